What follows belongs to an exercise in optimizing a design on an open flow for small area; a production flow would make more cautious choices.
RTL that was checked went through simulation tests only; none was proved equivalent to the original.
Order is by start time. A run may have started before the one above it ended, and the first run may already hold edits.
Some runs may be left out. An edit can pass the tests and still lose a function that they never use.
No functional check of the RTL was part of runs 8 to 11 and 15.
The flow treats the clock pin as an ideal source, which a real chip does not have.
Power is estimated from default activity; no workload was simulated.

## flow/config.mk

```make
export PLATFORM = sky130hd
export DESIGN_NAME = MIPSL
export DESIGN_NICKNAME = MIPSL
export VERILOG_FILES = /design/flow/design.v
export SDC_FILE = /design/flow/constraint.sdc
export NUM_CORES = 4
export LEC_CHECK = 0
export CAP_MARGIN = 20
export CORE_MARGIN = 2
export CORE_UTILIZATION = 40
export PLACE_DENSITY = 0.6
export SLEW_MARGIN = 20
```

## flow/constraint.sdc

```tcl
create_clock -name core_clock -period 11.0 [get_ports {clock}]
set_input_delay 2.2000 -clock core_clock [delete_from_list [all_inputs] [get_ports {clock}]]
set_output_delay 2.2000 -clock core_clock [all_outputs]
set_load 0.01 [all_outputs]
```

## flow/design.v

```verilog
module RegFile(
	rdata1,			 
	rdata2,			 
	clock,		
	wdata,			 
	waddr,			 
	raddr1,			 
	raddr2,			 
	write			 
	);			
output [15:0] rdata1, rdata2; 	
input clock;
input [15:0] wdata; 			
input [2:0] raddr1, raddr2; 	
input [2:0] waddr; 			
input write;					
reg [15:0] rdata1, rdata2;
reg [15:0] regcell[0:7];		 
always @(posedge clock) if (write==1) regcell[waddr]<=wdata;
always @(*)
	if (raddr1 == 0) 	rdata1 = 0;
	else 				rdata1 = regcell[raddr1];
always @(*)
	if (raddr2 == 0) 	rdata2 = 0;
	else 				rdata2 = regcell[raddr2];
endmodule
module ALU(
	result,			 
	zero_result,	 
	indata0,		 
	indata1,		 
	select			 
	);		
output [15:0] result;
output zero_result;
input [15:0] indata0, indata1;
input [2:0] select;
reg [15:0] result;
reg zero_result;
always @(indata0 or indata1 or select)
	case(select)
	0: result = indata0 + indata1;
	1: result = indata0 - indata1;
    2: result = indata1;
	3: result = indata0 | indata1;
	4: result = indata0 & indata1;
	default: result = 0;
	endcase
always @(result)  
	if (result == 0) 	zero_result = 1;
	else 			  	zero_result = 0;
endmodule
module MUX2(
	result,		 
	indata0,	 
	indata1,	 
	select		 
	);	
output [15:0] result;
input [15:0] indata0, indata1;
input select;
reg [15:0] result;
always @(indata0 or indata1 or select)
	case(select)
	0: result = indata0;
	1: result = indata1;
	endcase
endmodule
module Control(
		reg2loc,
		branch,
		memread,
		memtoreg,
		alu_select,
		memwrite,
		alusrc,
		regwrite,
		opcode
		);
output reg2loc;
output branch;
output memread;
output memtoreg;
output [2:0] alu_select;  
output memwrite;
output alusrc;
output regwrite;
input  [2:0] opcode;
reg reg2loc;
reg branch;
reg memread;
reg memtoreg;
reg [2:0] alu_select;
reg memwrite;
reg alusrc;
reg regwrite;
always @(opcode)
	case(opcode)
	0:			 
		begin
		reg2loc = 1;     
		branch = 0;     
		memread = 0;    
		memtoreg = 0;   
		alu_select = 0;  
		memwrite = 0;   
		alusrc = 0;     
		regwrite = 1;   
		end
    1:  begin		 
        reg2loc = 1;     
		branch = 0;     
		memread = 0;    
		memtoreg = 0;   
		alu_select = 1;  
		memwrite = 0;   
		alusrc = 0;     
		regwrite = 1;   
        end
    2:  begin		 
        reg2loc = 1;     
		branch = 0;     
		memread = 0;    
		memtoreg = 0;   
		alu_select = 2;  
		memwrite = 0;   
		alusrc = 0;     
		regwrite = 1;   
        end
    3: begin		 
        reg2loc = 0;     
		branch = 0;     
		memread = 1;    
		memtoreg = 1;   
		alu_select = 0;  
		memwrite = 0;   
		alusrc = 1;     
		regwrite = 1;   
        end
    4: begin		 
        reg2loc = 0;     
		branch = 0;     
		memread = 0;    
		memtoreg = 0;   
		alu_select = 0;  
		memwrite = 1;   
		alusrc = 1;     
		regwrite = 0;
        end
    5: begin		 
        reg2loc = 0;     
		branch = 1;     
		memread = 0;    
		memtoreg = 0;   
		alu_select = 1;  
		memwrite = 0;   
		alusrc = 0;     
		regwrite = 0;
        end
    6:	begin  
        reg2loc = 0;     
		branch = 0;     
		memread = 0;    
		memtoreg = 0;   
		alu_select = 0;  
		memwrite = 0;   
		alusrc = 1;     
		regwrite = 1;
        end
    7:  begin   
        reg2loc = 1;
        branch = 0;
        memread= 0;
        memtoreg = 0;
        alu_select = 4;
        memwrite = 0;
        alusrc = 1;
        regwrite = 1;
        end
    default:
			begin
        reg2loc = 0;     
		branch = 0;     
		memread = 0;    
		memtoreg = 0;   
		alu_select = 0;  
		memwrite = 0;   
		alusrc = 0;     
		regwrite = 0;
			end
	endcase
endmodule
module PCLogic(
		pc_next,	 
		pc,		 
		signext,	 
		branch,	 
		alu_zero,	 
		reset 
		);
output [15:0] pc_next;
input [15:0] pc;
input [15:0] signext;   
input branch;
input alu_zero;
input reset;
reg [15:0] pc_next;
always @(pc or reset or branch or alu_zero or signext)
	begin
	if (reset==1) pc_next = 0;
	else if((branch & alu_zero)==1)
        pc_next = (pc + {(signext << 1)});
    else 
        pc_next = pc+2;  
	end
endmodule
module MIPSL(
      iaddr,             
      daddr,             
      dwrite,            
      dread,             
      dwdata,            
      alu_out,     
      clock,
      idata,             
      ddata,             
      reset
            );
wire reg2loc;
wire branch;
wire memread;
wire memtoreg;
wire [2:0] alu_select;
wire memwrite;
wire alusrc;
wire regwrite;
wire [15:0] signext;
wire alu_zero;
wire [15:0] rdata1;
wire [15:0] rdata2;
wire [15:0] rdata3;      
wire [15:0] wdata;
wire [15:0] raddr;
reg [15:0] PC;
wire [15:0] PCNext;
output [15:0] iaddr;
output [15:0] daddr;
output dwrite;
output dread;
output [15:0] dwdata;
output [15:0] alu_out;
input clock;
input [15:0] idata;  
input [15:0] ddata;
input reset;
wire [2:0] opcode;
wire [2:0] Xm;
wire [2:0] Xn;
wire [2:0] Xd;
wire [6:0] immediate;
assign opcode = idata[15:13];
assign Xm = idata[12:10];
assign Xn= idata[5:3];
assign Xd = idata[2:0];
assign signext = {{9{idata[12]}},idata[12:6]};
assign dwdata = rdata2;
assign dwrite = memwrite;
assign dread = memread;
assign alu_out = daddr;
always @(posedge clock)
      begin
      if (reset == 1)
            begin
            PC <= 0;
            end
      else
            begin
            PC <= PCNext;
            end
      end
assign iaddr = PC;
PCLogic pclogic1(
            PCNext,      
            PC,          
            signext,     
            branch,      
            alu_zero,    
            reset        
            );
Control control1(
            reg2loc,
            branch,
            memread,
            memtoreg,
            alu_select,
            memwrite,
            alusrc,
            regwrite,
            opcode
            );
RegFile regfile1(
      rdata1,                  
      rdata2,                  
      clock,
      wdata,                   
      Xd,              
      Xn,                
      raddr[2:0],                
      regwrite                 
      );         
MUX2 mux_reg(
      raddr,             
      {13'b0,Xm},  
      {13'b0,Xd},  
      reg2loc             
      );   
MUX2 mux_alu(
      rdata3,            
      rdata2,      
      signext,     
      alusrc             
      );   
ALU alu1(
      daddr,                   
      alu_zero,    
      rdata1,            
      rdata3,            
      alu_select               
      );         
MUX2 mux_mem(
      wdata,             
      daddr,       
      ddata,       
      memtoreg           
      );   
endmodule
```

## flow/run.sh

```bash
#!/bin/bash
# synth_recipe.tcl (not shown) runs the flow's synth.tcl, then flattens the netlist and writes it again
# the make line also repeats each setting of config.mk as NAME=value (left out here)
make -C /OpenROAD-flow-scripts/flow DESIGN_CONFIG=/design/flow/config.mk WORK_HOME=/design/flow/orfs CLKGATE_MAP_FILE= SYNTH_SCRIPT=/design/flow/synth_recipe.tcl finish
```

==> results.py, run 1 <==
metrics = {
    "run_status": {
        "outcome": "complete, no violations",
    },
    "pwr": {
        "p_clk_share_pct": 27.6,
        "leakage_nw": 4.50,
        "fin_total_pwr_mw": 2.07,
        "combPwrFrac_pct": 41.4,
        "power.internal_mw": 1.32,
        "ir_drop_v": 0.0000957,
        "seq_power_share_pct": 31.1,
        "swShare_pct": 36.2,
        "powerDensity_nw_per_um2": 181,
        "p_switching_mw": 0.750,
    },
    "finish": {
        "multi_input_area_um2": 4740,
        "area_growth_pct": 29.4,
        "layout-drive-gt1-share_pct": 20.9,
        "mostFrequentLayoutCells": "edfxtp_1, buf_4, clkdlybuf4s50_1, nor2_1, a21oi_1",
        "fillCellCount": 1952,
        "final_util_pct": 52.7,
        "diodes": 0,
        "register_area_um2": 3780,
        "mostFrequentLayoutCell": "edfxtp_1",
        "fin_nets": 1118,
    },
    "clock_tree": {
        "cts.sinks": 131,
        "cts_tree": "done",
        "clk_latency_ps": 430,
        "clk_pin_slew_ps": 70,
        "h-tree-depth": 4,
        "cts_buffers": 17,
        "root_buffer": "clkbuf_16",
        "cts_max_path_buffers": 2,
    },
    "worst_setup_path": {
        "cp_slowest_cell": "clkdlybuf4s50_1",
        "cp_max_fo": 7,
        "cp-end-kind": "primary output",
        "reg2reg_slack_ps": 3130,
        "path_common_cell": "buf_4",
        "worstPathRequired_ps": 8800,
        "cp.arrival_ps": 8500,
        "cpPeakStageDelay_ps": 530,
        "path_class": "in -> out",
        "reg2reg_depth": 31,
        "cp-start-kind": "input port",
        "r2r_end": "PC[15]$_SDFF_PP0_",
        "r2r_start": "regfile1.regcell[2][0]$_DFFE_PP_",
    },
    "drt": {
        "dr.pass1.iters": 6,
        "vias": 7990,
        "ant_nets": 0,
        "drt_iter0_drc": 760,
        "wl_met3_um": 2390,
        "post-route-drc-count": 0,
        "highest_layer": "met4",
        "routed_wl_um": 29800,
        "met2_length_um": 14100,
        "drt-vias-per-instance": 5.95,
        "wl_met1_um": 12600,
        "wl_per_cell_um": 22.2,
    },
    "global_routing": {
        "first_global_vias": 7737,
        "grt_max_degree": 27,
        "antenna_found_initial": 0,
        "grt_pass1_wl_um": 44900,
        "grt_use_total_pct": 25.0,
        "overflow": 0,
    },
    "timing": {
        "hold_viol": 0,
        "slew_viol_final": 0,
        "hold_slack_ps": 659,
        "min_period_ps": 10700,
        "fin_tns_setup_ps": 0,
        "fin_crit_sh_pct": 97.3,
        "tightest_slew_ps": 821,
        "clock.fmax_mhz": 93.5,
        "setup_violations": 0,
        "max-slew-margin-rel_pct": 44.7,
        "skew_ps": 14.1,
    },
    "floorplan": {
        "fp.dieArea_um2": 23300,
        "ios": 100,
        "rows": 54,
        "coreArea_um2": 21800,
        "start_util_pct": 40.7,
        "die_h_um": 153,
        "fp.dieW_um": 153,
    },
    "yosys": {
        "yosys_warnings": 6,
        "synth_edf_count": 116,
        "syn-instance-count": 890,
        "synthArstFlopShare_pct": 0,
        "yosys-top-cells-area": "edfxtp_1, ha_1, a21oi_1",
        "avgSynthCellArea_um2": 9.95,
        "ys.flop_type": "edfxtp_1",
        "syn_area_um2": 8850,
        "seq_area_frac_synth_pct": 42.7,
        "yosys.area.top_type_share_pct": 39.3,
        "ys_seq_elements": 131,
        "yosysTopAreaCell": "edfxtp_1",
        "ys_types": 79,
    },
    "placement": {
        "port-buffer-count": 98,
        "dpl.hpwl_um": 22000,
        "place_congestion": 0.935,
    },
    "min_path": {
        "holdPathEnd": "PC[1]$_SDFF_PP0_",
        "hold_path.class": "reg -> reg",
        "hold_start": "PC[1]$_SDFF_PP0_",
        "holdPathStages": 2,
    },
    "flow_run": {
        "drv_cap": 0,
    },
}
==> synthesized netlist by cell type, types with 7 or more instances <==
master / instances
xnor2_1: 15
mux4_2: 16
nand2_1: 69
ha_1: 32
buf_2: 9
clkbuf_1: 30
edfxtp_1: 116
a21o_1: 17
a211oi_1: 9
mux2_2: 14
and3_1: 16
dfxtp_1: 15
nand3_1: 38
nor2b_1: 7
nor3_1: 19
mux2i_1: 16
xor2_1: 18
o21ai_0: 51
a31oi_1: 10
nor2_1: 74
o21ai_1: 8
a21oi_1: 73
buf_4: 21
inv_1: 40
and2_1: 8
a22oi_1: 14
==> cell families (layout without fill, tap and decap cells) <==
| kind of cell | Yosys count | in the layout | synth area share, % |
|---|---|---|---|
| xor gates and xnor gates | 33 | 33 | 3.26 |
| other | 1 | 1 | 0.0424 |
| buffers and inverters | 108 | 281 | 5.68 |
| AOI/OAI and AO/OA | 271 | 271 | 21.1 |
| DFF | 131 | 131 | 42.7 |
| adders and majority gates | 34 | 34 | 4.97 |
| muxes | 46 | 46 | 7.66 |
| and+or+nand+nor | 266 | 266 | 14.6 |
==> worst max-delay path: cells and delay by family <==
kind	cells	cell delay (ps)
AND/OR/NAND/NOR	6	990
XOR/XNOR	2	360
AO/OA/AOI/OAI	10	2560
adder cells (fa/ha/maj)	1	290
buffers and inverters	8	2090
==> per-stage QoR <==
stage	std cells	setup WS, ps	area, um2
finish	1343	300	11500
global route	1343	-93.0	11500
CTS	1342	128	11300
detailed placement	1310	-154	10700
global placement	1310	-140	10700
floorplan	890	746	8850
==> layout make-up <==
| class | instances | area share, % |
|---|---|---|
| sequential | 131 | 33.0 |
| clock buffer | 17 | 3.71 |
| tap | 280 | 3.06 |
| multi-input combinational | 651 | 41.4 |
| inverter | 42 | 1.38 |
| timing repair buffer | 207 | 15.9 |
| clock inverter | 15 | 1.52 |
==> power by group through the flow <==
| stage | Combinational [mW] | Clock, mW | Sequential, mW |
|---|---|---|---|
| 2_1_floorplan | 0.471 | 0 | 0.648 |
| 3_3_place_gp | 0.826 | 0 | 0.653 |
| 3_5_place_dp | 0.824 | 0 | 0.653 |
| 4_1_cts | 0.829 | 0.573 | 0.643 |
| 5_1_grt | 0.919 | 0.596 | 0.646 |
| 6_report | 0.856 | 0.570 | 0.643 |
==> sequential cells by signal, indices dropped and copies added (netlist names) <==
name / cells
regfile1.regcell: 116
PC: 15
==> repair_timing <==
item	in CTS	in global routing
buffers inserted	0	1
hold buffers	0	0
gates resized for setup	0	31
setup endpoints to repair	0	5
==> per-layer routing <==
layer  track usage, %  up-vias
met5                0        -
met4             8.51        0
met3             5.03       60
met2             40.7      380
met1             33.3     3866
li1                 -     3684
==> worst max-delay path by stage <==
stage	start	cells past startpoint	slack, ps	to
global route	idata[15]	43	-90	PC[15]$_SDFF_PP0_
finish	idata[15]	27	300	daddr[15]
CTS	idata[13]	23	130	daddr[15]
floorplan	idata[3]	35	750	PC[15]$_SDFF_PP0_
global placement	idata[13]	36	-140	PC[15]$_SDFF_PP0_
detailed placement	idata[13]	38	-150	PC[15]$_SDFF_PP0_
==> run 2: changes to the inputs <==
==> flow/design.v (replaced) <==
module g_inv(input a, output y);
assign y = ~a;
endmodule
module g_nand2(input a, input b, output y);
assign y = ~(a & b);
endmodule
module g_nand3(input a, input b, input c, output y);
assign y = ~(a & b & c);
endmodule
module g_xor2(input a, input b, output y);
assign y = a ^ b;
endmodule
module g_xnor2(input a, input b, output y);
assign y = ~(a ^ b);
endmodule
module g_a222oi(input a1, input a2, input b1, input b2, input c1, input c2, output y);
assign y = ~((a1 & a2) | (b1 & b2) | (c1 & c2));
endmodule
module g_a31oi(input a1, input a2, input a3, input b1, output y);
assign y = ~((a1 & a2 & a3) | b1);
endmodule
module g_a21oi(input a1, input a2, input b1, output y);
assign y = ~((a1 & a2) | b1);
endmodule
module g_a22o(input a1, input a2, input b1, input b2, output y);
assign y = (a1 & a2) | (b1 & b2);
endmodule
module g_mux2i(input a0, input a1, input s, output y);
assign y = ~(s ? a1 : a0);
endmodule
module g_ha(input a, input b, output s, output co);
assign s = a ^ b;
assign co = a & b;
endmodule
module g_fa(input a, input b, input ci, output s, output co);
assign s = a ^ b ^ ci;
assign co = (a & b) | (ci & (a ^ b));
endmodule
module Dec7(input [2:0] a, input en, output [7:1] y);
assign y[1] = en & (a == 3'd1);
assign y[2] = en & (a == 3'd2);
assign y[3] = en & (a == 3'd3);
assign y[4] = en & (a == 3'd4);
assign y[5] = en & (a == 3'd5);
assign y[6] = en & (a == 3'd6);
assign y[7] = en & (a == 3'd7);
endmodule
module ReadBit(input [7:1] sel, input [7:1] r, output y);
wire x1, x2, x3;
g_a222oi u1(.a1(sel[1]), .a2(r[1]), .b1(sel[2]), .b2(r[2]), .c1(sel[3]), .c2(r[3]), .y(x1));
g_a222oi u2(.a1(sel[4]), .a2(r[4]), .b1(sel[5]), .b2(r[5]), .c1(sel[6]), .c2(r[6]), .y(x2));
g_nand2  u3(.a(sel[7]), .b(r[7]), .y(x3));
g_nand3  u4(.a(x1), .b(x2), .c(x3), .y(y));
endmodule
module ReadBitK(input [7:1] sel, input [7:1] r, input kill, output y);
wire x1, x2, x3;
g_a222oi u1(.a1(sel[1]), .a2(r[1]), .b1(sel[2]), .b2(r[2]), .c1(sel[3]), .c2(r[3]), .y(x1));
g_a222oi u2(.a1(sel[4]), .a2(r[4]), .b1(sel[5]), .b2(r[5]), .c1(sel[6]), .c2(r[6]), .y(x2));
g_nand2  u3(.a(sel[7]), .b(r[7]), .y(x3));
g_a31oi  u4(.a1(x1), .a2(x2), .a3(x3), .b1(kill), .y(y));
endmodule
module RegFile(
    input         clock,
    input  [7:1]  wsel,      
    input  [15:0] wdata,
    input  [7:1]  rsel1,
    input  [15:0] kill1,
    output [15:0] rdata1,
    input  [7:1]  rsel2,
    output [15:0] rdata2
);
reg [15:0] regcell [1:7];
integer i;
always @(posedge clock)
    for (i = 1; i < 8; i = i + 1)
        if (wsel[i]) regcell[i] <= wdata;
genvar k;
generate for (k = 0; k < 16; k = k + 1) begin : rd
    wire [7:1] col = {regcell[7][k], regcell[6][k], regcell[5][k], regcell[4][k],
                      regcell[3][k], regcell[2][k], regcell[1][k]};
    ReadBitK p1(.sel(rsel1), .r(col), .kill(kill1[k]), .y(rdata1[k]));
    ReadBit  p2(.sel(rsel2), .r(col), .y(rdata2[k]));
end endgenerate
endmodule
module ALU(
    input  [15:0] a,
    input  [15:0] b,
    input  [15:0] imm,
    input         regb,
    input         sub,
    output [15:0] result
);
wire [16:0] c;       
assign c[0] = sub;
genvar k;
generate for (k = 0; k < 16; k = k + 1) begin : bs
    wire bn, bx, p;
    g_a21oi sel(.a1(b[k]), .a2(regb), .b1(imm[k]), .y(bn));
    if (k % 2 == 0) begin : ev
        g_xnor2 inv(.a(bn), .b(sub), .y(bx));                
        g_xor2  pr(.a(a[k]), .b(bx), .y(p));
        g_mux2i cy(.a0(a[k]), .a1(c[k]), .s(p), .y(c[k+1]));  
        g_xor2  sm(.a(p), .b(c[k]), .y(result[k]));
    end else begin : od
        g_xor2  inv(.a(bn), .b(sub), .y(bx));                 
        g_xnor2 pr(.a(a[k]), .b(bx), .y(p));
        g_mux2i cy(.a0(bx), .a1(c[k]), .s(p), .y(c[k+1]));    
        g_xnor2 sm(.a(p), .b(c[k]), .y(result[k]));
    end
end endgenerate
endmodule
module Control(
    input  [2:0] opcode,
    output       memread,    
    output       nmemread,
    output       memwrite,   
    output       regwrite,   
    output       nbranch,    
    output       sub,        
    output       regb,       
    output       kimm,       
    output       andi,       
    output       npass,      
    output       breg_xm     
);
assign memread  = (opcode == 3'd3);
assign nmemread = ~(opcode == 3'd3);
assign memwrite = (opcode == 3'd4);
assign nbranch  = ~(opcode == 3'd5);
assign regwrite = ~(opcode == 3'd4 || opcode == 3'd5);
assign sub      = (opcode == 3'd1 || opcode == 3'd5);
assign regb     = (opcode == 3'd0 || opcode == 3'd1 || opcode == 3'd2 || opcode == 3'd5);
assign kimm     = (opcode == 3'd3 || opcode == 3'd4 || opcode == 3'd6);
assign andi     = (opcode == 3'd7);
assign npass    = ~(opcode == 3'd2);
assign breg_xm  = opcode[2];
endmodule
module ImmGate(
    input  [6:0]  imm,
    input         kimm,
    input         andi,
    output [15:0] immg,
    output [15:0] kill
);
wire [6:0] ig = imm & {7{kimm}};
wire [6:0] kl = ~imm & {7{andi}};
assign immg = {{9{ig[6]}}, ig};
assign kill = {{9{kl[6]}}, kl};
endmodule
module PCLogic(
    input  [15:1] pc,
    input  [6:0]  imm,
    input         tk,
    input         ntk,
    output [15:1] pc_next
);
wire [15:1] off = {{8{imm[6]}}, imm};
wire [15:1] inc, tgt, ci, ct;
g_inv i1(.a(pc[1]), .y(inc[1]));
assign ci[1] = pc[1];
g_ha  t1(.a(pc[1]), .b(off[1]), .s(tgt[1]), .co(ct[1]));
genvar k;
generate for (k = 2; k < 16; k = k + 1) begin : bs
    if (k < 15) begin : c
        g_ha ia(.a(pc[k]), .b(ci[k-1]), .s(inc[k]), .co(ci[k]));
    end else begin : e
        g_xor2 ia(.a(pc[k]), .b(ci[k-1]), .y(inc[k]));
    end
    g_fa ta(.a(pc[k]), .b(off[k]), .ci(ct[k-1]), .s(tgt[k]), .co(ct[k]));
end endgenerate
generate for (k = 1; k < 16; k = k + 1) begin : mx
    g_a22o m(.a1(tk), .a2(tgt[k]), .b1(ntk), .b2(inc[k]), .y(pc_next[k]));
end endgenerate
endmodule
module Taken(
    input  [15:0] result,
    input         nbranch,
    input         reset,
    output        tk,
    output        ntk
);
wire zero = (result == 16'd0);
assign tk = zero & ~nbranch & ~reset;
assign ntk = ~tk & ~reset;
endmodule
module MIPSL(
    output [15:0] iaddr,     
    output [15:0] daddr,     
    output        dwrite,    
    output        dread,     
    output [15:0] dwdata,    
    output [15:0] alu_out,   
    input         clock,
    input  [15:0] idata,     
    input  [15:0] ddata,     
    input         reset
);
wire [2:0] opcode = idata[15:13];
wire [2:0] Xm = idata[12:10];
wire [2:0] Xn = idata[5:3];
wire [2:0] Xd = idata[2:0];
wire [6:0] imm = idata[12:6];
wire memread, nmemread, memwrite, regwrite, nbranch, sub, regb, kimm, andi, npass, breg_xm;
Control control1(
    .opcode(opcode), .memread(memread), .nmemread(nmemread), .memwrite(memwrite),
    .regwrite(regwrite), .nbranch(nbranch), .sub(sub), .regb(regb), .kimm(kimm),
    .andi(andi), .npass(npass), .breg_xm(breg_xm)
);
wire [15:0] immg, kill;
ImmGate immgate1(.imm(imm), .kimm(kimm), .andi(andi), .immg(immg), .kill(kill));
wire [7:1] wsel, rsel1, rsel2;
Dec7 decw(.a(Xd), .en(regwrite), .y(wsel));
Dec7 dec1(.a(Xn), .en(npass), .y(rsel1));
Dec7 dec2(.a(breg_xm ? Xm : Xd), .en(1'b1), .y(rsel2));
wire [15:0] rdata1, rdata2, result, wdata;
RegFile regfile1(
    .clock(clock), .wsel(wsel), .wdata(wdata),
    .rsel1(rsel1), .kill1(kill), .rdata1(rdata1),
    .rsel2(rsel2), .rdata2(rdata2)
);
ALU alu1(
    .a(rdata1), .b(rdata2), .imm(immg), .regb(regb), .sub(sub), .result(result)
);
genvar k;
generate for (k = 0; k < 16; k = k + 1) begin : wd
    g_a22o m(.a1(memread), .a2(ddata[k]), .b1(nmemread), .b2(result[k]), .y(wdata[k]));
end endgenerate
wire tk, ntk;
Taken taken1(.result(result), .nbranch(nbranch), .reset(reset), .tk(tk), .ntk(ntk));
reg [15:1] PC;
wire [15:1] PCNext;
PCLogic pclogic1(.pc(PC), .imm(imm), .tk(tk), .ntk(ntk), .pc_next(PCNext));
always @(posedge clock) PC <= PCNext;
assign iaddr = {PC, 1'b0};
assign daddr = result;
assign alu_out = result;
assign dread = memread;
assign dwrite = memwrite;
assign dwdata = rdata2;
endmodule
==> flow/flow/run.sh (new file) <==
#!/bin/bash
# Layout flow: the standard ORFS flow, with
#  - synthesis mapped by an area-oriented ABC script (flow/abc_area.script),
#  - the smallest buffer (buf_1) on the ports,
#  - small clock-tree buffers and no dummy clock loads.
# Each step's full output goes to a log file in the work folder.
set -euo pipefail
W=$(pwd)
rm -rf "$W/scripts_area"
cp -r "$FLOW_HOME/scripts" "$W/scripts_area"
cp "$W/flow/abc_area.script" "$W/scripts_area/abc_area.script"

bash "$W/standard.sh" SCRIPTS_DIR="$W/scripts_area" synth > "$W/flow_synth.log" 2>&1

bash "$W/standard.sh" \
  BUFFER_PORTS_ARGS="-buffer_cell sky130_fd_sc_hd__buf_1" \
  CTS_ARGS="-sink_clustering_enable -repair_clock_nets -dont_use_dummy_load -buf_list {sky130_fd_sc_hd__clkbuf_4 sky130_fd_sc_hd__clkbuf_8} -root_buf sky130_fd_sc_hd__clkbuf_8" \
  finish > "$W/flow_layout.log" 2>&1
==> flow/flow/abc_area.script (new file) <==
&get -n
&st
&dch
&nf -R 1000
&put
==> flow/standard.sh (new file) <==
#!/bin/bash
# synth_recipe.tcl (not shown) runs the flow's synth.tcl, then flattens the netlist and writes it again
# the make line also repeats each setting of config.mk as NAME=value (left out here)
make -C /OpenROAD-flow-scripts/flow DESIGN_CONFIG=/design/flow/config.mk WORK_HOME=/design/flow/orfs CLKGATE_MAP_FILE= SYNTH_SCRIPT=/design/flow/synth_recipe.tcl "${@:-finish}"
--- a/flow/config.mk
+++ b/flow/config.mk
@@ -5,8 +5,10 @@
 export SDC_FILE = /design/flow/constraint.sdc
 export NUM_CORES = 4
 export LEC_CHECK = 0
+export ABC_AREA = 1
 export CAP_MARGIN = 20
 export CORE_MARGIN = 2
 export CORE_UTILIZATION = 40
 export PLACE_DENSITY = 0.6
 export SLEW_MARGIN = 20
+export SYNTH_HIERARCHICAL = 1
removed: flow/run.sh
==> run 2 against run 1 <==
Against the previous run:
- power is 34% lower
- flip-flop and latch count is 4 lower
- sequential power is 0.9% higher
- non-clock buffer count is 82 lower
- clock skew is 14 ps higher
- critical path depth stayed put
- cell count is 38% lower
- worst setup slack better by 550 ps
- die area is 24% lower
- global-route usage is 2.7 points lower
- critical path type unchanged
==> results.py, run 2 <==
metrics = {
    "timing": {
        "tightest_slew_ps": 737,
        "hold_slack_ps": 528,
        "slew_viol_final": 0,
        "max-slew-margin-rel_pct": 50.9,
        "worst_slack_ps": 851,
        "rsz0062_at_grt": "no",
        "hold_viol": 0,
        "clock.fmax_mhz": 98.5,
        "setup_violations": 0,
        "skew_ps": 28.6,
        "fin_tns_setup_ps": 0,
        "fin_crit_sh_pct": 92.3,
        "min_period_ps": 10150,
    },
    "global_routing": {
        "grt_pass1_wl_um": 29000,
        "first_global_vias": 4951,
        "grt_max_degree": 20,
        "grt_use_total_pct": 22.2,
        "antenna_found_initial": 0,
        "overflow": 0,
    },
    "clock_tree": {
        "clk_pin_slew_ps": 50,
        "root_buffer": "clkbuf_8",
        "holdBufCountCts": 0,
        "h-tree-depth": 4,
        "ctsResizeCount": 0,
        "cts_max_path_buffers": 2,
        "cts_tree": "done",
        "clk_latency_ps": 450,
        "cts_setup_buffers": 0,
        "cts.sinks": 127,
        "cts_buffers": 17,
    },
    "floorplan": {
        "fp.dieArea_um2": 17700,
        "ios": 100,
        "rows": 47,
        "die_h_um": 133,
        "start_util_pct": 40.6,
        "fp.dieW_um": 133,
        "coreArea_um2": 16400,
    },
    "yosys": {
        "ys_types": 26,
        "seq_area_frac_synth_pct": 55.0,
        "yosys_warnings": 9,
        "post-synth-top-count-cell": "edfxtp_1",
        "syn-instance-count": 508,
        "synthArstFlopShare_pct": 0,
        "synth_edf_count": 112,
        "yosys.area.top_type_share_pct": 50.5,
        "yosys-top-cells-area": "edfxtp_1, a222oi_1, dfxtp_1",
        "yosysTopAreaCell": "edfxtp_1",
        "ys.flop_type": "edfxtp_1",
        "synth_common_cells": "edfxtp_1, a222oi_1, nand2_1",
        "syn_area_um2": 6660,
        "avgSynthCellArea_um2": 13.1,
        "ys_seq_elements": 127,
    },
    "worst_setup_path": {
        "path_common_cell": "mux2i_1",
        "cp_top_family": "multiplexers",
        "cp-start-kind": "input port",
        "cp_max_fo": 16,
        "worstPathRequired_ps": 8800,
        "cpPeakStageDelay_ps": 420,
        "cp.arrival_ps": 7950,
        "cp-end-kind": "primary output",
        "cp_slowest_cell": "mux2_1",
        "path_class": "in -> out",
        "crit_buf_inv": 3,
    },
    "pwr": {
        "ir_drop_v": 0.000133,
        "fin_total_pwr_mw": 1.37,
        "leakage_nw": 2.63,
        "powerDensity_nw_per_um2": 182,
    },
    "finish": {
        "register_area_um2": 3660,
        "diodes": 0,
        "final_util_pct": 45.7,
        "largest_register": "regfile1.regcell",
        "multi_input_area_um2": 2750,
        "largest_register_ffs": 112,
        "area_growth_pct": 12.6,
        "top_regs": "regfile1.regcell: 112 flops, PC: 15 flops",
        "layout-drive-gt1-share_pct": 8.13,
        "fin_nets": 679,
        "fillCellCount": 1485,
        "fin_area_um2": 7500,
        "mostFrequentLayoutCell": "edfxtp_1",
        "mostFrequentLayoutCells": "edfxtp_1, buf_1, a222oi_1, nand2_1, a22o_1",
        "layoutNonFillerInstCount": 835,
    },
    "drt": {
        "vias": 5074,
        "post-route-drc-count": 0,
        "ant_nets": 0,
        "dr.pass1.iters": 8,
        "drt-vias-per-instance": 6.08,
        "routed_wl_um": 19800,
        "drt_iter0_drc": 841,
        "wl_per_cell_um": 23.7,
    },
    "flow_run": {
        "drv_cap": 0,
    },
    "placement": {
        "port-buffer-count": 98,
        "place_ws_ps": 900,
        "dpl.hpwl_um": 12900,
        "place_congestion": 0.849,
        "dpl.cell_count": 818,
        "place_area_um2": 7270,
    },
    "min_path": {
        "hold_path.class": "reg -> reg",
    },
    "run_status": {
        "outcome": "complete, no violations",
    },
}
==> run 2: changes by cell type after synthesis, sizes merged, moves of 18 or more <==
cell / change
o21ai: -61
nand2: -26
nand3: -23
a21oi: -56
ha: -18
nor2: -51
clkbuf: -30
inv: -42
a222oi: +64
a22o: +28
==> run 2: final timing paths <==
kind              cells after the start  slack (ps)              to     startpoint
hold reg to reg                       2         530   PC[1]$_DFF_P_  PC[1]$_DFF_P_
hold / removal                        2         530   PC[1]$_DFF_P_  PC[1]$_DFF_P_
setup reg to reg                     16        4380  PC[15]$_DFF_P_  PC[1]$_DFF_P_
setup / recovery                     27         850     alu_out[15]      idata[15]
==> run 2: cells by family (layout without fill, tap and decap cells) <==
kind of cell             after synthesis  in the layout  share of synthesized area, %
AND/OR/NAND/NOR                      118            118                          8.23
buffers and inverters                 38            144                          4.17
other                                  2              3                         0.113
adder cells (fa/ha/maj)               28             28                          6.84
multiplexers                          18             18                          2.76
AO/OA/AOI/OAI                        128            128                          16.5
flip-flops                           127            127                          55.0
XOR/XNOR                              49             49                          6.44
==> run 2: layout make-up <==
class                   count  share of cell area (%)
clock buffers              17                    3.12
inverters                   2                   0.100
multi-input cells         344                    36.7
flip-flops and latches    127                    48.8
well taps                 220                    3.67
repair buffers            125                    7.61
==> run 2: worst min-delay path: stages (launching register included) <==
cell and delay (ps):
dfxtp_1 330, clkinv_1 50, a22o_1 110
==> run 2: power by group <==
part | switching (mW) | leakage (nW) | internal, mW | total [mW]
clock | 0.148 | 0.122 | 0.135 | 0.283
sequential | 0.0176 | 1.15 | 0.631 | 0.649
combinational | 0.297 | 1.36 | 0.137 | 0.434
==> run 2: metal layers <==
metal	vias up	GRT usage, %	routed length [um]
li1	2248	-	-
met1	2532	27.5	7660
met2	252	37.1	9850
met3	42	4.87	1670
met4	0	10.6	577
met5	-	0	0
==> run 2: Yosys stat by module (local to each module, per instance), a selection <==
module	flops+latches	cells inside
ImmGate	0	32
RegFile	112	112
Taken	0	10
g_a222oi	0	1
g_ha	0	1
Dec7	0	12
g_xor2	0	1
g_fa	0	1
MIPSL	15	37
g_mux2i	0	1
g_a22o	0	1
g_a21oi	0	1
Control	0	13
g_xnor2	0	1
g_nand2	0	1
g_a31oi	0	1
==> run 3: changes to the inputs <==
--- a/flow/design.v
+++ b/flow/design.v
@@ -27,6 +27,9 @@
 endmodule
 module g_mux2i(input a0, input a1, input s, output y);
 assign y = ~(s ? a1 : a0);
+endmodule
+module g_nor2(input a, input b, output y);
+assign y = ~(a | b);
 endmodule
 module g_ha(input a, input b, output s, output co);
 assign s = a ^ b;
@@ -88,7 +91,8 @@
     input  [15:0] imm,
     input         regb,
     input         sub,
-    output [15:0] result
+    output [15:0] result,
+    output [15:0] prop
 );
 wire [16:0] c;       
 assign c[0] = sub;
@@ -107,6 +111,7 @@
         g_mux2i cy(.a0(bx), .a1(c[k]), .s(p), .y(c[k+1]));    
         g_xnor2 sm(.a(p), .b(c[k]), .y(result[k]));
     end
+    assign prop[k] = p;
 end endgenerate
 endmodule
 module Control(
@@ -147,41 +152,62 @@
 assign immg = {{9{ig[6]}}, ig};
 assign kill = {{9{kl[6]}}, kl};
 endmodule
+module PCBit1(
+    input  pc1,
+    input  taken,
+    input  imm0,
+    input  reset,
+    output next1,
+    output c2
+);
+wire o1 = ~taken | imm0;
+assign next1 = ~reset & (pc1 ^ o1);
+assign c2 = pc1 & o1;
+endmodule
+module PCOffset(
+    input  [6:1] imm,
+    input        taken,
+    output [15:2] offn
+);
+wire [6:1] t = ~(imm & {6{taken}});
+assign offn = {{9{t[6]}}, t[5:1]};
+endmodule
 module PCLogic(
     input  [15:1] pc,
     input  [6:0]  imm,
-    input         tk,
-    input         ntk,
+    input         taken,
+    input         reset,
     output [15:1] pc_next
 );
-wire [15:1] off = {{8{imm[6]}}, imm};
-wire [15:1] inc, tgt, ci, ct;
-g_inv i1(.a(pc[1]), .y(inc[1]));
-assign ci[1] = pc[1];
-g_ha  t1(.a(pc[1]), .b(off[1]), .s(tgt[1]), .co(ct[1]));
+wire [15:2] offn;
+wire [16:2] c;       
+PCBit1 b1(.pc1(pc[1]), .taken(taken), .imm0(imm[0]), .reset(reset),
+          .next1(pc_next[1]), .c2(c[2]));
+PCOffset off1(.imm(imm[6:1]), .taken(taken), .offn(offn));
 genvar k;
 generate for (k = 2; k < 16; k = k + 1) begin : bs
-    if (k < 15) begin : c
-        g_ha ia(.a(pc[k]), .b(ci[k-1]), .s(inc[k]), .co(ci[k]));
-    end else begin : e
-        g_xor2 ia(.a(pc[k]), .b(ci[k-1]), .y(inc[k]));
+    wire p, sn;
+    g_xnor2 pr(.a(pc[k]), .b(offn[k]), .y(p));             
+    if (k % 2 == 0) begin : ev
+        if (k < 15) begin : cy
+            g_mux2i m(.a0(pc[k]), .a1(c[k]), .s(p), .y(c[k+1]));      
+        end
+        g_xnor2 sm(.a(p), .b(c[k]), .y(sn));                
+    end else begin : od
+        if (k < 15) begin : cy
+            g_mux2i m(.a0(offn[k]), .a1(c[k]), .s(p), .y(c[k+1]));    
+        end
+        g_xor2 sm(.a(p), .b(c[k]), .y(sn));                 
     end
-    g_fa ta(.a(pc[k]), .b(off[k]), .ci(ct[k-1]), .s(tgt[k]), .co(ct[k]));
-end endgenerate
-generate for (k = 1; k < 16; k = k + 1) begin : mx
-    g_a22o m(.a1(tk), .a2(tgt[k]), .b1(ntk), .b2(inc[k]), .y(pc_next[k]));
+    g_nor2 rs(.a(sn), .b(reset), .y(pc_next[k]));
 end endgenerate
 endmodule
 module Taken(
-    input  [15:0] result,
+    input  [15:0] prop,
     input         nbranch,
-    input         reset,
-    output        tk,
-    output        ntk
-);
-wire zero = (result == 16'd0);
-assign tk = zero & ~nbranch & ~reset;
-assign ntk = ~tk & ~reset;
+    output        taken
+);
+assign taken = (&prop) & ~nbranch;
 endmodule
 module MIPSL(
     output [15:0] iaddr,     
@@ -212,24 +238,24 @@
 Dec7 decw(.a(Xd), .en(regwrite), .y(wsel));
 Dec7 dec1(.a(Xn), .en(npass), .y(rsel1));
 Dec7 dec2(.a(breg_xm ? Xm : Xd), .en(1'b1), .y(rsel2));
-wire [15:0] rdata1, rdata2, result, wdata;
+wire [15:0] rdata1, rdata2, result, wdata, prop;
 RegFile regfile1(
     .clock(clock), .wsel(wsel), .wdata(wdata),
     .rsel1(rsel1), .kill1(kill), .rdata1(rdata1),
     .rsel2(rsel2), .rdata2(rdata2)
 );
 ALU alu1(
-    .a(rdata1), .b(rdata2), .imm(immg), .regb(regb), .sub(sub), .result(result)
+    .a(rdata1), .b(rdata2), .imm(immg), .regb(regb), .sub(sub), .result(result), .prop(prop)
 );
 genvar k;
 generate for (k = 0; k < 16; k = k + 1) begin : wd
     g_a22o m(.a1(memread), .a2(ddata[k]), .b1(nmemread), .b2(result[k]), .y(wdata[k]));
 end endgenerate
-wire tk, ntk;
-Taken taken1(.result(result), .nbranch(nbranch), .reset(reset), .tk(tk), .ntk(ntk));
+wire taken;
+Taken taken1(.prop(prop), .nbranch(nbranch), .taken(taken));
 reg [15:1] PC;
 wire [15:1] PCNext;
-PCLogic pclogic1(.pc(PC), .imm(imm), .tk(tk), .ntk(ntk), .pc_next(PCNext));
+PCLogic pclogic1(.pc(PC), .imm(imm), .taken(taken), .reset(reset), .pc_next(PCNext));
 always @(posedge clock) PC <= PCNext;
 assign iaddr = {PC, 1'b0};
 assign daddr = result;
--- a/flow/config.mk
+++ b/flow/config.mk
@@ -9,6 +9,7 @@
 export CAP_MARGIN = 20
 export CORE_MARGIN = 2
 export CORE_UTILIZATION = 40
+export GPL_TIMING_DRIVEN = 0
 export PLACE_DENSITY = 0.6
 export SLEW_MARGIN = 20
 export SYNTH_HIERARCHICAL = 1
==> run 3 against run 2 <==
Against the previous run:
- largest cell class unchanged
- routed wire length increased by 7.5%
- combinational power is 22% higher
- clock skew fell by 1.3 ps
- global-route usage is 1.4 points higher
- utilization is 3.4 points higher
- flip-flop and latch count stayed put
- first-iteration DRC count rose by 10%
- area after synthesis rose by 0.66%
- synthesized cell count up 7.9%
- sequential share of layout area fell by 3.5 points
- die area rose by 0.64%
- still clean on timing, DRC and antenna
- hold slack gained 71 ps
==> results.py, run 3 <==
metrics = {
    "finish": {
        "mostFrequentLayoutCell": "edfxtp_1",
        "mostFrequentLayoutCells": "edfxtp_1, buf_1, buf_4, a222oi_1, nand2_1",
        "layout-drive-gt1-share_pct": 20.1,
        "top_regs": "regfile1.regcell: 112 flops, PC: 15 flops",
        "diodes": 0,
        "area_growth_pct": 20.5,
        "largest_register_ffs": 112,
        "largest_register": "regfile1.regcell",
        "fin_nets": 730,
    },
    "timing": {
        "tightest_slew_ps": 936,
        "setup_violations": 0,
        "hold_viol": 0,
        "skew_ps": 27.3,
        "hold_slack_ps": 599,
        "min_period_ps": 10600,
        "rsz0062_at_grt": "no",
        "fin_tns_setup_ps": 0,
        "worst_slack_ps": 396,
        "slew_viol_final": 0,
        "clock.fmax_mhz": 94.3,
        "fin_crit_sh_pct": 96.4,
        "max-slew-margin-rel_pct": 37.6,
    },
    "yosys": {
        "seq_area_frac_synth_pct": 54.6,
        "synth_edf_count": 112,
        "ys_seq_elements": 127,
        "avgSynthCellArea_um2": 12.2,
        "syn-instance-count": 548,
        "ys.flop_type": "edfxtp_1",
        "post-synth-top-count-cell": "edfxtp_1",
        "synth_common_cells": "edfxtp_1, a222oi_1, buf_4",
        "yosys_warnings": 9,
        "synthArstFlopShare_pct": 0,
        "yosys.area.top_type_share_pct": 50.1,
        "ys_types": 25,
        "syn_area_um2": 6710,
        "yosys-top-cells-area": "edfxtp_1, a222oi_1, buf_4",
        "yosysTopAreaCell": "edfxtp_1",
    },
    "worst_setup_path": {
        "r2r_start": "regfile1.regcell[4][12]$_DFFE_PP_",
        "reg2reg_slack_ps": 4270,
        "cp-end-kind": "primary output",
        "cpPeakStageDelay_ps": 410,
        "cp_slowest_cell": "a222oi_1",
        "worstPathRequired_ps": 8800,
        "path_common_cell": "mux2i_1",
        "startpoint": "idata[15]",
        "path_class": "in -> out",
        "cp_max_fo": 8,
        "cp-start-kind": "input port",
        "cp.arrival_ps": 8400,
    },
    "global_routing": {
        "use_met2_pct": 35.3,
        "overflow": 0,
        "grt_use_total_pct": 23.7,
        "busiest_layer": "met2",
        "grt_pass1_wl_um": 30900,
        "use_met1_pct": 33.0,
        "gr-usage-met3_pct": 5.10,
        "antenna_found_initial": 0,
        "grt_max_degree": 17,
        "first_global_vias": 5372,
    },
    "pwr": {
        "powerDensity_nw_per_um2": 181,
        "p_clk_share_pct": 19.6,
        "swShare_pct": 32.9,
        "leakage_nw": 2.73,
        "fin_total_pwr_mw": 1.47,
        "power.internal_mw": 0.984,
        "seq_power_share_pct": 44.2,
        "p_switching_mw": 0.483,
        "combPwrFrac_pct": 36.1,
        "ir_drop_v": 0.000168,
    },
    "drt": {
        "post-route-drc-count": 0,
        "routed_wl_um": 21200,
        "vias": 5393,
        "wl_per_cell_um": 23.3,
        "dr.pass1.iters": 7,
        "ant_nets": 0,
        "drt-vias-per-instance": 5.91,
        "drt_iter0_drc": 926,
    },
    "clock_tree": {
        "holdBufCountCts": 0,
        "cts_tree": "done",
        "cts.sinks": 127,
        "clk_latency_ps": 450,
        "cts_max_path_buffers": 2,
        "cts_buffers": 17,
        "root_buffer": "clkbuf_8",
        "clk_pin_slew_ps": 50,
        "h-tree-depth": 4,
    },
    "floorplan": {
        "fp.dieW_um": 133,
        "die_h_um": 133,
        "fp.dieArea_um2": 17800,
        "rows": 47,
        "coreArea_um2": 16500,
        "start_util_pct": 40.7,
        "ios": 100,
    },
    "placement": {
        "place_ws_ps": -7.86,
        "port-buffer-count": 98,
        "dpl.hpwl_um": 15400,
        "place_congestion": 0.793,
    },
    "flow_run": {
        "drv_cap": 0,
    },
    "run_status": {
        "outcome": "complete, no violations",
    },
    "min_path": {
        "hold_start": "PC[1]$_DFF_P_",
        "hold_path.class": "reg -> reg",
    },
}
## run 3: changes by cell type after synthesis, sizes merged, moves of 3 or more
cell and change:
mux2i +13, ha -13, a22o -15, nand2 +6
nor4 -4, nand4 +3, fa -14, buf +24
xnor2 +21, xor2 +6, nor2 +12
## run 3: worst max-delay path, delay by kind of cell
kind | cells | cell delay (ps)
buffers and inverters | 4 | 780
AO/OA/AOI/OAI | 2 | 630
multiplexers | 15 | 3480
XOR/XNOR | 3 | 810
AND/OR/NAND/NOR | 3 | 470
## run 3: final timing paths
check | end | depth (start not counted)
setup reg to reg | PC[15]$_DFF_P_ | 26
hold / removal | PC[1]$_DFF_P_ | 2
setup / recovery | daddr[15] | 27
hold reg to reg | PC[1]$_DFF_P_ | 2
## run 3: kinds of logic after synthesis
group / share of synthesized area, %
AO/OA/AOI/OAI: 14.4
XOR/XNOR: 9.93
buffers and inverters: 6.77
other: 0.112
multiplexers: 4.68
flip-flops: 54.6
AND/OR/NAND/NOR: 9.29
adder cells (fa/ha/maj): 0.187
## run 3: per-stage QoR
step,utilization [%],instances,area (um2)
2_1_floorplan,-,549,6710
3_3_place_gp,44.7,867,7350
3_5_place_dp,47.2,894,7780
4_1_cts,48.8,911,8030
5_1_grt,49.1,913,8080
6_report,49.1,913,8080
## run 3: power groups by stage
stage | logic [mW] | clock network, mW | registers [mW]
3_5_place_dp | 0.512 | 0 | 0.658
3_3_place_gp | 0.483 | 0 | 0.656
5_1_grt | 0.565 | 0.312 | 0.652
6_report | 0.530 | 0.288 | 0.649
2_1_floorplan | 0.346 | 0 | 0.654
4_1_cts | 0.516 | 0.294 | 0.648
## run 3: modules after synthesis, one instance, submodules excluded, excerpt
module / cells / flip-flops and latches / copies in the design / area (um2)
g_a222oi: 1 / 0 / 64 / 10.0
MIPSL: 37 / 15 / 1 / 469
g_a21oi: 1 / 0 / 16 / 5.00
Taken: 7 / 0 / 1 / 38.8
Dec7: 12 / 0 / 3 / 53.8
PCBit1: 3 / 0 / 1 / 25.0
g_nand2: 1 / 0 / 32 / 3.75
g_xor2: 1 / 0 / 31 / 8.76
RegFile: 112 / 112 / 1 / 3360
g_mux2i: 1 / 0 / 28 / 10.0
## run 3: what timing repair did
action / CTS / global route
buffers inserted: 0 / 2
gates resized for setup: 3 / 9
endpoints found under the setup margin: 1 / 6
gates cloned: 0 / 0
hold endpoints to repair: 0 / 0
pin swaps: 0 / 0
## run 3: layout make-up
type                            count  area (um2)
Multi-Input combinational cell    361        2720
Fill cell                        1490        8380
Tap cell                          220         275
Sequential cell                   127        3660
Clock buffer                       17         234
Buffer                             60         450
Timing Repair Buffer              127         739
Inverter                            1        3.75
## run 3: layer usage
layer,part of all wire (%),up-vias
li1,-,2387
met1,41,2587
met2,45,371
met3,12,48
met4,2.8,0
met5,0,-
==> run 4: changes to the inputs <==
--- a/flow/config.mk
+++ b/flow/config.mk
@@ -9,7 +9,6 @@
 export CAP_MARGIN = 20
 export CORE_MARGIN = 2
 export CORE_UTILIZATION = 40
-export GPL_TIMING_DRIVEN = 0
 export PLACE_DENSITY = 0.6
 export SLEW_MARGIN = 20
 export SYNTH_HIERARCHICAL = 1
==> run 4 against run 3 <==
Against the previous run:
- still clean
- fmax is 2.8% higher
- global-route usage is 1.4 points lower
- cell count fell by 6.9%
- design area down 9.0%
- largest power group unchanged
==> results.py, run 4 <==
metrics = {
    "yosys": {
        "syn-instance-count": 548,
        "syn_area_um2": 6710,
        "synth_edf_count": 112,
        "synthArstFlopShare_pct": 0,
        "synth_common_cells": "edfxtp_1, a222oi_1, buf_4",
        "ys.flop_type": "edfxtp_1",
        "yosys-top-cells-area": "edfxtp_1, a222oi_1, buf_4",
        "yosysTopAreaCell": "edfxtp_1",
        "avgSynthCellArea_um2": 12.2,
        "yosys_warnings": 9,
        "ys_seq_elements": 127,
        "post-synth-top-count-cell": "edfxtp_1",
        "seq_area_frac_synth_pct": 54.6,
        "ys_types": 25,
        "yosys.area.top_type_share_pct": 50.1,
    },
    "worst_setup_path": {
        "r2r_end": "PC[15]$_DFF_P_",
        "reg2reg_slack_ps": 4750,
        "cp_top_family": "multiplexers",
        "cpPeakStageDelay_ps": 390,
        "crit_buf_inv": 3,
        "worstPathRequired_ps": 8800,
        "path_common_cell": "mux2i_1",
        "cp-start-kind": "input port",
        "cp_max_fo": 16,
        "r2r_start": "regfile1.regcell[4][12]$_DFFE_PP_",
        "cp.arrival_ps": 8120,
        "cp_slowest_cell": "mux2_1",
        "reg2reg_depth": 26,
        "cp-end-kind": "primary output",
        "path_class": "in -> out",
    },
    "pwr": {
        "combPwrFrac_pct": 31.4,
        "powerDensity_nw_per_um2": 185,
        "fin_total_pwr_mw": 1.36,
        "swShare_pct": 33.6,
        "p_clk_share_pct": 20.8,
        "p_switching_mw": 0.458,
        "ir_drop_v": 0.000121,
        "leakage_nw": 2.38,
        "power.internal_mw": 0.904,
        "seq_power_share_pct": 47.8,
    },
    "timing": {
        "worst_slack_ps": 682,
        "slew_viol_final": 0,
        "hold_viol": 0,
        "setup_violations": 0,
        "rsz0062_at_grt": "no",
        "fin_tns_setup_ps": 0,
        "skew_ps": 30.0,
        "tightest_slew_ps": 1040,
        "fin_crit_sh_pct": 93.8,
        "min_period_ps": 10320,
        "hold_slack_ps": 658,
        "clock.fmax_mhz": 96.9,
        "max-slew-margin-rel_pct": 30.7,
    },
    "clock_tree": {
        "h-tree-depth": 4,
        "ctsResizeCount": 0,
        "cts.sinks": 127,
        "cts_tree": "done",
        "cts_setup_buffers": 0,
        "holdBufCountCts": 0,
        "clk_latency_ps": 440,
        "cts_max_path_buffers": 2,
        "root_buffer": "clkbuf_8",
        "clk_pin_slew_ps": 60,
        "cts_buffers": 17,
    },
    "placement": {
        "place_ws_ps": 699,
        "dpl.hpwl_um": 12800,
        "place_congestion": 0.930,
        "port-buffer-count": 98,
    },
    "run_status": {
        "outcome": "complete, no violations",
    },
    "drt": {
        "drt_iter0_drc": 1086,
        "dr.pass1.iters": 10,
        "routed_wl_um": 20000,
        "wl_per_cell_um": 23.5,
        "post-route-drc-count": 0,
        "ant_nets": 0,
        "vias": 5174,
        "drt-vias-per-instance": 6.09,
    },
    "finish": {
        "mostFrequentLayoutCell": "edfxtp_1",
        "area_growth_pct": 9.65,
        "diodes": 0,
        "layout-drive-gt1-share_pct": 7.46,
        "largest_register": "regfile1.regcell",
        "final_util_pct": 44.7,
        "largest_register_ffs": 112,
        "top_regs": "regfile1.regcell: 112 flops, PC: 15 flops",
        "mostFrequentLayoutCells": "edfxtp_1, buf_1, a222oi_1, nand2_1, xnor2_1",
        "fin_nets": 667,
    },
    "global_routing": {
        "grt_use_total_pct": 22.2,
        "grt_pass1_wl_um": 29300,
        "overflow": 0,
        "antenna_found_initial": 0,
        "grt_max_degree": 20,
        "first_global_vias": 5037,
    },
    "floorplan": {
        "coreArea_um2": 16500,
        "fp.dieArea_um2": 17800,
        "rows": 47,
        "fp.dieW_um": 133,
        "ios": 100,
        "start_util_pct": 40.7,
        "die_h_um": 133,
    },
    "flow_run": {
        "drv_cap": 0,
    },
    "min_path": {
        "hold_path.class": "reg -> reg",
        "hold_start": "PC[1]$_DFF_P_",
        "holdPathStages": 2,
        "holdPathEnd": "PC[1]$_DFF_P_",
    },
}
-- run 4: cell counts after synthesis --
No cell type changed its count.
-- run 4: Yosys stat by module (local to each module, per instance), excerpt --
module | cells inside | area, um2
ImmGate | 32 | 223
Control | 13 | 63.8
Dec7 | 12 | 53.8
Taken | 7 | 38.8
g_a222oi | 1 | 10.0
g_a22o | 1 | 8.76
g_xor2 | 1 | 8.76
g_a31oi | 1 | 6.26
-- run 4: through the flow --
step / cells / cell area, um2
2_1_floorplan: 549 / 6710
3_3_place_gp: 833 / 7120
3_5_place_dp: 833 / 7120
4_1_cts: 850 / 7350
5_1_grt: 850 / 7350
6_report: 850 / 7350
-- run 4: worst register-to-register path, delay by kind of cell (launching register included) --
kind	cells	cell delay (ps)
mux	13	2750
simple gates	6	1220
xor+xnor	4	970
compound gates	2	580
flops	1	390
buf+inv	1	200
-- run 4: how the worst max path moves through the flow --
stage                     depth (start not counted)       from         to  slack (ps)
after floorplan                                  24  idata[13]  daddr[15]         800
after global placement                           27  idata[15]  daddr[15]        1020
after detailed placement                         27  idata[15]  daddr[15]         700
after CTS                                        27  idata[15]  daddr[15]         690
after global routing                             27  idata[15]  daddr[15]         220
final                                            27  idata[15]  daddr[15]         680
-- run 4: power groups by stage --
stage / sequential [mW] / clock [mW] / combinational, mW
3_5_place_dp: 0.659 / 0 / 0.424
6_report: 0.651 / 0.283 / 0.428
2_1_floorplan: 0.654 / 0 / 0.346
3_3_place_gp: 0.658 / 0 / 0.413
5_1_grt: 0.653 / 0.313 / 0.458
4_1_cts: 0.649 / 0.291 / 0.425
-- run 4: area by class of cell --
| type | instances | area, um2 |
|---|---|---|
| clock buffer | 17 | 234 |
| tap | 220 | 275 |
| inverter | 1 | 3.75 |
| timing repair buffer | 124 | 563 |
| multi-input combinational | 361 | 2610 |
| sequential | 127 | 3660 |
| fill | 1575 | 9110 |
-- run 4: kinds of logic after synthesis --
| group | count (synthesis) | share of synthesized area, % |
|---|---|---|
| AO/OA/AOI/OAI | 113 | 14.4 |
| buffers and inverters | 61 | 6.77 |
| adder cells (fa/ha/maj) | 1 | 0.187 |
| XOR/XNOR | 76 | 9.93 |
| AND/OR/NAND/NOR | 137 | 9.29 |
| other | 2 | 0.112 |
| multiplexers | 31 | 4.68 |
| flip-flops | 127 | 54.6 |
-- run 4: metal layers --
metal / track usage (%) / vias up / wire length (um)
met1: 29.4 / 2446 / 7930
li1: - / 2265 / -
met2: 35.5 / 408 / 9270
met3: 6.09 / 55 / 2320
met4: 7.51 / 0 / 433
met5: 0 / - / 0
==> run 5: changes to the inputs <==
==> flow/flow/run.sh (replaced) <==
#!/bin/bash
# Layout flow: the standard ORFS flow, with
#  - synthesis mapped by an area-oriented ABC script (flow/abc_area.script),
#  - the smallest buffer (buf_1) on the ports,
#  - a hand-built two-level clock tree (flow/manual_cts.tcl: one root
#    buffer driving eight leaf buffers, each at the centre of its group of
#    flip-flops) in place of TritonCTS, which is pointed at the clock port
#    net only and so finds nothing left to buffer.
# Each step's full output goes to a log file in the work folder.
set -euo pipefail
W=$(pwd)
rm -rf "$W/scripts_area"
cp -r "$FLOW_HOME/scripts" "$W/scripts_area"
cp "$W/flow/abc_area.script" "$W/scripts_area/abc_area.script"

bash "$W/standard.sh" SCRIPTS_DIR="$W/scripts_area" synth > "$W/flow_synth.log" 2>&1

export MCTS_N=8 MCTS_BUF=sky130_fd_sc_hd__clkbuf_8 MCTS_N1=1 MCTS_BUF1=sky130_fd_sc_hd__clkbuf_8
bash "$W/standard.sh" \
  BUFFER_PORTS_ARGS="-buffer_cell sky130_fd_sc_hd__buf_1" \
  PRE_CTS_TCL="$W/flow/manual_cts.tcl" \
  CTS_ARGS="-repair_clock_nets -dont_use_dummy_load -clk_nets clock" \
  finish > "$W/flow_layout.log" 2>&1
==> flow/flow/manual_cts.tcl (new file) <==
# Build the clock tree by hand: the flip-flops are split into MCTS_N groups
# by position (alternating median cuts), each driven by a buffer of type
# MCTS_BUF placed at its group's centre. If MCTS_N1 is set, those buffers
# are in turn split into MCTS_N1 groups, each driven by a buffer of type
# MCTS_BUF1; the clock port drives the top level.
proc mcts_split {items axis n} {
  if {$n <= 1} { return [list $items] }
  set idx [expr {$axis == "x" ? 1 : 2}]
  set sorted [lsort -real -index $idx $items]
  set half [expr {$n / 2}]
  set cut [expr {int(round([llength $sorted] * double($half) / $n))}]
  set a [lrange $sorted 0 [expr {$cut - 1}]]
  set b [lrange $sorted $cut end]
  set next [expr {$axis == "x" ? "y" : "x"}]
  return [concat [mcts_split $a $next $half] [mcts_split $b $next [expr {$n - $half}]]]
}
proc mcts_center {it} {
  set bb [[$it getInst] getBBox]
  return [list $it [expr {([$bb xMin] + [$bb xMax]) / 2}] [expr {([$bb yMin] + [$bb yMax]) / 2}]]
}
# Drive each group of iterms from a new buffer on net src; returns the
# buffers' input iterms.
proc mcts_level {src groups bufname prefix} {
  set db [ord::get_db]
  set block [ord::get_db_block]
  set master [$db findMaster $bufname]
  set ins {}
  set i 0
  foreach g $groups {
    set sx 0; set sy 0
    foreach e $g { set sx [expr {$sx + [lindex $e 1]}]; set sy [expr {$sy + [lindex $e 2]}] }
    set cx [expr {int($sx / [llength $g])}]
    set cy [expr {int($sy / [llength $g])}]
    set buf [odb::dbInst_create $block $master "${prefix}_buf_$i"]
    set net [odb::dbNet_create $block "${prefix}_net_$i"]
    $net setSigType CLOCK
    foreach e $g {
      set it [lindex $e 0]
      $it disconnect
      $it connect $net
    }
    [$buf findITerm A] connect $src
    [$buf findITerm X] connect $net
    $buf setLocation $cx $cy
    $buf setPlacementStatus PLACED
    puts "mcts: $prefix buffer $i ($bufname) drives [llength $g] pins at ($cx, $cy)"
    lappend ins [$buf findITerm A]
    incr i
  }
  return $ins
}
proc manual_clock_tree {} {
  set block [ord::get_db_block]
  set clk [$block findNet clock]
  set items {}
  foreach it [$clk getITerms] { lappend items [mcts_center $it] }
  set leaves [mcts_level $clk [mcts_split $items x $::env(MCTS_N)] $::env(MCTS_BUF) mcts_leaf]
  if {[info exists ::env(MCTS_N1)] && $::env(MCTS_N1) > 0} {
    set items {}
    foreach it $leaves { lappend items [mcts_center $it] }
    mcts_level $clk [mcts_split $items x $::env(MCTS_N1)] $::env(MCTS_BUF1) mcts_mid
  }
}
manual_clock_tree
==> run 5 against run 4 <==
Against the previous run:
- clock power shrank 24%
- highest routed layer unchanged
- critical path type unchanged
- largest cell class unchanged
- worst setup slack gained 20 ps
- fmax grew 0.19%
- sequential power is essentially flat
==> results.py, run 5 <==
metrics = {
    "timing": {
        "hold_slack_ps": 664,
        "fin_tns_setup_ps": 0,
        "rsz0062_at_grt": "no",
        "min_period_ps": 10300,
        "slew_viol_final": 0,
        "setup_violations": 0,
        "skew_ps": 17.2,
        "tightest_slew_ps": 1030,
        "fin_crit_sh_pct": 93.6,
        "clock.fmax_mhz": 97.1,
        "worst_slack_ps": 703,
        "hold_viol": 0,
        "max-slew-margin-rel_pct": 31.4,
    },
    "clock_tree": {
        "cts_setup_buffers": 0,
        "holdBufCountCts": 0,
        "clk_pin_slew_ps": 110,
        "clk_latency_ps": 400,
        "ctsResizeCount": 0,
    },
    "min_path": {
        "hold_start": "PC[1]$_DFF_P_",
        "holdPathStages": 2,
        "hold_path.class": "reg -> reg",
        "holdPathEnd": "PC[1]$_DFF_P_",
    },
    "pwr": {
        "ir_drop_v": 0.000120,
        "leakage_nw": 2.32,
        "fin_total_pwr_mw": 1.29,
        "powerDensity_nw_per_um2": 178,
    },
    "drt": {
        "post-route-drc-count": 0,
        "ant_nets": 0,
        "drt_iter0_drc": 1158,
        "dr.pass1.iters": 9,
        "vias": 5122,
        "drt-vias-per-instance": 6.08,
        "wl_per_cell_um": 23.6,
        "routed_wl_um": 19900,
    },
    "flow_run": {
        "drv_cap": 0,
    },
    "yosys": {
        "syn_area_um2": 6710,
        "synth_common_cells": "edfxtp_1, a222oi_1, buf_4",
        "ys.flop_type": "edfxtp_1",
        "yosysTopAreaCell": "edfxtp_1",
        "synth_edf_count": 112,
        "synthArstFlopShare_pct": 0,
        "yosys.area.top_type_share_pct": 50.1,
        "yosys_warnings": 9,
        "ys_types": 25,
        "ys_seq_elements": 127,
        "yosys-top-cells-area": "edfxtp_1, a222oi_1, buf_4",
        "post-synth-top-count-cell": "edfxtp_1",
        "seq_area_frac_synth_pct": 54.6,
        "avgSynthCellArea_um2": 12.2,
        "syn-instance-count": 548,
    },
    "placement": {
        "place_congestion": 0.930,
        "place_ws_ps": 699,
        "dpl.cell_count": 833,
        "place_area_um2": 7120,
        "port-buffer-count": 98,
        "dpl.hpwl_um": 12800,
    },
    "finish": {
        "fin_nets": 659,
        "area_growth_pct": 8.00,
        "diodes": 0,
        "layout-drive-gt1-share_pct": 6.27,
        "largest_register": "regfile1.regcell",
        "top_regs": "regfile1.regcell: 112 flops, PC: 15 flops",
        "largest_register_ffs": 112,
        "fin_area_um2": 7240,
        "mostFrequentLayoutCells": "edfxtp_1, buf_1, a222oi_1, nand2_1, xnor2_1",
        "layoutNonFillerInstCount": 842,
        "mostFrequentLayoutCell": "edfxtp_1",
        "final_util_pct": 44.0,
        "fillCellCount": 1580,
    },
    "worst_setup_path": {
        "cp-start-kind": "input port",
        "r2r_start": "regfile1.regcell[4][12]$_DFFE_PP_",
        "cp.arrival_ps": 8100,
        "reg2reg_depth": 26,
        "cp_max_fo": 16,
        "reg2reg_slack_ps": 4710,
        "cp-end-kind": "primary output",
        "r2r_end": "PC[15]$_DFF_P_",
        "worstPathRequired_ps": 8800,
        "path_class": "in -> out",
    },
    "global_routing": {
        "use_met1_pct": 29.2,
        "grt_max_degree": 20,
        "use_met2_pct": 35.3,
        "gr-usage-met3_pct": 3.23,
        "first_global_vias": 4951,
        "busiest_layer": "met2",
        "grt_use_total_pct": 21.1,
        "antenna_found_initial": 0,
        "overflow": 0,
        "grt_pass1_wl_um": 29100,
    },
    "floorplan": {
        "coreArea_um2": 16500,
        "start_util_pct": 40.7,
        "rows": 47,
        "fp.dieW_um": 133,
        "ios": 100,
        "fp.dieArea_um2": 17800,
        "die_h_um": 133,
    },
    "run_status": {
        "outcome": "complete, no violations",
    },
}
## run 5: logic make-up (layout without fill, tap and decap cells)
kind of cell | Yosys count | in the layout | share of synthesized area [%]
and+or+nand+nor | 137 | 137 | 9.29
other | 2 | 3 | 0.112
AOI/OAI and AO/OA | 113 | 113 | 14.4
adders and majority gates | 1 | 1 | 0.187
buffers and inverters | 61 | 134 | 6.77
muxes | 31 | 31 | 4.68
xor gates and xnor gates | 76 | 76 | 9.93
DFF | 127 | 127 | 54.6
## run 5: worst max path at each step
| stage | slack, ps | to | cells after the start | start |
|---|---|---|---|---|
| 2_1_floorplan | 800 | daddr[15] | 24 | idata[13] |
| 3_3_place_gp | 1020 | daddr[15] | 27 | idata[15] |
| 3_5_place_dp | 700 | daddr[15] | 27 | idata[15] |
| 4_1_cts | 690 | daddr[15] | 27 | idata[15] |
| 5_1_grt | 240 | daddr[15] | 27 | idata[15] |
| 6_report | 700 | daddr[15] | 27 | idata[15] |
## run 5: area by class of cell
class	instances	area, um2	share of cell area (%)
multi-input combinational	361	2610	36.1
sequential	127	3660	50.6
timing repair buffer	124	563	7.77
buffer	9	124	1.71
inverter	1	3.75	0.0518
tap	220	275	3.80
## run 5: power by group
| group | total, mW | internal [mW] | switching [mW] |
|---|---|---|---|
| Clock | 0.214 | 0.0742 | 0.140 |
| Combinational | 0.428 | 0.136 | 0.292 |
| Sequential | 0.649 | 0.631 | 0.0180 |
| Total | 1.29 | 0.842 | 0.449 |
## run 5: routing by layer
metal / vias up / wire, um
li1: 2245 / -
met1: 2495 / 7980
met2: 341 / 9290
met3: 41 / 2180
met4: 0 / 420
met5: - / 0
## run 5: Yosys stat by module (local to each module, per instance), excerpt
module,cell area (um2),flip-flops and latches,times used
g_a22o,8.76,0,16
ImmGate,223,0,1
PCBit1,25.0,0,1
Taken,38.8,0,1
PCOffset,82.6,0,1
g_a21oi,5.00,0,16
Dec7,53.8,0,3
ALU,120,0,1
g_a222oi,10.0,0,64
Control,63.8,0,1
MIPSL,469,15,1
g_nor2,3.75,0,14
## run 5: critical path, stage by stage
cell and delay, ps:
buf_1 330, mux2_1 390, nand2_1 130, nor3_1 80, buf_4 210, a222oi_1 370, nand3_1 150, a21oi_1 200
xnor2_1 160, xor2_1 310, mux2i_1 300, mux2i_1 150, mux2i_1 240, mux2i_1 150, mux2i_1 230, mux2i_1 150
mux2i_1 240, mux2i_1 150, mux2i_1 290, mux2i_1 190, mux2i_1 260, mux2i_1 170, mux2i_1 310, mux2i_1 170
mux2i_1 200, xnor2_1 180, buf_1 180
==> run 6: changes to the inputs <==
--- a/flow/design.v
+++ b/flow/design.v
@@ -47,6 +47,15 @@
 assign y[5] = en & (a == 3'd5);
 assign y[6] = en & (a == 3'd6);
 assign y[7] = en & (a == 3'd7);
+endmodule
+module Dec7N(input [2:0] a, output [7:1] y);
+assign y[1] = (a == 3'd1);
+assign y[2] = (a == 3'd2);
+assign y[3] = (a == 3'd3);
+assign y[4] = (a == 3'd4);
+assign y[5] = (a == 3'd5);
+assign y[6] = (a == 3'd6);
+assign y[7] = (a == 3'd7);
 endmodule
 module ReadBit(input [7:1] sel, input [7:1] r, output y);
 wire x1, x2, x3;
@@ -124,7 +133,7 @@
     output       sub,        
     output       regb,       
     output       kimm,       
-    output       andi,       
+    output       nandi,      
     output       npass,      
     output       breg_xm     
 );
@@ -136,19 +145,19 @@
 assign sub      = (opcode == 3'd1 || opcode == 3'd5);
 assign regb     = (opcode == 3'd0 || opcode == 3'd1 || opcode == 3'd2 || opcode == 3'd5);
 assign kimm     = (opcode == 3'd3 || opcode == 3'd4 || opcode == 3'd6);
-assign andi     = (opcode == 3'd7);
+assign nandi    = ~(opcode == 3'd7);
 assign npass    = ~(opcode == 3'd2);
 assign breg_xm  = opcode[2];
 endmodule
 module ImmGate(
     input  [6:0]  imm,
     input         kimm,
-    input         andi,
+    input         nandi,
     output [15:0] immg,
     output [15:0] kill
 );
 wire [6:0] ig = imm & {7{kimm}};
-wire [6:0] kl = ~imm & {7{andi}};
+wire [6:0] kl = ~(imm | {7{nandi}});
 assign immg = {{9{ig[6]}}, ig};
 assign kill = {{9{kl[6]}}, kl};
 endmodule
@@ -226,18 +235,18 @@
 wire [2:0] Xn = idata[5:3];
 wire [2:0] Xd = idata[2:0];
 wire [6:0] imm = idata[12:6];
-wire memread, nmemread, memwrite, regwrite, nbranch, sub, regb, kimm, andi, npass, breg_xm;
+wire memread, nmemread, memwrite, regwrite, nbranch, sub, regb, kimm, nandi, npass, breg_xm;
 Control control1(
     .opcode(opcode), .memread(memread), .nmemread(nmemread), .memwrite(memwrite),
     .regwrite(regwrite), .nbranch(nbranch), .sub(sub), .regb(regb), .kimm(kimm),
-    .andi(andi), .npass(npass), .breg_xm(breg_xm)
+    .nandi(nandi), .npass(npass), .breg_xm(breg_xm)
 );
 wire [15:0] immg, kill;
-ImmGate immgate1(.imm(imm), .kimm(kimm), .andi(andi), .immg(immg), .kill(kill));
+ImmGate immgate1(.imm(imm), .kimm(kimm), .nandi(nandi), .immg(immg), .kill(kill));
 wire [7:1] wsel, rsel1, rsel2;
 Dec7 decw(.a(Xd), .en(regwrite), .y(wsel));
 Dec7 dec1(.a(Xn), .en(npass), .y(rsel1));
-Dec7 dec2(.a(breg_xm ? Xm : Xd), .en(1'b1), .y(rsel2));
+Dec7N dec2(.a(breg_xm ? Xm : Xd), .y(rsel2));
 wire [15:0] rdata1, rdata2, result, wdata, prop;
 RegFile regfile1(
     .clock(clock), .wsel(wsel), .wdata(wdata),
--- a/flow/config.mk
+++ b/flow/config.mk
@@ -8,7 +8,7 @@
 export ABC_AREA = 1
 export CAP_MARGIN = 20
 export CORE_MARGIN = 2
-export CORE_UTILIZATION = 40
-export PLACE_DENSITY = 0.6
+export CORE_UTILIZATION = 60
+export PLACE_DENSITY = 0.72
 export SLEW_MARGIN = 20
 export SYNTH_HIERARCHICAL = 1
==> run 6 against run 5 <==
Against the previous run:
- still clean on timing, DRC and antenna
- critical path depth fell by 2
- area after synthesis fell by 0.34%
- sequential power rose by 2%
- die area fell by 33%
- routed wire length fell by 7.6%
- register-to-register slack got worse by 480 ps
- via count rose by 0.39%
==> results.py, run 6 <==
metrics = {
    "run_status": {
        "outcome": "complete, no violations",
    },
    "yosys": {
        "ys_seq_elements": 127,
        "post-synth-top-count-cell": "edfxtp_1",
        "yosys.area.top_type_share_pct": 50.3,
        "yosys-top-cells-area": "edfxtp_1, a222oi_1, buf_4",
        "synthArstFlopShare_pct": 0,
        "avgSynthCellArea_um2": 12.3,
        "syn-instance-count": 543,
        "yosys_warnings": 9,
        "ys.flop_type": "edfxtp_1",
        "ys_types": 27,
        "synth_edf_count": 112,
        "yosysTopAreaCell": "edfxtp_1",
        "synth_common_cells": "edfxtp_1, a222oi_1, buf_4",
        "syn_area_um2": 6680,
        "seq_area_frac_synth_pct": 54.8,
    },
    "finish": {
        "largest_register": "regfile1.regcell",
        "largest_register_ffs": 112,
        "fillCellCount": 838,
        "area_growth_pct": 6.59,
        "fin_nets": 651,
        "mostFrequentLayoutCell": "edfxtp_1",
        "diodes": 0,
        "mostFrequentLayoutCells": "edfxtp_1, buf_1, a222oi_1, nand2_1, xnor2_1",
        "top_regs": "regfile1.regcell: 112 flops, PC: 15 flops",
        "layout-drive-gt1-share_pct": 6.68,
    },
    "worst_setup_path": {
        "cp_max_fo": 16,
        "cp-start-kind": "input port",
        "worstPathRequired_ps": 8800,
        "startpoint": "idata[15]",
        "path_common_cell": "mux2i_1",
        "cp_slowest_cell": "mux2_1",
        "cpPeakStageDelay_ps": 480,
        "cp-end-kind": "primary output",
        "r2r_start": "regfile1.regcell[1][13]$_DFFE_PP_",
        "path_class": "in -> out",
        "cp.arrival_ps": 8170,
    },
    "drt": {
        "ant_nets": 0,
        "routed_wl_um": 18400,
        "drt_iter0_drc": 933,
        "vias": 5142,
        "wl_per_cell_um": 24.3,
        "post-route-drc-count": 0,
        "dr.pass1.iters": 12,
        "drt-vias-per-instance": 6.82,
    },
    "global_routing": {
        "grt_pass1_wl_um": 26500,
        "grt_use_total_pct": 29.6,
        "first_global_vias": 4806,
        "antenna_found_initial": 0,
        "grt_max_degree": 21,
        "overflow": 0,
    },
    "clock_tree": {
        "clk_pin_slew_ps": 110,
        "clk_latency_ps": 410,
        "holdBufCountCts": 0,
    },
    "placement": {
        "port-buffer-count": 98,
        "place_ws_ps": 544,
        "place_congestion": 0.868,
        "dpl.hpwl_um": 11700,
    },
    "floorplan": {
        "start_util_pct": 61.7,
        "die_h_um": 110,
        "coreArea_um2": 10800,
        "fp.dieW_um": 110,
        "fp.dieArea_um2": 12000,
        "rows": 38,
        "ios": 100,
    },
    "timing": {
        "clock.fmax_mhz": 96.5,
        "min_period_ps": 10370,
        "setup_violations": 0,
        "hold_slack_ps": 598,
        "fin_tns_setup_ps": 0,
        "rsz0062_at_grt": "no",
        "hold_viol": 0,
        "skew_ps": 16.7,
        "fin_crit_sh_pct": 94.2,
        "slew_viol_final": 0,
        "max-slew-margin-rel_pct": 25.5,
        "worst_slack_ps": 634,
        "tightest_slew_ps": 1110,
    },
    "pwr": {
        "swShare_pct": 35.6,
        "combPwrFrac_pct": 35.1,
        "ir_drop_v": 0.000124,
        "p_clk_share_pct": 15.9,
        "p_switching_mw": 0.479,
        "powerDensity_nw_per_um2": 189,
        "leakage_nw": 2.31,
        "seq_power_share_pct": 49.0,
        "power.internal_mw": 0.868,
    },
    "min_path": {
        "hold_start": "PC[1]$_DFF_P_",
        "hold_path.class": "reg -> reg",
    },
    "flow_run": {
        "drv_cap": 0,
    },
}
## run 6: cell count changes in the layout (fill, tap and decap cells not counted), sizes merged, moves of 2 or more
cell    delta
nor2b      -7
nand2b     -3
nor3b      +3
and3b      +2
buf        -2
conb       -2
nor2       +2
## run 6: cells by family after synthesis
logic type,synth area share (%)
multiplexers,4.70
flip-flops,54.8
AND/OR/NAND/NOR,9.04
adder cells (fa/ha/maj),0.187
AO/OA/AOI/OAI,14.5
buffers and inverters,6.80
XOR/XNOR,9.96
other,0.0561
## run 6: layer usage
metal	GRT usage (%)	wire length, um	vias to the layer above
li1	-	-	2237
met1	39.3	6620	2493
met2	49.6	8980	360
met3	3.68	2160	52
met4	11.8	584	0
met5	0	0	-
## run 6: stage by stage
stage,total power [mW],cell area [um2],cells,utilization (%)
6_report,1.35,7120,754,65.7
2_1_floorplan,1.05,6680,543,-
4_1_cts,1.29,7090,750,65.4
3_5_place_dp,1.13,6970,741,64.3
3_3_place_gp,1.12,6960,741,64.2
5_1_grt,1.41,7120,754,65.7
## run 6: area by class of cell
class	count	area, um2	share of cell area (%)
Multi-Input combinational cell	355	2610	36.6
Buffer	9	124	1.74
Tap cell	140	175	2.46
Sequential cell	127	3660	51.4
Inverter	1	3.75	0.0527
Timing Repair Buffer	122	548	7.69
## run 6: timing repair
| action | 4_1_cts | 5_1_grt |
|---|---|---|
| endpoints found under the hold margin | 0 | 0 |
| endpoints found under the setup margin | 0 | 2 |
| gates resized for setup | 0 | 2 |
| setup buffers | 0 | 4 |
## run 6: modules after synthesis, one instance, submodules excluded, excerpt
| module | cells inside | area [um2] | times used |
|---|---|---|---|
| RegFile | 112 | 3360 | 1 |
| MIPSL | 36 | 465 | 1 |
| g_a21oi | 1 | 5.00 | 16 |
| Dec7 | 12 | 53.8 | 2 |
| PCBit1 | 3 | 25.0 | 1 |
| g_nand2 | 1 | 3.75 | 32 |
| g_a222oi | 1 | 10.0 | 64 |
| g_nand3 | 1 | 5.00 | 16 |
| g_xnor2 | 1 | 8.76 | 45 |
| g_a22o | 1 | 8.76 | 16 |
| ImmGate | 32 | 205 | 1 |
| g_mux2i | 1 | 10.0 | 28 |
| Control | 13 | 62.6 | 1 |
| ALU | 16 | 120 | 1 |
| g_a31oi | 1 | 6.26 | 16 |
| PCOffset | 14 | 82.6 | 1 |
## run 6: final timing paths
check / to / slack [ps] / cells past startpoint
setup / recovery: daddr[15] / 630 / 25
hold / removal: PC[1]$_DFF_P_ / 600 / 2
setup reg to reg: PC[15]$_DFF_P_ / 4230 / 25
hold reg to reg: PC[1]$_DFF_P_ / 600 / 2
## run 6: worst max-delay path, delay by kind of cell
kind                   cells  cell delay (ps)
multiplexers              16             3540
AO/OA/AOI/OAI              2              600
buffers and inverters      2              480
AND/OR/NAND/NOR            2              640
XOR/XNOR                   3              690
## run 6: power by group through the flow
stage,Sequential [mW],Clock (mW),Combinational [mW]
floorplan,0.665,0,0.384
global placement,0.666,0,0.453
detailed placement,0.670,0,0.463
CTS,0.670,0.153,0.465
global route,0.663,0.236,0.509
finish,0.660,0.214,0.472
==> run 7: changes to the inputs <==
--- a/flow/config.mk
+++ b/flow/config.mk
@@ -8,7 +8,7 @@
 export ABC_AREA = 1
 export CAP_MARGIN = 20
 export CORE_MARGIN = 2
-export CORE_UTILIZATION = 60
-export PLACE_DENSITY = 0.72
+export CORE_UTILIZATION = 40
+export PLACE_DENSITY = 0.6
 export SLEW_MARGIN = 20
 export SYNTH_HIERARCHICAL = 1
==> run 7 against run 6 <==
Against the previous run:
- still clean on timing, DRC and antenna
- synthesized cell count is the same
- utilization shrank 22 points
- global-route usage shrank 7.9 points
- combinational power grew 2%
- flip-flop and latch count is the same
- clock skew is essentially flat
- sequential share of layout area shrank 0.66 points
- critical path depth grew 1
- worst setup slack gained 43 ps
- routed wire length grew 9.9%
- highest routed layer unchanged
==> results.py, run 7 <==
metrics = {
    "clock_tree": {
        "clk_pin_slew_ps": 100,
        "clk_latency_ps": 400,
        "ctsResizeCount": 0,
        "holdBufCountCts": 0,
        "cts_setup_buffers": 0,
    },
    "yosys": {
        "yosys_warnings": 9,
        "synth_common_cells": "edfxtp_1, a222oi_1, buf_4",
        "post-synth-top-count-cell": "edfxtp_1",
        "ys_types": 27,
        "synth_edf_count": 112,
        "ys_seq_elements": 127,
        "yosys-top-cells-area": "edfxtp_1, a222oi_1, buf_4",
        "syn-instance-count": 543,
        "syn_area_um2": 6680,
        "ys.flop_type": "edfxtp_1",
        "avgSynthCellArea_um2": 12.3,
        "yosysTopAreaCell": "edfxtp_1",
        "synthArstFlopShare_pct": 0,
        "seq_area_frac_synth_pct": 54.8,
        "yosys.area.top_type_share_pct": 50.3,
    },
    "finish": {
        "mostFrequentLayoutCell": "edfxtp_1",
        "final_util_pct": 43.8,
        "largest_register": "regfile1.regcell",
        "area_growth_pct": 7.97,
        "diodes": 0,
        "fin_nets": 651,
        "fillCellCount": 1544,
        "top_regs": "regfile1.regcell: 112 flops, PC: 15 flops",
        "largest_register_ffs": 112,
        "mostFrequentLayoutCells": "edfxtp_1, buf_1, a222oi_1, nand2_1, xnor2_1",
        "layout-drive-gt1-share_pct": 6.51,
    },
    "pwr": {
        "swShare_pct": 36.0,
        "leakage_nw": 2.31,
        "fin_total_pwr_mw": 1.36,
        "p_switching_mw": 0.489,
        "seq_power_share_pct": 48.7,
        "power.internal_mw": 0.867,
        "ir_drop_v": 0.0000709,
        "powerDensity_nw_per_um2": 188,
        "p_clk_share_pct": 15.9,
        "combPwrFrac_pct": 35.4,
    },
    "timing": {
        "min_period_ps": 10320,
        "rsz0062_at_grt": "no",
        "max-slew-margin-rel_pct": 22.5,
        "hold_viol": 0,
        "fin_tns_setup_ps": 0,
        "tightest_slew_ps": 1160,
        "setup_violations": 0,
        "clock.fmax_mhz": 96.9,
        "slew_viol_final": 0,
        "fin_crit_sh_pct": 93.8,
        "skew_ps": 16.5,
    },
    "drt": {
        "ant_nets": 0,
        "wl_per_cell_um": 24.2,
        "vias": 5123,
        "routed_wl_um": 20200,
        "drt_iter0_drc": 887,
        "dr.pass1.iters": 9,
        "post-route-drc-count": 0,
        "drt-vias-per-instance": 6.14,
    },
    "floorplan": {
        "die_h_um": 133,
        "coreArea_um2": 16500,
        "fp.dieArea_um2": 17800,
        "start_util_pct": 40.6,
        "fp.dieW_um": 133,
        "rows": 47,
        "ios": 100,
    },
    "placement": {
        "place_congestion": 0.890,
        "dpl.hpwl_um": 13700,
        "port-buffer-count": 98,
    },
    "global_routing": {
        "first_global_vias": 4950,
        "grt_pass1_wl_um": 29500,
        "grt_use_total_pct": 21.7,
        "antenna_found_initial": 0,
        "grt_max_degree": 20,
        "overflow": 0,
    },
    "worst_setup_path": {
        "cp.arrival_ps": 8120,
        "cp_max_fo": 11,
        "worstPathRequired_ps": 8800,
        "path_class": "in -> out",
        "cp-start-kind": "input port",
        "cp-end-kind": "primary output",
    },
    "min_path": {
        "hold_path.class": "reg -> reg",
    },
    "flow_run": {
        "drv_cap": 0,
    },
    "run_status": {
        "outcome": "complete, no violations",
    },
}
## run 7: cell counts after synthesis
Identical to the previous run, type by type.
## run 7: kinds of logic after synthesis
group | Yosys count | synth area share [%]
simple gates | 133 | 9.04
mux | 31 | 4.70
fa+ha+maj | 1 | 0.187
flops | 127 | 54.8
buf+inv | 61 | 6.80
compound gates | 113 | 14.5
xor+xnor | 76 | 9.96
other cells | 1 | 0.0561
## run 7: critical path, cell delays in order
cell and delay [ps]:
buf_1 180, mux2_1 450, nor3b_2 560, buf_4 340, a222oi_1 100, nand3_1 150
a21oi_1 90, xnor2_1 200, xor2_1 320, mux2i_1 170, mux2i_1 240, mux2i_1 150
mux2i_1 280, mux2i_1 170, mux2i_1 270, mux2i_1 160, mux2i_1 250, mux2i_1 150
mux2i_1 240, mux2i_1 160, mux2i_1 250, mux2i_1 160, mux2i_1 230, mux2i_1 120
xnor2_1 330, buf_1 190
## run 7: metrics by stage
step                      std cells  cell area (um2)  setup slack, ps  hold slack (ps)
after floorplan                 543             6680              805              629
after global placement          825             7090              986              584
after detailed placement        825             7090              823              644
after CTS                       834             7220              769              652
after global routing            834             7220              196              707
final                           834             7220              678              667
## run 7: modules after synthesis, one instance, submodules excluded, excerpt
module	flip-flops and latches	cells
Control	0	13
Dec7	0	12
Dec7N	0	8
MIPSL	15	36
PCBit1	0	3
PCOffset	0	14
g_a21oi	0	1
g_a222oi	0	1
g_a22o	0	1
g_nand2	0	1
g_nand3	0	1
g_xor2	0	1
## run 7: power by group through the flow
stage	Clock [mW]	Combinational, mW	Sequential [mW]
floorplan	0	0.384	0.665
global placement	0	0.470	0.668
detailed placement	0	0.475	0.670
CTS	0.153	0.477	0.670
global route	0.236	0.516	0.664
finish	0.216	0.480	0.660
## run 7: worst paths after layout
check	cells after the start	slack, ps	from	endpoint
worst max-delay path	26	680	idata[15]	daddr[15]
worst min-delay path	2	670	PC[1]$_DFF_P_	PC[1]$_DFF_P_
worst max register to register	26	4760	regfile1.regcell[1][14]$_DFFE_PP_	PC[15]$_DFF_P_
worst min register to register	2	670	PC[1]$_DFF_P_	PC[1]$_DFF_P_
## run 7: area by class of cell
type,instances,area [um2],share of cell area [%]
flip-flops and latches,127,3660,50.8
multi-input cells,355,2600,36.1
repair buffers,122,548,7.59
well taps,220,275,3.81
plain buffers,9,124,1.72
inverters,1,3.75,0.0520
## run 7: routing by layer
metal	global-route usage, %	up-vias	share of wire, %
li1	-	2234	-
met1	29.5	2472	39
met2	35.8	370	46
met3	4.15	47	11
met4	5.73	0	3.1
met5	0	-	0
==> run 8: changes to the inputs <==
--- a/flow/design.v
+++ b/flow/design.v
@@ -40,22 +40,38 @@
 assign co = (a & b) | (ci & (a ^ b));
 endmodule
 module Dec7(input [2:0] a, input en, output [7:1] y);
-assign y[1] = en & (a == 3'd1);
-assign y[2] = en & (a == 3'd2);
-assign y[3] = en & (a == 3'd3);
-assign y[4] = en & (a == 3'd4);
-assign y[5] = en & (a == 3'd5);
-assign y[6] = en & (a == 3'd6);
-assign y[7] = en & (a == 3'd7);
+wire [7:1] yn;
+assign yn[1] = ~(en & (a == 3'd1));
+assign yn[2] = ~(en & (a == 3'd2));
+assign yn[3] = ~(en & (a == 3'd3));
+assign yn[4] = ~(en & (a == 3'd4));
+assign yn[5] = ~(en & (a == 3'd5));
+assign yn[6] = ~(en & (a == 3'd6));
+assign yn[7] = ~(en & (a == 3'd7));
+g_inv d1(.a(yn[1]), .y(y[1]));
+g_inv d2(.a(yn[2]), .y(y[2]));
+g_inv d3(.a(yn[3]), .y(y[3]));
+g_inv d4(.a(yn[4]), .y(y[4]));
+g_inv d5(.a(yn[5]), .y(y[5]));
+g_inv d6(.a(yn[6]), .y(y[6]));
+g_inv d7(.a(yn[7]), .y(y[7]));
 endmodule
 module Dec7N(input [2:0] a, output [7:1] y);
-assign y[1] = (a == 3'd1);
-assign y[2] = (a == 3'd2);
-assign y[3] = (a == 3'd3);
-assign y[4] = (a == 3'd4);
-assign y[5] = (a == 3'd5);
-assign y[6] = (a == 3'd6);
-assign y[7] = (a == 3'd7);
+wire [7:1] yn;
+assign yn[1] = ~(a == 3'd1);
+assign yn[2] = ~(a == 3'd2);
+assign yn[3] = ~(a == 3'd3);
+assign yn[4] = ~(a == 3'd4);
+assign yn[5] = ~(a == 3'd5);
+assign yn[6] = ~(a == 3'd6);
+assign yn[7] = ~(a == 3'd7);
+g_inv d1(.a(yn[1]), .y(y[1]));
+g_inv d2(.a(yn[2]), .y(y[2]));
+g_inv d3(.a(yn[3]), .y(y[3]));
+g_inv d4(.a(yn[4]), .y(y[4]));
+g_inv d5(.a(yn[5]), .y(y[5]));
+g_inv d6(.a(yn[6]), .y(y[6]));
+g_inv d7(.a(yn[7]), .y(y[7]));
 endmodule
 module ReadBit(input [7:1] sel, input [7:1] r, output y);
 wire x1, x2, x3;
==> run 8 against run 7 <==
Against the previous run:
- still clean on timing, DRC and antenna
- register-to-register slack got worse by 90 ps
- design area about the same
- fmax is 1.0% higher
- clock skew shrank 3.4 ps
- hold slack lost 35 ps
- first-iteration DRC count shrank 5.7%
==> results.py, run 8 <==
metrics = {
    "run_status": {
        "outcome": "complete, no violations",
    },
    "floorplan": {
        "fp.dieArea_um2": 18000,
        "rows": 47,
        "fp.dieW_um": 134,
        "start_util_pct": 40.8,
        "ios": 100,
        "die_h_um": 134,
        "coreArea_um2": 16600,
    },
    "yosys": {
        "synthArstFlopShare_pct": 0,
        "syn_area_um2": 6770,
        "synth_common_cells": "edfxtp_1, a222oi_1, buf_4",
        "yosys.area.top_type_share_pct": 49.7,
        "synthSimpleGateAreaFrac_pct": 8.99,
        "post-synth-top-count-cell": "edfxtp_1",
        "seq_area_frac_synth_pct": 54.1,
        "synthMuxAreaShare_pct": 4.64,
        "synth_compound_area_share_pct": 14.3,
        "ys.flop_type": "edfxtp_1",
        "ys_seq_elements": 127,
        "synth_top_family_by_area": "compound AO/OA/AOI/OAI gates",
        "synth-adder-area-share_pct": 0.185,
        "ys_types": 26,
        "synth_xor_xnor_area_share_pct": 9.84,
        "yosys-top-cells-area": "edfxtp_1, a222oi_1, buf_4",
        "yosysTopAreaCell": "edfxtp_1",
        "avgSynthCellArea_um2": 12.0,
        "syn-instance-count": 562,
        "yosys_warnings": 9,
        "synth_edf_count": 112,
    },
    "timing": {
        "slew_viol_final": 0,
        "clock.fmax_mhz": 97.9,
        "rsz0062_at_grt": "no",
        "worst_slack_ps": 780,
        "fin_tns_setup_ps": 0,
        "hold_viol": 0,
        "tightest_slew_ps": 1130,
        "min_period_ps": 10220,
        "max-slew-margin-rel_pct": 24.1,
        "fin_crit_sh_pct": 92.9,
        "skew_ps": 13.0,
        "setup_violations": 0,
    },
    "worst_setup_path": {
        "reg2reg_depth": 26,
        "cp-start-kind": "input port",
        "r2r_end": "PC[15]$_DFF_P_",
        "path_class": "in -> out",
        "cp.arrival_ps": 8020,
        "reg2reg_slack_ps": 4670,
        "worstPathRequired_ps": 8800,
        "r2r_start": "regfile1.regcell[4][10]$_DFFE_PP_",
        "cp-end-kind": "primary output",
        "cp_max_fo": 10,
    },
    "finish": {
        "top_regs": "regfile1.regcell: 112 flops, PC: 15 flops",
        "layout-drive-gt1-share_pct": 4.31,
        "layoutNonFillerInstCount": 846,
        "fin_nets": 663,
        "mostFrequentLayoutCell": "edfxtp_1",
        "largest_register_ffs": 112,
        "mostFrequentLayoutCells": "edfxtp_1, buf_1, a222oi_1, nand2_1, xnor2_1",
        "fin_area_um2": 7210,
        "diodes": 0,
        "largest_register": "regfile1.regcell",
        "area_growth_pct": 6.60,
    },
    "pwr": {
        "leakage_nw": 2.28,
        "powerDensity_nw_per_um2": 187,
        "fin_total_pwr_mw": 1.35,
        "ir_drop_v": 0.000110,
    },
    "global_routing": {
        "grt_pass1_wl_um": 29800,
        "use_met1_pct": 28.2,
        "antenna_found_initial": 0,
        "busiest_layer": "met2",
        "grt_use_total_pct": 21.6,
        "grt_max_degree": 20,
        "overflow": 0,
        "first_global_vias": 5054,
        "use_met2_pct": 36.3,
        "gr-usage-met3_pct": 3.48,
    },
    "min_path": {
        "hold_path.class": "reg -> reg",
        "hold_start": "PC[1]$_DFF_P_",
        "holdPathStages": 2,
        "holdPathEnd": "PC[1]$_DFF_P_",
    },
    "placement": {
        "dpl.hpwl_um": 13700,
        "place_congestion": 0.872,
        "port-buffer-count": 98,
        "place_area_um2": 7090,
        "place_ws_ps": 804,
        "dpl.cell_count": 837,
    },
    "drt": {
        "drt_iter0_drc": 836,
        "ant_nets": 0,
        "dr.pass1.iters": 6,
        "wl_per_cell_um": 23.8,
        "vias": 5177,
        "drt-vias-per-instance": 6.12,
        "routed_wl_um": 20200,
        "post-route-drc-count": 0,
    },
    "clock_tree": {
        "holdBufCountCts": 0,
        "cts_setup_buffers": 0,
        "clk_latency_ps": 400,
        "ctsResizeCount": 0,
        "clk_pin_slew_ps": 100,
    },
    "flow_run": {
        "drv_cap": 0,
    },
}
[run 8: changes by cell type in the layout (fill, tap and decap cells not counted), sizes merged, moves of 6 or more]
cell    change
buf         -7
clkinv     +21
nand2b      -6
nand3       +9
nor2       -10
nor2b       +6
[run 8: how the worst max path moves through the flow]
| stage | start | end | slack (ps) | cells past startpoint |
|---|---|---|---|---|
| after floorplan | idata[13] | daddr[15] | 810 | 24 |
| after global placement | idata[15] | alu_out[15] | 1120 | 26 |
| after detailed placement | idata[15] | alu_out[15] | 800 | 26 |
| after CTS | idata[15] | alu_out[15] | 810 | 26 |
| after global routing | idata[15] | alu_out[15] | 150 | 26 |
| final | idata[15] | alu_out[15] | 780 | 26 |
[run 8: layout make-up]
| class | instances | area [um2] |
|---|---|---|
| Buffer | 9 | 124 |
| Fill cell | 1585 | 9370 |
| Inverter | 22 | 82.6 |
| Multi-Input combinational cell | 353 | 2570 |
| Sequential cell | 127 | 3660 |
| Tap cell | 220 | 275 |
| Timing Repair Buffer | 115 | 495 |
[run 8: kinds of logic after synthesis]
kind of cell             after synthesis
AND/OR/NAND/NOR                      131
flip-flops                           127
AO/OA/AOI/OAI                        113
buffers and inverters                 82
XOR/XNOR                              76
multiplexers                          31
adder cells (fa/ha/maj)                1
other                                  1
[run 8: per-stage QoR]
stage | util [%] | hold WS (ps)
2_1_floorplan | - | 629
3_3_place_gp | 42.7 | 608
3_5_place_dp | 42.7 | 613
4_1_cts | 43.5 | 613
5_1_grt | 43.5 | 674
6_report | 43.5 | 632
[run 8: worst max-delay path, stage by stage]
cell and delay [ps]:
buf_1 300, mux2_1 460, nand3b_1 140, clkinv_1 300, a222oi_1 390, nand3_1 150
a21oi_1 220, xnor2_1 170, xor2_1 340, mux2i_1 320, mux2i_1 150, mux2i_1 230
mux2i_1 150, mux2i_1 240, mux2i_1 150, mux2i_1 240, mux2i_1 160, mux2i_1 240
mux2i_1 140, mux2i_1 250, mux2i_1 160, mux2i_1 230, mux2i_1 150, mux2i_1 190
xnor2_1 180, buf_1 180
[run 8: Yosys stat by module, one instance, submodules excluded, a selection]
| module | cells inside | times used | area, um2 |
|---|---|---|---|
| ImmGate | 32 | 1 | 205 |
| g_xor2 | 1 | 31 | 8.76 |
| g_mux2i | 1 | 28 | 10.0 |
| Taken | 7 | 1 | 38.8 |
| RegFile | 112 | 1 | 3360 |
| g_nand2 | 1 | 32 | 3.75 |
| Dec7N | 8 | 1 | 52.6 |
| g_inv | 1 | 21 | 3.75 |
| g_xnor2 | 1 | 45 | 8.76 |
| g_a22o | 1 | 16 | 8.76 |
| g_nor2 | 1 | 14 | 3.75 |
| Dec7 | 11 | 2 | 56.3 |
| g_a222oi | 1 | 64 | 10.0 |
| g_a31oi | 1 | 16 | 6.26 |
[run 8: power by group]
group | internal, mW | switching (mW) | leakage [nW]
Clock | 0.0742 | 0.142 | 0.0647
Combinational | 0.151 | 0.322 | 1.07
Sequential | 0.641 | 0.0208 | 1.15
Total | 0.867 | 0.485 | 2.28
[run 8: routing by layer]
layer	vias to the layer above	part of all wire (%)
met4	0	3.5
met5	-	0
li1	2264	-
met1	2487	39
met2	363	47
met3	63	11
==> run 9: changes to the inputs <==
--- a/flow/config.mk
+++ b/flow/config.mk
@@ -9,6 +9,6 @@
 export CAP_MARGIN = 20
 export CORE_MARGIN = 2
 export CORE_UTILIZATION = 40
-export PLACE_DENSITY = 0.6
+export PLACE_DENSITY = 0.8
 export SLEW_MARGIN = 20
 export SYNTH_HIERARCHICAL = 1
==> run 9 against run 8 <==
Against the previous run:
- critical path type unchanged
- highest routed layer unchanged
- first-iteration DRC count increased by 27%
- via count down 0.15%
- routed wire length down 6.6%
==> results.py, run 9 <==
metrics = {
    "worst_setup_path": {
        "reg2reg_slack_ps": 4450,
        "cp_top_family": "multiplexers",
        "cp_max_fo": 9,
        "r2r_end": "PC[15]$_DFF_P_",
        "cpPeakStageDelay_ps": 450,
        "reg2reg_depth": 26,
        "path_class": "in -> out",
        "worstSetupEndpoint": "daddr[15]",
        "crit_buf_inv": 3,
        "path_depth": 26,
        "cp-end-kind": "primary output",
        "cp_slowest_cell": "mux2_1",
        "startpoint": "idata[15]",
        "worstPathRequired_ps": 8800,
        "cp-start-kind": "input port",
        "path_common_cell": "mux2i_1",
        "cp.arrival_ps": 8200,
        "r2r_start": "regfile1.regcell[4][14]$_DFFE_PP_",
    },
    "placement": {
        "place_congestion": 0.925,
        "dpl.hpwl_um": 12600,
        "port-buffer-count": 98,
        "place_area_um2": 7090,
        "place_ws_ps": 678,
    },
    "yosys": {
        "ys_types": 26,
        "seq_area_frac_synth_pct": 54.1,
        "yosys_warnings": 9,
        "yosys.area.top_type_share_pct": 49.7,
        "yosysTopAreaCell": "edfxtp_1",
        "avgSynthCellArea_um2": 12.0,
        "yosys-top-cells-area": "edfxtp_1, a222oi_1, buf_4",
        "syn_area_um2": 6770,
        "synth_edf_count": 112,
        "synthArstFlopShare_pct": 0,
        "ys_seq_elements": 127,
        "post-synth-top-count-cell": "edfxtp_1",
        "syn-instance-count": 562,
        "synth_common_cells": "edfxtp_1, a222oi_1, buf_4",
        "ys.flop_type": "edfxtp_1",
    },
    "floorplan": {
        "ios": 100,
        "die_h_um": 134,
        "rows": 47,
        "fp.dieArea_um2": 18000,
        "fp.dieW_um": 134,
        "start_util_pct": 40.8,
        "coreArea_um2": 16600,
    },
    "timing": {
        "hold_slack_ps": 618,
        "worst_slack_ps": 599,
        "fin_tns_setup_ps": 0,
        "fin_crit_sh_pct": 94.6,
        "tightest_slew_ps": 1040,
        "hold_viol": 0,
        "max-slew-margin-rel_pct": 30.3,
        "min_period_ps": 10400,
        "clock.fmax_mhz": 96.1,
        "skew_ps": 14.3,
        "rsz0062_at_grt": "no",
        "slew_viol_final": 0,
        "setup_violations": 0,
    },
    "finish": {
        "mostFrequentLayoutCell": "edfxtp_1",
        "largest_register_ffs": 112,
        "fillCellCount": 1530,
        "area_growth_pct": 6.64,
        "register_area_um2": 3660,
        "layout-drive-gt1-share_pct": 4.47,
        "diodes": 0,
        "fin_area_um2": 7220,
        "mostFrequentLayoutCells": "edfxtp_1, buf_1, a222oi_1, nand2_1, xnor2_1",
        "largest_register": "regfile1.regcell",
        "fin_nets": 663,
        "multi_input_area_um2": 2570,
        "top_regs": "regfile1.regcell: 112 flops, PC: 15 flops",
    },
    "drt": {
        "post-route-drc-count": 0,
        "drt_iter0_drc": 1063,
        "vias": 5169,
        "dr.pass1.iters": 9,
        "routed_wl_um": 18800,
        "wl_per_cell_um": 22.3,
        "ant_nets": 0,
        "drt-vias-per-instance": 6.11,
    },
    "pwr": {
        "p_clk_share_pct": 15.8,
        "ir_drop_v": 0.0000714,
        "combPwrFrac_pct": 35.2,
        "power.internal_mw": 0.867,
        "fin_total_pwr_mw": 1.35,
        "p_switching_mw": 0.484,
        "leakage_nw": 2.28,
        "seq_power_share_pct": 49.0,
        "swShare_pct": 35.9,
        "powerDensity_nw_per_um2": 187,
    },
    "global_routing": {
        "overflow": 0,
        "antenna_found_initial": 0,
        "first_global_vias": 4921,
        "use_met1_pct": 27.5,
        "grt_max_degree": 21,
        "busiest_layer": "met2",
        "gr-usage-met3_pct": 3.55,
        "use_met2_pct": 33.4,
        "grt_use_total_pct": 20.1,
        "grt_pass1_wl_um": 28200,
    },
    "clock_tree": {
        "holdBufCountCts": 0,
        "cts_setup_buffers": 0,
        "ctsResizeCount": 0,
        "clk_latency_ps": 390,
        "clk_pin_slew_ps": 100,
    },
    "flow_run": {
        "drv_cap": 0,
    },
    "run_status": {
        "outcome": "complete, no violations",
    },
    "min_path": {
        "hold_path.class": "reg -> reg",
    },
}
run 9: cell counts after synthesis:
No cell type changed its count.
run 9: layout make-up:
class	count	area share (%)
Timing Repair Buffer	115	6.87
Tap cell	220	3.81
Buffer	9	1.72
Inverter	22	1.14
Sequential cell	127	50.8
Multi-Input combinational cell	353	35.7
run 9: stage by stage:
step	std cells	util, %
floorplan	562	-
CTS	846	43.5
finish	846	43.5
detailed placement	837	42.8
global placement	837	42.8
global route	846	43.5
run 9: worst min path at each step:
stage                        from             to  cells after the start
floorplan           PC[1]$_DFF_P_  PC[1]$_DFF_P_                      2
global placement    PC[1]$_DFF_P_  PC[1]$_DFF_P_                      2
detailed placement  PC[1]$_DFF_P_  PC[1]$_DFF_P_                      2
CTS                 PC[1]$_DFF_P_  PC[1]$_DFF_P_                      2
global route        PC[1]$_DFF_P_  PC[1]$_DFF_P_                      2
finish              PC[1]$_DFF_P_  PC[1]$_DFF_P_                      2
run 9: cell families after synthesis:
group,count (synthesis),synth area share [%]
buffers and inverters,82,7.88
AND/OR/NAND/NOR,131,8.99
multiplexers,31,4.64
flip-flops,127,54.1
AO/OA/AOI/OAI,113,14.3
XOR/XNOR,76,9.84
other,1,0.0554
adder cells (fa/ha/maj),1,0.185
run 9: metal layers:
metal  part of all wire [%]  vias up
met3                     11       51
met5                      0        -
met1                     38     2442
li1                       -     2271
met4                    2.4        0
met2                     48      405
run 9: power by group through the flow:
stage / clock network [mW] / registers [mW] / logic (mW)
3_5_place_dp: 0 / 0.670 / 0.471
6_report: 0.214 / 0.662 / 0.475
2_1_floorplan: 0 / 0.665 / 0.385
5_1_grt: 0.229 / 0.665 / 0.513
4_1_cts: 0.153 / 0.672 / 0.472
3_3_place_gp: 0 / 0.670 / 0.463
run 9: per-module statistics from Yosys, one instance, submodules excluded, excerpt:
module | times used | cells | area [um2]
Dec7N | 1 | 8 | 52.6
g_nor2 | 14 | 1 | 3.75
PCOffset | 1 | 14 | 82.6
Dec7 | 2 | 11 | 56.3
g_nand3 | 16 | 1 | 5.00
RegFile | 1 | 112 | 3360
g_a222oi | 64 | 1 | 10.0
g_nand2 | 32 | 1 | 3.75
ALU | 1 | 16 | 120
g_xor2 | 31 | 1 | 8.76
ImmGate | 1 | 32 | 205
Taken | 1 | 7 | 38.8
PCBit1 | 1 | 3 | 25.0
g_a22o | 16 | 1 | 8.76
run 9: worst reg2reg max path, stage by stage, from the launching register on:
cell      delay [ps]
edfxtp_1         420
a222oi_1         460
nand3_1          190
a21oi_1          210
xnor2_1          150
xor2_1           320
nand4_1          240
or4_1            520
nor3_1           160
buf_4            190
nand2_1           80
xnor2_1          280
mux2i_1          320
mux2i_1          170
mux2i_1          270
mux2i_1          180
mux2i_1          270
mux2i_1          160
mux2i_1          260
mux2i_1          150
mux2i_1          270
mux2i_1          180
mux2i_1          310
mux2i_1          190
mux2i_1          240
xor2_1           170
nor2_1            60
==> run 10: changes to the inputs <==
--- a/flow/config.mk
+++ b/flow/config.mk
@@ -8,7 +8,8 @@
 export ABC_AREA = 1
 export CAP_MARGIN = 20
 export CORE_MARGIN = 2
-export CORE_UTILIZATION = 40
-export PLACE_DENSITY = 0.8
+export CORE_UTILIZATION = 50
+export GPL_ROUTABILITY_DRIVEN = 0
+export PLACE_DENSITY = 0.7
 export SLEW_MARGIN = 20
 export SYNTH_HIERARCHICAL = 1
==> run 10 against run 9 <==
Against the previous run:
- hold slack improved by 13 ps
- fmax rose by 3.1%
- power fell by 0.48%
- combinational power fell by 1%
- clock skew barely moved
- synthesized cell count did not move
- utilization rose by 10 points
==> results.py, run 10 <==
metrics = {
    "run_status": {
        "outcome": "complete, no violations",
    },
    "yosys": {
        "seq_area_frac_synth_pct": 54.1,
        "ys.flop_type": "edfxtp_1",
        "ys_seq_elements": 127,
        "syn_area_um2": 6770,
        "synth_edf_count": 112,
        "synth_common_cells": "edfxtp_1, a222oi_1, buf_4",
        "yosys.area.top_type_share_pct": 49.7,
        "ys_types": 26,
        "synthArstFlopShare_pct": 0,
        "syn-instance-count": 562,
        "yosys_warnings": 9,
        "post-synth-top-count-cell": "edfxtp_1",
        "yosysTopAreaCell": "edfxtp_1",
        "yosys-top-cells-area": "edfxtp_1, a222oi_1, buf_4",
        "avgSynthCellArea_um2": 12.0,
    },
    "drt": {
        "routed_wl_um": 19300,
        "post-route-drc-count": 0,
        "vias": 5129,
        "drt_iter0_drc": 748,
        "drt-vias-per-instance": 6.40,
        "wl_per_cell_um": 24.1,
        "ant_nets": 0,
        "dr.pass1.iters": 10,
    },
    "global_routing": {
        "grt_max_degree": 20,
        "first_global_vias": 5102,
        "grt_pass1_wl_um": 28700,
        "antenna_found_initial": 0,
        "grt_use_total_pct": 25.9,
        "overflow": 0,
    },
    "floorplan": {
        "start_util_pct": 51.1,
        "coreArea_um2": 13200,
        "ios": 100,
        "fp.dieW_um": 120,
        "fp.dieArea_um2": 14500,
        "die_h_um": 120,
        "rows": 42,
    },
    "timing": {
        "clock.fmax_mhz": 99.2,
        "max-slew-margin-rel_pct": 27.6,
        "hold_viol": 0,
        "min_period_ps": 10080,
        "skew_ps": 14.8,
        "setup_violations": 0,
        "fin_crit_sh_pct": 91.7,
        "fin_tns_setup_ps": 0,
        "rsz0062_at_grt": "no",
        "slew_viol_final": 0,
        "worst_slack_ps": 916,
        "tightest_slew_ps": 1080,
    },
    "finish": {
        "multi_input_area_um2": 2570,
        "fillCellCount": 1161,
        "largest_register": "regfile1.regcell",
        "mostFrequentLayoutCells": "edfxtp_1, buf_1, a222oi_1, nand2_1, xnor2_1",
        "area_growth_pct": 5.68,
        "register_area_um2": 3660,
        "top_regs": "regfile1.regcell: 112 flops, PC: 15 flops",
        "diodes": 0,
        "layout-drive-gt1-share_pct": 4.16,
        "largest_register_ffs": 112,
        "fin_area_um2": 7150,
        "mostFrequentLayoutCell": "edfxtp_1",
        "final_util_pct": 54.0,
        "fin_nets": 662,
    },
    "pwr": {
        "ir_drop_v": 0.000119,
        "powerDensity_nw_per_um2": 188,
        "leakage_nw": 2.27,
    },
    "placement": {
        "place_area_um2": 7030,
        "dpl.hpwl_um": 12400,
        "place_ws_ps": 963,
        "port-buffer-count": 98,
    },
    "worst_setup_path": {
        "reg2reg_depth": 25,
        "cp-end-kind": "primary output",
        "cp.arrival_ps": 7880,
        "cp_max_fo": 9,
        "reg2reg_slack_ps": 4160,
        "worstPathRequired_ps": 8800,
        "r2r_start": "regfile1.regcell[4][13]$_DFFE_PP_",
        "r2r_end": "PC[15]$_DFF_P_",
        "cp-start-kind": "input port",
        "path_class": "in -> out",
    },
    "clock_tree": {
        "clk_pin_slew_ps": 100,
        "cts_setup_buffers": 0,
        "clk_latency_ps": 410,
        "holdBufCountCts": 0,
        "ctsResizeCount": 0,
    },
    "min_path": {
        "hold_path.class": "reg -> reg",
        "holdPathEnd": "PC[1]$_DFF_P_",
        "hold_start": "PC[1]$_DFF_P_",
        "holdPathStages": 2,
    },
    "flow_run": {
        "drv_cap": 0,
    },
}
## run 10: cell counts after synthesis
No cell type changed its count.
## run 10: worst max-delay path by stage
stage / start / to / slack, ps / cells past startpoint
global route: idata[15] / alu_out[15] / 360 / 26
global placement: idata[15] / alu_out[15] / 1170 / 26
CTS: idata[15] / alu_out[15] / 940 / 26
floorplan: idata[13] / daddr[15] / 810 / 24
finish: idata[15] / alu_out[15] / 920 / 26
detailed placement: idata[15] / alu_out[15] / 960 / 26
## run 10: area by class of cell
cell class                      count  area share (%)
Timing Repair Buffer              114            6.82
Inverter                           22            1.15
Sequential cell                   127            51.2
Buffer                              9            1.73
Multi-Input combinational cell    353            36.0
Tap cell                          176            3.08
## run 10: where the power goes
part           total [mW]  internal [mW]  switching (mW)
Combinational       0.468          0.151           0.317
Clock               0.217         0.0741           0.143
Sequential          0.660          0.641          0.0189
Total                1.34          0.866           0.479
## run 10: worst max-delay path: stages
cell	delay (ps)
buf_1	330
mux2_1	460
or3b_1	210
clkinv_1	110
a222oi_1	350
nand3_1	150
a21oi_1	200
xnor2_1	150
xor2_1	310
mux2i_1	170
mux2i_1	260
mux2i_1	160
mux2i_1	260
mux2i_1	150
mux2i_1	230
mux2i_1	150
mux2i_1	240
mux2i_1	150
mux2i_1	240
mux2i_1	150
mux2i_1	280
mux2i_1	170
mux2i_1	240
mux2i_1	130
xnor2_1	260
buf_1	180
## run 10: kinds of logic (layout without fill, tap and decap cells)
kind of cell             after synthesis  count (layout)  synth area share [%]
multiplexers                          31              31                  4.64
buffers and inverters                 82             145                  7.88
XOR/XNOR                              76              76                  9.84
adder cells (fa/ha/maj)                1               1                 0.185
flip-flops                           127             127                  54.1
AND/OR/NAND/NOR                      131             131                  8.99
AO/OA/AOI/OAI                        113             113                  14.3
other                                  1               1                0.0554
## run 10: modules after synthesis, one instance, submodules excluded, a selection
module,area (um2),cells inside,copies in the design
Control,62.6,13,1
Dec7,56.3,11,2
Dec7N,52.6,8,1
ImmGate,205,32,1
MIPSL,465,36,1
PCBit1,25.0,3,1
PCOffset,82.6,14,1
Taken,38.8,7,1
g_a31oi,6.26,1,16
g_inv,3.75,1,21
g_mux2i,10.0,1,28
g_nand2,3.75,1,32
g_nand3,5.00,1,16
## run 10: layer usage
metal | wire (um) | track usage, %
met3 | 2270 | 4.29
met2 | 9120 | 42.7
met5 | 0 | 0
met4 | 769 | 9.96
met1 | 7160 | 34.3
## run 10: through the flow
step           cells  power [mW]  hold WS, ps
6_report         801        1.34          631
3_5_place_dp     792        1.13          616
4_1_cts          801        1.29          616
3_3_place_gp     792        1.12          593
2_1_floorplan    562        1.05          629
5_1_grt          801        1.40          669
==> run 11: changes to the inputs <==
--- a/flow/design.v
+++ b/flow/design.v
@@ -56,6 +56,22 @@
 g_inv d6(.a(yn[6]), .y(y[6]));
 g_inv d7(.a(yn[7]), .y(y[7]));
 endmodule
+module Dec7B(input [2:0] a, input en, output [7:1] y, output [7:1] yn);
+assign yn[1] = ~(en & (a == 3'd1));
+assign yn[2] = ~(en & (a == 3'd2));
+assign yn[3] = ~(en & (a == 3'd3));
+assign yn[4] = ~(en & (a == 3'd4));
+assign yn[5] = ~(en & (a == 3'd5));
+assign yn[6] = ~(en & (a == 3'd6));
+assign yn[7] = ~(en & (a == 3'd7));
+g_inv d1(.a(yn[1]), .y(y[1]));
+g_inv d2(.a(yn[2]), .y(y[2]));
+g_inv d3(.a(yn[3]), .y(y[3]));
+g_inv d4(.a(yn[4]), .y(y[4]));
+g_inv d5(.a(yn[5]), .y(y[5]));
+g_inv d6(.a(yn[6]), .y(y[6]));
+g_inv d7(.a(yn[7]), .y(y[7]));
+endmodule
 module Dec7N(input [2:0] a, output [7:1] y);
 wire [7:1] yn;
 assign yn[1] = ~(a == 3'd1);
@@ -90,6 +106,7 @@
 module RegFile(
     input         clock,
     input  [7:1]  wsel,      
+    input  [7:1]  wseln,
     input  [15:0] wdata,
     input  [7:1]  rsel1,
     input  [15:0] kill1,
@@ -97,15 +114,19 @@
     input  [7:1]  rsel2,
     output [15:0] rdata2
 );
-reg [15:0] regcell [1:7];
-integer i;
-always @(posedge clock)
-    for (i = 1; i < 8; i = i + 1)
-        if (wsel[i]) regcell[i] <= wdata;
-genvar k;
+wire [15:0] q [1:7];
+genvar j, k;
+generate for (j = 1; j < 8; j = j + 1) begin : rg
+    reg  [15:0] r;
+    wire [15:0] d;
+    for (k = 0; k < 16; k = k + 1) begin : b
+        g_a22o hold(.a1(wsel[j]), .a2(wdata[k]), .b1(wseln[j]), .b2(r[k]), .y(d[k]));
+    end
+    always @(posedge clock) r <= d;
+    assign q[j] = r;
+end endgenerate
 generate for (k = 0; k < 16; k = k + 1) begin : rd
-    wire [7:1] col = {regcell[7][k], regcell[6][k], regcell[5][k], regcell[4][k],
-                      regcell[3][k], regcell[2][k], regcell[1][k]};
+    wire [7:1] col = {q[7][k], q[6][k], q[5][k], q[4][k], q[3][k], q[2][k], q[1][k]};
     ReadBitK p1(.sel(rsel1), .r(col), .kill(kill1[k]), .y(rdata1[k]));
     ReadBit  p2(.sel(rsel2), .r(col), .y(rdata2[k]));
 end endgenerate
@@ -259,13 +280,13 @@
 );
 wire [15:0] immg, kill;
 ImmGate immgate1(.imm(imm), .kimm(kimm), .nandi(nandi), .immg(immg), .kill(kill));
-wire [7:1] wsel, rsel1, rsel2;
-Dec7 decw(.a(Xd), .en(regwrite), .y(wsel));
+wire [7:1] wsel, wseln, rsel1, rsel2;
+Dec7B decw(.a(Xd), .en(regwrite), .y(wsel), .yn(wseln));
 Dec7 dec1(.a(Xn), .en(npass), .y(rsel1));
 Dec7N dec2(.a(breg_xm ? Xm : Xd), .y(rsel2));
 wire [15:0] rdata1, rdata2, result, wdata, prop;
 RegFile regfile1(
-    .clock(clock), .wsel(wsel), .wdata(wdata),
+    .clock(clock), .wsel(wsel), .wseln(wseln), .wdata(wdata),
     .rsel1(rsel1), .kill1(kill), .rdata1(rdata1),
     .rsel2(rsel2), .rdata2(rdata2)
 );
--- a/flow/config.mk
+++ b/flow/config.mk
@@ -8,8 +8,7 @@
 export ABC_AREA = 1
 export CAP_MARGIN = 20
 export CORE_MARGIN = 2
-export CORE_UTILIZATION = 50
-export GPL_ROUTABILITY_DRIVEN = 0
-export PLACE_DENSITY = 0.7
+export CORE_UTILIZATION = 40
+export PLACE_DENSITY = 0.6
 export SLEW_MARGIN = 20
 export SYNTH_HIERARCHICAL = 1
==> run 11 against run 10 <==
Against the previous run:
- flip-flop and latch count unchanged
- die area up 22%
- clock power up 3%
- cell count up 20%
- largest cell class is now multi-input combinational cells
- worst setup slack worse by 270 ps
- largest power group is now combinational cells
- register-to-register slack better by 80 ps
- hold slack worse by 120 ps
- utilization down 11 points
==> results.py, run 11 <==
metrics = {
    "yosys": {
        "ys_seq_elements": 127,
        "synth_edf_count": 0,
        "ys.flop_type": "dfxtp_1",
        "syn-instance-count": 674,
        "yosysTopAreaCell": "dfxtp_1",
        "avgSynthCellArea_um2": 9.83,
        "post-synth-top-count-cell": "a22o_1",
        "synthArstFlopShare_pct": 0,
        "seq_area_frac_synth_pct": 38.4,
        "yosys.area.top_type_share_pct": 38.4,
        "synth_common_cells": "a22o_1, dfxtp_1, a222oi_1",
        "yosys_warnings": 8,
        "ys_types": 25,
        "syn_area_um2": 6630,
        "yosys-top-cells-area": "dfxtp_1, a22o_1, a222oi_1",
    },
    "timing": {
        "min_period_ps": 10360,
        "skew_ps": 18.9,
        "slew_viol_final": 0,
        "setup_violations": 0,
        "clock.fmax_mhz": 96.6,
        "max-slew-margin-rel_pct": 27.7,
        "fin_tns_setup_ps": 0,
        "worst_slack_ps": 643,
        "tightest_slew_ps": 1080,
        "fin_crit_sh_pct": 94.2,
        "rsz0062_at_grt": "no",
        "hold_viol": 0,
    },
    "finish": {
        "largest_register_ffs": 112,
        "final_util_pct": 43.4,
        "diodes": 0,
        "fin_nets": 780,
        "mostFrequentLayoutCells": "a22o_1, dfxtp_1, buf_1, a222oi_1, nand2_1",
        "area_growth_pct": 7.36,
        "layout-drive-gt1-share_pct": 4.58,
        "mostFrequentLayoutCell": "a22o_1",
        "largest_register": "regfile1.rg.r",
        "top_regs": "regfile1.rg.r: 112 flops, PC: 15 flops",
    },
    "global_routing": {
        "grt_use_total_pct": 25.1,
        "antenna_found_initial": 0,
        "first_global_vias": 6027,
        "grt_max_degree": 20,
        "grt_pass1_wl_um": 35000,
        "overflow": 0,
    },
    "drt": {
        "drt_iter0_drc": 1189,
        "drt-vias-per-instance": 6.50,
        "post-route-drc-count": 0,
        "wl_per_cell_um": 24.5,
        "ant_nets": 0,
        "routed_wl_um": 23600,
        "dr.pass1.iters": 11,
        "vias": 6257,
    },
    "floorplan": {
        "fp.dieW_um": 133,
        "rows": 47,
        "fp.dieArea_um2": 17600,
        "coreArea_um2": 16400,
        "start_util_pct": 40.4,
        "ios": 100,
        "die_h_um": 133,
    },
    "pwr": {
        "powerDensity_nw_per_um2": 293,
        "ir_drop_v": 0.000197,
        "leakage_nw": 2.73,
    },
    "worst_setup_path": {
        "crit_buf_inv": 3,
        "reg2reg_slack_ps": 4240,
        "cp_slowest_cell": "a222oi_1",
        "cp-end-kind": "primary output",
        "cp-start-kind": "input port",
        "cpPeakStageDelay_ps": 450,
        "cp.arrival_ps": 8160,
        "cp_top_family": "multiplexers",
        "path_class": "in -> out",
        "cp_max_fo": 10,
        "worstPathRequired_ps": 8800,
        "path_common_cell": "mux2i_1",
    },
    "placement": {
        "port-buffer-count": 98,
        "dpl.hpwl_um": 14900,
        "place_congestion": 0.874,
        "place_ws_ps": 534,
    },
    "clock_tree": {
        "cts_setup_buffers": 0,
        "clk_pin_slew_ps": 100,
        "clk_latency_ps": 420,
        "holdBufCountCts": 0,
    },
    "flow_run": {
        "drv_cap": 0,
    },
    "min_path": {
        "hold_path.class": "reg -> reg",
    },
    "run_status": {
        "outcome": "complete, no violations",
    },
}
==> run 11: changes by cell type in the layout (fill, tap and decap cells not counted) <==
cell      before  now
a22o_1        16  128
nor2_2         0    1
nor2_1        27   26
dfxtp_1       15  127
edfxtp_1     112    0
clkbuf_2       0    1
buf_1         98   97
buf_4         16   22
==> run 11: Yosys stat by module (local to each module, per instance), a selection <==
module / copies in the design / flip-flops and latches / cell area (um2) / cells
Taken: 1 / 0 / 38.8 / 7
PCOffset: 1 / 0 / 82.6 / 14
g_mux2i: 28 / 0 / 10.0 / 1
ImmGate: 1 / 0 / 205 / 32
g_nand2: 32 / 0 / 3.75 / 1
g_a22o: 128 / 0 / 8.76 / 1
MIPSL: 1 / 15 / 465 / 36
Dec7: 1 / 0 / 56.3 / 11
==> run 11: per-layer routing <==
layer | track usage [%] | wire (um) | vias up
met1 | 33.6 | 9360 | 2969
met2 | 39.0 | 10300 | 502
met5 | 0 | 0 | -
met3 | 4.90 | 2940 | 64
li1 | - | - | 2722
met4 | 11.6 | 970 | 0
==> run 11: worst reg2reg max path, stage by stage, from the launching register on <==
cell      delay [ps]
dfxtp_1          340
a222oi_1         450
nand3_1          200
a21oi_1          220
xnor2_1          160
xor2_1           290
nand4_1          280
or4_1            540
nor3_1           650
nand2_1          160
xnor2_1          340
mux2i_1          310
mux2i_1          160
mux2i_1          250
mux2i_1          160
mux2i_1          240
mux2i_1          170
mux2i_1          290
mux2i_1          170
mux2i_1          260
mux2i_1          150
mux2i_1          270
mux2i_1          150
mux2i_1          220
xor2_1           150
nor2_1            50
==> run 11: area by class of cell <==
type / count / area [um2]
inverter: 22 / 82.6
tap: 220 / 275
fill: 1600 / 9290
sequential: 127 / 2540
buffer: 9 / 124
multi-input combinational: 465 / 3560
timing repair buffer: 120 / 534
==> run 11: power by group <==
part	switching [mW]	internal, mW
Combinational	0.629	0.408
Sequential	0.163	0.662
Clock	0.148	0.0742
Total	0.940	1.14
==> run 11: cell families after synthesis <==
logic type | after synthesis | synth area share, %
AO/OA/AOI/OAI | 225 | 29.4
XOR/XNOR | 76 | 10.0
adder cells (fa/ha/maj) | 1 | 0.189
buffers and inverters | 82 | 8.04
flip-flops | 127 | 38.4
multiplexers | 31 | 4.74
other | 1 | 0.0566
AND/OR/NAND/NOR | 131 | 9.18
==> run 11: path summary, 6_finish.rpt <==
check	depth (start not counted)	to	start
worst min register to register	1	regfile1.rg[7].r[7]$_DFF_P_	regfile1.rg[7].r[7]$_DFF_P_
worst max register to register	25	PC[15]$_DFF_P_	regfile1.rg[1].r[14]$_DFF_P_
worst min-delay path	1	regfile1.rg[7].r[7]$_DFF_P_	regfile1.rg[7].r[7]$_DFF_P_
worst max-delay path	26	alu_out[15]	idata[15]
==> run 11: what timing repair did <==
action | in CTS | in global routing
setup endpoints to repair | 0 | 2
endpoints found under the hold margin | 0 | 0
gates resized for setup | 0 | 1
==> run 11: stage by stage <==
step	instances	area, um2	total power [mW]	hold slack, ps
final	963	7110	2.08	508
after floorplan	674	6630	1.64	460
after CTS	963	7110	2.01	485
after detailed placement	954	6990	1.84	480
after global routing	963	7110	2.18	522
after global placement	954	6990	1.81	473
==> run 12: changes to the inputs <==
--- a/flow/design.v
+++ b/flow/design.v
@@ -40,54 +40,32 @@
 assign co = (a & b) | (ci & (a ^ b));
 endmodule
 module Dec7(input [2:0] a, input en, output [7:1] y);
-wire [7:1] yn;
-assign yn[1] = ~(en & (a == 3'd1));
-assign yn[2] = ~(en & (a == 3'd2));
-assign yn[3] = ~(en & (a == 3'd3));
-assign yn[4] = ~(en & (a == 3'd4));
-assign yn[5] = ~(en & (a == 3'd5));
-assign yn[6] = ~(en & (a == 3'd6));
-assign yn[7] = ~(en & (a == 3'd7));
-g_inv d1(.a(yn[1]), .y(y[1]));
-g_inv d2(.a(yn[2]), .y(y[2]));
-g_inv d3(.a(yn[3]), .y(y[3]));
-g_inv d4(.a(yn[4]), .y(y[4]));
-g_inv d5(.a(yn[5]), .y(y[5]));
-g_inv d6(.a(yn[6]), .y(y[6]));
-g_inv d7(.a(yn[7]), .y(y[7]));
+assign y[1] = en & (a == 3'd1);
+assign y[2] = en & (a == 3'd2);
+assign y[3] = en & (a == 3'd3);
+assign y[4] = en & (a == 3'd4);
+assign y[5] = en & (a == 3'd5);
+assign y[6] = en & (a == 3'd6);
+assign y[7] = en & (a == 3'd7);
 endmodule
 module Dec7B(input [2:0] a, input en, output [7:1] y, output [7:1] yn);
-assign yn[1] = ~(en & (a == 3'd1));
-assign yn[2] = ~(en & (a == 3'd2));
-assign yn[3] = ~(en & (a == 3'd3));
-assign yn[4] = ~(en & (a == 3'd4));
-assign yn[5] = ~(en & (a == 3'd5));
-assign yn[6] = ~(en & (a == 3'd6));
-assign yn[7] = ~(en & (a == 3'd7));
-g_inv d1(.a(yn[1]), .y(y[1]));
-g_inv d2(.a(yn[2]), .y(y[2]));
-g_inv d3(.a(yn[3]), .y(y[3]));
-g_inv d4(.a(yn[4]), .y(y[4]));
-g_inv d5(.a(yn[5]), .y(y[5]));
-g_inv d6(.a(yn[6]), .y(y[6]));
-g_inv d7(.a(yn[7]), .y(y[7]));
+assign y[1] = en & (a == 3'd1);
+assign y[2] = en & (a == 3'd2);
+assign y[3] = en & (a == 3'd3);
+assign y[4] = en & (a == 3'd4);
+assign y[5] = en & (a == 3'd5);
+assign y[6] = en & (a == 3'd6);
+assign y[7] = en & (a == 3'd7);
+assign yn = ~y;
 endmodule
 module Dec7N(input [2:0] a, output [7:1] y);
-wire [7:1] yn;
-assign yn[1] = ~(a == 3'd1);
-assign yn[2] = ~(a == 3'd2);
-assign yn[3] = ~(a == 3'd3);
-assign yn[4] = ~(a == 3'd4);
-assign yn[5] = ~(a == 3'd5);
-assign yn[6] = ~(a == 3'd6);
-assign yn[7] = ~(a == 3'd7);
-g_inv d1(.a(yn[1]), .y(y[1]));
-g_inv d2(.a(yn[2]), .y(y[2]));
-g_inv d3(.a(yn[3]), .y(y[3]));
-g_inv d4(.a(yn[4]), .y(y[4]));
-g_inv d5(.a(yn[5]), .y(y[5]));
-g_inv d6(.a(yn[6]), .y(y[6]));
-g_inv d7(.a(yn[7]), .y(y[7]));
+assign y[1] = (a == 3'd1);
+assign y[2] = (a == 3'd2);
+assign y[3] = (a == 3'd3);
+assign y[4] = (a == 3'd4);
+assign y[5] = (a == 3'd5);
+assign y[6] = (a == 3'd6);
+assign y[7] = (a == 3'd7);
 endmodule
 module ReadBit(input [7:1] sel, input [7:1] r, output y);
 wire x1, x2, x3;
==> run 12 against run 11 <==
Against the previous run:
- still clean
- clock skew rose by 1.1 ps
- first-iteration DRC count grew 3.6%
- via count decreased by 2.8%
- design area decreased by 1.3%
- largest cell class unchanged
==> results.py, run 12 <==
metrics = {
    "yosys": {
        "synth-adder-area-share_pct": 0.190,
        "synthMuxAreaShare_pct": 4.78,
        "synth_edf_count": 0,
        "synthArstFlopShare_pct": 0,
        "ys_seq_elements": 127,
        "ys.flop_type": "dfxtp_1",
        "synth_xor_xnor_area_share_pct": 10.1,
        "synth_compound_area_share_pct": 29.6,
        "seq_area_frac_synth_pct": 38.7,
        "synth_top_family_by_area": "compound AO/OA/AOI/OAI gates",
        "ys_types": 27,
        "avgSynthCellArea_um2": 9.95,
        "syn_area_um2": 6570,
        "yosys.area.top_type_share_pct": 38.7,
        "yosys-top-cells-area": "dfxtp_1, a22o_1, a222oi_1",
        "synth_common_cells": "a22o_1, dfxtp_1, a222oi_1",
        "yosys_warnings": 8,
        "synthSimpleGateAreaFrac_pct": 9.25,
        "yosysTopAreaCell": "dfxtp_1",
        "syn-instance-count": 661,
        "post-synth-top-count-cell": "a22o_1",
    },
    "finish": {
        "mostFrequentLayoutCells": "a22o_1, dfxtp_1, buf_1, a222oi_1, nand2_1",
        "fillCellCount": 1601,
        "diodes": 0,
        "layout-drive-gt1-share_pct": 4.29,
        "fin_area_um2": 7020,
        "top_regs": "regfile1.rg.r: 112 flops, PC: 15 flops",
        "largest_register_ffs": 112,
        "mostFrequentLayoutCell": "a22o_1",
        "final_util_pct": 43.9,
        "fin_nets": 760,
        "largest_register": "regfile1.rg.r",
        "area_growth_pct": 6.85,
    },
    "timing": {
        "hold_viol": 0,
        "worst_slack_ps": 550,
        "setup_violations": 0,
        "fin_crit_sh_pct": 95.0,
        "max-slew-margin-rel_pct": 27.5,
        "rsz0062_at_grt": "no",
        "skew_ps": 20.0,
        "clock.fmax_mhz": 95.7,
        "slew_viol_final": 0,
        "fin_tns_setup_ps": 0,
        "tightest_slew_ps": 1080,
        "min_period_ps": 10450,
    },
    "floorplan": {
        "coreArea_um2": 16000,
        "start_util_pct": 41.1,
        "fp.dieArea_um2": 17500,
        "fp.dieW_um": 132,
        "die_h_um": 132,
        "ios": 100,
        "rows": 46,
    },
    "pwr": {
        "ir_drop_v": 0.000146,
        "fin_total_pwr_mw": 2.07,
        "powerDensity_nw_per_um2": 295,
        "leakage_nw": 2.69,
    },
    "worst_setup_path": {
        "r2r_start": "regfile1.rg[4].r[12]$_DFF_P_",
        "path_class": "in -> out",
        "cp-start-kind": "input port",
        "worstSetupEndpoint": "alu_out[15]",
        "cp.arrival_ps": 8250,
        "reg2reg_slack_ps": 4250,
        "worstPathRequired_ps": 8800,
        "startpoint": "idata[15]",
        "reg2reg_depth": 25,
        "r2r_end": "PC[15]$_DFF_P_",
        "cp_max_fo": 16,
        "cp-end-kind": "primary output",
    },
    "global_routing": {
        "grt_max_degree": 20,
        "antenna_found_initial": 0,
        "overflow": 0,
        "grt_use_total_pct": 24.0,
        "grt_pass1_wl_um": 34100,
        "first_global_vias": 6018,
    },
    "placement": {
        "place_area_um2": 6900,
        "place_congestion": 0.858,
        "port-buffer-count": 98,
        "dpl.hpwl_um": 14400,
        "place_ws_ps": 568,
    },
    "drt": {
        "post-route-drc-count": 0,
        "wl_per_cell_um": 23.9,
        "drt_iter0_drc": 1232,
        "routed_wl_um": 22400,
        "dr.pass1.iters": 7,
        "vias": 6083,
        "drt-vias-per-instance": 6.48,
        "ant_nets": 0,
    },
    "clock_tree": {
        "clk_pin_slew_ps": 90,
        "clk_latency_ps": 420,
        "cts_setup_buffers": 0,
    },
    "flow_run": {
        "drv_cap": 0,
    },
    "run_status": {
        "outcome": "complete, no violations",
    },
    "min_path": {
        "hold_path.class": "reg -> reg",
    },
}
-- run 12: cell types whose count changed after synthesis --
cell / before / now
nor2b_1: 8 / 5
nor3b_1: 0 / 3
and3_1: 0 / 1
or3_1: 0 / 1
nor2_1: 27 / 31
nand2b_1: 2 / 5
nand2_1: 48 / 49
nand3b_1: 3 / 0
clkinv_1: 22 / 8
nor3_1: 1 / 2
and3b_1: 0 / 2
nand3_1: 26 / 20
nand4_1: 5 / 4
or3b_1: 2 / 0
-- run 12: modules after synthesis, one instance, submodules excluded, excerpt --
module   area (um2)  cells  flip-flops and latches
g_a31oi        6.26      1                       0
Dec7           53.8     12                       0
g_a22o         8.76      1                       0
ImmGate         205     32                       0
g_a21oi        5.00      1                       0
ALU             120     16                       0
PCBit1         25.0      3                       0
g_xnor2        8.76      1                       0
Dec7N          53.8      8                       0
MIPSL           465     36                      15
Dec7B          83.8     18                       0
-- run 12: kinds of logic after synthesis --
| logic type | Yosys count |
|---|---|
| compound gates | 225 |
| simple gates | 132 |
| flops | 127 |
| xor+xnor | 76 |
| buf+inv | 68 |
| mux | 31 |
| fa+ha+maj | 1 |
| other cells | 1 |
-- run 12: metrics by stage --
step	hold slack, ps	std cells
finish	509	939
global route	519	939
CTS	487	939
detailed placement	482	930
global placement	473	930
floorplan	460	661
-- run 12: layout make-up --
| cell class | instances | area (um2) | area share (%) |
|---|---|---|---|
| Timing Repair Buffer | 113 | 480 | 6.84 |
| Buffer | 9 | 124 | 1.76 |
| Multi-Input combinational cell | 466 | 3580 | 50.9 |
| Sequential cell | 127 | 2540 | 36.2 |
| Tap cell | 216 | 270 | 3.85 |
| Inverter | 8 | 30.0 | 0.428 |
-- run 12: layer usage --
metal	vias up	wire length, um	global-route usage [%]
li1	2681	-	-
met1	2929	8920	31.7
met2	399	10400	38.8
met3	74	2190	3.73
met4	0	903	10.8
met5	-	0	0
-- run 12: timing repair --
item                       in CTS  in global routing
hold buffers                    0                  0
resized for setup               0                  1
setup endpoints to repair       0                  2
-- run 12: worst max-delay path, cell delays in order --
cell and delay, ps:
buf_1 340, mux2_1 470, and3b_1 470, a222oi_1 350, nand3_1 150, a21oi_1 250, xnor2_1 160, xor2_1 300
mux2i_1 160, mux2i_1 260, mux2i_1 160, mux2i_1 320, mux2i_1 170, mux2i_1 240, mux2i_1 150, mux2i_1 250
mux2i_1 170, mux2i_1 250, mux2i_1 160, mux2i_1 280, mux2i_1 170, mux2i_1 250, mux2i_1 130, xnor2_1 250
buf_1 180
-- run 12: how the worst min path moves through the flow --
stage | startpoint | cells after the start | slack, ps | endpoint
floorplan | regfile1.rg[1].r[0]$_DFF_P_ | 1 | 460 | regfile1.rg[1].r[0]$_DFF_P_
global placement | regfile1.rg[4].r[5]$_DFF_P_ | 1 | 470 | regfile1.rg[4].r[5]$_DFF_P_
detailed placement | regfile1.rg[3].r[12]$_DFF_P_ | 1 | 480 | regfile1.rg[3].r[12]$_DFF_P_
CTS | regfile1.rg[7].r[5]$_DFF_P_ | 1 | 490 | regfile1.rg[7].r[5]$_DFF_P_
global route | regfile1.rg[2].r[14]$_DFF_P_ | 1 | 520 | regfile1.rg[2].r[14]$_DFF_P_
finish | regfile1.rg[7].r[5]$_DFF_P_ | 1 | 510 | regfile1.rg[7].r[5]$_DFF_P_
-- run 12: where the power goes --
group	switching, mW	internal (mW)	total, mW
clock network	0.147	0.0742	0.222
logic	0.612	0.406	1.02
registers	0.167	0.662	0.829
==> run 13: changes to the inputs <==
--- a/flow/flow/run.sh
+++ b/flow/flow/run.sh
@@ -3,7 +3,7 @@
 #  - synthesis mapped by an area-oriented ABC script (flow/abc_area.script),
 #  - the smallest buffer (buf_1) on the ports,
 #  - a hand-built two-level clock tree (flow/manual_cts.tcl: one root
-#    buffer driving eight leaf buffers, each at the centre of its group of
+#    buffer driving nine leaf buffers, each at the centre of its group of
 #    flip-flops) in place of TritonCTS, which is pointed at the clock port
 #    net only and so finds nothing left to buffer.
 # Each step's full output goes to a log file in the work folder.
@@ -15,7 +15,7 @@
 
 bash "$W/standard.sh" SCRIPTS_DIR="$W/scripts_area" synth > "$W/flow_synth.log" 2>&1
 
-export MCTS_N=8 MCTS_BUF=sky130_fd_sc_hd__clkbuf_8 MCTS_N1=1 MCTS_BUF1=sky130_fd_sc_hd__clkbuf_8
+export MCTS_N=9 MCTS_BUF=sky130_fd_sc_hd__clkbuf_8 MCTS_N1=1 MCTS_BUF1=sky130_fd_sc_hd__clkbuf_8
 bash "$W/standard.sh" \
   BUFFER_PORTS_ARGS="-buffer_cell sky130_fd_sc_hd__buf_1" \
   PRE_CTS_TCL="$W/flow/manual_cts.tcl" \
--- a/flow/config.mk
+++ b/flow/config.mk
@@ -8,7 +8,8 @@
 export ABC_AREA = 1
 export CAP_MARGIN = 20
 export CORE_MARGIN = 2
-export CORE_UTILIZATION = 40
-export PLACE_DENSITY = 0.6
+export CORE_UTILIZATION = 50
+export GPL_ROUTABILITY_DRIVEN = 0
+export PLACE_DENSITY = 0.7
 export SLEW_MARGIN = 20
 export SYNTH_HIERARCHICAL = 1
==> run 13 against run 12 <==
Against the previous run:
- sequential share of layout area grew 0.23 points
- critical path depth unchanged
- synthesized cell count stayed put
- largest cell class unchanged
- critical path type unchanged
- largest power group unchanged
- flip-flop and latch count did not move
==> results.py, run 13 <==
metrics = {
    "finish": {
        "layout-drive-gt1-share_pct": 4.01,
        "area_growth_pct": 6.19,
        "largest_register": "regfile1.rg.r",
        "diodes": 0,
        "mostFrequentLayoutCell": "a22o_1",
        "mostFrequentLayoutCells": "a22o_1, dfxtp_1, buf_1, a222oi_1, nand2_1",
        "multi_input_area_um2": 3570,
        "fin_nets": 761,
        "register_area_um2": 2540,
        "fin_area_um2": 6980,
        "top_regs": "regfile1.rg.r: 112 flops, PC: 15 flops",
        "largest_register_ffs": 112,
        "fillCellCount": 1231,
    },
    "yosys": {
        "yosys_warnings": 8,
        "yosysTopAreaCell": "dfxtp_1",
        "synth_common_cells": "a22o_1, dfxtp_1, a222oi_1",
        "synthArstFlopShare_pct": 0,
        "synth_edf_count": 0,
        "yosys.area.top_type_share_pct": 38.7,
        "ys_types": 27,
        "seq_area_frac_synth_pct": 38.7,
        "ys.flop_type": "dfxtp_1",
        "syn_area_um2": 6570,
        "avgSynthCellArea_um2": 9.95,
        "ys_seq_elements": 127,
        "yosys-top-cells-area": "dfxtp_1, a22o_1, a222oi_1",
        "post-synth-top-count-cell": "a22o_1",
        "syn-instance-count": 661,
    },
    "timing": {
        "tightest_slew_ps": 1090,
        "rsz0062_at_grt": "no",
        "setup_violations": 0,
        "skew_ps": 17.2,
        "slew_viol_final": 0,
        "fin_tns_setup_ps": 0,
        "max-slew-margin-rel_pct": 26.9,
        "hold_viol": 0,
        "min_period_ps": 10500,
        "fin_crit_sh_pct": 95.4,
        "clock.fmax_mhz": 95.2,
    },
    "worst_setup_path": {
        "cp.arrival_ps": 8300,
        "cpPeakStageDelay_ps": 790,
        "crit_buf_inv": 2,
        "path_common_cell": "mux2i_1",
        "cp_top_family": "multiplexers",
        "cp-start-kind": "input port",
        "worstPathRequired_ps": 8800,
        "path_class": "in -> out",
        "cp-end-kind": "primary output",
        "cp_max_fo": 16,
        "cp_slowest_cell": "nor3b_4",
    },
    "placement": {
        "port-buffer-count": 98,
        "place_area_um2": 6840,
        "dpl.hpwl_um": 13900,
    },
    "drt": {
        "drt_iter0_drc": 1011,
        "dr.pass1.iters": 9,
        "wl_per_cell_um": 24.5,
        "vias": 6155,
        "ant_nets": 0,
        "post-route-drc-count": 0,
        "routed_wl_um": 21900,
        "drt-vias-per-instance": 6.87,
    },
    "clock_tree": {
        "clk_pin_slew_ps": 80,
        "clk_latency_ps": 410,
        "holdBufCountCts": 0,
        "ctsResizeCount": 0,
        "cts_setup_buffers": 0,
    },
    "global_routing": {
        "use_met2_pct": 47.7,
        "gr-usage-met3_pct": 3.19,
        "use_met1_pct": 39.9,
        "grt_max_degree": 21,
        "overflow": 0,
        "grt_use_total_pct": 29.4,
        "first_global_vias": 5985,
        "busiest_layer": "met2",
        "antenna_found_initial": 0,
        "grt_pass1_wl_um": 33100,
    },
    "flow_run": {
        "drv_cap": 0,
    },
    "pwr": {
        "leakage_nw": 2.70,
        "powerDensity_nw_per_um2": 296,
        "ir_drop_v": 0.000185,
    },
    "floorplan": {
        "start_util_pct": 51.7,
        "coreArea_um2": 12700,
        "fp.dieArea_um2": 14100,
        "fp.dieW_um": 119,
        "die_h_um": 119,
        "rows": 41,
        "ios": 100,
    },
    "run_status": {
        "outcome": "complete, no violations",
    },
    "min_path": {
        "hold_path.class": "reg -> reg",
    },
}
## run 13: cell counts after synthesis
No cell type changed its count.
## run 13: path summary, 6_finish.rpt
check / cells past startpoint / end / startpoint / slack [ps]
max: 25 / daddr[15] / idata[15] / 500
min: 1 / regfile1.rg[2].r[4]$_DFF_P_ / regfile1.rg[2].r[4]$_DFF_P_ / 500
min reg2reg: 1 / regfile1.rg[2].r[4]$_DFF_P_ / regfile1.rg[2].r[4]$_DFF_P_ / 500
max reg2reg: 25 / PC[15]$_DFF_P_ / regfile1.rg[4].r[14]$_DFF_P_ / 4220
## run 13: layer usage
metal	vias to the layer above	share of wire (%)
li1	2690	-
met1	2936	39
met2	448	45
met3	81	11
met4	0	4.3
met5	-	0
## run 13: logic make-up (layout without fill, tap and decap cells)
logic type               Yosys count  in the layout  synth area share, %
AO/OA/AOI/OAI                    225            225                 29.6
XOR/XNOR                          76             76                 10.1
adder cells (fa/ha/maj)            1              1                0.190
buffers and inverters             68            131                 7.31
flip-flops                       127            127                 38.7
multiplexers                      31             31                 4.78
other                              1              1               0.0570
AND/OR/NAND/NOR                  132            132                 9.25
## run 13: layout make-up
class | count | share of cell area, %
inverters | 8 | 0.430
multi-input cells | 466 | 51.2
flip-flops and latches | 127 | 36.4
well taps | 172 | 3.08
plain buffers | 10 | 1.97
repair buffers | 113 | 6.88
## run 13: per-stage QoR
stage | power, mW | setup WS [ps] | cells | hold slack (ps) | utilization (%)
2_1_floorplan | 1.64 | 805 | 661 | 460 | -
3_3_place_gp | 1.79 | 580 | 886 | 472 | 53.7
3_5_place_dp | 1.81 | 343 | 886 | 479 | 53.7
4_1_cts | 1.99 | 334 | 896 | 485 | 54.8
5_1_grt | 2.18 | 0.00888 | 896 | 520 | 54.9
6_report | 2.07 | 501 | 896 | 501 | 54.9
## run 13: where the power goes
group	internal [mW]	total [mW]	switching [mW]
Sequential	0.662	0.821	0.158
Clock	0.0820	0.231	0.149
Combinational	0.406	1.02	0.609
Total	1.15	2.07	0.917
## run 13: modules after synthesis, one instance, submodules excluded, a selection
| module | cells inside | copies in the design |
|---|---|---|
| g_nand2 | 1 | 32 |
| g_a222oi | 1 | 64 |
| Control | 13 | 1 |
| ImmGate | 32 | 1 |
| g_xor2 | 1 | 31 |
| g_a22o | 1 | 128 |
| PCOffset | 14 | 1 |
| Taken | 7 | 1 |
| Dec7 | 12 | 1 |
| g_mux2i | 1 | 28 |
## run 13: worst reg2reg max path, delay by kind of cell, from the launching register on
kind,cells,cell delay (ps)
muxes,13,2940
DFF,1,350
AOI/OAI and AO/OA,2,600
xor gates and xnor gates,4,960
and+or+nand+nor,6,1790
==> run 14: changes to the inputs <==
--- a/flow/config.mk
+++ b/flow/config.mk
@@ -8,8 +8,7 @@
 export ABC_AREA = 1
 export CAP_MARGIN = 20
 export CORE_MARGIN = 2
-export CORE_UTILIZATION = 50
-export GPL_ROUTABILITY_DRIVEN = 0
-export PLACE_DENSITY = 0.7
+export CORE_UTILIZATION = 40
+export PLACE_DENSITY = 0.6
 export SLEW_MARGIN = 20
 export SYNTH_HIERARCHICAL = 1
==> run 14 against run 13 <==
Against the previous run:
- still clean on timing, DRC and antenna
- die area increased by 24%
- combinational power about the same
- global-route usage decreased by 5.4 points
- utilization decreased by 11 points
- flip-flop and latch count unchanged
- power increased by 0.31%
- sequential power increased by 0.9%
- clock skew decreased by 1.6 ps
- first-iteration DRC count increased by 17%
- critical path type unchanged
- largest cell class unchanged
- highest routed layer unchanged
==> results.py, run 14 <==
metrics = {
    "timing": {
        "setup_violations": 0,
        "hold_viol": 0,
        "fin_tns_setup_ps": 0,
        "slew_viol_final": 0,
        "hold_slack_ps": 511,
        "skew_ps": 15.6,
        "fin_crit_sh_pct": 94.6,
        "min_period_ps": 10410,
        "tightest_slew_ps": 1090,
        "clock.fmax_mhz": 96.1,
        "max-slew-margin-rel_pct": 27.2,
        "rsz0062_at_grt": "no",
    },
    "yosys": {
        "avgSynthCellArea_um2": 9.95,
        "yosys.area.top_type_share_pct": 38.7,
        "post-synth-top-count-cell": "a22o_1",
        "ys.flop_type": "dfxtp_1",
        "syn-instance-count": 661,
        "yosys-top-cells-area": "dfxtp_1, a22o_1, a222oi_1",
        "yosys_warnings": 8,
        "ys_seq_elements": 127,
        "seq_area_frac_synth_pct": 38.7,
        "synth_common_cells": "a22o_1, dfxtp_1, a222oi_1",
        "synth_edf_count": 0,
        "synthArstFlopShare_pct": 0,
        "ys_types": 27,
        "yosysTopAreaCell": "dfxtp_1",
        "syn_area_um2": 6570,
    },
    "worst_setup_path": {
        "cp-start-kind": "input port",
        "worstPathRequired_ps": 8800,
        "cp-end-kind": "primary output",
        "path_common_cell": "mux2i_1",
        "cp_top_family": "multiplexers",
        "path_class": "in -> out",
        "crit_buf_inv": 3,
        "cp_slowest_cell": "mux2_1",
        "cp_max_fo": 16,
        "cpPeakStageDelay_ps": 480,
        "cp.arrival_ps": 8210,
    },
    "pwr": {
        "powerDensity_nw_per_um2": 295,
        "leakage_nw": 2.69,
        "ir_drop_v": 0.000146,
        "fin_total_pwr_mw": 2.07,
    },
    "clock_tree": {
        "cts_setup_buffers": 0,
        "ctsResizeCount": 0,
        "holdBufCountCts": 0,
        "clk_pin_slew_ps": 90,
        "clk_latency_ps": 420,
    },
    "drt": {
        "wl_met3_um": 2170,
        "post-route-drc-count": 0,
        "dr.pass1.iters": 9,
        "wl_per_cell_um": 23.9,
        "ant_nets": 0,
        "drt-vias-per-instance": 6.48,
        "met2_length_um": 10500,
        "drt_iter0_drc": 1185,
        "wl_met1_um": 8900,
        "vias": 6090,
        "routed_wl_um": 22500,
        "highest_layer": "met4",
    },
    "global_routing": {
        "antenna_found_initial": 0,
        "grt_pass1_wl_um": 34100,
        "overflow": 0,
        "grt_use_total_pct": 24.0,
        "grt_max_degree": 20,
        "first_global_vias": 6037,
    },
    "placement": {
        "port-buffer-count": 98,
        "dpl.hpwl_um": 14400,
        "place_congestion": 0.858,
    },
    "run_status": {
        "outcome": "complete, no violations",
    },
    "flow_run": {
        "drv_cap": 0,
    },
    "floorplan": {
        "fp.dieArea_um2": 17500,
        "die_h_um": 132,
        "ios": 100,
        "rows": 46,
        "fp.dieW_um": 132,
        "coreArea_um2": 16000,
        "start_util_pct": 41.1,
    },
    "finish": {
        "largest_register_ffs": 112,
        "top_regs": "regfile1.rg.r: 112 flops, PC: 15 flops",
        "largest_register": "regfile1.rg.r",
        "area_growth_pct": 7.06,
        "layout-drive-gt1-share_pct": 4.42,
        "register_area_um2": 2540,
        "mostFrequentLayoutCell": "a22o_1",
        "diodes": 0,
        "mostFrequentLayoutCells": "a22o_1, dfxtp_1, buf_1, a222oi_1, nand2_1",
        "multi_input_area_um2": 3580,
        "fin_nets": 761,
        "fillCellCount": 1598,
    },
    "min_path": {
        "hold_path.class": "reg -> reg",
    },
}
==> run 14: cell count changes in the layout (fill, tap and decap cells not counted) <==
cell	change
and3b_1	-1
nor3_1	-1
nor3_2	+1
nor3b_2	+1
nor2_2	+1
nor3b_4	-1
nor2_1	-1
and3b_2	+1
==> run 14: cell type report <==
| type | instances | share of cell area (%) |
|---|---|---|
| Buffer | 10 | 1.96 |
| Sequential cell | 127 | 36.1 |
| Multi-Input combinational cell | 466 | 50.8 |
| Tap cell | 216 | 3.84 |
| Timing Repair Buffer | 113 | 6.83 |
| Inverter | 8 | 0.427 |
==> run 14: metal layers <==
metal | track usage [%] | vias to the layer above
met5 | 0 | -
met4 | 10.8 | 0
met3 | 3.50 | 87
met2 | 38.9 | 383
met1 | 31.7 | 2933
li1 | - | 2687
==> run 14: Yosys stat by module (local to each module, per instance), a selection <==
module	cells inside	flops+latches	area, um2	copies in the design
Control	13	0	62.6	1
Dec7	12	0	53.8	1
Dec7N	8	0	53.8	1
MIPSL	36	15	465	1
PCBit1	3	0	25.0	1
PCOffset	14	0	82.6	1
RegFile	112	112	2240	1
Taken	7	0	38.8	1
g_a31oi	1	0	6.26	16
g_nand3	1	0	5.00	16
g_nor2	1	0	3.75	14
==> run 14: cell families (layout without fill, tap and decap cells) <==
kind of cell    count (synthesis)  after routing  share of synthesized area [%]
compound gates                225            225                           29.6
xor+xnor                       76             76                           10.1
fa+ha+maj                       1              1                          0.190
buf+inv                        68            131                           7.31
flops                         127            127                           38.7
mux                            31             31                           4.78
other cells                     1              1                         0.0570
simple gates                  132            132                           9.25
==> run 14: metrics by stage <==
step | area [um2] | worst slack (ps) | cells | utilization [%]
floorplan | 6570 | 805 | 661 | -
global placement | 6900 | 858 | 930 | 43.1
detailed placement | 6900 | 568 | 930 | 43.1
CTS | 7040 | 555 | 940 | 44.0
global route | 7040 | 35.3 | 940 | 44.0
finish | 7040 | 589 | 940 | 44.0
==> run 14: path summary, 6_finish.rpt <==
kind	from	endpoint	slack (ps)	depth (start not counted)
min	regfile1.rg[5].r[4]$_DFF_P_	regfile1.rg[5].r[4]$_DFF_P_	510	1
max reg2reg	regfile1.rg[4].r[12]$_DFF_P_	PC[15]$_DFF_P_	4300	25
max	idata[15]	alu_out[15]	590	26
min reg2reg	regfile1.rg[5].r[4]$_DFF_P_	regfile1.rg[5].r[4]$_DFF_P_	510	1
==> run 14: where the power goes <==
group / leakage [nW] / total, mW / internal, mW / switching [mW]
Clock: 0.0719 / 0.228 / 0.0818 / 0.146
Sequential: 1.06 / 0.828 / 0.662 / 0.166
Combinational: 1.56 / 1.02 / 0.407 / 0.612
Total: 2.69 / 2.07 / 1.15 / 0.924
==> run 15: changes to the inputs <==
--- a/flow/design.v
+++ b/flow/design.v
@@ -58,6 +58,23 @@
 assign y[7] = en & (a == 3'd7);
 assign yn = ~y;
 endmodule
+module Predec(input [2:0] a, input en, output [3:0] pn, output [1:0] hn);
+assign pn[0] = ~(a[1:0] == 2'd0);
+assign pn[1] = ~(a[1:0] == 2'd1);
+assign pn[2] = ~(a[1:0] == 2'd2);
+assign pn[3] = ~(a[1:0] == 2'd3);
+assign hn[0] = ~(en & ~a[2]);
+assign hn[1] = ~(en & a[2]);
+endmodule
+module DecHalf(input [3:0] pn, input [1:0] hn, output [7:1] y);
+g_nor2 s1(.a(pn[1]), .b(hn[0]), .y(y[1]));
+g_nor2 s2(.a(pn[2]), .b(hn[0]), .y(y[2]));
+g_nor2 s3(.a(pn[3]), .b(hn[0]), .y(y[3]));
+g_nor2 s4(.a(pn[0]), .b(hn[1]), .y(y[4]));
+g_nor2 s5(.a(pn[1]), .b(hn[1]), .y(y[5]));
+g_nor2 s6(.a(pn[2]), .b(hn[1]), .y(y[6]));
+g_nor2 s7(.a(pn[3]), .b(hn[1]), .y(y[7]));
+endmodule
 module Dec7N(input [2:0] a, output [7:1] y);
 assign y[1] = (a == 3'd1);
 assign y[2] = (a == 3'd2);
@@ -86,10 +103,12 @@
     input  [7:1]  wsel,      
     input  [7:1]  wseln,
     input  [15:0] wdata,
-    input  [7:1]  rsel1,
+    input  [7:1]  rsel1lo,   
+    input  [7:1]  rsel1hi,   
     input  [15:0] kill1,
     output [15:0] rdata1,
-    input  [7:1]  rsel2,
+    input  [7:1]  rsel2lo,
+    input  [7:1]  rsel2hi,
     output [15:0] rdata2
 );
 wire [15:0] q [1:7];
@@ -105,8 +124,8 @@
 end endgenerate
 generate for (k = 0; k < 16; k = k + 1) begin : rd
     wire [7:1] col = {q[7][k], q[6][k], q[5][k], q[4][k], q[3][k], q[2][k], q[1][k]};
-    ReadBitK p1(.sel(rsel1), .r(col), .kill(kill1[k]), .y(rdata1[k]));
-    ReadBit  p2(.sel(rsel2), .r(col), .y(rdata2[k]));
+    ReadBitK p1(.sel(k < 8 ? rsel1lo : rsel1hi), .r(col), .kill(kill1[k]), .y(rdata1[k]));
+    ReadBit  p2(.sel(k < 8 ? rsel2lo : rsel2hi), .r(col), .y(rdata2[k]));
 end endgenerate
 endmodule
 module ALU(
@@ -258,15 +277,21 @@
 );
 wire [15:0] immg, kill;
 ImmGate immgate1(.imm(imm), .kimm(kimm), .nandi(nandi), .immg(immg), .kill(kill));
-wire [7:1] wsel, wseln, rsel1, rsel2;
+wire [7:1] wsel, wseln, rsel1lo, rsel1hi, rsel2lo, rsel2hi;
+wire [3:0] pn1, pn2;
+wire [1:0] hn1, hn2;
 Dec7B decw(.a(Xd), .en(regwrite), .y(wsel), .yn(wseln));
-Dec7 dec1(.a(Xn), .en(npass), .y(rsel1));
-Dec7N dec2(.a(breg_xm ? Xm : Xd), .y(rsel2));
+Predec pre1(.a(Xn), .en(npass), .pn(pn1), .hn(hn1));
+DecHalf dec1lo(.pn(pn1), .hn(hn1), .y(rsel1lo));
+DecHalf dec1hi(.pn(pn1), .hn(hn1), .y(rsel1hi));
+Predec pre2(.a(breg_xm ? Xm : Xd), .en(1'b1), .pn(pn2), .hn(hn2));
+DecHalf dec2lo(.pn(pn2), .hn(hn2), .y(rsel2lo));
+DecHalf dec2hi(.pn(pn2), .hn(hn2), .y(rsel2hi));
 wire [15:0] rdata1, rdata2, result, wdata, prop;
 RegFile regfile1(
     .clock(clock), .wsel(wsel), .wseln(wseln), .wdata(wdata),
-    .rsel1(rsel1), .kill1(kill), .rdata1(rdata1),
-    .rsel2(rsel2), .rdata2(rdata2)
+    .rsel1lo(rsel1lo), .rsel1hi(rsel1hi), .kill1(kill), .rdata1(rdata1),
+    .rsel2lo(rsel2lo), .rsel2hi(rsel2hi), .rdata2(rdata2)
 );
 ALU alu1(
     .a(rdata1), .b(rdata2), .imm(immg), .regb(regb), .sub(sub), .result(result), .prop(prop)
--- a/flow/flow/run.sh
+++ b/flow/flow/run.sh
@@ -15,7 +15,7 @@
 
 bash "$W/standard.sh" SCRIPTS_DIR="$W/scripts_area" synth > "$W/flow_synth.log" 2>&1
 
-export MCTS_N=9 MCTS_BUF=sky130_fd_sc_hd__clkbuf_8 MCTS_N1=1 MCTS_BUF1=sky130_fd_sc_hd__clkbuf_8
+export MCTS_N=9 MCTS_BUF=sky130_fd_sc_hd__clkbuf_8 MCTS_N1=1 MCTS_BUF1=sky130_fd_sc_hd__clkbuf_4
 bash "$W/standard.sh" \
   BUFFER_PORTS_ARGS="-buffer_cell sky130_fd_sc_hd__buf_1" \
   PRE_CTS_TCL="$W/flow/manual_cts.tcl" \
==> run 15 against run 14 <==
Against the previous run:
- still clean on timing, DRC and antenna
- routed wire length increased by 5.2%
- worst setup slack improved by 120 ps
- critical path depth unchanged
- die area increased by 0.98%
- register-to-register slack improved by 270 ps
- sequential share of layout area decreased by 0.29 points
- critical endpoint unchanged
- highest routed layer is now met5
==> results.py, run 15 <==
metrics = {
    "run_status": {
        "outcome": "complete, no violations",
    },
    "yosys": {
        "seq_area_frac_synth_pct": 38.3,
        "yosysTopAreaCell": "dfxtp_1",
        "synthArstFlopShare_pct": 0,
        "yosys_warnings": 8,
        "synth_edf_count": 0,
        "ys.flop_type": "dfxtp_1",
        "yosys-top-cells-area": "dfxtp_1, a22o_1, a222oi_1",
        "syn-instance-count": 682,
        "yosys.area.top_type_share_pct": 38.3,
        "post-synth-top-count-cell": "a22o_1",
        "ys_types": 24,
        "syn_area_um2": 6640,
        "synth_common_cells": "a22o_1, dfxtp_1, a222oi_1",
        "ys_seq_elements": 127,
        "avgSynthCellArea_um2": 9.74,
    },
    "drt": {
        "drt_iter0_drc": 1373,
        "drt-vias-per-instance": 6.50,
        "vias": 6284,
        "post-route-drc-count": 0,
        "ant_nets": 0,
        "wl_per_cell_um": 24.4,
        "routed_wl_um": 23600,
        "dr.pass1.iters": 8,
    },
    "timing": {
        "clock.fmax_mhz": 97.2,
        "slew_viol_final": 0,
        "rsz0062_at_grt": "no",
        "fin_crit_sh_pct": 93.5,
        "max-slew-margin-rel_pct": 25.8,
        "hold_viol": 0,
        "min_period_ps": 10290,
        "hold_slack_ps": 509,
        "fin_tns_setup_ps": 0,
        "skew_ps": 20.4,
        "setup_violations": 0,
        "tightest_slew_ps": 1110,
    },
    "global_routing": {
        "first_global_vias": 6028,
        "antenna_found_initial": 1,
        "grt_max_degree": 20,
        "overflow": 0,
        "grt_use_total_pct": 25.5,
        "grt_pass1_wl_um": 35600,
    },
    "finish": {
        "area_growth_pct": 6.86,
        "mostFrequentLayoutCell": "a22o_1",
        "top_regs": "regfile1.rg.r: 112 flops, PC: 15 flops",
        "fin_nets": 783,
        "layout-drive-gt1-share_pct": 3.62,
        "layoutNonFillerInstCount": 967,
        "largest_register_ffs": 112,
        "mostFrequentLayoutCells": "a22o_1, dfxtp_1, buf_1, a222oi_1, nor2_1",
        "largest_register": "regfile1.rg.r",
    },
    "worst_setup_path": {
        "cp_top_family": "multiplexers",
        "r2r_start": "regfile1.rg[1].r[2]$_DFF_P_",
        "reg2reg_slack_ps": 4570,
        "cp.arrival_ps": 8090,
        "reg2reg_depth": 26,
        "cpPeakStageDelay_ps": 490,
        "cp_slowest_cell": "nor2_1",
        "cp-end-kind": "primary output",
        "cp_max_fo": 9,
        "cp-start-kind": "input port",
        "path_common_cell": "mux2i_1",
        "path_class": "in -> out",
        "r2r_end": "PC[15]$_DFF_P_",
        "crit_buf_inv": 2,
        "worstPathRequired_ps": 8800,
    },
    "min_path": {
        "hold_start": "regfile1.rg[1].r[10]$_DFF_P_",
        "hold_path.class": "reg -> reg",
        "holdPathEnd": "regfile1.rg[1].r[10]$_DFF_P_",
        "holdPathStages": 1,
    },
    "pwr": {
        "power.internal_mw": 1.14,
        "powerDensity_nw_per_um2": 287,
        "seq_power_share_pct": 42.8,
        "p_switching_mw": 0.898,
        "swShare_pct": 44.1,
        "ir_drop_v": 0.000122,
        "fin_total_pwr_mw": 2.04,
        "p_clk_share_pct": 11.0,
        "leakage_nw": 2.72,
        "combPwrFrac_pct": 46.3,
    },
    "floorplan": {
        "start_util_pct": 40.5,
        "fp.dieArea_um2": 17600,
        "die_h_um": 133,
        "rows": 47,
        "coreArea_um2": 16400,
        "fp.dieW_um": 133,
        "ios": 100,
    },
    "placement": {
        "place_congestion": 0.903,
        "dpl.cell_count": 956,
        "port-buffer-count": 98,
        "dpl.hpwl_um": 15900,
    },
    "clock_tree": {
        "clk_pin_slew_ps": 90,
        "holdBufCountCts": 0,
        "ctsResizeCount": 0,
        "clk_latency_ps": 560,
        "cts_setup_buffers": 0,
    },
    "flow_run": {
        "drv_cap": 0,
    },
}
[run 15: how the worst max path moves through the flow]
stage / startpoint / endpoint / slack, ps / cells past startpoint
2_1_floorplan: idata[13] / daddr[15] / 810 / 24
3_3_place_gp: idata[15] / alu_out[15] / 890 / 26
3_5_place_dp: idata[15] / alu_out[15] / 670 / 26
4_1_cts: idata[15] / alu_out[15] / 650 / 26
5_1_grt: idata[15] / alu_out[15] / 50 / 26
6_report: idata[15] / alu_out[15] / 710 / 26
[run 15: area by class of cell]
class | instances | area (um2)
well taps | 220 | 275
plain buffers | 10 | 131
flip-flops and latches | 127 | 2540
multi-input cells | 488 | 3630
repair buffers | 113 | 488
inverters | 8 | 30.0
diodes | 1 | 2.50
fillers | 1626 | 9310
[run 15: worst register-to-register path: cells and delay by family, from the launching register on]
kind                   cells  cell delay (ps)
AO/OA/AOI/OAI              2              720
XOR/XNOR                   4              890
buffers and inverters      1              220
flip-flops                 1              340
multiplexers              13             2810
AND/OR/NAND/NOR            6             1310
[run 15: logic make-up after synthesis]
logic type	count (synthesis)	share of synthesized area [%]
xor gates and xnor gates	76	10.0
other	2	0.113
DFF	127	38.3
buffers and inverters	68	7.24
AOI/OAI and AO/OA	225	29.3
and+or+nand+nor	152	10.1
adders and majority gates	1	0.188
muxes	31	4.73
[run 15: power by group through the flow]
stage	combinational, mW	clock (mW)	sequential (mW)
2_1_floorplan	0.802	0	0.805
6_report	0.942	0.224	0.871
4_1_cts	0.933	0.160	0.870
3_3_place_gp	0.913	0	0.861
3_5_place_dp	0.929	0	0.864
5_1_grt	1.01	0.246	0.891
[run 15: layer usage]
layer	global-route usage, %	up-vias	routed length, um	share of wire (%)
met5	0	-	13	0.055
met4	9.50	2	934	4.0
met3	3.49	89	2600	11
met2	39.9	427	10400	44
met1	35.9	3013	9640	41
li1	-	2753	-	-
[run 15: Yosys stat by module, one instance, submodules excluded, a selection]
module    cell area (um2)  copies in the design  flip-flops and latches  cells inside
g_a31oi              6.26                    16                       0             1
PCOffset             82.6                     1                       0            14
Taken                38.8                     1                       0             7
g_a222oi             10.0                    64                       0             1
g_a22o               8.76                   128                       0             1
RegFile              2240                     1                     112           112
[run 15: metrics by stage]
stage          util [%]  worst slack (ps)  cell area [um2]
2_1_floorplan         -               805             6640
3_3_place_gp       42.3               887             6940
3_5_place_dp       42.4               674             6960
4_1_cts            43.2               652             7090
5_1_grt            43.2              48.2             7100
6_report           43.2               710             7100
==> run 16: changes to the inputs <==
==> flow/design.v: back to that of run 12 <==
--- a/flow/config.mk
+++ b/flow/config.mk
@@ -8,7 +8,8 @@
 export ABC_AREA = 1
 export CAP_MARGIN = 20
 export CORE_MARGIN = 2
-export CORE_UTILIZATION = 40
-export PLACE_DENSITY = 0.6
+export CORE_UTILIZATION = 50
+export GPL_ROUTABILITY_DRIVEN = 0
+export PLACE_DENSITY = 0.7
 export SLEW_MARGIN = 20
 export SYNTH_HIERARCHICAL = 1
==> run 16 against run 15 <==
Against the previous run:
- worst setup slack lost 230 ps
- global-route usage grew 3.8 points
- largest power group unchanged
- register-to-register slack worse by 410 ps
- synthesized cell count decreased by 3.1%
==> results.py, run 16 <==
metrics = {
    "clock_tree": {
        "clk_latency_ps": 520,
        "clk_pin_slew_ps": 90,
        "ctsResizeCount": 0,
        "cts_setup_buffers": 0,
        "holdBufCountCts": 0,
    },
    "yosys": {
        "yosys.area.top_type_share_pct": 38.7,
        "yosys_warnings": 8,
        "yosysTopAreaCell": "dfxtp_1",
        "syn-instance-count": 661,
        "synth_common_cells": "a22o_1, dfxtp_1, a222oi_1",
        "yosys-top-cells-area": "dfxtp_1, a22o_1, a222oi_1",
        "post-synth-top-count-cell": "a22o_1",
        "ys_types": 27,
        "ys.flop_type": "dfxtp_1",
        "ys_seq_elements": 127,
        "synth_edf_count": 0,
        "synthArstFlopShare_pct": 0,
        "seq_area_frac_synth_pct": 38.7,
        "syn_area_um2": 6570,
        "avgSynthCellArea_um2": 9.95,
    },
    "timing": {
        "min_period_ps": 10520,
        "hold_slack_ps": 502,
        "fin_tns_setup_ps": 0,
        "fin_crit_sh_pct": 95.6,
        "worst_slack_ps": 481,
        "slew_viol_final": 0,
        "clock.fmax_mhz": 95.1,
        "max-slew-margin-rel_pct": 26.6,
        "hold_viol": 0,
        "tightest_slew_ps": 1100,
        "setup_violations": 0,
        "rsz0062_at_grt": "no",
        "skew_ps": 13.7,
    },
    "worst_setup_path": {
        "cp_top_family": "multiplexers",
        "cp_max_fo": 16,
        "path_common_cell": "mux2i_1",
        "cp_slowest_cell": "nor3b_4",
        "path_class": "in -> out",
        "worstPathRequired_ps": 8800,
        "crit_buf_inv": 2,
        "cp-end-kind": "primary output",
        "cpPeakStageDelay_ps": 790,
        "cp-start-kind": "input port",
        "cp.arrival_ps": 8320,
    },
    "pwr": {
        "ir_drop_v": 0.000184,
        "leakage_nw": 2.69,
        "powerDensity_nw_per_um2": 296,
        "fin_total_pwr_mw": 2.06,
    },
    "floorplan": {
        "coreArea_um2": 12700,
        "fp.dieW_um": 119,
        "ios": 100,
        "die_h_um": 119,
        "start_util_pct": 51.7,
        "fp.dieArea_um2": 14100,
        "rows": 41,
    },
    "global_routing": {
        "grt_use_total_pct": 29.4,
        "first_global_vias": 5977,
        "grt_max_degree": 21,
        "antenna_found_initial": 0,
        "grt_pass1_wl_um": 33000,
        "overflow": 0,
    },
    "drt": {
        "dr.pass1.iters": 8,
        "drt_iter0_drc": 1136,
        "post-route-drc-count": 0,
        "drt-vias-per-instance": 6.91,
        "wl_per_cell_um": 24.5,
        "ant_nets": 0,
        "vias": 6194,
        "routed_wl_um": 21900,
    },
    "finish": {
        "area_growth_pct": 6.09,
        "top_regs": "regfile1.rg.r: 112 flops, PC: 15 flops",
        "fin_area_um2": 6970,
        "diodes": 0,
        "fillCellCount": 1230,
        "largest_register": "regfile1.rg.r",
        "mostFrequentLayoutCell": "a22o_1",
        "register_area_um2": 2540,
        "final_util_pct": 54.8,
        "largest_register_ffs": 112,
        "layout-drive-gt1-share_pct": 4.01,
        "multi_input_area_um2": 3570,
        "mostFrequentLayoutCells": "a22o_1, dfxtp_1, buf_1, a222oi_1, nand2_1",
        "layoutNonFillerInstCount": 896,
        "fin_nets": 761,
    },
    "placement": {
        "port-buffer-count": 98,
        "dpl.cell_count": 886,
        "place_ws_ps": 343,
        "dpl.hpwl_um": 13900,
        "place_area_um2": 6840,
    },
    "run_status": {
        "outcome": "complete, no violations",
    },
    "min_path": {
        "hold_path.class": "reg -> reg",
    },
    "flow_run": {
        "drv_cap": 0,
    },
}
-- run 16: changes by cell type after synthesis, sizes merged --
cell,previous run,this run
or2,3,1
nor3,1,2
and3b,0,2
nor3b,0,3
nand2,50,49
nand2b,8,5
and3,0,1
conb,2,1
nor2,52,31
-- run 16: worst paths after layout --
kind	startpoint	endpoint	slack, ps	depth (start not counted)
max	idata[15]	daddr[15]	480	25
min	regfile1.rg[2].r[4]$_DFF_P_	regfile1.rg[2].r[4]$_DFF_P_	500	1
max reg2reg	regfile1.rg[4].r[14]$_DFF_P_	PC[15]$_DFF_P_	4160	25
min reg2reg	regfile1.rg[2].r[4]$_DFF_P_	regfile1.rg[2].r[4]$_DFF_P_	500	1
-- run 16: final cells by class --
type,count,area share [%]
multi-input combinational,466,51.3
sequential,127,36.5
timing repair buffer,113,6.89
tap,172,3.09
buffer,10,1.88
inverter,8,0.431
-- run 16: where the power goes --
| group | switching, mW | internal, mW | leakage [nW] | total [mW] |
|---|---|---|---|---|
| Sequential | 0.158 | 0.662 | 1.06 | 0.820 |
| Clock | 0.149 | 0.0768 | 0.0693 | 0.226 |
| Combinational | 0.609 | 0.406 | 1.56 | 1.02 |
-- run 16: cells by family (layout without fill, tap and decap cells) --
kind of cell               count (synthesis)  after routing  synth area share, %
AOI/OAI and AO/OA                        225            225                 29.6
xor gates and xnor gates                  76             76                 10.1
adders and majority gates                  1              1                0.190
buffers and inverters                     68            131                 7.31
DFF                                      127            127                 38.7
muxes                                     31             31                 4.78
other                                      1              1               0.0570
and+or+nand+nor                          132            132                 9.25
-- run 16: layer usage --
metal  vias up  track usage [%]  part of all wire (%)
met2       451             48.0                    46
met4         0             12.0                   4.0
met1      2969             39.2                    39
met3        78             3.81                    11
met5         -                0                     0
li1       2696                -                     -
-- run 16: worst register-to-register path, stage by stage (launching register included) --
cell and delay [ps]:
dfxtp_1 350, a222oi_1 410, nand3_1 180, a21oi_1 210, xnor2_1 160, xor2_1 320, nand4_1 250, or4_1 510
nor3_1 690, nand2_1 140, xnor2_1 320, mux2i_1 350, mux2i_1 190, mux2i_1 260, mux2i_1 160, mux2i_1 290
mux2i_1 200, mux2i_1 280, mux2i_1 150, mux2i_1 260, mux2i_1 150, mux2i_1 270, mux2i_1 160, mux2i_1 220
xor2_1 170, nor2_1 50
-- run 16: modules after synthesis, one instance, submodules excluded, a selection --
module	times used	flip-flops and latches	cell area, um2	cells
g_a22o	128	0	8.76	1
MIPSL	1	15	465	36
PCBit1	1	0	25.0	3
g_a31oi	16	0	6.26	1
g_a222oi	64	0	10.0	1
Taken	1	0	38.8	7
g_nand2	32	0	3.75	1
g_xnor2	45	0	8.76	1
Dec7	1	0	53.8	12
g_a21oi	16	0	5.00	1
Control	1	0	62.6	13
g_nor2	14	0	3.75	1
g_mux2i	28	0	10.0	1
Dec7N	1	0	53.8	8
Dec7B	1	0	83.8	18
PCOffset	1	0	82.6	14
==> run 17: changes to the inputs <==
--- a/flow/flow/run.sh
+++ b/flow/flow/run.sh
@@ -1,7 +1,8 @@
 #!/bin/bash
 # Layout flow: the standard ORFS flow, with
 #  - synthesis mapped by an area-oriented ABC script (flow/abc_area.script),
-#  - the smallest buffer (buf_1) on the ports,
+#  - the smallest buffer (buf_1) on the ports, and no buffer larger than
+#    buf_2 in repair,
 #  - a hand-built two-level clock tree (flow/manual_cts.tcl: one root
 #    buffer driving nine leaf buffers, each at the centre of its group of
 #    flip-flops) in place of TritonCTS, which is pointed at the clock port
@@ -15,8 +16,12 @@
 
 bash "$W/standard.sh" SCRIPTS_DIR="$W/scripts_area" synth > "$W/flow_synth.log" 2>&1
 
-export MCTS_N=9 MCTS_BUF=sky130_fd_sc_hd__clkbuf_8 MCTS_N1=1 MCTS_BUF1=sky130_fd_sc_hd__clkbuf_4
+# The platform's dont-use cells, and buffers larger than buf_2, which
+# repair would otherwise use on high-fanout nets.
+DONT_USE="sky130_fd_sc_hd__probe_p_8 sky130_fd_sc_hd__probec_p_8 sky130_fd_sc_hd__lpflow_bleeder_1 sky130_fd_sc_hd__lpflow_clkbufkapwr_1 sky130_fd_sc_hd__lpflow_clkbufkapwr_16 sky130_fd_sc_hd__lpflow_clkbufkapwr_2 sky130_fd_sc_hd__lpflow_clkbufkapwr_4 sky130_fd_sc_hd__lpflow_clkbufkapwr_8 sky130_fd_sc_hd__lpflow_clkinvkapwr_1 sky130_fd_sc_hd__lpflow_clkinvkapwr_16 sky130_fd_sc_hd__lpflow_clkinvkapwr_2 sky130_fd_sc_hd__lpflow_clkinvkapwr_4 sky130_fd_sc_hd__lpflow_clkinvkapwr_8 sky130_fd_sc_hd__lpflow_decapkapwr_12 sky130_fd_sc_hd__lpflow_decapkapwr_3 sky130_fd_sc_hd__lpflow_decapkapwr_4 sky130_fd_sc_hd__lpflow_decapkapwr_6 sky130_fd_sc_hd__lpflow_decapkapwr_8 sky130_fd_sc_hd__lpflow_inputiso0n_1 sky130_fd_sc_hd__lpflow_inputiso0p_1 sky130_fd_sc_hd__lpflow_inputiso1n_1 sky130_fd_sc_hd__lpflow_inputiso1p_1 sky130_fd_sc_hd__lpflow_inputisolatch_1 sky130_fd_sc_hd__lpflow_isobufsrc_1 sky130_fd_sc_hd__lpflow_isobufsrc_16 sky130_fd_sc_hd__lpflow_isobufsrc_2 sky130_fd_sc_hd__lpflow_isobufsrc_4 sky130_fd_sc_hd__lpflow_isobufsrc_8 sky130_fd_sc_hd__lpflow_isobufsrckapwr_16 sky130_fd_sc_hd__lpflow_lsbuf_lh_hl_isowell_tap_1 sky130_fd_sc_hd__lpflow_lsbuf_lh_hl_isowell_tap_2 sky130_fd_sc_hd__lpflow_lsbuf_lh_hl_isowell_tap_4 sky130_fd_sc_hd__lpflow_lsbuf_lh_isowell_4 sky130_fd_sc_hd__lpflow_lsbuf_lh_isowell_tap_1 sky130_fd_sc_hd__lpflow_lsbuf_lh_isowell_tap_2 sky130_fd_sc_hd__lpflow_lsbuf_lh_isowell_tap_4 sky130_fd_sc_hd__buf_4 sky130_fd_sc_hd__buf_6 sky130_fd_sc_hd__buf_8 sky130_fd_sc_hd__buf_12 sky130_fd_sc_hd__buf_16"
+export MCTS_N=9 MCTS_BUF=sky130_fd_sc_hd__clkbuf_8 MCTS_N1=1 MCTS_BUF1=sky130_fd_sc_hd__clkbuf_8
 bash "$W/standard.sh" \
+  DONT_USE_CELLS="$DONT_USE" \
   BUFFER_PORTS_ARGS="-buffer_cell sky130_fd_sc_hd__buf_1" \
   PRE_CTS_TCL="$W/flow/manual_cts.tcl" \
   CTS_ARGS="-repair_clock_nets -dont_use_dummy_load -clk_nets clock" \
--- a/flow/config.mk
+++ b/flow/config.mk
@@ -8,8 +8,7 @@
 export ABC_AREA = 1
 export CAP_MARGIN = 20
 export CORE_MARGIN = 2
-export CORE_UTILIZATION = 50
-export GPL_ROUTABILITY_DRIVEN = 0
-export PLACE_DENSITY = 0.7
+export CORE_UTILIZATION = 40
+export PLACE_DENSITY = 0.6
 export SLEW_MARGIN = 20
 export SYNTH_HIERARCHICAL = 1
==> run 17 against run 16 <==
Against the previous run:
- hold slack improved by 11 ps
- fmax rose by 1.9%
- clock skew rose by 7.3 ps
- design area rose by 1.4%
- global-route usage fell by 5.3 points
- routed wire length rose by 3.3%
- combinational power barely moved
- synthesized cell count did not move
- area after synthesis did not move
- still clean
==> results.py, run 17 <==
metrics = {
    "run_status": {
        "outcome": "complete, no violations",
    },
    "pwr": {
        "powerDensity_nw_per_um2": 295,
        "leakage_nw": 2.74,
        "ir_drop_v": 0.000167,
        "fin_total_pwr_mw": 2.09,
    },
    "global_routing": {
        "grt_pass1_wl_um": 33800,
        "first_global_vias": 5784,
        "use_met2_pct": 38.2,
        "grt_max_degree": 19,
        "antenna_found_initial": 0,
        "busiest_layer": "met2",
        "use_met1_pct": 33.2,
        "gr-usage-met3_pct": 3.69,
        "grt_use_total_pct": 24.0,
        "overflow": 0,
    },
    "timing": {
        "fin_crit_sh_pct": 93.8,
        "rsz0062_at_grt": "no",
        "max-slew-margin-rel_pct": 24.7,
        "min_period_ps": 10320,
        "slew_viol_final": 0,
        "setup_violations": 0,
        "tightest_slew_ps": 1130,
        "worst_slack_ps": 678,
        "hold_viol": 0,
        "fin_tns_setup_ps": 0,
        "skew_ps": 21.0,
        "clock.fmax_mhz": 96.9,
    },
    "yosys": {
        "ys.flop_type": "dfxtp_1",
        "ys_seq_elements": 127,
        "post-synth-top-count-cell": "a22o_1",
        "syn-instance-count": 661,
        "yosysTopAreaCell": "dfxtp_1",
        "seq_area_frac_synth_pct": 38.7,
        "synth_edf_count": 0,
        "yosys.area.top_type_share_pct": 38.7,
        "yosys_warnings": 8,
        "syn_area_um2": 6570,
        "synthArstFlopShare_pct": 0,
        "synth_common_cells": "a22o_1, dfxtp_1, a222oi_1",
        "avgSynthCellArea_um2": 9.95,
        "yosys-top-cells-area": "dfxtp_1, a22o_1, a222oi_1",
        "ys_types": 27,
    },
    "worst_setup_path": {
        "cp_top_family": "multiplexers",
        "path_class": "in -> out",
        "worstPathRequired_ps": 8800,
        "path_common_cell": "mux2i_1",
        "cp_slowest_cell": "mux2_1",
        "cp_max_fo": 16,
        "cp-start-kind": "input port",
        "cp.arrival_ps": 8120,
        "cp-end-kind": "primary output",
        "cpPeakStageDelay_ps": 470,
        "crit_buf_inv": 2,
    },
    "finish": {
        "layout-drive-gt1-share_pct": 3.03,
        "final_util_pct": 44.2,
        "largest_register": "regfile1.rg.r",
        "fin_nets": 762,
        "largest_register_ffs": 112,
        "fillCellCount": 1585,
        "diodes": 0,
        "area_growth_pct": 7.61,
        "mostFrequentLayoutCell": "a22o_1",
        "top_regs": "regfile1.rg.r: 112 flops, PC: 15 flops",
        "mostFrequentLayoutCells": "a22o_1, dfxtp_1, buf_1, a222oi_1, nand2_1",
    },
    "floorplan": {
        "rows": 46,
        "ios": 100,
        "fp.dieW_um": 132,
        "start_util_pct": 41.1,
        "fp.dieArea_um2": 17500,
        "coreArea_um2": 16000,
        "die_h_um": 132,
    },
    "clock_tree": {
        "clk_pin_slew_ps": 90,
        "holdBufCountCts": 0,
        "clk_latency_ps": 420,
    },
    "drt": {
        "drt_iter0_drc": 1123,
        "drt-vias-per-instance": 6.51,
        "routed_wl_um": 22700,
        "wl_per_cell_um": 24.1,
        "vias": 6126,
        "ant_nets": 0,
        "post-route-drc-count": 0,
        "dr.pass1.iters": 8,
    },
    "placement": {
        "port-buffer-count": 98,
        "dpl.hpwl_um": 15100,
        "place_congestion": 0.900,
        "place_ws_ps": 447,
    },
    "flow_run": {
        "drv_cap": 0,
    },
    "min_path": {
        "hold_path.class": "reg -> reg",
    },
}
## run 17: cell types whose count changed in the layout (fill, tap and decap cells not counted), moves of 2 or more
cell and change:
nor2_2 +2, and3b_2 +2, nor2_1 -2, and3b_1 -2
buf_4 -15, dlygate4sd1_1 +14
## run 17: area by class of cell
class                   count  area (um2)  share of cell area, %
multi-input cells         466        3590                   50.7
well taps                 216         270                   3.82
flip-flops and latches    127        2540                   35.9
inverters                   8        30.0                  0.424
repair buffers            114         507                   7.16
plain buffers              10         138                   1.95
## run 17: worst reg2reg max path: stages (launching register included)
cell      delay [ps]
dfxtp_1          340
a222oi_1         390
nand3_1          190
a21oi_1          220
xnor2_1          160
xor2_1           330
nand4_1          290
or4_1            540
nor3_1           570
nand2_1          140
xnor2_1          320
mux2i_1          320
mux2i_1          160
mux2i_1          280
mux2i_1          180
mux2i_1          290
mux2i_1          170
mux2i_1          270
mux2i_1          160
mux2i_1          260
mux2i_1          150
mux2i_1          260
mux2i_1          160
mux2i_1          240
xor2_1           190
nor2_1            60
## run 17: per-stage QoR
stage / hold WS, ps / area, um2 / cells
global route: 521 / 7070 / 941
finish: 513 / 7070 / 941
CTS: 485 / 7070 / 941
global placement: 473 / 6930 / 931
floorplan: 460 / 6570 / 661
detailed placement: 479 / 6930 / 931
## run 17: cell families (layout without fill, tap and decap cells)
group | count (synthesis) | in the layout | synth area share (%)
AOI/OAI and AO/OA | 225 | 225 | 29.6
muxes | 31 | 31 | 4.78
adders and majority gates | 1 | 1 | 0.190
DFF | 127 | 127 | 38.7
buffers and inverters | 68 | 132 | 7.31
other | 1 | 1 | 0.0570
and+or+nand+nor | 132 | 132 | 9.25
xor gates and xnor gates | 76 | 76 | 10.1
## run 17: power by group
group          total, mW  internal (mW)  switching (mW)
Clock              0.232         0.0819           0.150
Sequential         0.835          0.662           0.173
Combinational       1.02          0.406           0.613
## run 17: repair_timing
item                                    4_1_cts  5_1_grt
setup buffers                                 0        0
hold endpoints to repair                      0        0
resized for setup                             0        5
endpoints found under the setup margin        0        3
## run 17: modules after synthesis, one instance, submodules excluded, a selection
module | flops+latches | cells inside
g_a31oi | 0 | 1
g_a21oi | 0 | 1
Dec7N | 0 | 8
Dec7B | 0 | 18
MIPSL | 15 | 36
g_nand3 | 0 | 1
g_xor2 | 0 | 1
g_a222oi | 0 | 1
PCBit1 | 0 | 3
g_mux2i | 0 | 1
ImmGate | 0 | 32
g_a22o | 0 | 1
## run 17: path summary, 6_finish.rpt
check / cells past startpoint / start / slack [ps] / end
setup / recovery: 25 / idata[15] / 680 / daddr[15]
hold / removal: 1 / regfile1.rg[1].r[15]$_DFF_P_ / 510 / regfile1.rg[1].r[15]$_DFF_P_
setup reg to reg: 25 / regfile1.rg[1].r[12]$_DFF_P_ / 4240 / PC[15]$_DFF_P_
hold reg to reg: 1 / regfile1.rg[1].r[15]$_DFF_P_ / 510 / regfile1.rg[1].r[15]$_DFF_P_
## run 17: routing by layer
metal / up-vias / routed length (um) / part of all wire, %
li1: 2706 / - / -
met2: 463 / 10200 / 45
met4: 0 / 798 / 3.5
met5: - / 0 / 0
met1: 2897 / 9020 / 40
met3: 60 / 2700 / 12

port drivers added, routing unchanged:
How much do the figures lean on ideal ports? The routed layouts below were timed once more, with nothing changed but the port constraints.
Step 1, drivers: a clkbuf_16 drives clock and a buf_2 each remaining input, both assumed.
Step 2, shift: input delay + t, output delay - t, t = (earliest + latest rising clock arrival at the registers) / 2. This alone moves slack from input paths to output paths.
Slacks: no drivers / after step 1 / after step 2; pairs: no drivers / after step 1.
run	t (ns)	setup slack, ns	worst setup path at the end
run 1	0.471	0.300 / 0.259 / 0.072	input to register
run 2	0.470	0.851 / 0.829 / 0.829	input to output
run 3	0.471	0.396 / 0.371 / 0.371	input to output
run 4	0.465	0.682 / 0.650 / 0.650	input to output
run 5	0.427	0.703 / 0.670 / 0.670	input to output
run 6	0.434	0.634 / 0.606 / 0.606	input to output
run 7	0.434	0.678 / 0.654 / 0.654	input to output
run 8	0.429	0.780 / 0.744 / 0.744	input to output
run 9	0.422	0.599 / 0.553 / 0.553	input to output
run 10	0.436	0.916 / 0.855 / 0.855	input to output
run 11	0.450	0.643 / 0.606 / 0.606	input to output
run 12	0.444	0.550 / 0.525 / 0.525	input to output
run 13	0.444	0.501 / 0.475 / 0.475	input to output
run 14	0.444	0.589 / 0.565 / 0.565	input to output
run 15	0.587	0.710 / 0.654 / 0.654	input to output
run 16	0.546	0.481 / 0.455 / 0.455	input to output
run 17	0.452	0.678 / 0.654 / 0.654	input to output
After both steps setup and hold are still met in every run listed. The setup slack of run 1, which loses most, moves by -0.041 ns with the drivers and by -0.228 ns with both steps.
